From an optimization exercise on the open Yosys and OpenROAD flow, aimed at a short achievable clock period and few clock cycles; shortcuts taken in it are not production practice.
Where RTL was checked, it was by simulation tests only, not by an equivalence proof against the original.
The runs stand in the order in which they began. Some may have run side by side, so a run need not build on the results above it, and the first need not be the original design.
Some runs may be left out. An edit can pass the tests and still lose a function that they never use.
For runs 1 to 4, 6, 7, 9 and 13, only the layout was checked, not whether the RTL still works.
Power and IR drop assume default switching activity.

File: config.mk
export PLATFORM = sky130hd
export DESIGN_NAME = core_top
export DESIGN_NICKNAME = core_top
export VERILOG_FILES = /design/flow/design.v
export SDC_FILE = /design/flow/constraint.sdc
export NUM_CORES = 4
export LEC_CHECK = 0
export CAP_MARGIN = 20
export CORE_MARGIN = 2
export CORE_UTILIZATION = 40
export PLACE_DENSITY = 0.6
export SLEW_MARGIN = 20
File: constraint.sdc
create_clock -name core_clock -period 9.0 [get_ports {clk}]
set_input_delay 1.8000 -clock core_clock [delete_from_list [all_inputs] [get_ports {clk}]]
set_output_delay 1.8000 -clock core_clock [all_outputs]
set_load 0.01 [all_outputs]
File: design.v
module Core (clk, addr_to_sram, read_data_sram, write_data, write_enable, sram_req, rom_req, addr_rom, read_data_rom, sram_op_done, clr, reg_write_enable, reg_read_index_1, reg_read_index_2, reg_write_index, reg_write_data, reg_read_data_1, reg_read_data_2);
	input clk, clr, sram_op_done;  
	output reg[18:0] addr_to_sram;
	output reg[17:0] addr_rom;  
	input[7:0] read_data_sram, read_data_rom;  
	output reg write_enable, sram_req, rom_req;  
	output reg[7:0] write_data;  
	output reg reg_write_enable;
	output reg[3:0] reg_read_index_1, reg_read_index_2, reg_write_index;
	output reg[18:0] reg_write_data;
	input[18:0] reg_read_data_1, reg_read_data_2;
	parameter ADD = 5'b00000;
	parameter SUB = 5'b00001;
	parameter CMP = 5'b00010;
	parameter AND = 5'b00011;
	parameter OR = 5'b00100;
	parameter XOR = 5'b00101;
	parameter MOV = 5'b00110;
	parameter BLT = 5'b00111;
	parameter BLTE = 5'b01000;
	parameter LOAD = 5'b01001;
	parameter STORE = 5'b01010;
	parameter JR = 5'b01011;
	parameter BE = 5'b01100;
	parameter BNE = 5'b01101;
	parameter SHIFTLI = 5'b01110;
	parameter SHIFTRI = 5'b01111;
	parameter INC = 5'b11111;
	parameter ADDI = 5'b10000;
	parameter SUBI = 5'b10001;
	parameter CMPI = 5'b10010;
	parameter ANDI = 5'b10011;
	parameter ORI = 5'b10100;
	parameter XORI = 5'b10101;
	parameter MOVI = 5'b10110;
	parameter LOADI = 5'b10111;
	parameter STOREI = 5'b11000;
	parameter JA = 5'b11001;
	parameter BEI = 5'b11010;
	parameter BNEI = 5'b11011;
	parameter BLTI = 5'b11100;
	parameter BLTEI = 5'b11101;
	parameter JS = 5'b11110;	
	parameter FETCH1 = 0;
	parameter DECODE1 = 1;
	parameter FETCH2 = 2;
	parameter DECODE2 = 3;
	parameter FETCH3 = 15;
	parameter DECODE3 = 16;
	parameter FETCH4 = 17;
	parameter DECODE4 = 18;
	parameter OPERATION = 4;
	parameter BRANCH = 5;
	parameter LOADSTATE = 6;
	parameter STORESTATE = 7;
	parameter I_OPERATION = 8;
	parameter I_BRANCH = 9;
	parameter I_LOAD = 10;
	parameter I_STORE = 11;
	parameter I_STORE2 = 19;
	parameter LOADSTATE2 = 12;
	parameter I_LOAD2 = 13;
	parameter STORESTATE2 = 14;
	reg[4:0] state; 
	reg[17:0] PC; 
	reg neg_flag; 
	reg zero_flag; 
	reg[4:0] OPCODE; 
	reg[19:0] immd; 
	reg load_sram; 
	always @ (*) begin
		addr_rom = 19'd0;
		sram_req = 1'b0;
		write_enable = 0;
		reg_write_data = 0;
		write_data = 0;
		reg_write_enable = 0;
		rom_req = 0;
		addr_to_sram = 0;
			if(state == FETCH1) begin
				rom_req = 1'b1;
				addr_rom = PC;
			end
			else if(state == DECODE1) begin
			end
			else if(state == FETCH2) begin
				rom_req = 1;
				addr_rom = PC;
			end
			else if(state == DECODE2) begin
			end
			if(state == FETCH3) begin
				rom_req = 1;
				addr_rom = PC;
			end
			else if(state == DECODE3) begin
			end
			else if(state == FETCH4) begin
				rom_req = 1;
				addr_rom = PC;
			end
			else if(state == DECODE4) begin
			end
			else if(state == OPERATION) begin
				reg_write_enable = 1'b1;
				case(OPCODE)
					ADD: begin
							reg_write_data = reg_read_data_1 + reg_read_data_2;
					end
					SUB: begin
							reg_write_data = reg_read_data_1 - reg_read_data_2;
					end
					CMP: begin
							reg_write_data = reg_read_data_1 - reg_read_data_2;
					end
					AND: begin
							reg_write_data = reg_read_data_1 & reg_read_data_2;
					end
					OR: begin
							reg_write_data = reg_read_data_1 | reg_read_data_2;
					end
					XOR: begin
							reg_write_data = reg_read_data_1 ^ reg_read_data_2;
					end
					MOV: begin
							reg_write_data = reg_read_data_2;
					end
					SHIFTLI: begin
							reg_write_data = reg_read_data_1 << reg_read_index_2;
					end
					SHIFTRI: begin
							reg_write_data = reg_read_data_1 >> reg_read_index_2;
					end
					INC: begin
							reg_write_data = reg_read_data_1 + 1'b1;
					end
				endcase
				if(OPCODE == CMP) begin
					reg_write_enable = 1'b0;
				end
			end
			else if(state == I_BRANCH) begin
				if(OPCODE == JS) begin
						reg_write_data = PC;  
						reg_write_enable = 1;
				end
			end
			else if(state == LOADSTATE) begin
				if(reg_read_data_2 <= 20'hF)
					sram_req = 1'b1;
				else
					rom_req = 1;
				addr_to_sram = {reg_read_data_2};  
				addr_rom = {reg_read_data_2};
			end
			else if(state == LOADSTATE2) begin
				reg_write_data = load_sram ? read_data_sram : read_data_rom;  
				reg_write_enable = 1;
			end
			else if(state == I_LOAD) begin
				if(immd <= 20'hF)
					sram_req = 1'b1;
				else
					rom_req = 1;
				addr_to_sram = {immd};
				addr_rom = {immd};
			end
			else if(state == I_LOAD2) begin
				reg_write_data = load_sram ? read_data_sram : read_data_rom;  
				reg_write_enable = 1;
			end
			else if(state == STORESTATE) begin
				sram_req = 1'b1;
				write_enable = 1;
				addr_to_sram = {reg_read_data_2};
				write_data = reg_read_data_1[7:0];
			end 
			else if(state == I_STORE) begin
				sram_req = 1'b1;
				addr_to_sram = {immd};
				write_data = reg_read_data_1[7:0];
				write_enable = 1;
			end
			else if(state == I_OPERATION) begin
				reg_write_enable = 1'b1;
				case(OPCODE)
					ADDI: begin
							reg_write_data = reg_read_data_1 + immd;
					end
					SUBI:begin
							reg_write_data = reg_read_data_1 - immd;
					end
					CMPI: begin
							reg_write_data = reg_read_data_1 - immd;
					end
					ANDI: begin
							reg_write_data = reg_read_data_1 & immd;
					end
					ORI: begin
							reg_write_data = reg_read_data_1 | immd;
					end
					XORI: begin
							reg_write_data = reg_read_data_1 ^ immd;
					end
					MOVI: begin
							reg_write_data = immd;
					end
				endcase
				if(OPCODE == CMPI) begin
					reg_write_enable = 1'b0;
				end
			end
	end
	always @ (posedge clk or negedge clr) begin
			if(~clr) begin
				state <= FETCH1;
				PC <= 0;
			end
			else if(state == FETCH1) begin
				state <= DECODE1;
				PC <= PC + 1'b1;
			end
			else if(state == DECODE1) begin
				OPCODE <= read_data_rom[7:3];
				state <= FETCH2;
			end
			else if(state == FETCH2) begin
				state <= DECODE2;
				PC <= PC + 1'b1;
			end
			else if(state == DECODE2) begin
					reg_read_index_1 <= read_data_rom[7:4];	
					reg_read_index_2 <= read_data_rom[3:0];
					reg_write_index <= read_data_rom[7:4];
					immd[19:16] <= read_data_rom[3:0];
					if(OPCODE == INC || OPCODE <= MOV || OPCODE == SHIFTLI || OPCODE == SHIFTRI) begin
						state <= OPERATION;
					end
					else if(OPCODE[4] == 1'b1) begin
						state <= FETCH3;
					end
					else if(OPCODE == LOAD) begin
						state <= LOADSTATE;
					end
					else if(OPCODE == STORE) begin
						state <= STORESTATE;
					end
					else begin
						state <= BRANCH;
					end
			end
			else if(state == FETCH3) begin
				state <= DECODE3;
				PC <= PC + 1'b1;
			end
			else if(state == DECODE3) begin
				state <= FETCH4;
				immd[15:8] <= read_data_rom;
			end
			else if(state == FETCH4) begin
				state <= DECODE4;
				PC <= PC + 1'b1;
			end
			else if(state == DECODE4) begin
				immd[7:0] <= read_data_rom;
				if(OPCODE <= MOVI) 
					state <= I_OPERATION;
				else if(OPCODE == LOADI)
					state <= I_LOAD;
				else if(OPCODE == STOREI)
					state <= I_STORE;
				else begin
					if(OPCODE == JS) 
						reg_write_index <= 4'd3;
					state <= I_BRANCH;
				end
			end
			else if(state == OPERATION || state == I_OPERATION) begin
				if(reg_write_data == 0) begin
					zero_flag <= 1; 
				end
				else begin
					zero_flag <= 0;
				end
				if(reg_write_data[18] == 1'b1) begin
					neg_flag <= 1;
				end
				else begin
					neg_flag <= 0;
				end
				state <= FETCH1;
			end
			else if(state == BRANCH) begin
				case(OPCODE)
					BLT: begin
						if(neg_flag) 
							PC <= reg_read_data_1;
					end
					BLTE: begin
						if(neg_flag || zero_flag) 
							PC <= reg_read_data_1;
					end
					JR: begin
						PC <= reg_read_data_1;
					end
					BE: begin
						if(zero_flag)
							PC <= reg_read_data_1;
					end
					BNE: begin
						if(!zero_flag) 
							PC <= reg_read_data_1;
					end
				endcase
				state <= FETCH1;
			end 
			else if(state == I_BRANCH) begin
				case(OPCODE)
					BLTI: begin
						if(neg_flag) 
							PC <= immd;
					end
					BLTEI: begin
						if(neg_flag || zero_flag) 
							PC <= immd;
					end
					JA: begin
						PC <= immd;
					end
					JS: begin
						PC <= immd;
					end
					BEI: begin
						if(zero_flag)
							PC <= immd;
					end
					BNEI: begin
						if(!zero_flag) 
							PC <= immd;
					end
				endcase
				state <= FETCH1;
			end
			else if(state == STORESTATE) begin
				state <= STORESTATE2;
			end
			else if(state == STORESTATE2) begin
				if(sram_op_done)
					state <= FETCH1;
				else
					state <= STORESTATE;
			end
			else if(state == I_STORE) begin
				state <= I_STORE2;
			end
			else if(state == I_STORE2) begin
				if(sram_op_done)
					state <= FETCH1;
				else
					state <= I_STORE;
			end
			else if(state == LOADSTATE) begin
				if(reg_read_data_2 <= 20'hF)
					load_sram <= 1'b1;
				else 
					load_sram <= 1'b0;
				state <= LOADSTATE2;
			end
			else if(state == LOADSTATE2) begin
				if((sram_op_done && load_sram) || ~load_sram)
					state <= FETCH1;
				else 
					state <= LOADSTATE;
			end
			else if(state == I_LOAD) begin
				if(immd <= 20'hF)
					load_sram <= 1'b1;
				else
					load_sram <= 1'b0;
				state <= I_LOAD2;
			end
			else if(state == I_LOAD2) begin
				if((sram_op_done && load_sram) || ~load_sram)
					state <= FETCH1;
				else
					state <= I_LOAD;
			end
	end
endmodule
module Register_File (clk,
					  we,
					  read_index_1,
					  read_index_2,
					  write_index,
					  write_data,
					  read_data_1,
					  read_data_2);
	input clk, we;
	input[3:0] read_index_1, read_index_2, write_index;
	input[18:0] write_data;
	output reg[18:0] read_data_1, read_data_2;
	reg [15:0] sp;
	reg [15:0] fp;
	reg [18:0] ra;
	reg [18:0] a0;
	reg [18:0] a1;
	reg [15:0] m0;
	reg [15:0] m1;
	reg [15:0] rv;
	reg [15:0] v0;
	reg [15:0] v1;
	reg [15:0] p0;
	reg [15:0] p1;
	reg [15:0] p2;
	reg [15:0] p3;
	reg [15:0] p4;
	always@(*) 
	begin
		case(read_index_1)
			0: read_data_1 = 0;
			1: read_data_1 = sp;
			2: read_data_1 = fp;
			3: read_data_1 = ra;
			4: read_data_1 = a0;
			5: read_data_1 = a1;
			6: read_data_1 = m0;
			7: read_data_1 = m1;
			8: read_data_1 = rv;
			9: read_data_1 = v0;
			10: read_data_1 = v1;
			11: read_data_1 = p0;
			12: read_data_1 = p1;
			13: read_data_1 = p2;
			14: read_data_1 = p3;
			15: read_data_1 = p4;
		endcase
	end
	always@(*) 
	begin
		case(read_index_2)
			0: read_data_2 = 0;
			1: read_data_2 = sp;
			2: read_data_2 = fp;
			3: read_data_2 = ra;
			4: read_data_2 = a0;
			5: read_data_2 = a1;
			6: read_data_2 = m0;
			7: read_data_2 = m1;
			8: read_data_2 = rv;
			9: read_data_2 = v0;
			10: read_data_2 = v1;
			11: read_data_2 = p0;
			12: read_data_2 = p1;
			13: read_data_2 = p2;
			14: read_data_2 = p3;
			15: read_data_2 = p4;
		endcase
	end
	always@(posedge clk)begin
		if(we) begin
			case(write_index)
				1: sp <= write_data;
				2: fp <= write_data;
				3: ra <= write_data;
				4: a0 <= write_data;
				5: a1 <= write_data;
				6: m0 <= write_data;
				7: m1 <= write_data;
				8: rv <= write_data;
				9: v0 <= write_data;
				10: v1 <= write_data;
				11: p0 <= write_data;
				12: p1 <= write_data;
				13: p2 <= write_data;
				14: p3 <= write_data;
				15: p4 <= write_data;
		endcase
	end
	end
endmodule
module core_top (
	input clk,
	input clr,
	output rom_req,
	output [17:0] rom_addr,
	input [7:0] rom_data,
	output sram_req,
	output sram_we,
	output [18:0] sram_addr,
	output [7:0] sram_wdata,
	input [7:0] sram_rdata,
	input sram_done
	);
	wire reg_write_enable;
	wire[3:0] reg_read_index_1, reg_read_index_2, reg_write_index;
	wire[18:0] reg_write_data, reg_read_data_1, reg_read_data_2;
	Core _Core(.clk(clk),
			   .addr_to_sram(sram_addr),
			   .read_data_sram(sram_rdata),
			   .write_data(sram_wdata),
			   .write_enable(sram_we),
			   .sram_req(sram_req),
			   .rom_req(rom_req),
			   .addr_rom(rom_addr),
			   .read_data_rom(rom_data),
			   .sram_op_done(sram_done),
			   .clr(clr),
			   .reg_write_enable(reg_write_enable),
			   .reg_read_index_1(reg_read_index_1),
			   .reg_read_index_2(reg_read_index_2),
			   .reg_write_index(reg_write_index),
			   .reg_write_data(reg_write_data),
			   .reg_read_data_1(reg_read_data_1),
			   .reg_read_data_2(reg_read_data_2));
	Register_File _RegisterFile(.clk(clk),
							    .we(reg_write_enable),
							    .read_index_1(reg_read_index_1),
							    .read_index_2(reg_read_index_2),
							    .write_index(reg_write_index),
							    .write_data(reg_write_data),
							    .read_data_1(reg_read_data_1),
							    .read_data_2(reg_read_data_2));
endmodule
File: run.sh
#!/bin/bash
# synth_recipe.tcl (not shown) runs the flow's synth.tcl, then flattens the netlist and writes it again
# the make line also repeats each setting of config.mk as NAME=value (left out here)
make -C /OpenROAD-flow-scripts/flow DESIGN_CONFIG=/design/flow/config.mk WORK_HOME=/design/flow/orfs CLKGATE_MAP_FILE= SYNTH_SCRIPT=/design/flow/synth_recipe.tcl finish
==> impl_metrics.toml, run 1 <==
[outcome]
outcome = "finished clean"

[floorplan]
die_y_um = 246
start_util_pct = 40.5
io_pins = 67
die-area_mm2 = 0.0604
chipWidth_um = 246
rows = 88
core_mm2 = 0.0577

[clocking]
h-tree-depth = 2
clock_sinks = 308
cts_tree = "built"
path_clk_slew_ns = 0.06
cts_buffers = 37
cts_buffer_depth = 3
clock_latency_ns = 0.59
postCtsResizedCells = 0
cts_root_buffer = "clkbuf_16"
holdBufCountCts = 0
cts_setup_buffers = 0

[power_and_ir_drop]
powerDensity_mw_per_mm2 = 244
seq_power_share_pct = 29.9
p_leak_nw = 9.51
internal_power_mw = 3.58
clock_power_share_pct = 22.3
p_sw_share_pct = 44.0
p_switching_mw = 2.81
comb_power_share_pct = 47.8
ir_drop_v = 0.000178

[drt]
drt_iter0_markers = 3386
drt-met1-wl_um = 42300
viasPerCell = 6.91
vias = 22500
wl_met2_um = 48900
finalWirelength_um = 110000
antenna_left = 0
drc = 0
met3_length_um = 11100
wl_per_cell_um = 33.6
highest_layer = "met5"
drt-pass1-iter-count = 9

[sta]
max_freq_mhz = 130
slew_viol_final = 0
fin_tns_setup_ns = 0
slew_headroom_pct = 23.7
fin_crit_sh_pct = 85.6
rsz0062_at_grt = "false"
skew_ns = 0.0233
worstMarginPinSlew_ns = 1.14
setup_violations = 0
worst_slack_ns = 1.30
finalHoldViolCount = 0
min_period_ns = 7.70
hold_ws_ns = 0.632

[setup_path]
crit_fanout = 41
crit_required_ns = 7.20
worstPathCellList = "buf_4, nor4b_1, buf_4, a22o_1, a221o_1, nor3_1, inv_1, nor3_1, nand2_1, o21ai_0, o2111a_1, clkdlybuf4s50_1"
worstPathArrival_ns = 5.90
critical_path.startpoint_type = "flop"
slowest_delay_ns = 0.95
slowest_stage = "edfxtp_1"
path_class = "reg2out"
crit_buf_inv = 4
crit_family = "buffers and inverters"
r2r_slack_ns = 1.43
end_kind = "output port"

[run]
drv_cap = 0

[global_routing]
grt_pass1_wl_um = 156000
grt_pass1_vias = 21400
overflow = 0
grt_max_degree = 76
track_usage_pct = 35.8
antenna_found_initial = 5

[logic_synthesis]
synth_ff_type = "edfxtp_1"
yosys_warnings = 2
synth.yosys.seq_area_share_pct = 39.1
syn_nets = 2568
synth_async_sr_flop_share_pct = 7.47
synthCells = 2434
synth-edff-count = 285
synth_area_mm2 = 0.0234
syn_area_per_cell_um2 = 9.60
synth.distinct_cells = 104
synth-seq-cells = 308

[cells_and_area]
syn_to_final_growth_pct = 12.1
drive_gt1_share_pct = 11.1
nets = 2600
fillers = 5505

[hold_path]
worstHoldPathType = "reg2reg"

[placement]
io_buffers = 66
gp_congestion = 1.02
hpwl_um = 78900
post-place-ws_ns = 1.58
[synthesized netlist by cell type, types with 38 or more instances]
cell type	n	area (um2)
nor2_1	168	631
xnor2_1	44	385
nand3_1	59	295
o21ai_0	151	756
clkbuf_1	96	360
mux2i_1	102	1020
nand2_1	214	803
ha_1	113	1410
edfxtp_1	285	8560
a21oi_1	185	926
buf_2	38	190
a22oi_1	43	323
nor3_1	49	245
a31oi_1	47	294
inv_1	91	342
[registers in the layout, indices dropped and copies added, names as in the netlist, 18 cells and up]
register and count:
_RegisterFile.a0 19, _RegisterFile.a1 19, _RegisterFile.ra 19, _Core.PC 18
[metrics by stage]
| stage | cell area [um2] | utilization [%] | total power, mW | cells |
|---|---|---|---|---|
| final | 26200 | 45.4 | 6.39 | 3262 |
| after global routing | 26200 | 45.4 | 6.65 | 3259 |
| after CTS | 26200 | 45.4 | 6.30 | 3258 |
| after detailed placement | 25100 | 43.5 | 4.88 | 3192 |
| after global placement | 25100 | 43.4 | 4.86 | 3192 |
| after floorplan | 23400 | - | 3.74 | 2434 |
[metal layers]
metal / vias up / GRT usage [%]
li1: 9494 / -
met1: 11000 / 46.3
met2: 1672 / 55.7
met3: 376 / 6.98
met4: 2 / 20.4
met5: - / 0
[cell type report]
cell class | count | area [um2] | area share [%]
well taps | 765 | 957 | 3.65
clock inverters | 16 | 108 | 0.411
repair buffers | 167 | 1440 | 5.51
clock buffers | 50 | 996 | 3.80
inverters | 101 | 382 | 1.46
diodes | 4 | 10.0 | 0.0382
flip-flops and latches | 308 | 9130 | 34.9
multi-input cells | 1851 | 13200 | 50.3
[power groups by stage]
stage,clock (mW),combinational (mW),sequential [mW]
finish,1.43,3.05,1.91
global route,1.49,3.23,1.92
CTS,1.44,2.96,1.90
detailed placement,0,2.95,1.93
global placement,0,2.93,1.93
floorplan,0,1.91,1.83
[final timing paths]
kind	from	end	depth (start not counted)
worst min register to register	_Core.PC[5]	_Core.PC[5]	2
max in group asynchronous	clr	_Core.PC[15]	2
worst max register to register	_Core.reg_read_index_2[3]	_Core.zero_flag	23
worst min-delay path	_Core.PC[5]	_Core.PC[5]	2
worst max-delay path	_Core.reg_read_index_2[1]	sram_req	12
min in group asynchronous	clr	_Core.state[0]	2
[logic make-up after synthesis]
| group | count (synthesis) | share of synthesized area (%) |
|---|---|---|
| AOI/OAI and AO/OA | 817 | 24.1 |
| and+or+nand+nor | 703 | 15.0 |
| xor gates and xnor gates | 54 | 2.02 |
| DFF | 308 | 39.1 |
| buffers and inverters | 275 | 5.16 |
| adders and majority gates | 115 | 6.22 |
| muxes | 162 | 8.38 |
[worst min-delay path, delay by kind of cell (launching register included)]
family | cells | cell delay [ns]
DFF | 1 | 0.42
AOI/OAI and AO/OA | 2 | 0.17
[cells in the final DEF, fill, tap and decap left out, types with 37 or more instances in the layout]
master / count
edfxtp_1: 285
nand2_1: 214
a21oi_1: 184
nor2_1: 153
o21ai_0: 150
ha_1: 113
mux2i_1: 102
buf_4: 99
inv_1: 91
clkdlybuf4s50_1: 66
nand3_1: 59
a31oi_1: 47
xnor2_1: 44
nor3_1: 43
a22oi_1: 43
clkbuf_16: 38
a221oi_1: 37
==> run 2, diff against run 1 <==
==> design.v (replaced) <==
module Core (
	input clk,
	input clr,
	output rom_req,
	output [17:0] rom_addr,
	input [7:0] rom_data,
	output sram_req,
	output sram_we,
	output [18:0] sram_addr,
	output [7:0] sram_wdata,
	input [7:0] sram_rdata,
	input sram_done,
	output rf_we,
	output [3:0] rf_ridx1,
	output [3:0] rf_ridx2,
	output [3:0] rf_widx,
	output [18:0] rf_wdata,
	input [18:0] rf_rdata1,
	input [18:0] rf_rdata2,
	input rf_rsmall2,
	output rf_swe,
	output [3:0] rf_sidx,
	output rf_sdata
	);
	localparam CMP = 5'd2, BLT = 5'd7, BLTE = 5'd8, LOAD = 5'd9, STORE = 5'd10,
	           JR = 5'd11, BE = 5'd12, BNE = 5'd13, CMPI = 5'd18,
	           LOADI = 5'd23, STOREI = 5'd24, JA = 5'd25, BEI = 5'd26, BNEI = 5'd27,
	           BLTI = 5'd28, BLTEI = 5'd29, JS = 5'd30, INC = 5'd31;
	reg [17:0] ra_q;      
	reg        rq_ld;     
	reg [17:0] fa_save;   
	reg        bv;        
	reg [1:0]  pos;       
	assign rom_req = 1'b1;
	assign rom_addr = ra_q;
	reg [4:0] op_q;
	reg [3:0] a_q;        
	reg [3:0] ih_q;       
	reg [7:0] im_q;       
	reg       brt_q;      
	reg [18:0] fres;      
	wire zf = ~|fres;
	wire nf = fres[18];
	reg        ex_v;
	reg [18:0] opA, opB;
	reg [3:0]  sh;
	reg [3:0]  widx;
	reg        wen, fen;
	reg        f_add, f_sub, f_and, f_or, f_xor, f_mov, f_shl, f_shr;
	reg       ldp;        
	reg       ldp_rom;
	reg [3:0] ldp_dst;
	reg       ldw;        
	reg       ldw_rom;
	reg [3:0] ldw_dst;
	reg       ldw_fwd;    
	reg        sreq_q, swe_q;
	reg [18:0] saddr_q;
	reg [7:0]  swd_q;
	assign sram_req = sreq_q;
	assign sram_we = swe_q;
	assign sram_addr = saddr_q;
	assign sram_wdata = swd_q;
	assign rf_ridx1 = rom_data[7:4];
	assign rf_ridx2 = rom_data[3:0];
	wire fwdA = ldw_fwd && (rom_data[7:4] == ldw_dst);
	wire fwdB = ldw_fwd && (rom_data[3:0] == ldw_dst);
	wire [18:0] rA = fwdA ? {11'd0, sram_rdata} : rf_rdata1;
	wire [18:0] rB = fwdB ? {11'd0, sram_rdata} : rf_rdata2;
	reg        wp_q;
	reg [3:0]  wi_q;
	reg [18:0] wv_q;
	wire wsmall = ~|wv_q[15:4] & (~|wv_q[18:16] | ~((wi_q == 4'd3) | (wi_q == 4'd4) | (wi_q == 4'd5)));
	assign rf_swe = wp_q;
	assign rf_sidx = wi_q;
	assign rf_sdata = wsmall;
	wire smallB = fwdB ? ~|sram_rdata[7:4]
	            : (wp_q && (wi_q == rom_data[3:0])) ? wsmall : rf_rsmall2;
	wire [18:0] sum = opA + opB + {18'd0, f_sub};
	wire [18:0] res = ({19{f_add | f_sub}} & sum)
	                | ({19{f_and}} & (opA & opB))
	                | ({19{f_or}}  & (opA | opB))
	                | ({19{f_xor}} & (opA ^ opB))
	                | ({19{f_mov}} & opB)
	                | ({19{f_shl}} & (opA << sh))
	                | ({19{f_shr}} & (opA >> sh));
	wire [7:0] ld_byte = ldw_rom ? rom_data : sram_rdata;
	assign rf_we = ldw | (ex_v & wen);
	assign rf_widx = ldw ? ldw_dst : widx;
	assign rf_wdata = ldw ? {11'd0, ld_byte} : res;
	wire is2 = ~op_q[4] | (op_q == INC);
	wire alu2 = (op_q <= 5'd6) | (op_q == 5'd14) | (op_q == 5'd15) | (op_q == INC);
	wire alui = op_q[4] & (op_q <= 5'd22);
	wire rbr_taken = (op_q == JR) | ((op_q == BLT) & nf) | ((op_q == BLTE) & (nf | zf))
	               | ((op_q == BE) & zf) | ((op_q == BNE) & ~zf);
	wire ibr_cond = (op_q == BEI) | (op_q == BNEI) | (op_q == BLTI) | (op_q == BLTEI);
	wire ibr_taken = (op_q == JA) | (op_q == JS) | ((op_q == BLTI) & nf) | ((op_q == BLTEI) & (nf | zf))
	               | ((op_q == BEI) & zf) | ((op_q == BNEI) & ~zf);
	wire is_ibr = (op_q >= JA) & (op_q <= JS);
	wire [19:0] imm = {ih_q, im_q, rom_data};
	wire at1 = bv & (pos == 2'd1);
	wire at3 = bv & (pos == 2'd3);
	wire rbr_go   = at1 & is2 & rbr_taken & ((op_q == JR) | (op_q == BLT) | (op_q == BLTE) | (op_q == BE) | (op_q == BNE));
	wire ibr_skip = at1 & ibr_cond & ~ibr_taken;
	wire ibr_go   = at3 & is_ibr & brt_q;
	wire ld2_rom  = at1 & (op_q == LOAD) & ~smallB;
	wire ldi_le15 = (ih_q == 4'd0) & (im_q == 8'd0) & (rom_data[7:4] == 4'd0);
	wire ldi_rom  = at3 & (op_q == LOADI) & ~ldi_le15;
	wire kill = rbr_go | ibr_skip | ibr_go;
	always @(posedge clk or negedge clr) begin
		if (!clr) begin
			ra_q <= 18'd0;
			rq_ld <= 1'b0;
			bv <= 1'b0;
			pos <= 2'd0;
			ex_v <= 1'b0;
			ldp <= 1'b0;
			ldw <= 1'b0;
			ldw_fwd <= 1'b0;
			sreq_q <= 1'b0;
			wp_q <= 1'b0;
		end else begin
			wp_q <= rf_we & (rf_widx != 4'd0);
			wi_q <= rf_widx;
			wv_q <= rf_wdata;
			bv <= ~rq_ld & ~kill;
			rq_ld <= ld2_rom | ldi_rom;
			if (rq_ld)
				ra_q <= fa_save;
			else if (rbr_go)
				ra_q <= rA[17:0];
			else if (ld2_rom)
				ra_q <= rB[17:0];
			else if (ibr_go)
				ra_q <= imm[17:0];
			else if (ldi_rom)
				ra_q <= imm[17:0];
			else if (ibr_skip)
				ra_q <= ra_q + 18'd2;
			else
				ra_q <= ra_q + 18'd1;
			if (ld2_rom | ldi_rom)
				fa_save <= ra_q + 18'd1;
			ex_v <= 1'b0;
			ldp <= 1'b0;
			sreq_q <= 1'b0;
			ldw <= ldp;
			ldw_rom <= ldp_rom;
			ldw_dst <= ldp_dst;
			ldw_fwd <= ldp & ~ldp_rom & (ldp_dst != 4'd0);
			if (bv) begin
				case (pos)
					2'd0: begin
						op_q <= rom_data[7:3];
						pos <= 2'd1;
					end
					2'd1: begin
						a_q <= rom_data[7:4];
						ih_q <= rom_data[3:0];
						opA <= rA;
						brt_q <= ibr_taken;
						pos <= (is2 | ibr_skip) ? 2'd0 : 2'd2;
						if (alu2) begin
							ex_v <= 1'b1;
							opB <= (op_q == INC) ? 19'd1 : ((op_q == 5'd1) | (op_q == CMP)) ? ~rB : rB;
							sh <= rom_data[3:0];
							widx <= rom_data[7:4];
							wen <= (op_q != CMP);
							fen <= 1'b1;
						end
						if (op_q == LOAD) begin
							ldp <= 1'b1;
							ldp_rom <= ~smallB;
							ldp_dst <= rom_data[7:4];
							sreq_q <= smallB;
							swe_q <= 1'b0;
							saddr_q <= rB;
						end
						if (op_q == STORE) begin
							sreq_q <= 1'b1;
							swe_q <= 1'b1;
							saddr_q <= rB;
							swd_q <= rA[7:0];
						end
						f_add <= (op_q == 5'd0) | (op_q == INC);
						f_sub <= (op_q == 5'd1) | (op_q == CMP);
						f_and <= (op_q == 5'd3);
						f_or  <= (op_q == 5'd4);
						f_xor <= (op_q == 5'd5);
						f_mov <= (op_q == 5'd6);
						f_shl <= (op_q == 5'd14);
						f_shr <= (op_q == 5'd15);
					end
					2'd2: begin
						im_q <= rom_data;
						pos <= 2'd3;
					end
					2'd3: begin
						pos <= 2'd0;
						if (alui) begin
							ex_v <= 1'b1;
							opB <= ((op_q == 5'd17) | (op_q == CMPI)) ? ~imm[18:0] : imm[18:0];
							widx <= a_q;
							wen <= (op_q != CMPI);
							fen <= 1'b1;
						end
						if (op_q == JS) begin
							ex_v <= 1'b1;
							opB <= {1'b0, ra_q};
							widx <= 4'd3;
							wen <= 1'b1;
							fen <= 1'b0;
						end
						if (op_q == LOADI) begin
							ldp <= 1'b1;
							ldp_rom <= ~ldi_le15;
							ldp_dst <= a_q;
							sreq_q <= ldi_le15;
							swe_q <= 1'b0;
							saddr_q <= imm[18:0];
						end
						if (op_q == STOREI) begin
							sreq_q <= 1'b1;
							swe_q <= 1'b1;
							saddr_q <= imm[18:0];
							swd_q <= opA[7:0];
						end
						f_add <= (op_q == 5'd16);
						f_sub <= (op_q == 5'd17) | (op_q == CMPI);
						f_and <= (op_q == 5'd19);
						f_or  <= (op_q == 5'd20);
						f_xor <= (op_q == 5'd21);
						f_mov <= (op_q == 5'd22) | (op_q == JS);
						f_shl <= 1'b0;
						f_shr <= 1'b0;
					end
				endcase
			end
			if (ex_v & fen)
				fres <= res;
		end
	end
endmodule
module Register_File (
	input clk,
	input we,
	input [3:0] read_index_1,
	input [3:0] read_index_2,
	input [3:0] write_index,
	input [18:0] write_data,
	output reg [18:0] read_data_1,
	output reg [18:0] read_data_2,
	output reg read_small_2,
	input small_we,
	input [3:0] small_index,
	input small_data
	);
	reg [15:0] r1;
	reg [15:0] r2;
	reg [18:0] r3;
	reg [18:0] r4;
	reg [18:0] r5;
	reg [15:0] r6;
	reg [15:0] r7;
	reg [15:0] r8;
	reg [15:0] r9;
	reg [15:0] r10;
	reg [15:0] r11;
	reg [15:0] r12;
	reg [15:0] r13;
	reg [15:0] r14;
	reg [15:0] r15;
	reg [15:1] sml;
	always @(*) begin
		case (read_index_1)
			4'd0: read_data_1 = 19'd0;
			4'd1: read_data_1 = {3'd0, r1};
			4'd2: read_data_1 = {3'd0, r2};
			4'd3: read_data_1 = {r3};
			4'd4: read_data_1 = {r4};
			4'd5: read_data_1 = {r5};
			4'd6: read_data_1 = {3'd0, r6};
			4'd7: read_data_1 = {3'd0, r7};
			4'd8: read_data_1 = {3'd0, r8};
			4'd9: read_data_1 = {3'd0, r9};
			4'd10: read_data_1 = {3'd0, r10};
			4'd11: read_data_1 = {3'd0, r11};
			4'd12: read_data_1 = {3'd0, r12};
			4'd13: read_data_1 = {3'd0, r13};
			4'd14: read_data_1 = {3'd0, r14};
			4'd15: read_data_1 = {3'd0, r15};
		endcase
	end
	always @(*) begin
		case (read_index_2)
			4'd0: read_data_2 = 19'd0;
			4'd1: read_data_2 = {3'd0, r1};
			4'd2: read_data_2 = {3'd0, r2};
			4'd3: read_data_2 = {r3};
			4'd4: read_data_2 = {r4};
			4'd5: read_data_2 = {r5};
			4'd6: read_data_2 = {3'd0, r6};
			4'd7: read_data_2 = {3'd0, r7};
			4'd8: read_data_2 = {3'd0, r8};
			4'd9: read_data_2 = {3'd0, r9};
			4'd10: read_data_2 = {3'd0, r10};
			4'd11: read_data_2 = {3'd0, r11};
			4'd12: read_data_2 = {3'd0, r12};
			4'd13: read_data_2 = {3'd0, r13};
			4'd14: read_data_2 = {3'd0, r14};
			4'd15: read_data_2 = {3'd0, r15};
		endcase
		case (read_index_2)
			4'd0: read_small_2 = 1'b1;
			4'd1: read_small_2 = sml[1];
			4'd2: read_small_2 = sml[2];
			4'd3: read_small_2 = sml[3];
			4'd4: read_small_2 = sml[4];
			4'd5: read_small_2 = sml[5];
			4'd6: read_small_2 = sml[6];
			4'd7: read_small_2 = sml[7];
			4'd8: read_small_2 = sml[8];
			4'd9: read_small_2 = sml[9];
			4'd10: read_small_2 = sml[10];
			4'd11: read_small_2 = sml[11];
			4'd12: read_small_2 = sml[12];
			4'd13: read_small_2 = sml[13];
			4'd14: read_small_2 = sml[14];
			4'd15: read_small_2 = sml[15];
		endcase
	end
	always @(posedge clk) begin
		if (we) begin
			case (write_index)
				4'd1: r1 <= write_data[15:0];
				4'd2: r2 <= write_data[15:0];
				4'd3: r3 <= write_data;
				4'd4: r4 <= write_data;
				4'd5: r5 <= write_data;
				4'd6: r6 <= write_data[15:0];
				4'd7: r7 <= write_data[15:0];
				4'd8: r8 <= write_data[15:0];
				4'd9: r9 <= write_data[15:0];
				4'd10: r10 <= write_data[15:0];
				4'd11: r11 <= write_data[15:0];
				4'd12: r12 <= write_data[15:0];
				4'd13: r13 <= write_data[15:0];
				4'd14: r14 <= write_data[15:0];
				4'd15: r15 <= write_data[15:0];
				default: ;
			endcase
		end
		if (small_we && small_index != 4'd0)
			sml[small_index] <= small_data;
	end
endmodule
module core_top (
	input clk,
	input clr,
	output rom_req,
	output [17:0] rom_addr,
	input [7:0] rom_data,
	output sram_req,
	output sram_we,
	output [18:0] sram_addr,
	output [7:0] sram_wdata,
	input [7:0] sram_rdata,
	input sram_done
	);
	wire rf_we, rf_small2, rf_swe, rf_sdata;
	wire [3:0] rf_sidx;
	wire [3:0] rf_ridx1, rf_ridx2, rf_widx;
	wire [18:0] rf_wdata, rf_rdata1, rf_rdata2;
	Core _Core(.clk(clk), .clr(clr),
		.rom_req(rom_req), .rom_addr(rom_addr), .rom_data(rom_data),
		.sram_req(sram_req), .sram_we(sram_we), .sram_addr(sram_addr),
		.sram_wdata(sram_wdata), .sram_rdata(sram_rdata), .sram_done(sram_done),
		.rf_we(rf_we), .rf_ridx1(rf_ridx1), .rf_ridx2(rf_ridx2), .rf_widx(rf_widx),
		.rf_wdata(rf_wdata), .rf_rdata1(rf_rdata1), .rf_rdata2(rf_rdata2),
		.rf_rsmall2(rf_small2), .rf_swe(rf_swe), .rf_sidx(rf_sidx), .rf_sdata(rf_sdata));
	Register_File _RegisterFile(.clk(clk), .we(rf_we),
		.read_index_1(rf_ridx1), .read_index_2(rf_ridx2), .write_index(rf_widx),
		.write_data(rf_wdata), .read_data_1(rf_rdata1), .read_data_2(rf_rdata2),
		.read_small_2(rf_small2), .small_we(rf_swe), .small_index(rf_sidx), .small_data(rf_sdata));
endmodule
--- a/config.mk
+++ b/config.mk
@@ -6,7 +6,9 @@
 export NUM_CORES = 4
 export LEC_CHECK = 0
+export ABC_CLOCK_PERIOD_IN_PS = 3000
 export CAP_MARGIN = 20
 export CORE_MARGIN = 2
 export CORE_UTILIZATION = 40
 export PLACE_DENSITY = 0.6
+export SETUP_SLACK_MARGIN = 5
 export SLEW_MARGIN = 20
==> run 2 against run 1 <==
Combinational power decreased by 23%; critical path depth decreased by 1; die area increased by 8.4%; wire length decreased by 12%; core utilization increased by 1.4 points; flip-flop and latch count increased by 156; worst setup slack improved by 3.7 ns; power increased by 21%; synthesized cell count decreased by 6.7%; sequential power increased by 72%; critical path type is now in2reg; critical endpoint is now _Core.opB[1]; largest cell class is now registers; largest power group is now sequential cells.
==> impl_metrics.toml, run 2 <==
[clocking]
cts_buffer_depth = 3
cts_tree = "built"
path_clk_slew_ns = 0.06
cts_buffers = 50
clock_latency_ns = 0.64
cts_root_buffer = "clkbuf_16"
h-tree-depth = 2
clock_sinks = 464

[sta]
setup_violations = 0
fin_crit_sh_pct = 44.4
finalHoldViolCount = 0
worstMarginPinSlew_ns = 1.14
slew_headroom_pct = 23.0
rsz0062_at_grt = "true"
slew_viol_final = 0
fin_tns_setup_ns = 0
min_period_ns = 3.99
max_freq_mhz = 250
skew_ns = 0.0777

[floorplan]
rows = 92
chipWidth_um = 256
io_pins = 67
core_mm2 = 0.0629
start_util_pct = 40.3
die_y_um = 256
die-area_mm2 = 0.0654

[logic_synthesis]
yosysMostFrequentCell = "edfxtp_1"
synth_top_area_cell = "edfxtp_1"
synth.distinct_cells = 97
synthCells = 2270
synth_commonest_cells = "edfxtp_1, nand2_1, nor2_1"
synth_area_mm2 = 0.0254
synth.area.top_cells = "edfxtp_1, a22oi_1, nand2_1"
syn_nets = 2343
yosys_warnings = 2
synth_ff_type = "edfxtp_1"
syn_area_per_cell_um2 = 11.2
synth-edff-count = 436
synth.yosys.seq_area_share_pct = 54.4
synth-seq-cells = 464
synth_async_sr_flop_share_pct = 6.03
synth_top_area_share_pct = 51.6

[run]
drv_cap = 0

[drt]
drc = 0
wl_per_cell_um = 30.2
drt-pass1-iter-count = 7
drt_iter0_markers = 3071
viasPerCell = 6.60
vias = 21200
antenna_left = 0
finalWirelength_um = 97000

[cells_and_area]
fin_area_mm2 = 0.0294
nets = 2398
syn_to_final_growth_pct = 16.1
drive_gt1_share_pct = 13.8
fin_cells = 3210
layout_common_cells = "edfxtp_1, nand2_1, nor2_1"
utilization_pct = 46.8
mostFrequentLayoutCell = "edfxtp_1"
fillers = 5745

[outcome]
outcome = "finished clean"

[placement]
hpwl_um = 62200
placed_cells = 3073
io_buffers = 64
postPlaceCellArea_mm2 = 0.0270
gp_congestion = 0.980

[setup_path]
crit_required_ns = 9.42
worstPathArrival_ns = 4.41
path_class = "in2reg"
crit_fanout = 12
critical_path.startpoint_type = "input pin"
end_kind = "flop"

[hold_path]
worstHoldPathType = "reg2reg"

[power_and_ir_drop]
powerDensity_mw_per_mm2 = 262
ir_drop_v = 0.000175
power_mw = 7.72
p_leak_nw = 10.1

[global_routing]
track_usage_pct = 28.0
overflow = 0
grt_pass1_wl_um = 136000
antenna_found_initial = 2
grt_pass1_vias = 20200
grt_max_degree = 51
==> run 2: what timing repair did <==
action	CTS	global route
setup endpoints to repair	157	147
hold buffers	0	0
pin swaps	5	6
resized for setup	48	45
setup buffers	18	21
gates cloned	0	7
==> run 2: cell type report <==
type	count	area, um2	share of cell area [%]
Inverter	74	288	0.978
Timing Repair Buffer	167	1610	5.45
Tap cell	846	1060	3.60
Clock buffer	62	1300	4.40
Clock inverter	28	320	1.09
Antenna cell	1	2.50	0.00850
Sequential cell	464	13800	46.9
Multi-Input combinational cell	1568	11100	37.6
==> run 2: critical path, cell delays in order <==
cell and delay (ns):
buf_6 0.15, buf_12 0.15, buf_4 0.18, and4bb_2 0.45, a22o_1 0.29, a221oi_1 0.20
and3_1 0.19, nand4_1 0.23, a22o_1 0.34, xnor2_1 0.14, o22ai_1 0.27
==> run 2: cell families (layout without fill, tap and decap cells) <==
kind of cell / count (synthesis) / in the layout / share of synthesized area, %
AO/OA/AOI/OAI: 639 / 640 / 18.3
XOR/XNOR: 88 / 88 / 3.04
adder cells (fa/ha/maj): 54 / 54 / 2.72
buffers and inverters: 239 / 331 / 3.81
flip-flops: 464 / 464 / 54.4
multiplexers: 78 / 78 / 3.47
other: 1 / 2 / 0.0148
AND/OR/NAND/NOR: 707 / 707 / 14.2
==> run 2: final timing paths <==
path	startpoint	endpoint	slack, ns	cells past startpoint
max	rom_data[0]	_Core.opB[1]	5.01	11
min	_Core.ldp	_Core.ldw	0.40	0
max reg2reg	_Core.wi_q[0]	_RegisterFile.sml[8]	5.13	13
min reg2reg	_Core.ldp	_Core.ldw	0.40	0
max in group asynchronous	clr	_Core.ra_q[7]	6.86	2
min in group asynchronous	clr	_Core.wp_q	1.18	1
==> run 2: where the power goes <==
part           total [mW]  leakage, nW  switching (mW)  internal, mW
combinational        2.36         5.05            1.53         0.836
clock                2.08        0.789           0.903          1.17
sequential           3.28         4.24           0.354          2.93
==> run 2: metal layers <==
layer  up-vias  wire [um]  part of all wire, %  GRT usage, %
met5         -         13                0.013             0
met4         2       6830                  7.0          15.4
met3       400      11500                   12          6.46
met2      1591      42800                   44          44.4
met1     10300      35800                   37          35.6
li1       8934          -                    -             -
==> run 2: metrics by stage <==
| step | hold slack [ns] | setup slack, ns |
|---|---|---|
| 4_1_cts | 0.396 | 5.01 |
| 6_report | 0.402 | 5.01 |
| 3_5_place_dp | 0.380 | 3.65 |
| 5_1_grt | 0.417 | 4.96 |
| 2_1_floorplan | 0.346 | 5.04 |
| 3_3_place_gp | 0.372 | 3.66 |
==> run 3, diff against run 2 <==
==> design.v (replaced) <==
module Core (
	input clk,
	input clr,
	output rom_req,
	output [17:0] rom_addr,
	input [7:0] rom_data,
	output sram_req,
	output sram_we,
	output [18:0] sram_addr,
	output [7:0] sram_wdata,
	input [7:0] sram_rdata,
	input sram_done,
	output [15:1] rf_we,
	output [18:0] rf_wdata,
	output [15:1] rf_rsel1,
	output [15:1] rf_rsel2,
	input [18:0] rf_rdata1,
	input [18:0] rf_rdata2,
	input rf_rsmall2,
	output [15:1] rf_swe,
	output rf_small16,
	output rf_small19
	);
	localparam CMP = 5'd2, BLT = 5'd7, BLTE = 5'd8, LOAD = 5'd9, STORE = 5'd10,
	           JR = 5'd11, BE = 5'd12, BNE = 5'd13, SUBI = 5'd17, CMPI = 5'd18,
	           LOADI = 5'd23, STOREI = 5'd24, JA = 5'd25, BEI = 5'd26, BNEI = 5'd27,
	           BLTI = 5'd28, BLTEI = 5'd29, JS = 5'd30, INC = 5'd31;
	function [15:1] onehot(input [3:0] x);
		integer k;
		for (k = 1; k < 16; k = k + 1)
			onehot[k] = (x == k);
	endfunction
	reg [17:0] ra_q;      
	reg        rq_ld;     
	reg [17:0] fa_save;   
	assign rom_req = 1'b1;
	assign rom_addr = ra_q;
	reg       av_q;       
	reg [1:0] apos;       
	reg       a4_q;       
	reg [7:0]  bq;
	reg        bv_q;
	reg [1:0]  bpos;
	reg [15:1] rsA_q, rsB_q;    
	reg        fwdA_q, fwdB_q;  
	reg        smf_q;           
	reg [4:0]  op_q;
	reg [3:0]  ih_q;      
	reg [15:1] a_oh;      
	reg        brt_q;     
	reg [18:0] fres;      
	wire zf = ~|fres;
	wire nf = fres[18];
	reg [18:0] opA, opB;  
	reg [3:0]  sh;
	reg [15:1] wsel;      
	reg        fen;       
	reg        f_add, f_sub, f_and, f_or, f_xor, f_mov, f_shl, f_shr;
	reg        ldp;       
	reg        ldp_rom;
	reg [15:1] ldp_oh;
	reg        ldw;       
	reg        ldw_rom;
	reg [15:1] ldw_oh;
	reg        sreq_q, swe_q;
	reg [18:0] saddr_q;
	reg [7:0]  swd_q;
	assign sram_req = sreq_q;
	assign sram_we = swe_q;
	assign sram_addr = saddr_q;
	assign sram_wdata = swd_q;
	wire [7:0] ld_byte = ldw_rom ? rom_data : sram_rdata;
	assign rf_rsel1 = rsA_q;
	assign rf_rsel2 = rsB_q;
	wire [18:0] rA = fwdA_q ? {11'd0, ld_byte} : rf_rdata1;
	wire [18:0] rB = fwdB_q ? {11'd0, ld_byte} : rf_rdata2;
	reg [15:1] wp_oh;
	reg [18:0] wv_q;
	assign rf_swe = wp_oh;
	assign rf_small16 = ~|wv_q[15:4];
	assign rf_small19 = ~|wv_q[18:4];
	wire wv_smallB = (rsB_q[3] | rsB_q[4] | rsB_q[5]) ? rf_small19 : rf_small16;
	wire smallB = fwdB_q ? ~|ld_byte[7:4] : smf_q ? wv_smallB : rf_rsmall2;
	wire [18:0] sum = opA + opB + {18'd0, f_sub};
	wire [18:0] res = ({19{f_add | f_sub}} & sum)
	                | ({19{f_and}} & (opA & opB))
	                | ({19{f_or}}  & (opA | opB))
	                | ({19{f_xor}} & (opA ^ opB))
	                | ({19{f_mov}} & opB)
	                | ({19{f_shl}} & (opA << sh))
	                | ({19{f_shr}} & (opA >> sh));
	assign rf_we = wsel | ldw_oh;
	assign rf_wdata = ldw ? {11'd0, ld_byte} : res;
	wire alu2 = (op_q <= 5'd6) | (op_q == 5'd14) | (op_q == 5'd15) | (op_q == INC);
	wire alui = op_q[4] & (op_q <= 5'd22);
	wire is_rbr = (op_q == JR) | (op_q == BLT) | (op_q == BLTE) | (op_q == BE) | (op_q == BNE);
	wire rbr_taken = (op_q == JR) | ((op_q == BLT) & nf) | ((op_q == BLTE) & (nf | zf))
	               | ((op_q == BE) & zf) | ((op_q == BNE) & ~zf);
	wire ibr_taken = (op_q == JA) | (op_q == JS) | ((op_q == BLTI) & nf) | ((op_q == BLTEI) & (nf | zf))
	               | ((op_q == BEI) & zf) | ((op_q == BNEI) & ~zf);
	wire is_ibr = (op_q >= JA) & (op_q <= JS);
	wire d1 = bv_q & (bpos == 2'd1);            
	wire b3 = av_q & (apos == 2'd3);            
	wire [19:0] imm = {ih_q, bq, rom_data};
	wire rbr_go  = d1 & is_rbr & rbr_taken;
	wire ld2_rom = d1 & (op_q == LOAD) & ~smallB;
	wire ibr_go  = b3 & is_ibr & brt_q;
	wire ldi_le15 = (ih_q == 4'd0) & (bq == 8'd0) & (rom_data[7:4] == 4'd0);
	wire ldi_rom = b3 & (op_q == LOADI) & ~ldi_le15;
	always @(posedge clk or negedge clr) begin
		if (!clr) begin
			ra_q <= 18'd0;
			rq_ld <= 1'b0;
			av_q <= 1'b0;
			apos <= 2'd0;
			bv_q <= 1'b0;
			wsel <= 15'd0;
			fen <= 1'b0;
			ldp <= 1'b0;
			ldw <= 1'b0;
			ldw_oh <= 15'd0;
			sreq_q <= 1'b0;
			wp_oh <= 15'd0;
		end else begin
			rq_ld <= ld2_rom | ldi_rom;
			if (rq_ld)
				ra_q <= fa_save;
			else if (rbr_go)
				ra_q <= rA[17:0];
			else if (ld2_rom)
				ra_q <= rB[17:0];
			else if (ibr_go | ldi_rom)
				ra_q <= imm[17:0];
			else
				ra_q <= ra_q + 18'd1;
			if (ld2_rom | ldi_rom)
				fa_save <= ra_q + 18'd1;
			av_q <= ~rq_ld & ~rbr_go & ~ibr_go;
			if (rbr_go) begin
				apos <= 2'd0;
			end else if (av_q) begin
				case (apos)
					2'd0: begin
						apos <= 2'd1;
						a4_q <= rom_data[7] & ~&rom_data[6:3];
					end
					2'd1: apos <= a4_q ? 2'd2 : 2'd0;
					2'd2: apos <= 2'd3;
					2'd3: apos <= 2'd0;
				endcase
			end
			bq <= rom_data;
			bv_q <= av_q & ~rbr_go;
			bpos <= apos;
			rsA_q <= onehot(rom_data[7:4]);
			rsB_q <= onehot(rom_data[3:0]);
			fwdA_q <= ldp & |(ldp_oh & onehot(rom_data[7:4]));
			fwdB_q <= ldp & |(ldp_oh & onehot(rom_data[3:0]));
			smf_q <= |(rf_we & onehot(rom_data[3:0]));
			wp_oh <= rf_we;
			wv_q <= rf_wdata;
			wsel <= 15'd0;
			fen <= 1'b0;
			ldp <= 1'b0;
			sreq_q <= 1'b0;
			ldw <= ldp;
			ldw_rom <= ldp_rom;
			ldw_oh <= ldp ? ldp_oh : 15'd0;
			if (fen)
				fres <= res;
			if (bv_q && bpos == 2'd0)
				op_q <= bq[7:3];
			if (d1) begin
				ih_q <= bq[3:0];
				a_oh <= rsA_q;
				opA <= rA;
				brt_q <= ibr_taken;
				if (alu2) begin
					opB <= (op_q == INC) ? 19'd1 : ((op_q == 5'd1) | (op_q == CMP)) ? ~rB : rB;
					sh <= bq[3:0];
					wsel <= (op_q == CMP) ? 15'd0 : rsA_q;
					fen <= 1'b1;
				end
				if (op_q == LOAD) begin
					ldp <= 1'b1;
					ldp_rom <= ~smallB;
					ldp_oh <= rsA_q;
					sreq_q <= smallB;
					swe_q <= 1'b0;
					saddr_q <= rB;
				end
				if (op_q == STORE) begin
					sreq_q <= 1'b1;
					swe_q <= 1'b1;
					saddr_q <= rB;
					swd_q <= rA[7:0];
				end
				f_add <= (op_q == 5'd0) | (op_q == INC);
				f_sub <= (op_q == 5'd1) | (op_q == CMP);
				f_and <= (op_q == 5'd3);
				f_or  <= (op_q == 5'd4);
				f_xor <= (op_q == 5'd5);
				f_mov <= (op_q == 5'd6);
				f_shl <= (op_q == 5'd14);
				f_shr <= (op_q == 5'd15);
			end
			if (b3) begin
				if (alui) begin
					opB <= ((op_q == SUBI) | (op_q == CMPI)) ? ~imm[18:0] : imm[18:0];
					wsel <= (op_q == CMPI) ? 15'd0 : a_oh;
					fen <= 1'b1;
				end
				if (op_q == JS) begin
					opB <= {1'b0, ra_q};
					wsel <= onehot(4'd3);
				end
				if (op_q == LOADI) begin
					ldp <= 1'b1;
					ldp_rom <= ~ldi_le15;
					ldp_oh <= a_oh;
					sreq_q <= ldi_le15;
					swe_q <= 1'b0;
					saddr_q <= imm[18:0];
				end
				if (op_q == STOREI) begin
					sreq_q <= 1'b1;
					swe_q <= 1'b1;
					saddr_q <= imm[18:0];
					swd_q <= opA[7:0];
				end
				f_add <= (op_q == 5'd16);
				f_sub <= (op_q == SUBI) | (op_q == CMPI);
				f_and <= (op_q == 5'd19);
				f_or  <= (op_q == 5'd20);
				f_xor <= (op_q == 5'd21);
				f_mov <= (op_q == 5'd22) | (op_q == JS);
				f_shl <= 1'b0;
				f_shr <= 1'b0;
			end
		end
	end
endmodule
module Register_File (
	input clk,
	input [15:1] we,
	input [18:0] write_data,
	input [15:1] rsel_1,
	input [15:1] rsel_2,
	output [18:0] read_data_1,
	output [18:0] read_data_2,
	output read_small_2,
	input [15:1] small_we,
	input small16,
	input small19
	);
	reg [18:0] r [1:15];
	reg [15:1] sml;
	integer i;
	always @(posedge clk) begin
		for (i = 1; i < 16; i = i + 1) begin
			if (we[i]) begin
				r[i][15:0] <= write_data[15:0];
				if (i >= 3 && i <= 5)
					r[i][18:16] <= write_data[18:16];
			end
			if (small_we[i])
				sml[i] <= (i >= 3 && i <= 5) ? small19 : small16;
		end
	end
	reg [18:0] d1, d2;
	reg s2;
	always @(*) begin
		d1 = 19'd0;
		d2 = 19'd0;
		s2 = 1'b0;
		for (i = 1; i < 16; i = i + 1) begin
			d1 = d1 | ({19{rsel_1[i]}} & ((i >= 3 && i <= 5) ? r[i] : {3'd0, r[i][15:0]}));
			d2 = d2 | ({19{rsel_2[i]}} & ((i >= 3 && i <= 5) ? r[i] : {3'd0, r[i][15:0]}));
			s2 = s2 | (rsel_2[i] & sml[i]);
		end
	end
	assign read_data_1 = d1;
	assign read_data_2 = d2;
	assign read_small_2 = s2 | ~|rsel_2;
endmodule
module core_top (
	input clk,
	input clr,
	output rom_req,
	output [17:0] rom_addr,
	input [7:0] rom_data,
	output sram_req,
	output sram_we,
	output [18:0] sram_addr,
	output [7:0] sram_wdata,
	input [7:0] sram_rdata,
	input sram_done
	);
	wire [15:1] rf_we, rf_rsel1, rf_rsel2, rf_swe;
	wire [18:0] rf_wdata, rf_rdata1, rf_rdata2;
	wire rf_rsmall2, rf_small16, rf_small19;
	Core _Core(.clk(clk), .clr(clr),
		.rom_req(rom_req), .rom_addr(rom_addr), .rom_data(rom_data),
		.sram_req(sram_req), .sram_we(sram_we), .sram_addr(sram_addr),
		.sram_wdata(sram_wdata), .sram_rdata(sram_rdata), .sram_done(sram_done),
		.rf_we(rf_we), .rf_wdata(rf_wdata), .rf_rsel1(rf_rsel1), .rf_rsel2(rf_rsel2),
		.rf_rdata1(rf_rdata1), .rf_rdata2(rf_rdata2), .rf_rsmall2(rf_rsmall2),
		.rf_swe(rf_swe), .rf_small16(rf_small16), .rf_small19(rf_small19));
	Register_File _RegisterFile(.clk(clk), .we(rf_we), .write_data(rf_wdata),
		.rsel_1(rf_rsel1), .rsel_2(rf_rsel2),
		.read_data_1(rf_rdata1), .read_data_2(rf_rdata2), .read_small_2(rf_rsmall2),
		.small_we(rf_swe), .small16(rf_small16), .small19(rf_small19));
endmodule
==> run 3 against run 2 <==
Largest power group unchanged; sequential power increased by 8.2%; synthesized cell count increased by 0.18%; clock power increased by 15%; wire length increased by 6.3%; combinational power decreased by 31%; power decreased by 1.6%; highest routed layer unchanged.
==> impl_metrics.toml, run 3 <==
[sta]
slew_headroom_pct = 18.8
setup_violations = 0
slew_viol_final = 0
max_freq_mhz = 250
fin_crit_sh_pct = 44.4
fin_tns_setup_ns = 0
worstMarginPinSlew_ns = 1.21
finalHoldViolCount = 0
rsz0062_at_grt = "false"
min_period_ns = 4.00
skew_ns = 0.0776

[hold_path]
worstHoldPathType = "reg2reg"
whs_path_depth = 0

[floorplan]
die_y_um = 266
rows = 95
io_pins = 67
core_mm2 = 0.0675
chipWidth_um = 266
die-area_mm2 = 0.0706
start_util_pct = 40.6

[cells_and_area]
utilization_pct = 45.8
fillers = 6141
largest_register_ffs = 249
drive_gt1_share_pct = 11.1
mostFrequentLayoutCell = "edfxtp_1"
top_register = "_RegisterFile.r"
syn_to_final_growth_pct = 12.9
layout_common_cells = "edfxtp_1, a22oi_1, nand2_1"
fin_cells = 3226
nets = 2363

[power_and_ir_drop]
ir_drop_v = 0.000183
powerDensity_mw_per_mm2 = 245
p_leak_nw = 10.9

[setup_path]
critical_path.startpoint_type = "input pin"
crit_fanout = 11
path_class = "in2reg"
path_common_cell = "a21oi_1"
worstPathCellList = "clkdlybuf4s50_1, mux2i_1, nand2_1, o21ai_1, nor2_1, a21oi_1, a21oi_1"
slowest_delay_ns = 0.85
r2r_slack_ns = 5.26
slowest_stage = "clkdlybuf4s50_1"
crit_required_ns = 9.31
end_kind = "flop"
worstPathArrival_ns = 4.31
r2r_cells = 10

[global_routing]
overflow = 0
grt_pass1_wl_um = 147000
track_usage_pct = 28.8
grt_max_degree = 139
grt_pass1_vias = 21000
antenna_found_initial = 5

[logic_synthesis]
synthCells = 2274
synth.yosys.seq_area_share_pct = 59.1
yosys_warnings = 3
synth_area_mm2 = 0.0274
synth_async_sr_flop_share_pct = 13.0
syn_area_per_cell_um2 = 12.1
synth_top_area_cell = "edfxtp_1"
synth-edff-count = 480
synth_ff_type = "edfxtp_1"
yosysMostFrequentCell = "edfxtp_1"
syn_nets = 2334
synth_commonest_cells = "edfxtp_1, a22oi_1, nand2_1"
synth.distinct_cells = 85
synth.area.top_cells = "edfxtp_1, dfrtp_1, a22oi_1"
synth_top_area_share_pct = 52.6
synth-seq-cells = 552

[drt]
antenna_left = 0
drt-pass1-iter-count = 6
vias = 21400
drc = 0
wl_per_cell_um = 31.9
drt_iter0_markers = 3326
finalWirelength_um = 103000
viasPerCell = 6.63

[run]
drv_cap = 0

[placement]
placed_cells = 3113
gp_congestion = 0.970
hpwl_um = 65100
io_buffers = 64

[clocking]
clock_latency_ns = 0.67
cts_buffer_depth = 3
cts_root_buffer = "clkbuf_16"
h-tree-depth = 2
cts_buffers = 57
path_clk_slew_ns = 0.06
clock_sinks = 552
cts_tree = "built"

[outcome]
outcome = "finished clean"
[run 3: cell count changes after synthesis, moves of 24 or more]
cell      delta
a22oi_1    +123
nand2_1     -49
dfrtp_1     +44
edfxtp_1    +44
a21oi_1     +35
mux2i_1     +34
nand4_1     +25
nor2_1      -24
[run 3: path summary, 6_finish.rpt]
kind,endpoint,startpoint
worst min register to register,_RegisterFile.sml[1],_Core.wp_oh[1]
worst min-delay path,_RegisterFile.sml[1],_Core.wp_oh[1]
worst max register to register,_RegisterFile.r[1][14],_Core.f_sub
max in group asynchronous,_Core.ldw,clr
worst max-delay path,_Core.swd_q[2],rom_data[2]
min in group asynchronous,_Core.ldw_oh[13],clr
[run 3: cell type report]
cell class | instances | area [um2] | area share, %
flip-flops and latches | 552 | 16200 | 52.4
clock buffers | 82 | 1660 | 5.37
diodes | 2 | 5.00 | 0.0162
clock inverters | 25 | 241 | 0.780
repair buffers | 137 | 1220 | 3.95
inverters | 71 | 270 | 0.873
multi-input cells | 1484 | 10200 | 33.1
well taps | 873 | 1090 | 3.53
[run 3: worst max-delay path, delay by kind of cell]
| family | cells | cell delay (ns) |
|---|---|---|
| buffers and inverters | 1 | 0.85 |
| multiplexers | 1 | 0.53 |
| AND/OR/NAND/NOR | 2 | 0.21 |
| AO/OA/AOI/OAI | 3 | 0.90 |
[run 3: power breakdown]
part | internal [mW] | switching, mW
registers | 3.25 | 0.298
clock network | 1.35 | 1.05
logic | 0.591 | 1.05
total | 5.19 | 2.40
[run 3: stage by stage]
stage	hold slack, ns	area [um2]	worst slack, ns	power (mW)
floorplan	0.424	27400	5.03	4.45
global placement	0.430	29000	3.74	5.16
detailed placement	0.433	29000	3.76	5.19
CTS	0.447	30900	5.07	7.56
global route	0.455	30900	5.00	7.84
finish	0.447	31000	5.00	7.59
[run 3: kinds of logic after synthesis]
| logic type | share of synthesized area [%] |
|---|---|
| AOI/OAI and AO/OA | 17.0 |
| and+or+nand+nor | 10.2 |
| DFF | 59.1 |
| buffers and inverters | 3.68 |
| muxes | 6.07 |
| xor gates and xnor gates | 2.01 |
| adders and majority gates | 1.93 |
| other | 0.0137 |
[run 3: timing repair]
item                                    4_1_cts  5_1_grt
hold buffers                                  0        0
resized for setup                             1        4
buffers inserted                              2        0
gates cloned                                  0        0
endpoints found under the setup margin       18       53
pin swaps                                     1        0
[run 3: layer usage]
| layer | track usage (%) | part of all wire (%) |
|---|---|---|
| met1 | 38.3 | 38 |
| met5 | 0 | 0.013 |
| met2 | 44.5 | 45 |
| met3 | 6.34 | 12 |
| met4 | 14.6 | 5.5 |
==> run 4, diff against run 3 <==
==> flow/run.sh (new file) <==
#!/bin/bash
# The standard layout (bash standard.sh), with timing repair aiming for a
# setup slack of MARGIN ns at the design's clock period, so that the
# layout is pushed below the period. Each tool's output goes to its own
# log under orfs/logs; make's own output goes to make.log here.
set -euo pipefail
MARGIN=6.0
bash standard.sh SETUP_SLACK_MARGIN=$MARGIN finish > make.log 2>&1
==> standard.sh (new file) <==
#!/bin/bash
# synth_recipe.tcl (not shown) runs the flow's synth.tcl, then flattens the netlist and writes it again
# the make line also repeats each setting of config.mk as NAME=value (left out here)
make -C /OpenROAD-flow-scripts/flow DESIGN_CONFIG=/design/flow/config.mk WORK_HOME=/design/flow/orfs CLKGATE_MAP_FILE= SYNTH_SCRIPT=/design/flow/synth_recipe.tcl "${@:-finish}"
--- a/config.mk
+++ b/config.mk
@@ -6,9 +6,8 @@
 export NUM_CORES = 4
 export LEC_CHECK = 0
-export ABC_CLOCK_PERIOD_IN_PS = 3000
+export ABC_CLOCK_PERIOD_IN_PS = 2500
 export CAP_MARGIN = 20
 export CORE_MARGIN = 2
 export CORE_UTILIZATION = 40
 export PLACE_DENSITY = 0.6
-export SETUP_SLACK_MARGIN = 5
 export SLEW_MARGIN = 20
removed: run.sh
==> run 4 against run 3 <==
Largest power group unchanged; final cell count increased by 2.9%; clock-buffer cell count increased by 5; synthesized cell count unchanged; global-route usage increased by 0.35 points; critical path depth increased by 2; sequential power decreased by 1%; critical endpoint is now _RegisterFile.r[6][6]; largest cell class unchanged; flip-flop and latch count unchanged; wire length increased by 2.9%; power increased by 2.6%; non-clock buffer count increased by 95; still clean; die area unchanged; first-iteration DRC count decreased by 8.5%.
==> impl_metrics.toml, run 4 <==
[power_and_ir_drop]
clock_power_share_pct = 29.3
powerDensity_mw_per_mm2 = 241
internal_power_mw = 5.31
p_sw_share_pct = 31.8
p_leak_nw = 11.6
comb_power_share_pct = 25.6
seq_power_share_pct = 45.1
ir_drop_v = 0.000169
p_switching_mw = 2.48

[logic_synthesis]
syn_nets = 2334
yosys_warnings = 3
synth_ff_type = "edfxtp_1"
synth-seq-cells = 552
synth_top_area_cell = "edfxtp_1"
yosysMostFrequentCell = "edfxtp_1"
synth_top_area_share_pct = 52.6
synth_commonest_cells = "edfxtp_1, a22oi_1, nand2_1"
synth_async_sr_flop_share_pct = 13.0
synth.distinct_cells = 85
synthCells = 2274
synth_area_mm2 = 0.0274
synth.area.top_cells = "edfxtp_1, dfrtp_1, a22oi_1"
synth-edff-count = 480
syn_area_per_cell_um2 = 12.1
synth.yosys.seq_area_share_pct = 59.1

[setup_path]
r2r_slack_ns = 5.76
end_kind = "flop"
slowest_stage = "a2111o_1"
crit_required_ns = 9.38
path_class = "reg2reg"
worstPathCellList = "fa_2, inv_2, fa_2, nor2b_2, o31a_1, o22ai_4, xnor2_2, a2111o_1, o21a_4"
path_common_cell = "fa_2"
worstPathArrival_ns = 3.62
crit_fanout = 8
critical_path.startpoint_type = "flop"
slowest_delay_ns = 0.60

[floorplan]
io_pins = 67
die-area_mm2 = 0.0706
chipWidth_um = 266
rows = 95
die_y_um = 266
start_util_pct = 40.6
core_mm2 = 0.0675

[clocking]
cts_buffer_depth = 3
path_clk_slew_ns = 0.06
cts_root_buffer = "clkbuf_16"
clock_sinks = 552
clock_latency_ns = 0.66
h-tree-depth = 2
cts_tree = "built"
cts_buffers = 55
holdBufCountCts = 0

[global_routing]
grt_pass1_vias = 21100
grt_max_degree = 61
overflow = 0
antenna_found_initial = 4
track_usage_pct = 29.1
grt_pass1_wl_um = 149000

[sta]
fin_crit_sh_pct = 36.0
setup_violations = 0
finalHoldViolCount = 0
min_period_ns = 3.24
fin_tns_setup_ns = 0
worstMarginPinSlew_ns = 1.17
slew_headroom_pct = 22.1
worst_slack_ns = 5.76
rsz0062_at_grt = "true"
skew_ns = 0.0720
max_freq_mhz = 309
slew_viol_final = 0

[placement]
hpwl_um = 64900
gp_congestion = 0.976
placed_cells = 3112
io_buffers = 64
post-place-ws_ns = 4.26

[drt]
antenna_left = 0
drc = 0
viasPerCell = 6.67
drt-pass1-iter-count = 9
drt-met1-wl_um = 39500
wl_met2_um = 46900
vias = 22200
drt_iter0_markers = 3042
highest_layer = "met5"
finalWirelength_um = 106000
wl_per_cell_um = 31.9
met3_length_um = 13000

[cells_and_area]
syn_to_final_growth_pct = 17.9
fillers = 5971
fin_cells = 3321
top_register = "_RegisterFile.r"
largest_register_ffs = 249
nets = 2461
layout_common_cells = "edfxtp_1, a22oi_1, nand2_1"
drive_gt1_share_pct = 21.0
mostFrequentLayoutCell = "edfxtp_1"

[hold_path]
worstHoldPathType = "reg2reg"

[outcome]
outcome = "finished clean"

[run]
drv_cap = 0
==> run 4: path summary, 6_finish.rpt <==
kind | start | to | depth (start not counted)
max | _Core.f_sub | _RegisterFile.r[6][6] | 9
min | _Core.wp_oh[11] | _RegisterFile.sml[11] | 0
max reg2reg | _Core.f_sub | _RegisterFile.r[6][6] | 9
min reg2reg | _Core.wp_oh[11] | _RegisterFile.sml[11] | 0
max in group asynchronous | clr | _Core.fen | 3
min in group asynchronous | clr | _Core.ldw_oh[13] | 1
==> run 4: cells by family after synthesis <==
group | Yosys count | share of synthesized area, %
muxes | 135 | 6.07
and+or+nand+nor | 571 | 10.2
other | 1 | 0.0137
AOI/OAI and AO/OA | 673 | 17.0
adders and majority gates | 41 | 1.93
buffers and inverters | 238 | 3.68
xor gates and xnor gates | 63 | 2.01
DFF | 552 | 59.1
==> run 4: what timing repair did <==
item | 4_1_cts | 5_1_grt
pin swaps | 23 | 21
cloned | 6 | 3
endpoints found under the setup margin | 518 | 441
resized for setup | 356 | 76
setup buffers | 70 | 25
==> run 4: power by group through the flow <==
stage               registers, mW  clock network, mW  logic, mW
floorplan                    3.46                  0      0.998
global route                 3.53               2.39       2.09
detailed placement           3.60                  0       1.59
CTS                          3.50               2.29       1.83
finish                       3.51               2.28       1.99
global placement             3.59                  0       1.56
==> run 4: cell type report <==
type / instances / area [um2] / area share (%)
inverters: 71 / 272 / 0.840
clock buffers: 87 / 1640 / 5.07
repair buffers: 232 / 2060 / 6.38
well taps: 873 / 1090 / 3.38
clock inverters: 16 / 144 / 0.445
diodes: 1 / 2.50 / 0.00774
flip-flops and latches: 552 / 16200 / 50.2
multi-input cells: 1489 / 10900 / 33.7
==> run 4: routing by layer <==
layer / GRT usage [%] / up-vias
li1: - / 9106
met1: 38.6 / 11000
met2: 44.8 / 1651
met3: 6.32 / 393
met4: 15.7 / 2
met5: 0 / -
==> run 4: critical path: cells and delay by family (launching register included) <==
| kind | cells | cell delay (ns) |
|---|---|---|
| fa+ha+maj | 2 | 0.66 |
| simple gates | 1 | 0.15 |
| buf+inv | 1 | 0.05 |
| xor+xnor | 1 | 0.17 |
| flops | 1 | 0.54 |
| compound gates | 4 | 1.39 |
==> run 4: through the flow <==
| step | hold slack (ns) | area, um2 | utilization [%] | total power, mW |
|---|---|---|---|---|
| after floorplan | 0.424 | 27600 | - | 4.46 |
| after global placement | 0.431 | 29100 | 43.1 | 5.15 |
| after detailed placement | 0.433 | 29100 | 43.1 | 5.19 |
| after CTS | 0.447 | 31800 | 47.1 | 7.63 |
| after global routing | 0.456 | 32300 | 47.9 | 8.02 |
| final | 0.447 | 32300 | 47.9 | 7.79 |
==> run 5, diff against run 4 <==
==> design.v (replaced) <==
module Core (
	input clk,
	input clr,
	output rom_req,
	output [17:0] rom_addr,
	input [7:0] rom_data,
	output sram_req,
	output sram_we,
	output [18:0] sram_addr,
	output [7:0] sram_wdata,
	input [7:0] sram_rdata,
	input sram_done,
	output rf_we,
	output [3:0] rf_ridx1,
	output [3:0] rf_ridx2,
	output [3:0] rf_widx,
	output [18:0] rf_wdata,
	input [18:0] rf_rdata1,
	input [18:0] rf_rdata2,
	input rf_rsmall2
	);
	localparam CMP = 5'd2, BLT = 5'd7, BLTE = 5'd8, LOAD = 5'd9, STORE = 5'd10,
	           JR = 5'd11, BE = 5'd12, BNE = 5'd13, CMPI = 5'd18,
	           LOADI = 5'd23, STOREI = 5'd24, JA = 5'd25, BEI = 5'd26, BNEI = 5'd27,
	           BLTI = 5'd28, BLTEI = 5'd29, JS = 5'd30, INC = 5'd31;
	reg [17:0] ra_q;      
	reg        rq_ld;     
	reg [17:0] fa_save;   
	reg        bv;        
	reg [1:0]  pos;       
	assign rom_req = 1'b1;
	assign rom_addr = ra_q;
	reg [4:0] op_q;
	reg [3:0] a_q;        
	reg [3:0] ih_q;       
	reg [7:0] im_q;       
	reg       brt_q;      
	reg       zf, nf;     
	reg        ex_v;
	reg [18:0] opA, opB;
	reg [3:0]  sh;
	reg [3:0]  widx;
	reg        wen, fen;
	reg        f_add, f_sub, f_and, f_or, f_xor, f_mov, f_shl, f_shr;
	reg       ldp;        
	reg       ldp_rom;
	reg [3:0] ldp_dst;
	reg       ldw;        
	reg       ldw_rom;
	reg [3:0] ldw_dst;
	reg       ldw_fwd;    
	reg        sreq_q, swe_q;
	reg [18:0] saddr_q;
	reg [7:0]  swd_q;
	assign sram_req = sreq_q;
	assign sram_we = swe_q;
	assign sram_addr = saddr_q;
	assign sram_wdata = swd_q;
	assign rf_ridx1 = rom_data[7:4];
	assign rf_ridx2 = rom_data[3:0];
	wire fwdA = ldw_fwd && (rom_data[7:4] == ldw_dst);
	wire fwdB = ldw_fwd && (rom_data[3:0] == ldw_dst);
	wire [18:0] rA = fwdA ? {11'd0, sram_rdata} : rf_rdata1;
	wire [18:0] rB = fwdB ? {11'd0, sram_rdata} : rf_rdata2;
	wire smallB = fwdB ? ~|sram_rdata[7:4] : rf_rsmall2;
	wire [18:0] bx = f_sub ? ~opB : opB;
	wire [18:0] sum = opA + bx + {18'd0, f_sub};
	wire [18:0] res = ({19{f_add | f_sub}} & sum)
	                | ({19{f_and}} & (opA & opB))
	                | ({19{f_or}}  & (opA | opB))
	                | ({19{f_xor}} & (opA ^ opB))
	                | ({19{f_mov}} & opB)
	                | ({19{f_shl}} & (opA << sh))
	                | ({19{f_shr}} & (opA >> sh));
	wire [7:0] ld_byte = ldw_rom ? rom_data : sram_rdata;
	assign rf_we = ldw | (ex_v & wen);
	assign rf_widx = ldw ? ldw_dst : widx;
	assign rf_wdata = ldw ? {11'd0, ld_byte} : res;
	wire is2 = ~op_q[4] | (op_q == INC);
	wire alu2 = (op_q <= 5'd6) | (op_q == 5'd14) | (op_q == 5'd15) | (op_q == INC);
	wire alui = op_q[4] & (op_q <= 5'd22);
	wire rbr_taken = (op_q == JR) | ((op_q == BLT) & nf) | ((op_q == BLTE) & (nf | zf))
	               | ((op_q == BE) & zf) | ((op_q == BNE) & ~zf);
	wire ibr_cond = (op_q == BEI) | (op_q == BNEI) | (op_q == BLTI) | (op_q == BLTEI);
	wire ibr_taken = (op_q == JA) | (op_q == JS) | ((op_q == BLTI) & nf) | ((op_q == BLTEI) & (nf | zf))
	               | ((op_q == BEI) & zf) | ((op_q == BNEI) & ~zf);
	wire is_ibr = (op_q >= JA) & (op_q <= JS);
	wire [19:0] imm = {ih_q, im_q, rom_data};
	wire at1 = bv & (pos == 2'd1);
	wire at3 = bv & (pos == 2'd3);
	wire rbr_go   = at1 & is2 & rbr_taken & ((op_q == JR) | (op_q == BLT) | (op_q == BLTE) | (op_q == BE) | (op_q == BNE));
	wire ibr_skip = at1 & ibr_cond & ~ibr_taken;
	wire ibr_go   = at3 & is_ibr & brt_q;
	wire ld2_rom  = at1 & (op_q == LOAD) & ~smallB;
	wire ldi_le15 = (ih_q == 4'd0) & (im_q == 8'd0) & (rom_data[7:4] == 4'd0);
	wire ldi_rom  = at3 & (op_q == LOADI) & ~ldi_le15;
	wire kill = rbr_go | ibr_skip | ibr_go;
	always @(posedge clk or negedge clr) begin
		if (!clr) begin
			ra_q <= 18'd0;
			rq_ld <= 1'b0;
			bv <= 1'b0;
			pos <= 2'd0;
			ex_v <= 1'b0;
			ldp <= 1'b0;
			ldw <= 1'b0;
			ldw_fwd <= 1'b0;
			sreq_q <= 1'b0;
		end else begin
			bv <= ~rq_ld & ~kill;
			rq_ld <= ld2_rom | ldi_rom;
			if (rq_ld)
				ra_q <= fa_save;
			else if (rbr_go)
				ra_q <= rA[17:0];
			else if (ld2_rom)
				ra_q <= rB[17:0];
			else if (ibr_go)
				ra_q <= imm[17:0];
			else if (ldi_rom)
				ra_q <= imm[17:0];
			else if (ibr_skip)
				ra_q <= ra_q + 18'd2;
			else
				ra_q <= ra_q + 18'd1;
			if (ld2_rom | ldi_rom)
				fa_save <= ra_q + 18'd1;
			ex_v <= 1'b0;
			ldp <= 1'b0;
			sreq_q <= 1'b0;
			ldw <= ldp;
			ldw_rom <= ldp_rom;
			ldw_dst <= ldp_dst;
			ldw_fwd <= ldp & ~ldp_rom & (ldp_dst != 4'd0);
			if (bv) begin
				case (pos)
					2'd0: begin
						op_q <= rom_data[7:3];
						pos <= 2'd1;
					end
					2'd1: begin
						a_q <= rom_data[7:4];
						ih_q <= rom_data[3:0];
						opA <= rA;
						brt_q <= ibr_taken;
						pos <= (is2 | ibr_skip) ? 2'd0 : 2'd2;
						if (alu2) begin
							ex_v <= 1'b1;
							opB <= (op_q == INC) ? 19'd1 : rB;
							sh <= rom_data[3:0];
							widx <= rom_data[7:4];
							wen <= (op_q != CMP);
							fen <= 1'b1;
						end
						if (op_q == LOAD) begin
							ldp <= 1'b1;
							ldp_rom <= ~smallB;
							ldp_dst <= rom_data[7:4];
							sreq_q <= smallB;
							swe_q <= 1'b0;
							saddr_q <= rB;
						end
						if (op_q == STORE) begin
							sreq_q <= 1'b1;
							swe_q <= 1'b1;
							saddr_q <= rB;
							swd_q <= rA[7:0];
						end
						f_add <= (op_q == 5'd0) | (op_q == INC);
						f_sub <= (op_q == 5'd1) | (op_q == CMP);
						f_and <= (op_q == 5'd3);
						f_or  <= (op_q == 5'd4);
						f_xor <= (op_q == 5'd5);
						f_mov <= (op_q == 5'd6);
						f_shl <= (op_q == 5'd14);
						f_shr <= (op_q == 5'd15);
					end
					2'd2: begin
						im_q <= rom_data;
						pos <= 2'd3;
					end
					2'd3: begin
						pos <= 2'd0;
						if (alui) begin
							ex_v <= 1'b1;
							opB <= imm[18:0];
							widx <= a_q;
							wen <= (op_q != CMPI);
							fen <= 1'b1;
						end
						if (op_q == JS) begin
							ex_v <= 1'b1;
							opB <= {1'b0, ra_q};
							widx <= 4'd3;
							wen <= 1'b1;
							fen <= 1'b0;
						end
						if (op_q == LOADI) begin
							ldp <= 1'b1;
							ldp_rom <= ~ldi_le15;
							ldp_dst <= a_q;
							sreq_q <= ldi_le15;
							swe_q <= 1'b0;
							saddr_q <= imm[18:0];
						end
						if (op_q == STOREI) begin
							sreq_q <= 1'b1;
							swe_q <= 1'b1;
							saddr_q <= imm[18:0];
							swd_q <= opA[7:0];
						end
						f_add <= (op_q == 5'd16);
						f_sub <= (op_q == 5'd17) | (op_q == CMPI);
						f_and <= (op_q == 5'd19);
						f_or  <= (op_q == 5'd20);
						f_xor <= (op_q == 5'd21);
						f_mov <= (op_q == 5'd22) | (op_q == JS);
						f_shl <= 1'b0;
						f_shr <= 1'b0;
					end
				endcase
			end
			if (ex_v & fen) begin
				zf <= (res == 19'd0);
				nf <= res[18];
			end
		end
	end
endmodule
module Register_File (
	input clk,
	input we,
	input [3:0] read_index_1,
	input [3:0] read_index_2,
	input [3:0] write_index,
	input [18:0] write_data,
	output reg [18:0] read_data_1,
	output reg [18:0] read_data_2,
	output reg read_small_2
	);
	reg [15:0] r1;
	reg [15:0] r2;
	reg [18:0] r3;
	reg [18:0] r4;
	reg [18:0] r5;
	reg [15:0] r6;
	reg [15:0] r7;
	reg [15:0] r8;
	reg [15:0] r9;
	reg [15:0] r10;
	reg [15:0] r11;
	reg [15:0] r12;
	reg [15:0] r13;
	reg [15:0] r14;
	reg [15:0] r15;
	reg [15:1] sml;
	wire small16 = ~|write_data[15:4];
	wire small19 = ~|write_data[18:4];
	always @(*) begin
		case (read_index_1)
			4'd0: read_data_1 = 19'd0;
			4'd1: read_data_1 = {3'd0, r1};
			4'd2: read_data_1 = {3'd0, r2};
			4'd3: read_data_1 = {r3};
			4'd4: read_data_1 = {r4};
			4'd5: read_data_1 = {r5};
			4'd6: read_data_1 = {3'd0, r6};
			4'd7: read_data_1 = {3'd0, r7};
			4'd8: read_data_1 = {3'd0, r8};
			4'd9: read_data_1 = {3'd0, r9};
			4'd10: read_data_1 = {3'd0, r10};
			4'd11: read_data_1 = {3'd0, r11};
			4'd12: read_data_1 = {3'd0, r12};
			4'd13: read_data_1 = {3'd0, r13};
			4'd14: read_data_1 = {3'd0, r14};
			4'd15: read_data_1 = {3'd0, r15};
		endcase
	end
	always @(*) begin
		case (read_index_2)
			4'd0: read_data_2 = 19'd0;
			4'd1: read_data_2 = {3'd0, r1};
			4'd2: read_data_2 = {3'd0, r2};
			4'd3: read_data_2 = {r3};
			4'd4: read_data_2 = {r4};
			4'd5: read_data_2 = {r5};
			4'd6: read_data_2 = {3'd0, r6};
			4'd7: read_data_2 = {3'd0, r7};
			4'd8: read_data_2 = {3'd0, r8};
			4'd9: read_data_2 = {3'd0, r9};
			4'd10: read_data_2 = {3'd0, r10};
			4'd11: read_data_2 = {3'd0, r11};
			4'd12: read_data_2 = {3'd0, r12};
			4'd13: read_data_2 = {3'd0, r13};
			4'd14: read_data_2 = {3'd0, r14};
			4'd15: read_data_2 = {3'd0, r15};
		endcase
		case (read_index_2)
			4'd0: read_small_2 = 1'b1;
			4'd1: read_small_2 = sml[1];
			4'd2: read_small_2 = sml[2];
			4'd3: read_small_2 = sml[3];
			4'd4: read_small_2 = sml[4];
			4'd5: read_small_2 = sml[5];
			4'd6: read_small_2 = sml[6];
			4'd7: read_small_2 = sml[7];
			4'd8: read_small_2 = sml[8];
			4'd9: read_small_2 = sml[9];
			4'd10: read_small_2 = sml[10];
			4'd11: read_small_2 = sml[11];
			4'd12: read_small_2 = sml[12];
			4'd13: read_small_2 = sml[13];
			4'd14: read_small_2 = sml[14];
			4'd15: read_small_2 = sml[15];
		endcase
	end
	always @(posedge clk) begin
		if (we) begin
			case (write_index)
				4'd1: begin r1 <= write_data[15:0]; sml[1] <= small16; end
				4'd2: begin r2 <= write_data[15:0]; sml[2] <= small16; end
				4'd3: begin r3 <= write_data; sml[3] <= small19; end
				4'd4: begin r4 <= write_data; sml[4] <= small19; end
				4'd5: begin r5 <= write_data; sml[5] <= small19; end
				4'd6: begin r6 <= write_data[15:0]; sml[6] <= small16; end
				4'd7: begin r7 <= write_data[15:0]; sml[7] <= small16; end
				4'd8: begin r8 <= write_data[15:0]; sml[8] <= small16; end
				4'd9: begin r9 <= write_data[15:0]; sml[9] <= small16; end
				4'd10: begin r10 <= write_data[15:0]; sml[10] <= small16; end
				4'd11: begin r11 <= write_data[15:0]; sml[11] <= small16; end
				4'd12: begin r12 <= write_data[15:0]; sml[12] <= small16; end
				4'd13: begin r13 <= write_data[15:0]; sml[13] <= small16; end
				4'd14: begin r14 <= write_data[15:0]; sml[14] <= small16; end
				4'd15: begin r15 <= write_data[15:0]; sml[15] <= small16; end
				default: ;
			endcase
		end
	end
endmodule
module core_top (
	input clk,
	input clr,
	output rom_req,
	output [17:0] rom_addr,
	input [7:0] rom_data,
	output sram_req,
	output sram_we,
	output [18:0] sram_addr,
	output [7:0] sram_wdata,
	input [7:0] sram_rdata,
	input sram_done
	);
	wire rf_we, rf_small2;
	wire [3:0] rf_ridx1, rf_ridx2, rf_widx;
	wire [18:0] rf_wdata, rf_rdata1, rf_rdata2;
	Core _Core(.clk(clk), .clr(clr),
		.rom_req(rom_req), .rom_addr(rom_addr), .rom_data(rom_data),
		.sram_req(sram_req), .sram_we(sram_we), .sram_addr(sram_addr),
		.sram_wdata(sram_wdata), .sram_rdata(sram_rdata), .sram_done(sram_done),
		.rf_we(rf_we), .rf_ridx1(rf_ridx1), .rf_ridx2(rf_ridx2), .rf_widx(rf_widx),
		.rf_wdata(rf_wdata), .rf_rdata1(rf_rdata1), .rf_rdata2(rf_rdata2),
		.rf_rsmall2(rf_small2));
	Register_File _RegisterFile(.clk(clk), .we(rf_we),
		.read_index_1(rf_ridx1), .read_index_2(rf_ridx2), .write_index(rf_widx),
		.write_data(rf_wdata), .read_data_1(rf_rdata1), .read_data_2(rf_rdata2),
		.read_small_2(rf_small2));
endmodule
==> run.sh (new file) <==
#!/bin/bash
# synth_recipe.tcl (not shown) runs the flow's synth.tcl, then flattens the netlist and writes it again
# the make line also repeats each setting of config.mk as NAME=value (left out here)
make -C /OpenROAD-flow-scripts/flow DESIGN_CONFIG=/design/flow/config.mk WORK_HOME=/design/flow/orfs CLKGATE_MAP_FILE= SYNTH_SCRIPT=/design/flow/synth_recipe.tcl finish
--- a/config.mk
+++ b/config.mk
@@ -6,8 +6,9 @@
 export NUM_CORES = 4
 export LEC_CHECK = 0
-export ABC_CLOCK_PERIOD_IN_PS = 2500
+export ABC_CLOCK_PERIOD_IN_PS = 3000
 export CAP_MARGIN = 20
 export CORE_MARGIN = 2
 export CORE_UTILIZATION = 40
 export PLACE_DENSITY = 0.6
+export SETUP_SLACK_MARGIN = 5
 export SLEW_MARGIN = 20
removed: flow/run.sh
removed: standard.sh
==> run 5 against run 4 <==
Via count is 13% lower; die area is 14% lower; power is 7.8% lower; final cell count is 13% lower; highest routed layer unchanged; clock power is 17% lower; largest cell class unchanged; flip-flop and latch count is 125 lower; design area is 14% lower; still clean; synthesized cell count is 11% lower; wire length is 16% lower; clock-buffer cell count is 28 lower; combinational power is 19% higher.
==> impl_metrics.toml, run 5 <==
[clocking]
cts_buffer_depth = 3
cts_buffers = 48
cts_tree = "built"
h-tree-depth = 2
cts_root_buffer = "clkbuf_16"
holdBufCountCts = 0
clock_latency_ns = 0.60
path_clk_slew_ns = 0.07
clock_sinks = 427

[drt]
antenna_left = 0
wl_per_cell_um = 30.6
drt_iter0_markers = 2956
viasPerCell = 6.64
drt-pass1-iter-count = 8
drc = 0
vias = 19200
finalWirelength_um = 88600

[sta]
rsz0062_at_grt = "true"
min_period_ns = 3.98
slew_headroom_pct = 27.7
max_freq_mhz = 251
worstMarginPinSlew_ns = 1.08
fin_crit_sh_pct = 44.3
skew_ns = 0.0251
finalHoldViolCount = 0
fin_tns_setup_ns = 0
slew_viol_final = 0
setup_violations = 0
hold_ws_ns = 0.393

[global_routing]
antenna_found_initial = 0
overflow = 0
track_usage_pct = 28.7
grt_pass1_wl_um = 127000
grt_max_degree = 59
grt_pass1_vias = 18500

[logic_synthesis]
synth_top_area_share_pct = 51.4
synth-edff-count = 400
synth_area_mm2 = 0.0234
yosys_warnings = 2
synth_ff_type = "edfxtp_1"
synth.area.top_cells = "edfxtp_1, a22oi_1, ha_1"
synth.distinct_cells = 88
yosysMostFrequentCell = "edfxtp_1"
synth-seq-cells = 427
synth_top_family_by_area = "compound AO/OA/AOI/OAI gates"
synth.yosys.seq_area_share_pct = 54.2
synth-xor-area-share_pct = 2.73
synth_commonest_cells = "edfxtp_1, nand2_1, nor2_1"
muxShareOfSynthArea_pct = 5.78
synth_top_area_cell = "edfxtp_1"
synth-simple-area-share_pct = 12.7
syn_nets = 2104
syn_area_per_cell_um2 = 11.5
synth_compound_area_share_pct = 17.6
synth_async_sr_flop_share_pct = 6.32
synthCells = 2027
synth_fa_ha_area_share_pct = 3.13

[hold_path]
worstHoldStart = "_Core.ldp"
worstHoldPathType = "reg2reg"

[placement]
hpwl_um = 55700
io_buffers = 64
gp_congestion = 0.948

[cells_and_area]
mostFrequentLayoutCell = "edfxtp_1"
nets = 2172
num_antenna_cells = 0
fillers = 5120
syn_to_final_growth_pct = 18.6
layout_common_cells = "edfxtp_1, nand2_1, a22oi_1"
drive_gt1_share_pct = 16.8

[floorplan]
core_mm2 = 0.0578
rows = 88
start_util_pct = 40.5
die-area_mm2 = 0.0604
die_y_um = 246
io_pins = 67
chipWidth_um = 246

[setup_path]
startpoint = "rom_data[4]"
worstPathArrival_ns = 4.45
regToRegStartpoint = "_Core.f_sub"
end_kind = "flop"
path_class = "in2reg"
critical_path.startpoint_type = "input pin"
crit_required_ns = 9.47
crit_fanout = 24

[run]
drv_cap = 0

[power_and_ir_drop]
power_mw = 7.18
ir_drop_v = 0.000144
powerDensity_mw_per_mm2 = 259
p_leak_nw = 9.53

[outcome]
outcome = "finished clean"
## run 5: changes by cell type in the layout (fill, tap and decap cells not counted), moves of 46 or more
cell / delta
a22oi_1: -105
o21ai_0: -52
buf_4: -53
edfxtp_1: -80
a21oi_1: -46
clkdlybuf4s50_1: +53
## run 5: through the flow
step	setup WS, ns	instances	util, %	cell area (um2)
global placement	3.68	2770	43.6	25200
global route	4.97	2896	48.0	27700
finish	5.02	2896	48.0	27700
floorplan	5.02	2027	-	23400
detailed placement	3.63	2770	43.6	25200
CTS	4.91	2885	47.3	27300
## run 5: power breakdown
group	internal, mW	switching, mW
combinational	0.894	1.47
sequential	2.61	0.308
clock	1.06	0.832
## run 5: cells by family (layout without fill, tap and decap cells)
logic type               Yosys count  after routing
flip-flops                       427            427
adder cells (fa/ha/maj)           58             58
AO/OA/AOI/OAI                    554            554
XOR/XNOR                          73             73
multiplexers                     103            103
AND/OR/NAND/NOR                  592            592
buffers and inverters            219            323
other                              1              1
## run 5: critical path, stage by stage
cell	delay, ns
clkdlybuf4s50_1	0.45
buf_12	0.20
nand2_2	0.13
nor2_2	0.05
buf_4	0.24
a22o_1	0.26
a221oi_1	0.27
and3_1	0.20
a31oi_1	0.19
a22oi_1	0.25
nor2_1	0.08
a221o_1	0.29
## run 5: area by class of cell
cell class              instances  area [um2]  share of cell area (%)
multi-input cells            1381       10600                    38.4
well taps                     765         957                    3.45
inverters                      62         236                   0.852
repair buffers                175        1730                    6.24
clock buffers                  59        1270                    4.59
clock inverters                27         208                   0.749
flip-flops and latches        427       12700                    45.7
## run 5: path summary, 6_finish.rpt
check                                 end  cells after the start  slack [ns]
max                        _Core.ra_q[11]                     12        5.02
min                             _Core.ldw                      0        0.39
max reg2reg                      _Core.zf                     13        5.02
min reg2reg                     _Core.ldw                      0        0.39
max in group asynchronous  _Core.ra_q[10]                      2        7.12
min in group asynchronous       async pin                      1        1.15
## run 5: repair_timing
item	CTS	global route
endpoints found under the setup margin	184	98
buffers inserted	27	9
pin swaps	19	18
gates resized for setup	72	66
cloned	2	2
## run 5: layer usage
metal / up-vias / global-route usage, % / routed length, um
met4: 2 / 12.3 / 4420
li1: 8111 / - / -
met1: 9459 / 38.0 / 34100
met3: 300 / 5.66 / 9330
met5: - / 0 / 76
met2: 1360 / 45.9 / 40600
Testbench counts for the RTL of run 5, summed over its fixed seeds: cycles 141,007.
==> run 6, diff against run 5 <==
==> design.v (replaced) <==
module Core (
	input clk,
	input clr,
	output rom_req,
	output [17:0] rom_addr,
	input [7:0] rom_data,
	output sram_req,
	output sram_we,
	output [18:0] sram_addr,
	output [7:0] sram_wdata,
	input [7:0] sram_rdata,
	input sram_done,
	output [15:1] rf_we,
	output [18:0] rf_wdata,
	output [15:1] rf_rsel1,
	output [15:1] rf_rsel2,
	input [18:0] rf_rdata1,
	input [18:0] rf_rdata2,
	input rf_rsmall2,
	output [15:1] rf_swe,
	output rf_small16,
	output rf_small19
	);
	localparam CMP = 5'd2, BLT = 5'd7, BLTE = 5'd8, LOAD = 5'd9, STORE = 5'd10,
	           JR = 5'd11, BE = 5'd12, BNE = 5'd13, SUBI = 5'd17, CMPI = 5'd18,
	           LOADI = 5'd23, STOREI = 5'd24, JA = 5'd25, BEI = 5'd26, BNEI = 5'd27,
	           BLTI = 5'd28, BLTEI = 5'd29, JS = 5'd30, INC = 5'd31;
	function [15:1] onehot(input [3:0] x);
		integer k;
		for (k = 1; k < 16; k = k + 1)
			onehot[k] = (x == k);
	endfunction
	reg [17:0] ra_q;      
	reg        rq_ld;     
	reg [17:0] fa_save;   
	assign rom_req = 1'b1;
	assign rom_addr = ra_q;
	reg       av_q;       
	reg [1:0] apos;       
	reg       a4_q;       
	reg [7:0]  bq;
	reg        bv_q;
	reg [1:0]  bpos;
	reg [15:1] rsA_q, rsB_q;    
	reg        fwdA_q, fwdB_q;  
	reg        smf_q;           
	reg [4:0]  op_q;
	reg [3:0]  ih_q;      
	reg [15:1] a_oh;      
	reg        brt_q;     
	reg [18:0] fres;      
	wire zf = ~|fres;
	wire nf = fres[18];
	reg [18:0] opA, opB;  
	reg [3:0]  sh;
	reg [15:1] wsel;      
	reg        fen;       
	reg        f_add, f_sub, f_and, f_or, f_xor, f_mov, f_shl, f_shr;
	reg        ldp;       
	reg        ldp_rom;
	reg [15:1] ldp_oh;
	reg        ldw;       
	reg        ldw_rom;
	reg [15:1] ldw_oh;
	reg        sreq_q, swe_q;
	reg [18:0] saddr_q;
	reg [7:0]  swd_q;
	assign sram_req = sreq_q;
	assign sram_we = swe_q;
	assign sram_addr = saddr_q;
	assign sram_wdata = swd_q;
	wire [7:0] ld_byte = ldw_rom ? rom_data : sram_rdata;
	assign rf_rsel1 = rsA_q;
	assign rf_rsel2 = rsB_q;
	wire [18:0] rA = fwdA_q ? {11'd0, ld_byte} : rf_rdata1;
	wire [18:0] rB = fwdB_q ? {11'd0, ld_byte} : rf_rdata2;
	reg [15:1] wp_oh;
	reg [18:0] wv_q;
	assign rf_swe = wp_oh;
	assign rf_small16 = ~|wv_q[15:4];
	assign rf_small19 = ~|wv_q[18:4];
	wire wv_smallB = (rsB_q[3] | rsB_q[4] | rsB_q[5]) ? rf_small19 : rf_small16;
	wire smallB = fwdB_q ? ~|ld_byte[7:4] : smf_q ? wv_smallB : rf_rsmall2;
	wire [18:0] sum;
	Adder19 _add(.a(opA), .b(opB), .cin(f_sub), .s(sum));
	wire [18:0] res = ({19{f_add | f_sub}} & sum)
	                | ({19{f_and}} & (opA & opB))
	                | ({19{f_or}}  & (opA | opB))
	                | ({19{f_xor}} & (opA ^ opB))
	                | ({19{f_mov}} & opB)
	                | ({19{f_shl}} & (opA << sh))
	                | ({19{f_shr}} & (opA >> sh));
	assign rf_we = wsel | ldw_oh;
	assign rf_wdata = ldw ? {11'd0, ld_byte} : res;
	wire alu2 = (op_q <= 5'd6) | (op_q == 5'd14) | (op_q == 5'd15) | (op_q == INC);
	wire alui = op_q[4] & (op_q <= 5'd22);
	wire is_rbr = (op_q == JR) | (op_q == BLT) | (op_q == BLTE) | (op_q == BE) | (op_q == BNE);
	wire rbr_taken = (op_q == JR) | ((op_q == BLT) & nf) | ((op_q == BLTE) & (nf | zf))
	               | ((op_q == BE) & zf) | ((op_q == BNE) & ~zf);
	wire ibr_taken = (op_q == JA) | (op_q == JS) | ((op_q == BLTI) & nf) | ((op_q == BLTEI) & (nf | zf))
	               | ((op_q == BEI) & zf) | ((op_q == BNEI) & ~zf);
	wire is_ibr = (op_q >= JA) & (op_q <= JS);
	wire d1 = bv_q & (bpos == 2'd1);            
	wire b3 = av_q & (apos == 2'd3);            
	wire [19:0] imm = {ih_q, bq, rom_data};
	wire rbr_go  = d1 & is_rbr & rbr_taken;
	wire ld2_rom = d1 & (op_q == LOAD) & ~smallB;
	wire ibr_go  = b3 & is_ibr & brt_q;
	wire ldi_le15 = (ih_q == 4'd0) & (bq == 8'd0) & (rom_data[7:4] == 4'd0);
	wire ldi_rom = b3 & (op_q == LOADI) & ~ldi_le15;
	always @(posedge clk or negedge clr) begin
		if (!clr) begin
			ra_q <= 18'd0;
			rq_ld <= 1'b0;
			av_q <= 1'b0;
			apos <= 2'd0;
			bv_q <= 1'b0;
			wsel <= 15'd0;
			fen <= 1'b0;
			ldp <= 1'b0;
			ldw <= 1'b0;
			ldw_oh <= 15'd0;
			sreq_q <= 1'b0;
			wp_oh <= 15'd0;
		end else begin
			rq_ld <= ld2_rom | ldi_rom;
			if (rq_ld)
				ra_q <= fa_save;
			else if (rbr_go)
				ra_q <= rA[17:0];
			else if (ld2_rom)
				ra_q <= rB[17:0];
			else if (ibr_go | ldi_rom)
				ra_q <= imm[17:0];
			else
				ra_q <= ra_q + 18'd1;
			if (ld2_rom | ldi_rom)
				fa_save <= ra_q + 18'd1;
			av_q <= ~rq_ld & ~rbr_go & ~ibr_go;
			if (rbr_go) begin
				apos <= 2'd0;
			end else if (av_q) begin
				case (apos)
					2'd0: begin
						apos <= 2'd1;
						a4_q <= rom_data[7] & ~&rom_data[6:3];
					end
					2'd1: apos <= a4_q ? 2'd2 : 2'd0;
					2'd2: apos <= 2'd3;
					2'd3: apos <= 2'd0;
				endcase
			end
			bq <= rom_data;
			bv_q <= av_q & ~rbr_go;
			bpos <= apos;
			rsA_q <= onehot(rom_data[7:4]);
			rsB_q <= onehot(rom_data[3:0]);
			fwdA_q <= ldp & |(ldp_oh & onehot(rom_data[7:4]));
			fwdB_q <= ldp & |(ldp_oh & onehot(rom_data[3:0]));
			smf_q <= |(rf_we & onehot(rom_data[3:0]));
			wp_oh <= rf_we;
			wv_q <= rf_wdata;
			wsel <= 15'd0;
			fen <= 1'b0;
			ldp <= 1'b0;
			sreq_q <= 1'b0;
			ldw <= ldp;
			ldw_rom <= ldp_rom;
			ldw_oh <= ldp ? ldp_oh : 15'd0;
			if (fen)
				fres <= res;
			saddr_q <= b3 ? imm[18:0] : rB;
			swd_q <= b3 ? opA[7:0] : rA[7:0];
			swe_q <= b3 ? (op_q == STOREI) : (op_q == STORE);
			if (bv_q && bpos == 2'd0)
				op_q <= bq[7:3];
			if (d1) begin
				ih_q <= bq[3:0];
				a_oh <= rsA_q;
				opA <= rA;
				brt_q <= ibr_taken;
				if (alu2) begin
					opB <= (op_q == INC) ? 19'd1 : ((op_q == 5'd1) | (op_q == CMP)) ? ~rB : rB;
					sh <= bq[3:0];
					wsel <= (op_q == CMP) ? 15'd0 : rsA_q;
					fen <= 1'b1;
				end
				if (op_q == LOAD) begin
					ldp <= 1'b1;
					ldp_rom <= ~smallB;
					ldp_oh <= rsA_q;
					sreq_q <= smallB;
				end
				if (op_q == STORE)
					sreq_q <= 1'b1;
				f_add <= (op_q == 5'd0) | (op_q == INC);
				f_sub <= (op_q == 5'd1) | (op_q == CMP);
				f_and <= (op_q == 5'd3);
				f_or  <= (op_q == 5'd4);
				f_xor <= (op_q == 5'd5);
				f_mov <= (op_q == 5'd6);
				f_shl <= (op_q == 5'd14);
				f_shr <= (op_q == 5'd15);
			end
			if (b3) begin
				if (alui) begin
					opB <= ((op_q == SUBI) | (op_q == CMPI)) ? ~imm[18:0] : imm[18:0];
					wsel <= (op_q == CMPI) ? 15'd0 : a_oh;
					fen <= 1'b1;
				end
				if (op_q == JS) begin
					opB <= {1'b0, ra_q};
					wsel <= onehot(4'd3);
				end
				if (op_q == LOADI) begin
					ldp <= 1'b1;
					ldp_rom <= ~ldi_le15;
					ldp_oh <= a_oh;
					sreq_q <= ldi_le15;
				end
				if (op_q == STOREI)
					sreq_q <= 1'b1;
				f_add <= (op_q == 5'd16);
				f_sub <= (op_q == SUBI) | (op_q == CMPI);
				f_and <= (op_q == 5'd19);
				f_or  <= (op_q == 5'd20);
				f_xor <= (op_q == 5'd21);
				f_mov <= (op_q == 5'd22) | (op_q == JS);
				f_shl <= 1'b0;
				f_shr <= 1'b0;
			end
		end
	end
endmodule
module Adder19 (
	input [18:0] a,
	input [18:0] b,
	input cin,
	output [18:0] s
	);
	wire [18:0] p0 = a ^ b;
	wire [18:0] g0 = (a & b) | {18'd0, p0[0] & cin};
	wire [18:0] g1, p1, g2, p2, g3, p3, g4, p4, g5, p5;
	genvar i;
	generate
		for (i = 0; i < 19; i = i + 1) begin : pre
			if (i >= 1) begin
				assign g1[i] = g0[i] | (p0[i] & g0[i-1]);
				assign p1[i] = p0[i] & p0[i-1];
			end else begin
				assign g1[i] = g0[i];
				assign p1[i] = p0[i];
			end
			if (i >= 2) begin
				assign g2[i] = g1[i] | (p1[i] & g1[i-2]);
				assign p2[i] = p1[i] & p1[i-2];
			end else begin
				assign g2[i] = g1[i];
				assign p2[i] = p1[i];
			end
			if (i >= 4) begin
				assign g3[i] = g2[i] | (p2[i] & g2[i-4]);
				assign p3[i] = p2[i] & p2[i-4];
			end else begin
				assign g3[i] = g2[i];
				assign p3[i] = p2[i];
			end
			if (i >= 8) begin
				assign g4[i] = g3[i] | (p3[i] & g3[i-8]);
				assign p4[i] = p3[i] & p3[i-8];
			end else begin
				assign g4[i] = g3[i];
				assign p4[i] = p3[i];
			end
			if (i >= 16) begin
				assign g5[i] = g4[i] | (p4[i] & g4[i-16]);
				assign p5[i] = p4[i] & p4[i-16];
			end else begin
				assign g5[i] = g4[i];
				assign p5[i] = p4[i];
			end
		end
	endgenerate
	assign s = p0 ^ {g5[17:0], cin};
endmodule
module Register_File (
	input clk,
	input [15:1] we,
	input [18:0] write_data,
	input [15:1] rsel_1,
	input [15:1] rsel_2,
	output [18:0] read_data_1,
	output [18:0] read_data_2,
	output read_small_2,
	input [15:1] small_we,
	input small16,
	input small19
	);
	reg [18:0] r [1:15];
	reg [15:1] sml;
	integer i;
	always @(posedge clk) begin
		for (i = 1; i < 16; i = i + 1) begin
			if (we[i]) begin
				r[i][15:0] <= write_data[15:0];
				if (i >= 3 && i <= 5)
					r[i][18:16] <= write_data[18:16];
			end
			if (small_we[i])
				sml[i] <= (i >= 3 && i <= 5) ? small19 : small16;
		end
	end
	reg [18:0] d1, d2;
	reg s2;
	always @(*) begin
		d1 = 19'd0;
		d2 = 19'd0;
		s2 = 1'b0;
		for (i = 1; i < 16; i = i + 1) begin
			d1 = d1 | ({19{rsel_1[i]}} & ((i >= 3 && i <= 5) ? r[i] : {3'd0, r[i][15:0]}));
			d2 = d2 | ({19{rsel_2[i]}} & ((i >= 3 && i <= 5) ? r[i] : {3'd0, r[i][15:0]}));
			s2 = s2 | (rsel_2[i] & sml[i]);
		end
	end
	assign read_data_1 = d1;
	assign read_data_2 = d2;
	assign read_small_2 = s2 | ~|rsel_2;
endmodule
module core_top (
	input clk,
	input clr,
	output rom_req,
	output [17:0] rom_addr,
	input [7:0] rom_data,
	output sram_req,
	output sram_we,
	output [18:0] sram_addr,
	output [7:0] sram_wdata,
	input [7:0] sram_rdata,
	input sram_done
	);
	wire [15:1] rf_we, rf_rsel1, rf_rsel2, rf_swe;
	wire [18:0] rf_wdata, rf_rdata1, rf_rdata2;
	wire rf_rsmall2, rf_small16, rf_small19;
	Core _Core(.clk(clk), .clr(clr),
		.rom_req(rom_req), .rom_addr(rom_addr), .rom_data(rom_data),
		.sram_req(sram_req), .sram_we(sram_we), .sram_addr(sram_addr),
		.sram_wdata(sram_wdata), .sram_rdata(sram_rdata), .sram_done(sram_done),
		.rf_we(rf_we), .rf_wdata(rf_wdata), .rf_rsel1(rf_rsel1), .rf_rsel2(rf_rsel2),
		.rf_rdata1(rf_rdata1), .rf_rdata2(rf_rdata2), .rf_rsmall2(rf_rsmall2),
		.rf_swe(rf_swe), .rf_small16(rf_small16), .rf_small19(rf_small19));
	Register_File _RegisterFile(.clk(clk), .we(rf_we), .write_data(rf_wdata),
		.rsel_1(rf_rsel1), .rsel_2(rf_rsel2),
		.read_data_1(rf_rdata1), .read_data_2(rf_rdata2), .read_small_2(rf_rsmall2),
		.small_we(rf_swe), .small16(rf_small16), .small19(rf_small19));
endmodule
==> flow/run.sh (new file) <==
#!/bin/bash
# The standard layout (bash standard.sh), with timing repair aiming for a
# setup slack of MARGIN ns at the design's clock period, so that the
# layout is pushed below the period. Each tool's output goes to its own
# log under orfs/logs; make's own output goes to make.log here.
set -euo pipefail
MARGIN=6.5
bash standard.sh SETUP_SLACK_MARGIN=$MARGIN finish > make.log 2>&1
==> standard.sh (new file) <==
#!/bin/bash
# synth_recipe.tcl (not shown) runs the flow's synth.tcl, then flattens the netlist and writes it again
# the make line also repeats each setting of config.mk as NAME=value (left out here)
make -C /OpenROAD-flow-scripts/flow DESIGN_CONFIG=/design/flow/config.mk WORK_HOME=/design/flow/orfs CLKGATE_MAP_FILE= SYNTH_SCRIPT=/design/flow/synth_recipe.tcl "${@:-finish}"
--- a/config.mk
+++ b/config.mk
@@ -6,9 +6,8 @@
 export NUM_CORES = 4
 export LEC_CHECK = 0
-export ABC_CLOCK_PERIOD_IN_PS = 3000
+export ABC_CLOCK_PERIOD_IN_PS = 2500
 export CAP_MARGIN = 20
 export CORE_MARGIN = 2
 export CORE_UTILIZATION = 40
 export PLACE_DENSITY = 0.6
-export SETUP_SLACK_MARGIN = 5
 export SLEW_MARGIN = 20
removed: run.sh
==> run 6 against run 5 <==
Largest power group unchanged; die area rose by 15%; clock-buffer cell count rose by 20; still clean on timing, DRC and antenna; clock power rose by 33%; via count rose by 18%; register-to-register slack improved by 0.83 ns; wire length rose by 24%; critical path depth fell by 1; non-clock buffer count rose by 154.
==> impl_metrics.toml, run 6 <==
[setup_path]
slowest_stage = "a2111o_1"
r2r_slack_ns = 5.85
end_kind = "flop"
path_common_cell = "fa_2"
path_class = "reg2reg"
crit_fanout = 16
regToRegEndpoint = "_RegisterFile.r[13][6]"
r2r_cells = 11
slowest_delay_ns = 0.51
crit_required_ns = 9.37
startpoint = "_Core.opB[0]"
cp-endpoint = "_RegisterFile.r[13][6]"
worstPathCellList = "buf_12, fa_2, inv_2, fa_2, nor2b_2, o31a_1, o21ai_1, and2_1, xnor2_1, a2111o_1, o21a_4"
critical_path.startpoint_type = "flop"
regToRegStartpoint = "_Core.opB[0]"
worstPathArrival_ns = 3.52

[power_and_ir_drop]
seq_power_share_pct = 41.5
p_leak_nw = 12.5
powerDensity_mw_per_mm2 = 245
p_sw_share_pct = 32.2
internal_power_mw = 5.72
ir_drop_v = 0.000142
clock_power_share_pct = 30.0
comb_power_share_pct = 28.5
p_switching_mw = 2.71

[cells_and_area]
fillers = 5652
layout_common_cells = "edfxtp_1, a22oi_1, buf_4"
utilization_pct = 51.4
largest_register_ffs = 249
nets = 2499
syn_to_final_growth_pct = 27.5
drive_gt1_share_pct = 29.1
top_register = "_RegisterFile.r"
mostFrequentLayoutCell = "edfxtp_1"

[sta]
max_freq_mhz = 317
min_period_ns = 3.15
slew_viol_final = 0
rsz0062_at_grt = "true"
fin_crit_sh_pct = 35.0
slew_headroom_pct = 21.0
fin_tns_setup_ns = 0
worstMarginPinSlew_ns = 1.18
skew_ns = 0.0649
worst_slack_ns = 5.85
setup_violations = 0
finalHoldViolCount = 0

[floorplan]
chipWidth_um = 264
io_pins = 67
die-area_mm2 = 0.0697
start_util_pct = 40.3
core_mm2 = 0.0670
die_y_um = 264
rows = 95

[logic_synthesis]
synth.yosys.seq_area_share_pct = 60.0
synth-edff-count = 480
synth_area_mm2 = 0.0270
yosysMostFrequentCell = "edfxtp_1"
synth-seq-cells = 552
synth.area.top_cells = "edfxtp_1, dfrtp_1, a22oi_1"
yosys_warnings = 3
synth_async_sr_flop_share_pct = 13.0
synthCells = 2206
synth_top_area_cell = "edfxtp_1"
syn_area_per_cell_um2 = 12.3
synth_top_area_share_pct = 53.3
synth_commonest_cells = "edfxtp_1, a22oi_1, nand2_1"
syn_nets = 2266
synth_ff_type = "edfxtp_1"
synth.distinct_cells = 75

[run]
drv_cap = 0

[clocking]
cts_root_buffer = "clkbuf_16"
cts_buffer_depth = 3
holdBufCountCts = 0
clock_latency_ns = 0.65
clock_sinks = 552
path_clk_slew_ns = 0.07
cts_tree = "built"
h-tree-depth = 2
cts_buffers = 57

[global_routing]
grt_pass1_wl_um = 155000
overflow = 0
grt_pass1_vias = 21500
antenna_found_initial = 2
track_usage_pct = 30.5
grt_max_degree = 67

[drt]
viasPerCell = 6.72
antenna_left = 0
drc = 0
drt_iter0_markers = 3532
wl_per_cell_um = 32.8
vias = 22600
drt-pass1-iter-count = 9
finalWirelength_um = 110000

[placement]
io_buffers = 64
post-place-ws_ns = 4.15
hpwl_um = 63100
gp_congestion = 0.925

[hold_path]
worstHoldPathType = "reg2reg"

[outcome]
outcome = "finished clean"
-- run 6: cell types whose count changed after synthesis, sizes merged, moves of 16 or more --
cell    delta
nand4     +24
o21ai     +62
xor2      -24
dfrtp     +45
xnor2     +16
and2      +23
ha        -18
nor2      -49
a221oi    -18
nand3     -25
a22oi     +71
edfxtp    +80
-- run 6: power by group through the flow --
stage          Clock [mW]  Combinational (mW)  Sequential, mW
6_report             2.53                2.41            3.50
5_1_grt              2.64                2.52            3.52
4_1_cts              2.53                2.18            3.50
3_5_place_dp            0                1.77            3.63
3_3_place_gp            0                1.73            3.62
2_1_floorplan           0                1.10            3.50
-- run 6: per-layer routing --
metal / wire length [um] / up-vias / track usage, %
met2: 48900 / 1755 / 46.7
met1: 40700 / 11300 / 40.4
li1: - / 9146 / -
met4: 6700 / 0 / 15.8
met5: 0 / - / 0
met3: 13800 / 427 / 7.49
-- run 6: how the worst min path moves through the flow --
stage | startpoint | to | depth (start not counted)
2_1_floorplan | _Core.rsA_q[10] | _Core.a_oh[10] | 0
6_report | _Core.wp_oh[4] | _RegisterFile.sml[4] | 0
3_5_place_dp | _Core.wp_oh[4] | _RegisterFile.sml[4] | 0
5_1_grt | _Core.wp_oh[11] | _RegisterFile.sml[11] | 0
4_1_cts | _Core.wp_oh[4] | _RegisterFile.sml[4] | 0
3_3_place_gp | _Core.wp_oh[14] | _RegisterFile.sml[14] | 0
-- run 6: stage by stage --
step,power (mW),cell area [um2],hold slack [ns],std cells
final,8.44,34500,0.443,3363
after global placement,5.36,29000,0.430,3034
after detailed placement,5.40,29000,0.433,3036
after floorplan,4.60,27600,0.424,2206
after CTS,8.21,33300,0.445,3293
after global routing,8.68,34500,0.457,3361
-- run 6: critical path, delay by kind of cell (launching register included) --
kind            cells  cell delay (ns)
compound gates      4             1.34
xor+xnor            1             0.08
fa+ha+maj           2             0.57
buf+inv             2             0.22
flops               1             0.42
simple gates        2             0.21
-- run 6: cell families (layout without fill, tap and decap cells) --
kind of cell,count (synthesis),after routing,synth area share (%)
muxes,114,114,5.03
AOI/OAI and AO/OA,658,662,17.4
xor gates and xnor gates,65,65,2.11
other,1,3,0.0139
adders and majority gates,41,41,1.95
DFF,552,552,60.0
and+or+nand+nor,548,554,10.1
buffers and inverters,227,499,3.47
-- run 6: final cells by class --
cell class	instances	area, um2	share of cell area [%]
inverters	62	249	0.722
well taps	873	1090	3.17
repair buffers	329	3320	9.64
clock inverters	29	368	1.07
diodes	2	5.00	0.0145
flip-flops and latches	552	16200	47.1
multi-input cells	1437	11600	33.5
clock buffers	79	1640	4.76
-- run 6: repair_timing --
item	in CTS	in global routing
buffers inserted	132	65
setup endpoints to repair	630	423
endpoints found under the hold margin	0	0
pin swaps	60	79
gates resized for setup	493	137
gates cloned	17	3
==> run 7, diff against run 6 <==
==> design.v (replaced) <==
module Core (
	input clk,
	input clr,
	output rom_req,
	output [17:0] rom_addr,
	input [7:0] rom_data,
	output sram_req,
	output sram_we,
	output [18:0] sram_addr,
	output [7:0] sram_wdata,
	input [7:0] sram_rdata,
	input sram_done,
	output [15:1] rf_we,
	output [18:0] rf_wdata,
	output [15:1] rf_rsel1,
	output [15:1] rf_rsel2,
	input [18:0] rf_rdata1,
	input [18:0] rf_rdata2,
	input rf_rsmall2
	);
	localparam CMP = 5'd2, BLT = 5'd7, BLTE = 5'd8, LOAD = 5'd9, STORE = 5'd10,
	           JR = 5'd11, BE = 5'd12, BNE = 5'd13, SUBI = 5'd17, CMPI = 5'd18,
	           LOADI = 5'd23, STOREI = 5'd24, JA = 5'd25, BEI = 5'd26, BNEI = 5'd27,
	           BLTI = 5'd28, BLTEI = 5'd29, JS = 5'd30, INC = 5'd31;
	function [15:1] onehot(input [3:0] x);
		integer k;
		for (k = 1; k < 16; k = k + 1)
			onehot[k] = (x == k);
	endfunction
	reg [17:0] ra_q;      
	reg        rq_ld;     
	reg [17:0] fa_save;   
	assign rom_req = 1'b1;
	assign rom_addr = ra_q;
	reg       av_q;       
	reg [1:0] apos;       
	reg       a4_q;       
	reg [7:0]  bq;
	reg        bv_q;
	reg [1:0]  bpos;
	reg [15:1] rsA_q, rsB_q;      
	reg        flA_q, flB_q;      
	reg        frA_q, frB_q;      
	reg [4:0]  op_q;
	reg [3:0]  ih_q;      
	reg [15:1] a_oh;      
	reg        brt_q;     
	reg [18:0] opA, opB;  
	reg [18:0] lres;      
	reg [3:0]  sh;
	reg [15:1] wsel;      
	reg        fen;       
	reg        f_ar, f_sub, f_shl, f_shr, f_log;
	reg [18:0] res_q;     
	reg [15:1] wsel_d;    
	reg        fen_d;     
	reg [18:0] fres;      
	wire [18:0] fsrc = fen_d ? res_q : fres;
	wire zf = ~|fsrc;
	wire nf = fsrc[18];
	reg        ldp;       
	reg        ldp_rom;
	reg [15:1] ldp_oh;
	reg        ldw;       
	reg        ldw_rom;
	reg [15:1] ldw_oh;
	reg        sreq_q, swe_q;
	reg [18:0] saddr_q;
	reg [7:0]  swd_q;
	assign sram_req = sreq_q;
	assign sram_we = swe_q;
	assign sram_addr = saddr_q;
	assign sram_wdata = swd_q;
	wire [7:0] ld_byte = ldw_rom ? rom_data : sram_rdata;
	assign rf_rsel1 = rsA_q;
	assign rf_rsel2 = rsB_q;
	wire [18:0] resA = {res_q[18:16] & {3{rsA_q[3] | rsA_q[4] | rsA_q[5]}}, res_q[15:0]};
	wire [18:0] resB = {res_q[18:16] & {3{rsB_q[3] | rsB_q[4] | rsB_q[5]}}, res_q[15:0]};
	wire [18:0] rA = flA_q ? {11'd0, ld_byte} : frA_q ? resA : rf_rdata1;
	wire [18:0] rB = flB_q ? {11'd0, ld_byte} : frB_q ? resB : rf_rdata2;
	wire res_smallB = ~|res_q[15:4] & (~|res_q[18:16] | ~(rsB_q[3] | rsB_q[4] | rsB_q[5]));
	wire smallB = flB_q ? ~|ld_byte[7:4] : frB_q ? res_smallB : rf_rsmall2;
	wire [18:0] sum;
	Adder19 _add(.a(opA), .b(opB), .cin(f_sub), .s(sum));
	wire [18:0] res = ({19{f_ar}}  & sum)
	                | ({19{f_shl}} & (opA << sh))
	                | ({19{f_shr}} & (opA >> sh))
	                | ({19{f_log}} & lres);
	assign rf_we = wsel_d | ldw_oh;
	assign rf_wdata = ldw ? {11'd0, ld_byte} : res_q;
	wire alu2 = (op_q <= 5'd6) | (op_q == 5'd14) | (op_q == 5'd15) | (op_q == INC);
	wire alui = op_q[4] & (op_q <= 5'd22);
	wire is_rbr = (op_q == JR) | (op_q == BLT) | (op_q == BLTE) | (op_q == BE) | (op_q == BNE);
	wire rbr_taken = (op_q == JR) | ((op_q == BLT) & nf) | ((op_q == BLTE) & (nf | zf))
	               | ((op_q == BE) & zf) | ((op_q == BNE) & ~zf);
	wire ibr_taken = (op_q == JA) | (op_q == JS) | ((op_q == BLTI) & nf) | ((op_q == BLTEI) & (nf | zf))
	               | ((op_q == BEI) & zf) | ((op_q == BNEI) & ~zf);
	wire is_ibr = (op_q >= JA) & (op_q <= JS);
	wire d1 = bv_q & (bpos == 2'd1);            
	wire b3 = av_q & (apos == 2'd3);            
	wire [19:0] imm = {ih_q, bq, rom_data};
	wire rbr_go  = d1 & is_rbr & rbr_taken;
	wire ld2_rom = d1 & (op_q == LOAD) & ~smallB;
	wire ldi_le15 = (ih_q == 4'd0) & (bq == 8'd0) & (rom_data[7:4] == 4'd0);
	wire ldi_rom = b3 & (op_q == LOADI) & ~ldi_le15;
	wire sel_imm = b3 & ((is_ibr & brt_q) | ((op_q == LOADI) & ~ldi_le15));
	wire ibr_go  = b3 & is_ibr & brt_q;
	wire [17:0] ra_base = rq_ld ? fa_save
	                    : rbr_go ? rA[17:0]
	                    : ld2_rom ? rB[17:0]
	                    : ra_q + 18'd1;
	always @(posedge clk or negedge clr) begin
		if (!clr) begin
			ra_q <= 18'd0;
			rq_ld <= 1'b0;
			av_q <= 1'b0;
			apos <= 2'd0;
			bv_q <= 1'b0;
			sreq_q <= 1'b0;
		end else begin
			rq_ld <= ld2_rom | ldi_rom;
			ra_q <= sel_imm ? imm[17:0] : ra_base;
			av_q <= ~rq_ld & ~rbr_go & ~ibr_go;
			if (rbr_go) begin
				apos <= 2'd0;
			end else if (av_q) begin
				case (apos)
					2'd0: apos <= 2'd1;
					2'd1: apos <= a4_q ? 2'd2 : 2'd0;
					2'd2: apos <= 2'd3;
					2'd3: apos <= 2'd0;
				endcase
			end
			bv_q <= av_q & ~rbr_go;
			sreq_q <= (d1 & (((op_q == LOAD) & smallB) | (op_q == STORE)))
			        | (b3 & (((op_q == LOADI) & ldi_le15) | (op_q == STOREI)));
		end
	end
	always @(posedge clk) begin
		if (ld2_rom | ldi_rom)
			fa_save <= ra_q + 18'd1;
		if (av_q && apos == 2'd0)
			a4_q <= rom_data[7] & ~&rom_data[6:3];
		bq <= rom_data;
		bpos <= apos;
		rsA_q <= onehot(rom_data[7:4]);
		rsB_q <= onehot(rom_data[3:0]);
		flA_q <= ldp & |(ldp_oh & onehot(rom_data[7:4]));
		flB_q <= ldp & |(ldp_oh & onehot(rom_data[3:0]));
		frA_q <= |(wsel & onehot(rom_data[7:4]));
		frB_q <= |(wsel & onehot(rom_data[3:0]));
		saddr_q <= b3 ? imm[18:0] : rB;
		swd_q <= b3 ? opA[7:0] : rA[7:0];
		swe_q <= b3 ? (op_q == STOREI) : (op_q == STORE);
		res_q <= res;
		wsel_d <= wsel;
		fen_d <= fen;
		if (fen_d)
			fres <= res_q;
		ldp <= 1'b0;
		ldw <= ldp;
		ldw_rom <= ldp_rom;
		ldw_oh <= ldp ? ldp_oh : 15'd0;
		wsel <= 15'd0;
		fen <= 1'b0;
		if (bv_q && bpos == 2'd0)
			op_q <= bq[7:3];
		if (d1) begin
			ih_q <= bq[3:0];
			a_oh <= rsA_q;
			opA <= rA;
			brt_q <= ibr_taken;
			if (alu2) begin
				opB <= (op_q == INC) ? 19'd1 : ((op_q == 5'd1) | (op_q == CMP)) ? ~rB : rB;
				lres <= (op_q == 5'd3) ? (rA & rB)
				      : (op_q == 5'd4) ? (rA | rB)
				      : (op_q == 5'd5) ? (rA ^ rB)
				      : rB;
				sh <= bq[3:0];
				wsel <= (op_q == CMP) ? 15'd0 : rsA_q;
				fen <= 1'b1;
			end
			if (op_q == LOAD) begin
				ldp <= 1'b1;
				ldp_rom <= ~smallB;
				ldp_oh <= rsA_q;
			end
			f_ar  <= (op_q <= 5'd2) | (op_q == INC);
			f_sub <= (op_q == 5'd1) | (op_q == CMP);
			f_shl <= (op_q == 5'd14);
			f_shr <= (op_q == 5'd15);
			f_log <= (op_q >= 5'd3) & (op_q <= 5'd6);
		end
		if (b3) begin
			if (alui) begin
				opB <= ((op_q == SUBI) | (op_q == CMPI)) ? ~imm[18:0] : imm[18:0];
				lres <= (op_q == 5'd19) ? (opA & imm[18:0])
				      : (op_q == 5'd20) ? (opA | imm[18:0])
				      : (op_q == 5'd21) ? (opA ^ imm[18:0])
				      : imm[18:0];
				wsel <= (op_q == CMPI) ? 15'd0 : a_oh;
				fen <= 1'b1;
			end
			if (op_q == JS) begin
				lres <= {1'b0, ra_q};
				wsel <= onehot(4'd3);
			end
			if (op_q == LOADI) begin
				ldp <= 1'b1;
				ldp_rom <= ~ldi_le15;
				ldp_oh <= a_oh;
			end
			f_ar  <= op_q <= 5'd18;
			f_sub <= (op_q == SUBI) | (op_q == CMPI);
			f_shl <= 1'b0;
			f_shr <= 1'b0;
			f_log <= ~(op_q <= 5'd18);
		end
	end
endmodule
module Adder19 (
	input [18:0] a,
	input [18:0] b,
	input cin,
	output [18:0] s
	);
	wire [18:0] p0 = a ^ b;
	wire [18:0] g0 = (a & b) | {18'd0, p0[0] & cin};
	wire [18:0] g1, p1, g2, p2, g3, p3, g4, p4, g5, p5;
	genvar i;
	generate
		for (i = 0; i < 19; i = i + 1) begin : pre
			if (i >= 1) begin
				assign g1[i] = g0[i] | (p0[i] & g0[i-1]);
				assign p1[i] = p0[i] & p0[i-1];
			end else begin
				assign g1[i] = g0[i];
				assign p1[i] = p0[i];
			end
			if (i >= 2) begin
				assign g2[i] = g1[i] | (p1[i] & g1[i-2]);
				assign p2[i] = p1[i] & p1[i-2];
			end else begin
				assign g2[i] = g1[i];
				assign p2[i] = p1[i];
			end
			if (i >= 4) begin
				assign g3[i] = g2[i] | (p2[i] & g2[i-4]);
				assign p3[i] = p2[i] & p2[i-4];
			end else begin
				assign g3[i] = g2[i];
				assign p3[i] = p2[i];
			end
			if (i >= 8) begin
				assign g4[i] = g3[i] | (p3[i] & g3[i-8]);
				assign p4[i] = p3[i] & p3[i-8];
			end else begin
				assign g4[i] = g3[i];
				assign p4[i] = p3[i];
			end
			if (i >= 16) begin
				assign g5[i] = g4[i] | (p4[i] & g4[i-16]);
				assign p5[i] = p4[i] & p4[i-16];
			end else begin
				assign g5[i] = g4[i];
				assign p5[i] = p4[i];
			end
		end
	endgenerate
	assign s = p0 ^ {g5[17:0], cin};
endmodule
module Register_File (
	input clk,
	input [15:1] we,
	input [18:0] write_data,
	input [15:1] rsel_1,
	input [15:1] rsel_2,
	output [18:0] read_data_1,
	output [18:0] read_data_2,
	output read_small_2
	);
	reg [18:0] r [1:15];
	reg [15:1] sml;
	wire small16 = ~|write_data[15:4];
	wire small19 = ~|write_data[18:4];
	integer i;
	always @(posedge clk) begin
		for (i = 1; i < 16; i = i + 1) begin
			if (we[i]) begin
				r[i][15:0] <= write_data[15:0];
				if (i >= 3 && i <= 5) begin
					r[i][18:16] <= write_data[18:16];
					sml[i] <= small19;
				end else begin
					sml[i] <= small16;
				end
			end
		end
	end
	reg [18:0] d1, d2;
	reg s2;
	always @(*) begin
		d1 = 19'd0;
		d2 = 19'd0;
		s2 = 1'b0;
		for (i = 1; i < 16; i = i + 1) begin
			d1 = d1 | ({19{rsel_1[i]}} & ((i >= 3 && i <= 5) ? r[i] : {3'd0, r[i][15:0]}));
			d2 = d2 | ({19{rsel_2[i]}} & ((i >= 3 && i <= 5) ? r[i] : {3'd0, r[i][15:0]}));
			s2 = s2 | (rsel_2[i] & sml[i]);
		end
	end
	assign read_data_1 = d1;
	assign read_data_2 = d2;
	assign read_small_2 = s2 | ~|rsel_2;
endmodule
module core_top (
	input clk,
	input clr,
	output rom_req,
	output [17:0] rom_addr,
	input [7:0] rom_data,
	output sram_req,
	output sram_we,
	output [18:0] sram_addr,
	output [7:0] sram_wdata,
	input [7:0] sram_rdata,
	input sram_done
	);
	wire [15:1] rf_we, rf_rsel1, rf_rsel2;
	wire [18:0] rf_wdata, rf_rdata1, rf_rdata2;
	wire rf_rsmall2;
	Core _Core(.clk(clk), .clr(clr),
		.rom_req(rom_req), .rom_addr(rom_addr), .rom_data(rom_data),
		.sram_req(sram_req), .sram_we(sram_we), .sram_addr(sram_addr),
		.sram_wdata(sram_wdata), .sram_rdata(sram_rdata), .sram_done(sram_done),
		.rf_we(rf_we), .rf_wdata(rf_wdata), .rf_rsel1(rf_rsel1), .rf_rsel2(rf_rsel2),
		.rf_rdata1(rf_rdata1), .rf_rdata2(rf_rdata2), .rf_rsmall2(rf_rsmall2));
	Register_File _RegisterFile(.clk(clk), .we(rf_we), .write_data(rf_wdata),
		.rsel_1(rf_rsel1), .rsel_2(rf_rsel2),
		.read_data_1(rf_rdata1), .read_data_2(rf_rdata2), .read_small_2(rf_rsmall2));
endmodule
==> run 7 against run 6 <==
Clock power increased by 4%; core utilization decreased by 0.82 points; non-clock buffer count decreased by 15; clock skew decreased by 0.023 ns; flip-flop and latch count increased by 22; final cell count increased by 12%; maximum frequency decreased by 0.97%; worst setup slack got worse by 0.031 ns; critical path type is now in2reg.
==> impl_metrics.toml, run 7 <==
[logic_synthesis]
synth-seq-cells = 574
synth_ff_type = "edfxtp_1"
synth_commonest_cells = "edfxtp_1, a22oi_1, dfxtp_1"
synth-edff-count = 334
synth_area_mm2 = 0.0283
synthCells = 2602
yosys_warnings = 3
yosysMostFrequentCell = "edfxtp_1"
synth.distinct_cells = 93
syn_nets = 2717
synth_top_area_share_pct = 35.5
synth.yosys.seq_area_share_pct = 52.9
synth.area.top_cells = "edfxtp_1, dfxtp_1, a22oi_1"
syn_area_per_cell_um2 = 10.9
synth_async_sr_flop_share_pct = 4.18
synth_top_area_cell = "edfxtp_1"

[sta]
max_freq_mhz = 314
skew_ns = 0.0421
worstMarginPinSlew_ns = 1.02
fin_crit_sh_pct = 35.4
finalHoldViolCount = 0
rsz0062_at_grt = "true"
setup_violations = 0
slew_headroom_pct = 31.6
slew_viol_final = 0
fin_tns_setup_ns = 0
min_period_ns = 3.18

[clocking]
clock_sinks = 574
cts_buffer_depth = 3
h-tree-depth = 2
cts_root_buffer = "clkbuf_16"
cts_tree = "built"
path_clk_slew_ns = 0.06
clock_latency_ns = 0.66
cts_buffers = 58
holdBufCountCts = 0

[floorplan]
die-area_mm2 = 0.0729
core_mm2 = 0.0700
chipWidth_um = 270
io_pins = 67
die_y_um = 270
start_util_pct = 40.4
rows = 97

[setup_path]
path_class = "in2reg"
end_kind = "flop"
critical_path.startpoint_type = "input pin"
crit_fanout = 4
worstPathArrival_ns = 3.69
r2r_slack_ns = 6.05
crit_required_ns = 9.51

[drt]
antenna_left = 0
vias = 25000
drt_iter0_markers = 3555
wl_per_cell_um = 31.4
drc = 0
viasPerCell = 6.60
drt-pass1-iter-count = 7
finalWirelength_um = 119000

[cells_and_area]
layout_common_cells = "edfxtp_1, a22oi_1, dfxtp_1"
nets = 2905
fillers = 6062
mostFrequentLayoutCell = "edfxtp_1"
largest_register_ffs = 249
syn_to_final_growth_pct = 25.3
top_register = "_RegisterFile.r"
fin_cells = 3783
drive_gt1_share_pct = 27.8

[power_and_ir_drop]
ir_drop_v = 0.000200
p_leak_nw = 13.2
powerDensity_mw_per_mm2 = 323

[placement]
placed_cells = 3491
hpwl_um = 71500
io_buffers = 64
gp_congestion = 0.935

[outcome]
outcome = "finished clean"

[run]
drv_cap = 0

[global_routing]
grt_pass1_wl_um = 168000
overflow = 0
grt_pass1_vias = 24100
antenna_found_initial = 5
track_usage_pct = 31.4
grt_max_degree = 61

[hold_path]
worstHoldPathType = "reg2reg"
==> run 7: cell count changes after synthesis, moves of 35 or more <==
cell	before	now
dfxtp_1	0	216
edfxtp_1	480	334
a21oi_1	66	158
ha_1	39	94
dfrtp_1	72	24
mux2_2	16	58
inv_1	62	101
nor2_1	98	137
a22oi_1	198	233
==> run 7: layer usage <==
metal	wire length (um)	global-route usage [%]
met1	43400	39.8
met4	8560	17.8
met5	39	0
met2	52300	48.8
met3	14500	8.18
==> run 7: repair_timing <==
item,CTS,global route
hold endpoints to repair,0,0
gates resized for setup,528,151
endpoints found under the setup margin,353,167
gates cloned,2,5
pin swaps,75,76
buffers inserted,131,41
==> run 7: layout make-up <==
type | instances | area [um2] | area share [%]
Clock inverter | 33 | 365 | 1.03
Antenna cell | 3 | 7.51 | 0.0212
Multi-Input combinational cell | 1738 | 13600 | 38.3
Timing Repair Buffer | 314 | 3120 | 8.81
Sequential cell | 574 | 15000 | 42.4
Inverter | 104 | 437 | 1.23
Clock buffer | 77 | 1720 | 4.85
Tap cell | 940 | 1180 | 3.32
==> run 7: cells by family (layout without fill, tap and decap cells) <==
kind of cell / after synthesis / after routing / share of synthesized area (%)
other cells: 1 / 4 / 0.0133
xor+xnor: 68 / 68 / 2.11
compound gates: 805 / 805 / 19.5
buf+inv: 291 / 528 / 4.36
flops: 574 / 574 / 52.9
mux: 133 / 133 / 5.44
fa+ha+maj: 96 / 96 / 4.30
simple gates: 634 / 635 / 11.4
==> run 7: worst paths after layout <==
| check | start | to | cells after the start |
|---|---|---|---|
| min in group asynchronous | clr | _Core.ra_q[5] | 2 |
| worst max-delay path | rom_data[6] | _RegisterFile.sml[3] | 7 |
| worst min-delay path | _Core.fen | _Core.fen_d | 0 |
| worst max register to register | _Core.apos[0] | _Core.ra_q[1] | 10 |
| max in group asynchronous | clr | _Core.ra_q[16] | 2 |
| worst min register to register | _Core.fen | _Core.fen_d | 0 |
==> run 7: report_power, final <==
part / switching, mW / internal, mW / total [mW]
combinational: 2.75 / 1.84 / 4.59
sequential: 0.644 / 3.59 / 4.24
clock: 1.11 / 1.52 / 2.63
==> run 7: metrics by stage <==
step           hold WS (ns)  instance area, um2  setup slack [ns]  power [mW]  utilization [%]
3_3_place_gp          0.314               30200              3.88        7.86             43.1
3_5_place_dp          0.320               30200              3.81        7.95             43.1
4_1_cts               0.337               34400              5.81        11.1             49.1
2_1_floorplan         0.310               28700              5.23        6.37                -
5_1_grt               0.342               35400              5.81        11.9             50.6
6_report              0.332               35400              5.82        11.5             50.6
==> run 7: critical path, stage by stage <==
cell and delay [ns]:
buf_6 0.10, buf_12 0.13, mux2_4 0.29, mux2_4 0.30
or4_4 0.59, nor4b_4 0.27, o21a_1 0.22
==> run 8, diff against run 7 <==
--- a/design.v
+++ b/design.v
@@ -43,13 +43,14 @@
 	reg        frA_q, frB_q;      
 	reg [4:0]  op_q;
+	reg [3:0]  a_q;       
 	reg [3:0]  ih_q;      
-	reg [15:1] a_oh;      
+	reg [7:0]  im_q;      
 	reg        brt_q;     
 	reg [18:0] opA, opB;  
-	reg [18:0] lres;      
 	reg [3:0]  sh;
-	reg [15:1] wsel;      
+	reg [3:0]  widx;      
+	reg        wen;
 	reg        fen;       
-	reg        f_ar, f_sub, f_shl, f_shr, f_log;
+	reg        f_ar, f_sub, f_and, f_or, f_xor, f_mov, f_shl, f_shr;
 	reg [18:0] res_q;     
 	reg [15:1] wsel_d;    
@@ -60,8 +61,8 @@
 	wire nf = fsrc[18];
 	reg        ldp;       
-	reg        ldp_rom;
-	reg [15:1] ldp_oh;
+	reg        ldp_sm;    
+	reg [3:0]  ldp_idx;
 	reg        ldw;       
-	reg        ldw_rom;
+	reg        ldw_sm;
 	reg [15:1] ldw_oh;
 	reg        sreq_q, swe_q;
@@ -72,5 +73,5 @@
 	assign sram_addr = saddr_q;
 	assign sram_wdata = swd_q;
-	wire [7:0] ld_byte = ldw_rom ? rom_data : sram_rdata;
+	wire [7:0] ld_byte = ldw_sm ? sram_rdata : rom_data;
 	assign rf_rsel1 = rsA_q;
 	assign rf_rsel2 = rsB_q;
@@ -80,11 +81,14 @@
 	wire [18:0] rB = flB_q ? {11'd0, ld_byte} : frB_q ? resB : rf_rdata2;
 	wire res_smallB = ~|res_q[15:4] & (~|res_q[18:16] | ~(rsB_q[3] | rsB_q[4] | rsB_q[5]));
-	wire smallB = flB_q ? ~|ld_byte[7:4] : frB_q ? res_smallB : rf_rsmall2;
+	wire smallB_r = frB_q ? res_smallB : rf_rsmall2;
 	wire [18:0] sum;
 	Adder19 _add(.a(opA), .b(opB), .cin(f_sub), .s(sum));
 	wire [18:0] res = ({19{f_ar}}  & sum)
+	                | ({19{f_and}} & (opA & opB))
+	                | ({19{f_or}}  & (opA | opB))
+	                | ({19{f_xor}} & (opA ^ opB))
+	                | ({19{f_mov}} & opB)
 	                | ({19{f_shl}} & (opA << sh))
-	                | ({19{f_shr}} & (opA >> sh))
-	                | ({19{f_log}} & lres);
+	                | ({19{f_shr}} & (opA >> sh));
 	assign rf_we = wsel_d | ldw_oh;
 	assign rf_wdata = ldw ? {11'd0, ld_byte} : res_q;
@@ -98,15 +102,17 @@
 	wire is_ibr = (op_q >= JA) & (op_q <= JS);
 	wire d1 = bv_q & (bpos == 2'd1);            
+	wire d3 = bv_q & (bpos == 2'd3);            
 	wire b3 = av_q & (apos == 2'd3);            
-	wire [19:0] imm = {ih_q, bq, rom_data};
+	wire [19:0] imm_b = {ih_q, bq, rom_data};   
+	wire [19:0] imm_d = {ih_q, im_q, bq};       
+	wire ldi_sm = (ih_q == 4'd0) & (im_q == 8'd0) & (bq[7:4] == 4'd0);
 	wire rbr_go  = d1 & is_rbr & rbr_taken;
-	wire ld2_rom = d1 & (op_q == LOAD) & ~smallB;
-	wire ldi_le15 = (ih_q == 4'd0) & (bq == 8'd0) & (rom_data[7:4] == 4'd0);
-	wire ldi_rom = b3 & (op_q == LOADI) & ~ldi_le15;
-	wire sel_imm = b3 & ((is_ibr & brt_q) | ((op_q == LOADI) & ~ldi_le15));
+	wire ld2_rom = d1 & (op_q == LOAD) & (flB_q | ~smallB_r);
+	wire ldi_rom = d3 & (op_q == LOADI) & ~ldi_sm;
 	wire ibr_go  = b3 & is_ibr & brt_q;
 	wire [17:0] ra_base = rq_ld ? fa_save
 	                    : rbr_go ? rA[17:0]
 	                    : ld2_rom ? rB[17:0]
+	                    : ldi_rom ? imm_d[17:0]
 	                    : ra_q + 18'd1;
 	always @(posedge clk or negedge clr) begin
@@ -120,5 +126,5 @@
 		end else begin
 			rq_ld <= ld2_rom | ldi_rom;
-			ra_q <= sel_imm ? imm[17:0] : ra_base;
+			ra_q <= ibr_go ? imm_b[17:0] : ra_base;
 			av_q <= ~rq_ld & ~rbr_go & ~ibr_go;
 			if (rbr_go) begin
@@ -133,6 +139,7 @@
 			end
 			bv_q <= av_q & ~rbr_go;
-			sreq_q <= (d1 & (((op_q == LOAD) & smallB) | (op_q == STORE)))
-			        | (b3 & (((op_q == LOADI) & ldi_le15) | (op_q == STOREI)));
+			sreq_q <= (d1 & ((op_q == LOAD) | (op_q == STORE)))
+			        | (d3 & (op_q == LOADI) & ldi_sm)
+			        | (b3 & (op_q == STOREI));
 		end
 	end
@@ -146,13 +153,13 @@
 		rsA_q <= onehot(rom_data[7:4]);
 		rsB_q <= onehot(rom_data[3:0]);
-		flA_q <= ldp & |(ldp_oh & onehot(rom_data[7:4]));
-		flB_q <= ldp & |(ldp_oh & onehot(rom_data[3:0]));
-		frA_q <= |(wsel & onehot(rom_data[7:4]));
-		frB_q <= |(wsel & onehot(rom_data[3:0]));
-		saddr_q <= b3 ? imm[18:0] : rB;
+		flA_q <= ldp & (rom_data[7:4] == ldp_idx) & (ldp_idx != 4'd0);
+		flB_q <= ldp & (rom_data[3:0] == ldp_idx) & (ldp_idx != 4'd0);
+		frA_q <= wen & (rom_data[7:4] == widx);
+		frB_q <= wen & (rom_data[3:0] == widx);
+		saddr_q <= b3 ? imm_b[18:0] : d3 ? imm_d[18:0] : rB;
 		swd_q <= b3 ? opA[7:0] : rA[7:0];
-		swe_q <= b3 ? (op_q == STOREI) : (op_q == STORE);
+		swe_q <= b3 | (op_q == STORE);
 		res_q <= res;
-		wsel_d <= wsel;
+		wsel_d <= wen ? onehot(widx) : 15'd0;
 		fen_d <= fen;
 		if (fen_d)
@@ -160,60 +167,70 @@
 		ldp <= 1'b0;
 		ldw <= ldp;
-		ldw_rom <= ldp_rom;
-		ldw_oh <= ldp ? ldp_oh : 15'd0;
-		wsel <= 15'd0;
+		ldw_sm <= ldp_sm;
+		ldw_oh <= ldp ? onehot(ldp_idx) : 15'd0;
+		wen <= 1'b0;
 		fen <= 1'b0;
 		if (bv_q && bpos == 2'd0)
 			op_q <= bq[7:3];
+		if (bv_q && bpos == 2'd2)
+			im_q <= bq;
 		if (d1) begin
+			a_q <= bq[7:4];
 			ih_q <= bq[3:0];
-			a_oh <= rsA_q;
 			opA <= rA;
 			brt_q <= ibr_taken;
 			if (alu2) begin
 				opB <= (op_q == INC) ? 19'd1 : ((op_q == 5'd1) | (op_q == CMP)) ? ~rB : rB;
-				lres <= (op_q == 5'd3) ? (rA & rB)
-				      : (op_q == 5'd4) ? (rA | rB)
-				      : (op_q == 5'd5) ? (rA ^ rB)
-				      : rB;
 				sh <= bq[3:0];
-				wsel <= (op_q == CMP) ? 15'd0 : rsA_q;
+				widx <= bq[7:4];
+				wen <= (op_q != CMP) & (bq[7:4] != 4'd0);
 				fen <= 1'b1;
 			end
 			if (op_q == LOAD) begin
 				ldp <= 1'b1;
-				ldp_rom <= ~smallB;
-				ldp_oh <= rsA_q;
+				ldp_sm <= flB_q ? ~|ld_byte[7:4] : smallB_r;
+				ldp_idx <= bq[7:4];
 			end
 			f_ar  <= (op_q <= 5'd2) | (op_q == INC);
 			f_sub <= (op_q == 5'd1) | (op_q == CMP);
+			f_and <= (op_q == 5'd3);
+			f_or  <= (op_q == 5'd4);
+			f_xor <= (op_q == 5'd5);
+			f_mov <= (op_q == 5'd6);
 			f_shl <= (op_q == 5'd14);
 			f_shr <= (op_q == 5'd15);
-			f_log <= (op_q >= 5'd3) & (op_q <= 5'd6);
 		end
-		if (b3) begin
+		if (d3) begin
 			if (alui) begin
-				opB <= ((op_q == SUBI) | (op_q == CMPI)) ? ~imm[18:0] : imm[18:0];
-				lres <= (op_q == 5'd19) ? (opA & imm[18:0])
-				      : (op_q == 5'd20) ? (opA | imm[18:0])
-				      : (op_q == 5'd21) ? (opA ^ imm[18:0])
-				      : imm[18:0];
-				wsel <= (op_q == CMPI) ? 15'd0 : a_oh;
+				opB <= ((op_q == SUBI) | (op_q == CMPI)) ? ~imm_d[18:0] : imm_d[18:0];
+				widx <= a_q;
+				wen <= (op_q != CMPI) & (a_q != 4'd0);
 				fen <= 1'b1;
 			end
-			if (op_q == JS) begin
-				lres <= {1'b0, ra_q};
-				wsel <= onehot(4'd3);
-			end
 			if (op_q == LOADI) begin
 				ldp <= 1'b1;
-				ldp_rom <= ~ldi_le15;
-				ldp_oh <= a_oh;
+				ldp_sm <= ldi_sm;
+				ldp_idx <= a_q;
 			end
 			f_ar  <= op_q <= 5'd18;
 			f_sub <= (op_q == SUBI) | (op_q == CMPI);
+			f_and <= (op_q == 5'd19);
+			f_or  <= (op_q == 5'd20);
+			f_xor <= (op_q == 5'd21);
+			f_mov <= (op_q == 5'd22);
+			f_shl <= 1'b0;
+			f_shr <= 1'b0;
+		end
+		if (b3 && op_q == JS) begin
+			opB <= {1'b0, ra_q};
+			widx <= 4'd3;
+			wen <= 1'b1;
+			f_ar  <= 1'b0;
+			f_and <= 1'b0;
+			f_or  <= 1'b0;
+			f_xor <= 1'b0;
+			f_mov <= 1'b1;
 			f_shl <= 1'b0;
 			f_shr <= 1'b0;
-			f_log <= ~(op_q <= 5'd18);
 		end
 	end
==> run 8 against run 7 <==
Synthesized cell count decreased by 12%; global-route usage shrank 1.9 points; die area shrank 9.6%; core utilization decreased by 1.5 points; clock skew decreased by 0.012 ns; maximum frequency is 4.7% higher; worst hold slack gained 0.032 ns; critical endpoint is now rom_addr[2].
==> impl_metrics.toml, run 8 <==
[outcome]
outcome = "finished clean"

[logic_synthesis]
yosysMostFrequentCell = "edfxtp_1"
syn_nets = 2338
synth-seq-cells = 534
yosys_warnings = 3
muxShareOfSynthArea_pct = 6.90
synth_top_family_by_area = "compound AO/OA/AOI/OAI gates"
synth_top_area_cell = "edfxtp_1"
synth_top_area_share_pct = 38.7
synth_area_mm2 = 0.0255
synth-edff-count = 329
synth-xor-area-share_pct = 2.78
synth_fa_ha_area_share_pct = 2.07
synth.yosys.seq_area_share_pct = 55.2
synth_commonest_cells = "edfxtp_1, a22oi_1, nor2_1"
synth.distinct_cells = 88
synth.area.top_cells = "edfxtp_1, dfxtp_1, a22oi_1"
synthCells = 2278
synth_async_sr_flop_share_pct = 4.49
synth_compound_area_share_pct = 17.7
synth_ff_type = "edfxtp_1"
syn_area_per_cell_um2 = 11.2
synth-simple-area-share_pct = 11.4

[cells_and_area]
regArea_mm2 = 0.0142
layout_common_cells = "edfxtp_1, a22oi_1, nor2_1"
top_register = "_RegisterFile.r"
syn_to_final_growth_pct = 21.3
mostFrequentLayoutCell = "edfxtp_1"
drive_gt1_share_pct = 25.0
fillers = 5620
multi_input_area_mm2 = 0.0112
nets = 2460
largest_register_ffs = 249

[setup_path]
crit_family = "flip-flops"
crit_fanout = 4
slowest_stage = "dfrtp_2"
path_class = "reg2out"
crit_required_ns = 7.20
regToRegEndpoint = "_Core.res_q[14]"
regToRegStartpoint = "_Core.f_sub"
r2r_cells = 11
worstPathCellList = "buf_6"
startpoint = "_Core.ra_q[2]"
slowest_delay_ns = 0.46
critical_path.startpoint_type = "flop"
crit_buf_inv = 1
end_kind = "output port"
worstPathArrival_ns = 1.24
r2r_slack_ns = 6.31

[floorplan]
die-area_mm2 = 0.0659
io_pins = 67
die_y_um = 257
start_util_pct = 40.5
core_mm2 = 0.0631
chipWidth_um = 257
rows = 92

[clocking]
cts_buffers = 55
cts_tree = "built"
cts_root_buffer = "clkbuf_16"
clock_latency_ns = 0.63
cts_buffer_depth = 3
path_clk_slew_ns = 0.08
holdBufCountCts = 0
h-tree-depth = 2
clock_sinks = 534

[power_and_ir_drop]
power_mw = 10.1
powerDensity_mw_per_mm2 = 325
p_leak_nw = 11.3
ir_drop_v = 0.000173

[sta]
max_freq_mhz = 329
worst_slack_ns = 5.96
worstMarginPinSlew_ns = 1.29
skew_ns = 0.0300
slew_viol_final = 0
fin_tns_setup_ns = 0
min_period_ns = 3.04
setup_violations = 0
fin_crit_sh_pct = 33.8
rsz0062_at_grt = "true"
finalHoldViolCount = 0
slew_headroom_pct = 14.2

[drt]
drt_iter0_markers = 3107
vias = 21500
finalWirelength_um = 99700
drt-pass1-iter-count = 9
drc = 0
viasPerCell = 6.52
wl_per_cell_um = 30.3
antenna_left = 0

[placement]
post-place-ws_ns = 4.47
hpwl_um = 60800
io_buffers = 64
gp_congestion = 0.949

[global_routing]
grt_max_degree = 42
grt_pass1_vias = 20500
overflow = 0
track_usage_pct = 29.5
antenna_found_initial = 0
grt_pass1_wl_um = 143000

[hold_path]
worstHoldStart = "_Core.fen"
hold_path_end = "_Core.fen_d"
whs_path_depth = 0
worstHoldPathType = "reg2reg"

[run]
drv_cap = 0
-- run 8: worst max path at each step --
stage                     cells past startpoint  slack (ns)                    to
after floorplan                               5        5.56  _RegisterFile.sml[3]
after global placement                        6        4.51  _RegisterFile.sml[4]
after detailed placement                      6        4.47  _RegisterFile.sml[4]
after CTS                                     1        5.95           rom_addr[2]
after global routing                          1        5.94           rom_addr[2]
final                                         1        5.96           rom_addr[2]
-- run 8: layer usage --
metal  track usage (%)  vias to the layer above  wire length, um
li1                  -                     8998                -
met1              40.1                    10500            38100
met2              43.4                     1647            42500
met3              8.82                      373            13600
met4              13.1                        0             5450
met5                 0                        -                0
-- run 8: metrics by stage --
step | instances | util [%] | hold slack (ns) | area (um2)
2_1_floorplan | 2278 | - | 0.310 | 25700
3_3_place_gp | 3067 | 42.9 | 0.404 | 27100
3_5_place_dp | 3067 | 42.9 | 0.397 | 27100
4_1_cts | 3246 | 47.9 | 0.382 | 30200
5_1_grt | 3293 | 49.1 | 0.377 | 31000
6_report | 3294 | 49.1 | 0.364 | 31000
-- run 8: layout make-up --
type,count,area share [%]
tap,846,3.42
antenna,1,0.00808
timing repair buffer,241,7.56
multi-input combinational,1501,36.3
sequential,534,45.8
clock buffer,77,5.20
inverter,67,0.860
clock inverter,27,0.868
-- run 8: worst reg2reg max path: stages, from the launching register on --
cell and delay [ns]:
edfxtp_1 0.43, fa_2 0.42, inv_2 0.07, fa_2 0.23, nor2b_2 0.06, o2111ai_2 0.20, nand4b_1 0.21, a41oi_2 0.30
buf_4 0.17, o21bai_1 0.07, a211oi_2 0.26, o31ai_4 0.12
-- run 8: what timing repair did --
action                                  4_1_cts  5_1_grt
pin swaps                                    38       42
buffers inserted                             69       45
resized for setup                           456       88
endpoints found under the setup margin      318      107
cloned                                        6        1
-- run 8: cells by family (layout without fill, tap and decap cells) --
group / count (synthesis) / count (layout)
DFF: 534 / 534
AOI/OAI and AO/OA: 640 / 640
muxes: 149 / 149
xor gates and xnor gates: 81 / 81
adders and majority gates: 41 / 41
and+or+nand+nor: 588 / 589
buffers and inverters: 244 / 412
other: 1 / 2
-- run 8: where the power goes --
group          switching, mW  total (mW)  internal, mW
clock network           1.01        2.38          1.37
logic                   2.18        3.80          1.63
registers              0.606        3.87          3.27
Testbench counts for the RTL of run 8, summed over its fixed seeds: cycles 143,602.
==> run 9, diff against run 8 <==
--- a/design.v
+++ b/design.v
@@ -17,5 +17,7 @@
 	input [18:0] rf_rdata1,
 	input [18:0] rf_rdata2,
-	input rf_rsmall2
+	input rf_rsmall2,
+	output rf_small16,
+	output rf_small19
 	);
 	localparam CMP = 5'd2, BLT = 5'd7, BLTE = 5'd8, LOAD = 5'd9, STORE = 5'd10,
@@ -29,8 +31,9 @@
 	endfunction
 	reg [17:0] ra_q;      
+	reg [17:0] ra_o;      
 	reg        rq_ld;     
 	reg [17:0] fa_save;   
 	assign rom_req = 1'b1;
-	assign rom_addr = ra_q;
+	assign rom_addr = ra_o;
 	reg       av_q;       
 	reg [1:0] apos;       
@@ -93,4 +96,7 @@
 	assign rf_we = wsel_d | ldw_oh;
 	assign rf_wdata = ldw ? {11'd0, ld_byte} : res_q;
+	wire ld_small = ldw_sm ? ~|sram_rdata[7:4] : ~|rom_data[7:4];
+	assign rf_small16 = ldw ? ld_small : ~|res_q[15:4];
+	assign rf_small19 = ldw ? ld_small : ~|res_q[18:4];
 	wire alu2 = (op_q <= 5'd6) | (op_q == 5'd14) | (op_q == 5'd15) | (op_q == INC);
 	wire alui = op_q[4] & (op_q <= 5'd22);
@@ -119,4 +125,5 @@
 		if (!clr) begin
 			ra_q <= 18'd0;
+			ra_o <= 18'd0;
 			rq_ld <= 1'b0;
 			av_q <= 1'b0;
@@ -127,4 +134,10 @@
 			rq_ld <= ld2_rom | ldi_rom;
 			ra_q <= ibr_go ? imm_b[17:0] : ra_base;
+			ra_o <= ({18{ibr_go}} & imm_b[17:0])
+			      | ({18{rq_ld}} & fa_save)
+			      | ({18{rbr_go}} & rA[17:0])
+			      | ({18{ld2_rom}} & rB[17:0])
+			      | ({18{ldi_rom}} & imm_d[17:0])
+			      | ({18{~(ibr_go | rq_ld | rbr_go | ld2_rom | ldi_rom)}} & (ra_q + 18'd1));
 			av_q <= ~rq_ld & ~rbr_go & ~ibr_go;
 			if (rbr_go) begin
@@ -295,10 +308,10 @@
 	output [18:0] read_data_1,
 	output [18:0] read_data_2,
-	output read_small_2
+	output read_small_2,
+	input small16,
+	input small19
 	);
 	reg [18:0] r [1:15];
 	reg [15:1] sml;
-	wire small16 = ~|write_data[15:4];
-	wire small19 = ~|write_data[18:4];
 	integer i;
 	always @(posedge clk) begin
@@ -346,5 +359,5 @@
 	wire [15:1] rf_we, rf_rsel1, rf_rsel2;
 	wire [18:0] rf_wdata, rf_rdata1, rf_rdata2;
-	wire rf_rsmall2;
+	wire rf_rsmall2, rf_small16, rf_small19;
 	Core _Core(.clk(clk), .clr(clr),
 		.rom_req(rom_req), .rom_addr(rom_addr), .rom_data(rom_data),
@@ -352,7 +365,9 @@
 		.sram_wdata(sram_wdata), .sram_rdata(sram_rdata), .sram_done(sram_done),
 		.rf_we(rf_we), .rf_wdata(rf_wdata), .rf_rsel1(rf_rsel1), .rf_rsel2(rf_rsel2),
-		.rf_rdata1(rf_rdata1), .rf_rdata2(rf_rdata2), .rf_rsmall2(rf_rsmall2));
+		.rf_rdata1(rf_rdata1), .rf_rdata2(rf_rdata2), .rf_rsmall2(rf_rsmall2),
+		.rf_small16(rf_small16), .rf_small19(rf_small19));
 	Register_File _RegisterFile(.clk(clk), .we(rf_we), .write_data(rf_wdata),
 		.rsel_1(rf_rsel1), .rsel_2(rf_rsel2),
-		.read_data_1(rf_rdata1), .read_data_2(rf_rdata2), .read_small_2(rf_rsmall2));
+		.read_data_1(rf_rdata1), .read_data_2(rf_rdata2), .read_small_2(rf_rsmall2),
+		.small16(rf_small16), .small19(rf_small19));
 endmodule
==> run 9 against run 8 <==
Largest power group unchanged; non-clock buffer count down 22; combinational power increased by 1%; clock-buffer cell count decreased by 2; clock skew is 0.023 ns higher; power grew 3.1%; critical path type unchanged; worst hold slack got worse by 0.0078 ns; design area up 3.4%; global-route usage increased by 0.52 points; flip-flop and latch count rose by 18; highest routed layer unchanged; first-iteration DRC count up 15%; clock power grew 4%; still clean on timing, DRC and antenna; register-to-register slack got worse by 0.30 ns.
==> impl_metrics.toml, run 9 <==
[logic_synthesis]
synth_area_mm2 = 0.0264
synth.distinct_cells = 81
synth-edff-count = 329
synth_commonest_cells = "edfxtp_1, a22oi_1, dfxtp_1"
synth_ff_type = "edfxtp_1"
synthCells = 2405
synth_top_area_share_pct = 37.4
syn_nets = 2465
yosys_warnings = 3
synth_async_sr_flop_share_pct = 7.61
syn_area_per_cell_um2 = 11.0
synth_top_area_cell = "edfxtp_1"
synth.yosys.seq_area_share_pct = 55.1
synth-seq-cells = 552
yosysMostFrequentCell = "edfxtp_1"
synth.area.top_cells = "edfxtp_1, dfxtp_1, a22oi_1"

[sta]
fin_crit_sh_pct = 33.9
fin_tns_setup_ns = 0
finalHoldViolCount = 0
max_freq_mhz = 328
setup_violations = 0
slew_viol_final = 0
slew_headroom_pct = 17.0
worst_slack_ns = 5.95
min_period_ns = 3.05
skew_ns = 0.0527
worstMarginPinSlew_ns = 1.24
rsz0062_at_grt = "true"

[placement]
hpwl_um = 63700
postPlaceCellArea_mm2 = 0.0281
post-place-ws_ns = 4.38
gp_congestion = 0.932
io_buffers = 64

[floorplan]
rows = 94
die-area_mm2 = 0.0681
io_pins = 67
die_y_um = 261
chipWidth_um = 261
start_util_pct = 40.3
core_mm2 = 0.0655

[drt]
wl_per_cell_um = 30.8
drt_iter0_markers = 3564
viasPerCell = 6.68
finalWirelength_um = 105000
antenna_left = 0
vias = 22800
drc = 0
drt-pass1-iter-count = 7

[setup_path]
end_kind = "output port"
worstPathArrival_ns = 1.25
path_class = "reg2out"
regToRegEndpoint = "_Core.ra_o[0]"
regToRegStartpoint = "_Core.flB_q"
critical_path.startpoint_type = "flop"
slowest_stage = "dfrtp_1"
crit_family = "flip-flops"
slowest_delay_ns = 0.44
crit_fanout = 1
crit_buf_inv = 1
startpoint = "_Core.ra_o[14]"
cp-endpoint = "rom_addr[14]"
r2r_slack_ns = 6.01
worstPathCellList = "buf_6"
r2r_cells = 8
crit_required_ns = 7.20
path_depth = 1

[power_and_ir_drop]
internal_power_mw = 6.37
p_switching_mw = 3.99
powerDensity_mw_per_mm2 = 324
seq_power_share_pct = 39.1
p_sw_share_pct = 38.5
comb_power_share_pct = 37.1
power_mw = 10.4
clock_power_share_pct = 23.8
p_leak_nw = 11.7
ir_drop_v = 0.000192

[cells_and_area]
drive_gt1_share_pct = 23.5
largest_register_ffs = 249
syn_to_final_growth_pct = 21.3
fillers = 5707
mostFrequentLayoutCell = "edfxtp_1"
nets = 2565
fin_area_mm2 = 0.0320
layout_common_cells = "edfxtp_1, a22oi_1, nand2_1"
top_register = "_RegisterFile.r"
utilization_pct = 48.9

[run]
drv_cap = 0

[global_routing]
overflow = 0
antenna_found_initial = 1
grt_pass1_wl_um = 148000
grt_pass1_vias = 21700
track_usage_pct = 30.0
grt_max_degree = 53

[clocking]
h-tree-depth = 2
cts_tree = "built"
holdBufCountCts = 0
cts_root_buffer = "clkbuf_16"
path_clk_slew_ns = 0.07
cts_buffer_depth = 3
clock_sinks = 552
cts_buffers = 58
clock_latency_ns = 0.68

[outcome]
outcome = "finished clean"

[hold_path]
worstHoldPathType = "reg2reg"
run 9: changes by cell type after synthesis, moves of 18 or more:
cell / before / now
o21ai_0: 54 / 76
nor2_1: 195 / 161
dfrtp_1: 24 / 42
buf_2: 23 / 4
clkbuf_1: 130 / 164
nand2_1: 116 / 166
run 9: cells by family after synthesis:
logic type | after synthesis | synth area share [%]
compound gates | 700 | 18.6
simple gates | 627 | 11.6
flops | 552 | 55.1
buf+inv | 267 | 3.83
mux | 134 | 6.00
xor+xnor | 83 | 2.75
fa+ha+maj | 41 | 2.00
other cells | 1 | 0.0142
run 9: what timing repair did:
action,CTS,global route
cloned,8,2
endpoints found under the hold margin,0,0
setup buffers,62,39
pin swaps,59,46
endpoints found under the setup margin,339,158
resized for setup,423,103
run 9: layout make-up:
| type | instances | area [um2] | share of cell area (%) |
|---|---|---|---|
| well taps | 864 | 1080 | 3.38 |
| clock inverters | 35 | 332 | 1.04 |
| clock buffers | 75 | 1650 | 5.14 |
| flip-flops and latches | 552 | 14600 | 45.7 |
| repair buffers | 219 | 2010 | 6.26 |
| multi-input cells | 1596 | 12000 | 37.5 |
| inverters | 78 | 308 | 0.961 |
| diodes | 1 | 2.50 | 0.00781 |
run 9: per-layer routing:
layer	up-vias	track usage, %	share of wire [%]
met3	420	9.02	14
met5	-	0	0
met1	11100	39.8	37
li1	9440	-	-
met4	0	16.5	6.5
met2	1881	44.0	43
run 9: worst min-delay path by stage:
stage                      start           end  cells after the start
detailed placement  _Core.ldp_sm  _Core.ldw_sm                      0
global route        _Core.ldp_sm  _Core.ldw_sm                      0
finish              _Core.ldp_sm  _Core.ldw_sm                      0
floorplan              _Core.fen   _Core.fen_d                      0
global placement    _Core.ldp_sm  _Core.ldw_sm                      0
CTS                 _Core.ldp_sm  _Core.ldw_sm                      0
run 9: power groups by stage:
| stage | clock [mW] | sequential, mW | combinational [mW] |
|---|---|---|---|
| after global routing | 2.58 | 4.08 | 4.10 |
| after global placement | 0 | 4.08 | 3.19 |
| after CTS | 2.48 | 4.02 | 3.52 |
| after floorplan | 0 | 3.72 | 2.26 |
| after detailed placement | 0 | 4.09 | 3.24 |
| final | 2.47 | 4.05 | 3.85 |
run 9: per-stage QoR:
| step | cells | hold slack (ns) |
|---|---|---|
| 2_1_floorplan | 2405 | 0.310 |
| 3_3_place_gp | 3198 | 0.345 |
| 3_5_place_dp | 3198 | 0.350 |
| 4_1_cts | 3378 | 0.356 |
| 5_1_grt | 3419 | 0.367 |
| 6_report | 3420 | 0.356 |
==> run 10, diff against run 9 <==
--- a/design.v
+++ b/design.v
@@ -46,4 +46,6 @@
 	reg        frA_q, frB_q;      
 	reg [4:0]  op_q;
+	reg        is_load, is_store, is_rbr, is_alu2;
+	reg        c_jr, c_lt, c_le, c_eq, c_ne;    
 	reg [3:0]  a_q;       
 	reg [3:0]  ih_q;      
@@ -99,9 +101,7 @@
 	assign rf_small16 = ldw ? ld_small : ~|res_q[15:4];
 	assign rf_small19 = ldw ? ld_small : ~|res_q[18:4];
-	wire alu2 = (op_q <= 5'd6) | (op_q == 5'd14) | (op_q == 5'd15) | (op_q == INC);
+	wire alu2 = is_alu2;
 	wire alui = op_q[4] & (op_q <= 5'd22);
-	wire is_rbr = (op_q == JR) | (op_q == BLT) | (op_q == BLTE) | (op_q == BE) | (op_q == BNE);
-	wire rbr_taken = (op_q == JR) | ((op_q == BLT) & nf) | ((op_q == BLTE) & (nf | zf))
-	               | ((op_q == BE) & zf) | ((op_q == BNE) & ~zf);
+	wire rbr_taken = c_jr | (c_lt & nf) | (c_le & (nf | zf)) | (c_eq & zf) | (c_ne & ~zf);
 	wire ibr_taken = (op_q == JA) | (op_q == JS) | ((op_q == BLTI) & nf) | ((op_q == BLTEI) & (nf | zf))
 	               | ((op_q == BEI) & zf) | ((op_q == BNEI) & ~zf);
@@ -114,12 +114,11 @@
 	wire ldi_sm = (ih_q == 4'd0) & (im_q == 8'd0) & (bq[7:4] == 4'd0);
 	wire rbr_go  = d1 & is_rbr & rbr_taken;
-	wire ld2_rom = d1 & (op_q == LOAD) & (flB_q | ~smallB_r);
+	wire ld2_rom = d1 & is_load & (flB_q | ~smallB_r);
 	wire ldi_rom = d3 & (op_q == LOADI) & ~ldi_sm;
 	wire ibr_go  = b3 & is_ibr & brt_q;
-	wire [17:0] ra_base = rq_ld ? fa_save
-	                    : rbr_go ? rA[17:0]
-	                    : ld2_rom ? rB[17:0]
-	                    : ldi_rom ? imm_d[17:0]
-	                    : ra_q + 18'd1;
+	wire [17:0] ra_early = rq_ld ? fa_save : ldi_rom ? imm_d[17:0] : ra_q + 18'd1;
+	wire [17:0] ra_next = rbr_go ? rA[17:0] : ld2_rom ? rB[17:0] : ibr_go ? imm_b[17:0] : ra_early;
+	wire [17:0] ra_early_o = ldi_rom ? imm_d[17:0] : rq_ld ? fa_save : ra_q + 18'd1;
+	wire [17:0] ra_next_o = ld2_rom ? rB[17:0] : rbr_go ? rA[17:0] : ibr_go ? imm_b[17:0] : ra_early_o;
 	always @(posedge clk or negedge clr) begin
 		if (!clr) begin
@@ -133,11 +132,6 @@
 		end else begin
 			rq_ld <= ld2_rom | ldi_rom;
-			ra_q <= ibr_go ? imm_b[17:0] : ra_base;
-			ra_o <= ({18{ibr_go}} & imm_b[17:0])
-			      | ({18{rq_ld}} & fa_save)
-			      | ({18{rbr_go}} & rA[17:0])
-			      | ({18{ld2_rom}} & rB[17:0])
-			      | ({18{ldi_rom}} & imm_d[17:0])
-			      | ({18{~(ibr_go | rq_ld | rbr_go | ld2_rom | ldi_rom)}} & (ra_q + 18'd1));
+			ra_q <= ra_next;
+			ra_o <= ra_next_o;
 			av_q <= ~rq_ld & ~rbr_go & ~ibr_go;
 			if (rbr_go) begin
@@ -152,5 +146,5 @@
 			end
 			bv_q <= av_q & ~rbr_go;
-			sreq_q <= (d1 & ((op_q == LOAD) | (op_q == STORE)))
+			sreq_q <= (d1 & (is_load | is_store))
 			        | (d3 & (op_q == LOADI) & ldi_sm)
 			        | (b3 & (op_q == STOREI));
@@ -184,6 +178,16 @@
 		wen <= 1'b0;
 		fen <= 1'b0;
-		if (bv_q && bpos == 2'd0)
+		if (bv_q && bpos == 2'd0) begin
 			op_q <= bq[7:3];
+			is_load <= bq[7:3] == LOAD;
+			is_store <= bq[7:3] == STORE;
+			is_alu2 <= (bq[7:3] <= 5'd6) | (bq[7:3] == 5'd14) | (bq[7:3] == 5'd15) | (bq[7:3] == INC);
+			is_rbr <= (bq[7:3] == JR) | (bq[7:3] == BLT) | (bq[7:3] == BLTE) | (bq[7:3] == BE) | (bq[7:3] == BNE);
+			c_jr <= bq[7:3] == JR;
+			c_lt <= bq[7:3] == BLT;
+			c_le <= bq[7:3] == BLTE;
+			c_eq <= bq[7:3] == BE;
+			c_ne <= bq[7:3] == BNE;
+		end
 		if (bv_q && bpos == 2'd2)
 			im_q <= bq;
@@ -200,5 +204,5 @@
 				fen <= 1'b1;
 			end
-			if (op_q == LOAD) begin
+			if (is_load) begin
 				ldp <= 1'b1;
 				ldp_sm <= flB_q ? ~|ld_byte[7:4] : smallB_r;
==> run 10 against run 9 <==
Still clean; core utilization is 1.6 points higher; worst hold slack improved by 0.0014 ns; first-iteration DRC count down 1.6%; worst setup slack improved by 0.081 ns; final cell count is 5.8% higher; synthesized cell count up 5.9%; register-to-register slack improved by 0.16 ns; via count grew 5.2%; flip-flop and latch count is 9 higher; synthesized area rose by 2.9%; non-clock buffer count up 56; critical path type unchanged; critical endpoint is now rom_addr[15].
==> impl_metrics.toml, run 10 <==
[outcome]
outcome = "finished clean"

[drt]
drt_iter0_markers = 3506
antenna_left = 0
wl_per_cell_um = 31.3
viasPerCell = 6.64
vias = 24000
drc = 0
finalWirelength_um = 113000
drt-pass1-iter-count = 6

[global_routing]
overflow = 0
grt_pass1_vias = 23100
antenna_found_initial = 3
grt_max_degree = 51
grt_pass1_wl_um = 160000
track_usage_pct = 31.0

[floorplan]
io_pins = 67
die-area_mm2 = 0.0700
start_util_pct = 40.4
core_mm2 = 0.0673
chipWidth_um = 265
die_y_um = 265
rows = 95

[cells_and_area]
fin_cells = 3617
syn_to_final_growth_pct = 25.0
layout_common_cells = "edfxtp_1, a22oi_1, nor2_1"
utilization_pct = 50.5
largest_register_ffs = 249
fin_area_mm2 = 0.0340
drive_gt1_share_pct = 25.6
fillers = 5930
mostFrequentLayoutCell = "edfxtp_1"
nets = 2752
top_register = "_RegisterFile.r"

[logic_synthesis]
syn_nets = 2608
synth-edff-count = 338
synth_fa_ha_area_share_pct = 1.94
synth.distinct_cells = 90
synthCells = 2548
muxShareOfSynthArea_pct = 5.13
synth.area.top_cells = "edfxtp_1, dfxtp_1, a22oi_1"
yosys_warnings = 3
yosysMostFrequentCell = "edfxtp_1"
syn_area_per_cell_um2 = 10.7
synth.yosys.seq_area_share_pct = 54.5
synth_ff_type = "edfxtp_1"
synth_commonest_cells = "edfxtp_1, a22oi_1, nand2_1"
synth_compound_area_share_pct = 19.7
synth_top_area_share_pct = 37.3
synth_top_family_by_area = "compound AO/OA/AOI/OAI gates"
synth-simple-area-share_pct = 11.8
synth_top_area_cell = "edfxtp_1"
synth-xor-area-share_pct = 2.71
synth-seq-cells = 561
synth_area_mm2 = 0.0272
synth_async_sr_flop_share_pct = 7.49

[clocking]
h-tree-depth = 2
path_clk_slew_ns = 0.06
cts_buffer_depth = 3
holdBufCountCts = 0
cts_tree = "built"
cts_root_buffer = "clkbuf_16"
cts_buffers = 57
clock_sinks = 561
clock_latency_ns = 0.66

[placement]
placed_cells = 3352
io_buffers = 64
postPlaceCellArea_mm2 = 0.0288
gp_congestion = 0.961
post-place-ws_ns = 4.83
hpwl_um = 66500

[sta]
setup_violations = 0
fin_crit_sh_pct = 33.0
rsz0062_at_grt = "true"
slew_headroom_pct = 19.8
hold_ws_ns = 0.357
worstMarginPinSlew_ns = 1.20
max_freq_mhz = 337
min_period_ns = 2.97
worst_slack_ns = 6.03
skew_ns = 0.0345
finalHoldViolCount = 0
fin_tns_setup_ns = 0
slew_viol_final = 0

[power_and_ir_drop]
p_sw_share_pct = 39.1
internal_power_mw = 6.88
power_mw = 11.3
seq_power_share_pct = 37.4
ir_drop_v = 0.000166
powerDensity_mw_per_mm2 = 333
comb_power_share_pct = 40.3
p_switching_mw = 4.42
p_leak_nw = 12.6
clock_power_share_pct = 22.3

[setup_path]
end_kind = "output port"
crit_required_ns = 7.20
worstPathArrival_ns = 1.17
r2r_cells = 12
crit_family = "flip-flops"
critical_path.startpoint_type = "flop"
crit_buf_inv = 1
crit_fanout = 1
path_depth = 1
slowest_delay_ns = 0.39
slowest_stage = "dfrtp_1"
worstPathCellList = "buf_2"
path_class = "reg2out"

[hold_path]
worstHoldPathType = "reg2reg"
whs_path_depth = 0

[run]
drv_cap = 0
-- run 10: cell count changes after synthesis, moves of 23 or more --
cell      delta
nand2_1     +30
o21ai_0     +77
a21oi_1     +46
nand4_1     -32
nor2_1      +34
clkbuf_1    -23
a22oi_1     -26
o21ai_1     -26
-- run 10: layer usage --
layer  track usage, %  vias to the layer above  share of wire, %
li1                 -                     9927                 -
met1             39.7                    11700                36
met2             46.9                     1914                43
met3             8.19                      520                13
met4             19.5                        2               7.9
met5                0                        -             0.011
-- run 10: logic make-up (layout without fill, tap and decap cells) --
logic type | Yosys count | after routing
xor+xnor | 84 | 84
buf+inv | 273 | 460
flops | 561 | 561
simple gates | 667 | 672
mux | 127 | 127
compound gates | 794 | 795
other cells | 1 | 4
fa+ha+maj | 41 | 41
-- run 10: path summary, 6_finish.rpt --
kind                                 from              end  slack (ns)
setup / recovery           _Core.ra_o[15]     rom_addr[15]        6.03
hold / removal               _Core.ldp_sm     _Core.ldw_sm        0.36
setup reg to reg              _Core.f_sub  _Core.res_q[18]        6.17
hold reg to reg              _Core.ldp_sm     _Core.ldw_sm        0.36
max in group asynchronous             clr    _Core.ra_o[0]        7.28
min in group asynchronous             clr   _Core.ra_o[15]        1.26
-- run 10: repair_timing --
| item | CTS | global route |
|---|---|---|
| pin swaps | 75 | 64 |
| gates resized for setup | 491 | 200 |
| buffers inserted | 93 | 42 |
| gates cloned | 13 | 6 |
| endpoints found under the setup margin | 346 | 199 |
| endpoints found under the hold margin | 0 | 0 |
-- run 10: cell type report --
class                      count  area [um2]  area share, %
sequential                   561       14900           43.9
multi-input combinational   1720       12800           37.6
timing repair buffer         275        2900           8.53
clock buffer                  78        1620           4.76
tap                          873        1090           3.22
clock inverter                30         364           1.07
inverter                      77         308          0.906
antenna                        3        7.51         0.0221
-- run 10: power groups by stage --
stage | Clock, mW | Combinational [mW] | Sequential, mW
after floorplan | 0 | 2.41 | 3.88
after global placement | 0 | 3.48 | 4.21
after detailed placement | 0 | 3.54 | 4.23
after CTS | 2.53 | 3.98 | 4.18
after global routing | 2.63 | 4.80 | 4.27
final | 2.52 | 4.55 | 4.23
Testbench counts for the RTL of run 10, summed over its fixed seeds: cycles 143,602.
==> run 11, diff against run 10 <==
==> flow/run.sh (replaced) <==
#!/bin/bash
# The standard layout (bash standard.sh), with timing repair aiming for a
# setup slack of MARGIN ns at the design's clock period (and sizing cells
# freely, not only within a footprint), so that the
# layout is pushed below the period. Each tool's output goes to its own
# log under orfs/logs; make's own output goes to make.log here.
set -euo pipefail
MARGIN=6.5
bash standard.sh SETUP_SLACK_MARGIN=$MARGIN MATCH_CELL_FOOTPRINT=0 finish > make.log 2>&1
--- a/config.mk
+++ b/config.mk
@@ -9,5 +9,5 @@
 export CAP_MARGIN = 20
 export CORE_MARGIN = 2
-export CORE_UTILIZATION = 40
-export PLACE_DENSITY = 0.6
+export CORE_UTILIZATION = 55
+export PLACE_DENSITY = 0.7
 export SLEW_MARGIN = 20
==> run 11 against run 10 <==
Register-to-register slack improved by 0.18 ns; combinational power is 6.8% lower; worst hold slack worse by 0.022 ns; clock-buffer cell count rose by 6; largest cell class unchanged.
==> impl_metrics.toml, run 11 <==
[floorplan]
die-area_mm2 = 0.0512
rows = 81
die_y_um = 226
start_util_pct = 55.6
io_pins = 67
core_mm2 = 0.0488
chipWidth_um = 226

[drt]
drt-pass1-iter-count = 6
finalWirelength_um = 106000
vias = 24000
drt_iter0_markers = 3907
antenna_left = 0
viasPerCell = 7.08
wl_per_cell_um = 31.3
drc = 0

[cells_and_area]
fin_cells = 3392
mostFrequentLayoutCell = "edfxtp_1"
drive_gt1_share_pct = 23.5
syn_to_final_growth_pct = 21.6
layout_common_cells = "edfxtp_1, a22oi_1, nor2_1"
nets = 2738
top_register = "_RegisterFile.r"
largest_register_ffs = 249

[power_and_ir_drop]
internal_power_mw = 6.62
p_leak_nw = 12.4
seq_power_share_pct = 39.0
powerDensity_mw_per_mm2 = 327
clock_power_share_pct = 21.9
p_sw_share_pct = 38.8
comb_power_share_pct = 39.2
p_switching_mw = 4.20
ir_drop_v = 0.000194

[setup_path]
crit_family = "flip-flops"
path_depth = 1
end_kind = "output port"
slowest_stage = "dfrtp_1"
critical_path.startpoint_type = "flop"
regToRegEndpoint = "_Core.res_q[14]"
regToRegStartpoint = "_Core.opA[0]"
crit_buf_inv = 1
worstPathArrival_ns = 1.19
r2r_cells = 10
r2r_slack_ns = 6.35
crit_fanout = 1
worstPathCellList = "clkbuf_2"
path_class = "reg2out"
slowest_delay_ns = 0.40
crit_required_ns = 7.20

[logic_synthesis]
synth.area.top_cells = "edfxtp_1, dfxtp_1, a22oi_1"
synth_async_sr_flop_share_pct = 7.49
synth_area_mm2 = 0.0272
synth.yosys.seq_area_share_pct = 54.5
synthCells = 2548
yosysMostFrequentCell = "edfxtp_1"
synth_top_area_cell = "edfxtp_1"
syn_nets = 2608
synth_commonest_cells = "edfxtp_1, a22oi_1, nand2_1"
synth.distinct_cells = 90
synth_ff_type = "edfxtp_1"
yosys_warnings = 3
syn_area_per_cell_um2 = 10.7
synth-seq-cells = 561
synth-edff-count = 338
synth_top_area_share_pct = 37.3

[global_routing]
overflow = 0
antenna_found_initial = 6
grt_max_degree = 51
grt_pass1_wl_um = 150000
grt_pass1_vias = 22500
track_usage_pct = 40.3

[sta]
setup_violations = 0
finalHoldViolCount = 0
worstMarginPinSlew_ns = 0.980
slew_viol_final = 0
fin_tns_setup_ns = 0
fin_crit_sh_pct = 33.3
skew_ns = 0.0165
max_freq_mhz = 334
min_period_ns = 2.99
slew_headroom_pct = 34.6
rsz0062_at_grt = "true"

[placement]
hpwl_um = 63500
gp_congestion = 0.980
io_buffers = 64
placed_cells = 3138

[hold_path]
whs_path_depth = 0
worstHoldPathType = "reg2reg"
hold_path_end = "_Core.fen_d"
worstHoldStart = "_Core.fen"

[clocking]
cts_buffers = 56
clock_latency_ns = 0.65
cts_root_buffer = "clkbuf_16"
cts_tree = "built"
path_clk_slew_ns = 0.07
cts_buffer_depth = 3
holdBufCountCts = 0
h-tree-depth = 2
clock_sinks = 561

[run]
drv_cap = 0

[outcome]
outcome = "finished clean"
run 11: changes by cell type in the layout (fill, tap and decap cells not counted), sizes merged, moves of 4 or more:
cell	before	now
bufinv	7	3
dlymetal6s2s	0	5
clkdlybuf4s15	5	0
buf	266	225
clkinv	20	15
clkbuf	82	116
run 11: through the flow:
stage                     util (%)  power (mW)  instance area (um2)  hold slack (ns)  worst slack [ns]
final                         67.6        10.8                33000            0.336              6.01
after global routing          67.6        11.2                33000            0.342              5.99
after CTS                     64.8        10.2                31700            0.329              6.02
after detailed placement      58.3        7.68                28500            0.318              4.82
after global placement        58.3        7.59                28500            0.318              4.84
after floorplan                  -        6.29                27400            0.310              6.22
run 11: layer usage:
metal	track usage (%)	part of all wire (%)
met3	11.8	13
met4	26.7	8.2
met5	0	0.060
met2	61.6	44
met1	49.7	34
run 11: how the worst max path moves through the flow:
stage	startpoint	endpoint	slack, ns
floorplan	rom_data[4]	_RegisterFile.sml[10]	6.22
global placement	rom_data[2]	_Core.opB[2]	4.84
detailed placement	rom_data[2]	_Core.opB[2]	4.82
CTS	_Core.ra_o[7]	rom_addr[7]	6.02
global route	_Core.ra_o[7]	rom_addr[7]	5.99
finish	_Core.ra_o[7]	rom_addr[7]	6.01
run 11: layout make-up:
class	count	area, um2
fill	3670	15800
sequential	561	14900
multi-input combinational	1719	12500
timing repair buffer	262	2680
clock buffer	84	1640
tap	664	831
inverter	77	303
clock inverter	20	204
antenna	4	10.0
timing repair inverter	1	5.00
run 11: cells by family (layout without fill, tap and decap cells):
family	Yosys count	after routing	synth area share [%]
adders and majority gates	41	41	1.94
other	1	5	0.0138
xor gates and xnor gates	84	84	2.71
DFF	561	561	54.5
and+or+nand+nor	667	672	11.8
buffers and inverters	273	444	4.12
muxes	127	127	5.13
AOI/OAI and AO/OA	794	794	19.7
run 11: power groups by stage:
stage               clock (mW)  sequential (mW)  combinational, mW
floorplan                    0             3.88               2.41
global placement             0             4.19               3.40
detailed placement           0             4.22               3.46
CTS                       2.35             4.16               3.73
global route              2.46             4.25               4.47
finish                    2.36             4.21               4.24
run 11: repair_timing:
item,in CTS,in global routing
cloned,11,9
setup buffers,65,61
pin swaps,51,58
setup endpoints to repair,348,171
gates resized for setup,345,170
==> run 12, diff against run 11 <==
--- a/config.mk
+++ b/config.mk
@@ -9,5 +9,5 @@
 export CAP_MARGIN = 20
 export CORE_MARGIN = 2
-export CORE_UTILIZATION = 55
-export PLACE_DENSITY = 0.7
+export CORE_UTILIZATION = 40
+export PLACE_DENSITY = 0.6
 export SLEW_MARGIN = 20
==> run 12 against run 11 <==
Non-clock buffer count is 17 higher; synthesized cell count stayed put; sequential share of layout area is 0.86 points lower; worst setup slack better by 0.041 ns; design area is 1.9% higher; combinational power is 4% higher; critical path depth stayed put; core utilization is 18 points lower; die area is 37% higher; worst hold slack better by 0.032 ns; clock-buffer cell count is 14 lower; global-route usage is 9.3 points lower.
==> impl_metrics.toml, run 12 <==
[floorplan]
io_pins = 67
die-area_mm2 = 0.0700
die_y_um = 265
rows = 95
chipWidth_um = 265
start_util_pct = 40.4
core_mm2 = 0.0673

[clocking]
holdBufCountCts = 0
cts_buffers = 58
clock_sinks = 561
cts_root_buffer = "clkbuf_16"
clock_latency_ns = 0.67
cts_buffer_depth = 3
cts_tree = "built"
h-tree-depth = 2
path_clk_slew_ns = 0.07

[logic_synthesis]
synth_top_area_share_pct = 37.3
synth_commonest_cells = "edfxtp_1, a22oi_1, nand2_1"
synth_area_mm2 = 0.0272
synth_top_area_cell = "edfxtp_1"
yosys_warnings = 3
synth.distinct_cells = 90
synth-seq-cells = 561
synth.yosys.seq_area_share_pct = 54.5
synth.area.top_cells = "edfxtp_1, dfxtp_1, a22oi_1"
syn_nets = 2608
yosysMostFrequentCell = "edfxtp_1"
syn_area_per_cell_um2 = 10.7
synthCells = 2548
synth_ff_type = "edfxtp_1"
synth_async_sr_flop_share_pct = 7.49
synth-edff-count = 338

[cells_and_area]
nets = 2755
mostFrequentLayoutCell = "edfxtp_1"
largest_register_ffs = 249
syn_to_final_growth_pct = 23.9
fin_cells = 3618
drive_gt1_share_pct = 24.8
layout_common_cells = "edfxtp_1, a22oi_1, nor2_1"
num_antenna_cells = 0
fillers = 5851
top_register = "_RegisterFile.r"

[sta]
fin_tns_setup_ns = 0
rsz0062_at_grt = "true"
worstMarginPinSlew_ns = 1.17
min_period_ns = 2.95
finalHoldViolCount = 0
slew_viol_final = 0
setup_violations = 0
hold_ws_ns = 0.367
max_freq_mhz = 339
fin_crit_sh_pct = 32.8
worst_slack_ns = 6.05
slew_headroom_pct = 22.1
skew_ns = 0.0474

[power_and_ir_drop]
p_leak_nw = 12.6
seq_power_share_pct = 37.4
comb_power_share_pct = 39.5
p_sw_share_pct = 39.2
powerDensity_mw_per_mm2 = 333
p_switching_mw = 4.39
internal_power_mw = 6.82
ir_drop_v = 0.000166
clock_power_share_pct = 23.1
power_mw = 11.2

[drt]
finalWirelength_um = 113000
drt_iter0_markers = 3654
viasPerCell = 6.63
wl_per_cell_um = 31.2
highest_layer = "met5"
vias = 24000
drt-met1-wl_um = 41000
drt-pass1-iter-count = 6
wl_met2_um = 49900
antenna_left = 0
met3_length_um = 14300
drc = 0

[outcome]
outcome = "finished clean"

[run]
drv_cap = 0

[placement]
post-place-ws_ns = 4.80
io_buffers = 64
hpwl_um = 66100
placed_cells = 3352
gp_congestion = 0.949

[setup_path]
worstPathCellList = "buf_6"
slowest_delay_ns = 0.40
crit_required_ns = 7.20
crit_family = "flip-flops"
crit_fanout = 1
worstPathArrival_ns = 1.15
path_class = "reg2out"
slowest_stage = "dfxtp_4"
crit_buf_inv = 1
end_kind = "output port"
critical_path.startpoint_type = "flop"

[global_routing]
overflow = 0
grt_max_degree = 51
grt_pass1_vias = 22200
track_usage_pct = 31.0
antenna_found_initial = 8
grt_pass1_wl_um = 159000

[hold_path]
worstHoldPathType = "reg2reg"
[run 12: cell counts after synthesis]
Identical to the previous run, type by type.
[run 12: logic make-up after synthesis]
logic type	synth area share, %
other	0.0138
XOR/XNOR	2.71
multiplexers	5.13
adder cells (fa/ha/maj)	1.94
buffers and inverters	4.12
AND/OR/NAND/NOR	11.8
flip-flops	54.5
AO/OA/AOI/OAI	19.7
[run 12: final timing paths]
check,start,to,slack (ns),depth (start not counted)
max,_Core.saddr_q[4],sram_addr[4],6.05,1
min,_Core.ldp_sm,_Core.ldw_sm,0.37,0
min in group asynchronous,clr,_Core.sreq_q,1.24,2
min reg2reg,_Core.ldp_sm,_Core.ldw_sm,0.37,0
max in group asynchronous,clr,_Core.ra_q[0],7.23,2
max reg2reg,_Core.f_sub,_Core.res_q[18],6.24,11
[run 12: through the flow]
stage | area [um2] | utilization (%)
floorplan | 27400 | -
global placement | 28800 | 42.8
detailed placement | 28800 | 42.8
CTS | 32500 | 48.4
global route | 33700 | 50.0
finish | 33700 | 50.0
[run 12: final cells by class]
type | count | area (um2) | share of cell area [%]
clock buffers | 70 | 1530 | 4.54
clock inverters | 40 | 505 | 1.50
inverters | 77 | 303 | 0.899
multi-input cells | 1717 | 12600 | 37.3
flip-flops and latches | 561 | 14900 | 44.2
well taps | 873 | 1090 | 3.24
repair buffers | 279 | 2810 | 8.35
repair inverters | 1 | 5.00 | 0.0149
[run 12: repair_timing]
item,in CTS,in global routing
pin swaps,72,64
cloned,15,5
resized for setup,407,140
buffers inserted,75,61
hold endpoints to repair,0,0
setup endpoints to repair,348,163
[run 12: power groups by stage]
stage          clock (mW)  sequential (mW)  combinational (mW)
2_1_floorplan           0             3.88                2.41
3_3_place_gp            0             4.17                3.56
3_5_place_dp            0             4.19                3.58
4_1_cts              2.59             4.14                4.00
5_1_grt              2.69             4.22                4.69
6_report             2.58             4.19                4.43
[run 12: metal layers]
layer | up-vias | GRT usage (%)
li1 | 9931 | -
met1 | 11600 | 39.9
met2 | 1957 | 48.1
met3 | 502 | 7.62
met4 | 2 | 17.5
met5 | - | 0
==> run 13, diff against run 12 <==
--- a/design.v
+++ b/design.v
@@ -117,8 +117,22 @@
 	wire ldi_rom = d3 & (op_q == LOADI) & ~ldi_sm;
 	wire ibr_go  = b3 & is_ibr & brt_q;
+	wire [18:0] zp = opA ^ opB;
+	wire [18:0] zk = {opA[17:0] | opB[17:0], f_sub};
+	wire z_sum = &(zp ~^ zk);
+	wire [18:0] lres = ({19{f_and}} & (opA & opB)) | ({19{f_or}} & (opA | opB))
+	                 | ({19{f_xor}} & (opA ^ opB)) | ({19{f_mov}} & opB);
+	wire z_now = f_ar ? z_sum : ~|lres;
+	wire z_known = ~fen | ~(f_shl | f_shr);
+	wire zf_next = fen ? z_now : zf;
+	wire sk_bei = bq[7:3] == BEI;
+	wire sk_bne = bq[7:3] == BNEI;
+	wire skip = bv_q & (bpos == 2'd0) & av_q & (apos == 2'd1) & ~rq_ld & z_known
+	          & ((sk_bei & ~zf_next) | (sk_bne & zf_next));
 	wire [17:0] ra_early = rq_ld ? fa_save : ldi_rom ? imm_d[17:0] : ra_q + 18'd1;
-	wire [17:0] ra_next = rbr_go ? rA[17:0] : ld2_rom ? rB[17:0] : ibr_go ? imm_b[17:0] : ra_early;
+	wire [17:0] ra_next = rbr_go ? rA[17:0] : ld2_rom ? rB[17:0] : ibr_go ? imm_b[17:0]
+	                    : skip ? ra_q + 18'd2 : ra_early;
 	wire [17:0] ra_early_o = ldi_rom ? imm_d[17:0] : rq_ld ? fa_save : ra_q + 18'd1;
-	wire [17:0] ra_next_o = ld2_rom ? rB[17:0] : rbr_go ? rA[17:0] : ibr_go ? imm_b[17:0] : ra_early_o;
+	wire [17:0] ra_next_o = ld2_rom ? rB[17:0] : rbr_go ? rA[17:0] : ibr_go ? imm_b[17:0]
+	                      : skip ? ra_q + 18'd2 : ra_early_o;
 	always @(posedge clk or negedge clr) begin
 		if (!clr) begin
@@ -134,5 +148,5 @@
 			ra_q <= ra_next;
 			ra_o <= ra_next_o;
-			av_q <= ~rq_ld & ~rbr_go & ~ibr_go;
+			av_q <= ~rq_ld & ~rbr_go & ~ibr_go & ~skip;
 			if (rbr_go) begin
 				apos <= 2'd0;
@@ -140,5 +154,5 @@
 				case (apos)
 					2'd0: apos <= 2'd1;
-					2'd1: apos <= a4_q ? 2'd2 : 2'd0;
+					2'd1: apos <= (a4_q & ~skip) ? 2'd2 : 2'd0;
 					2'd2: apos <= 2'd3;
 					2'd3: apos <= 2'd0;
==> run 13 against run 12 <==
Still clean; combinational power is 12% higher; core utilization is 0.76 points lower; wire length is 0.79% higher; largest cell class unchanged; highest routed layer unchanged.
==> impl_metrics.toml, run 13 <==
[setup_path]
cp-endpoint = "_Core.ra_o[6]"
crit_buf_inv = 3
r2r_slack_ns = 5.51
worstPathArrival_ns = 4.06
startpoint = "_Core.opB[16]"
path_depth = 14
end_kind = "flop"
crit_required_ns = 9.57
regToRegEndpoint = "_Core.ra_o[6]"
path_class = "reg2reg"
worstPathCellList = "inv_1, ha_4, xnor2_1, nor4_1, nand4_1, or4_1, o21ai_2, mux2i_2, o21a_2, buf_12, buf_4, o21ai_1, o21bai_1, a41oi_2"
crit_fanout = 13
slowest_stage = "or4_1"
crit_family = "simple AND/OR/NAND/NOR gates"
slowest_delay_ns = 0.45
regToRegStartpoint = "_Core.opB[16]"
r2r_cells = 14
critical_path.startpoint_type = "flop"

[cells_and_area]
syn_to_final_growth_pct = 22.2
layout_common_cells = "edfxtp_1, nor2_1, a22oi_1"
fin_area_mm2 = 0.0337
largest_register_ffs = 249
mostFrequentLayoutCell = "edfxtp_1"
top_register = "_RegisterFile.r"
nets = 2813
drive_gt1_share_pct = 23.6

[outcome]
outcome = "finished clean"

[drt]
drc = 0
viasPerCell = 6.65
drt-met1-wl_um = 43700
antenna_left = 0
highest_layer = "met5"
finalWirelength_um = 114000
wl_met2_um = 48600
drt-pass1-iter-count = 6
vias = 24500
wl_per_cell_um = 30.9
met3_length_um = 15100
drt_iter0_markers = 3615

[logic_synthesis]
synth_commonest_cells = "edfxtp_1, nor2_1, a22oi_1"
synth.area.top_cells = "edfxtp_1, dfxtp_1, a22oi_1"
synth-edff-count = 338
synth_async_sr_flop_share_pct = 7.49
yosysMostFrequentCell = "edfxtp_1"
synth-seq-cells = 561
synth_area_mm2 = 0.0276
synth_top_area_cell = "edfxtp_1"
yosys_warnings = 3
synth.distinct_cells = 79
synth.yosys.seq_area_share_pct = 53.7
synth_top_area_share_pct = 36.8
synthCells = 2630
syn_area_per_cell_um2 = 10.5
synth_ff_type = "edfxtp_1"
syn_nets = 2691

[global_routing]
antenna_found_initial = 5
track_usage_pct = 31.2
overflow = 0
grt_max_degree = 57
grt_pass1_vias = 23500
grt_pass1_wl_um = 162000

[clocking]
cts_root_buffer = "clkbuf_16"
path_clk_slew_ns = 0.06
clock_latency_ns = 0.67
clock_sinks = 561
cts_tree = "built"
h-tree-depth = 2
cts_buffers = 60
cts_buffer_depth = 3

[floorplan]
rows = 96
io_pins = 67
die_y_um = 267
chipWidth_um = 267
core_mm2 = 0.0685
start_util_pct = 40.3
die-area_mm2 = 0.0711

[sta]
skew_ns = 0.0420
fin_tns_setup_ns = 0
slew_headroom_pct = 24.1
hold_ws_ns = 0.364
min_period_ns = 3.49
fin_crit_sh_pct = 38.8
worstMarginPinSlew_ns = 1.14
max_freq_mhz = 287
finalHoldViolCount = 0
rsz0062_at_grt = "true"
slew_viol_final = 0
setup_violations = 0

[placement]
io_buffers = 64
postPlaceCellArea_mm2 = 0.0293
gp_congestion = 1.01
hpwl_um = 69100

[power_and_ir_drop]
powerDensity_mw_per_mm2 = 350
ir_drop_v = 0.000200
power_mw = 11.8
p_leak_nw = 12.3

[hold_path]
worstHoldPathType = "reg2reg"
whs_path_depth = 0

[run]
drv_cap = 0
[run 13: cell count changes in the layout (fill, tap and decap cells not counted), sizes merged, moves of 10 or more]
cell / delta
nor2: +63
o21ai: -44
nand2: -42
xnor2: +31
nand4: +30
a22oi: +27
a22o: -22
a21oi: +16
o22ai: +16
a221oi: -14
nor3: +14
o221ai: +12
a221o: +11
a211oi: +10
[run 13: layout make-up]
cell class	instances	area [um2]
multi-input cells	1793	13100
inverters	73	295
flip-flops and latches	561	14900
well taps	882	1100
repair buffers	262	2360
fillers	6080	34700
clock inverters	34	378
clock buffers	80	1650
repair inverters	1	7.51
diodes	4	10.0
[run 13: how the worst min path moves through the flow]
stage,endpoint,startpoint,slack (ns)
2_1_floorplan,_Core.ldw_sm,_Core.ldp_sm,0.33
3_3_place_gp,_Core.ldw_sm,_Core.ldp_sm,0.35
3_5_place_dp,_Core.ldw_sm,_Core.ldp_sm,0.34
4_1_cts,_Core.ldw_sm,_Core.ldp_sm,0.37
5_1_grt,_Core.ldw_sm,_Core.ldp_sm,0.37
6_report,_Core.ldw_sm,_Core.ldp_sm,0.36
[run 13: stage by stage]
stage	util, %	setup slack, ns	std cells
2_1_floorplan	-	6.05	2630
3_3_place_gp	42.8	4.32	3436
3_5_place_dp	42.8	4.31	3436
4_1_cts	48.3	5.62	3662
5_1_grt	49.3	5.54	3686
6_report	49.3	5.51	3690
[run 13: metal layers]
layer	global-route usage, %	vias up
li1	-	10200
met1	42.2	12000
met2	46.1	1881
met3	8.51	424
met4	15.2	6
met5	0	-
[run 13: kinds of logic (layout without fill, tap and decap cells)]
kind of cell / after synthesis / in the layout / share of synthesized area [%]
AOI/OAI and AO/OA: 781 / 781 / 19.1
xor gates and xnor gates: 111 / 111 / 3.52
adders and majority gates: 42 / 42 / 1.96
buffers and inverters: 280 / 450 / 4.02
DFF: 561 / 561 / 53.7
muxes: 128 / 129 / 5.26
other: 1 / 5 / 0.0136
and+or+nand+nor: 726 / 729 / 12.5
[run 13: what timing repair did]
item / 4_1_cts / 5_1_grt
pin swaps: 76 / 57
resized for setup: 396 / 112
gates cloned: 11 / 2
endpoints found under the setup margin: 353 / 194
hold buffers: 0 / 0
setup buffers: 101 / 22
[run 13: power by group]
part	switching, mW	internal, mW
combinational	2.91	2.04
clock	1.10	1.45
sequential	0.741	3.58
total	4.74	7.06

==> port drivers added, routing unchanged <==
In the flow no input, the clock included, has a driving cell. The finished layouts below were timed again as built, in two steps.
Step 1 sets driving cells, clkbuf_16 on the clock port and buf_2 on the other inputs (assumed; they add their load-dependent delay and slew).
Step 2 adds t to the input delays and takes it off the output delays; t is the mean of the earliest and latest rising clock arrival at the registers after step 1. Input paths then give back, and output paths get back, about the clock's delay inside the block.
a / b / c = no drivers / after step 1 / after step 2; a / b = the first two.
run | shift t [ns] | setup WS [ns] | worst register clock-pin slew, ns | worst slew at a driven data input, ns
run 1 | 0.637 | 1.295 / 1.237 / 1.431 | 0.06 / 0.06 | 0.05
run 2 | 0.666 | 5.007 / 5.024 / 4.357 | 0.07 / 0.07 | 0.11
run 3 | 0.696 | 5.000 / 5.035 / 4.339 | 0.07 / 0.07 | 0.07
run 4 | 0.682 | 5.761 / 5.761 / 5.266 | 0.07 / 0.07 | 0.12
run 5 | 0.649 | 5.016 / 5.025 / 4.402 | 0.07 / 0.07 | 0.04
run 6 | 0.677 | 5.849 / 5.849 / 5.202 | 0.07 / 0.07 | 0.30
run 7 | 0.700 | 5.818 / 5.839 / 5.139 | 0.07 / 0.07 | 0.09
run 8 | 0.673 | 5.961 / 5.902 / 5.404 | 0.08 / 0.08 | 0.07
run 9 | 0.712 | 5.949 / 5.889 / 5.572 | 0.07 / 0.07 | 0.04
run 10 | 0.699 | 6.031 / 5.973 / 5.752 | 0.07 / 0.07 | 0.10
run 11 | 0.698 | 6.007 / 5.947 / 5.806 | 0.07 / 0.07 | 0.06
run 12 | 0.714 | 6.048 / 5.985 / 5.715 | 0.07 / 0.07 | 0.06
run 13 | 0.712 | 5.511 / 5.511 / 5.511 | 0.07 / 0.07 | 0.06
After both steps setup and hold are still met in every run listed. For run 7, which loses most, drivers alone change the setup slack by +0.021 ns; drivers and shift together by -0.679 ns.
